Background: an optimization exercise with open tools, aiming at small area. Do not read the settings as production practice.
RTL that was checked went through simulation tests only; none was proved equivalent to the original.
Order is by start time. A run may have started before the one above it ended, and the first run may already hold edits.
Some runs may be left out. An edit can pass the tests and still lose a function that they never use.
The RTL of run 16 was laid out without a check of its function.
Power and IR drop assume default switching activity.

==> flow/config.mk <==
export PLATFORM = sky130hd
export DESIGN_NAME = Digtal_Top
export DESIGN_NICKNAME = Digtal_Top
export VERILOG_FILES = /design/flow/design.v
export SDC_FILE = /design/flow/constraint.sdc
export NUM_CORES = 4
export LEC_CHECK = 0
export CAP_MARGIN = 20
export CORE_MARGIN = 2
export CORE_UTILIZATION = 40
export PLACE_DENSITY = 0.6
export SLEW_MARGIN = 20
==> flow/constraint.sdc <==
create_clock -name core_clock -period 5.0 [get_ports {CLOCK_Digtal}]
set_input_delay 1.0000 -clock core_clock [delete_from_list [all_inputs] [get_ports {CLOCK_Digtal}]]
set_output_delay 1.0000 -clock core_clock [all_outputs]
set_load 0.01 [all_outputs]
==> flow/design.v <==
module Digtal_Baud(
	input 		Clock,
	input 		RST,
	output 		Baud16X_Tick
);
	parameter unsigned CLOCK_Frequency = 29491200;
	parameter unsigned Baud_Frequency = 921600;
	localparam DIV = CLOCK_Frequency / Baud_Frequency / 16;
	reg [31:0]	Counter;
	reg 			Baud_16X_Reg;
	always @(posedge Clock)	begin
		if(RST == 1'B1)	begin
			Counter <= 32'D0;
			Baud_16X_Reg <= 1'B0;
		end
		else if(DIV == 2)	begin
			Counter <= Counter + 1'B1;
		end
		else	begin
			if(Counter == (DIV >> 1))	begin
				Baud_16X_Reg <= 1'B1;
				Counter <= Counter + 1'B1;
			end
			else if(Counter >= (DIV - 1))	begin
				Baud_16X_Reg <= 1'B0;
				Counter <= 32'D0;
			end
			else	begin
				Counter <= Counter + 1'B1;
			end
		end
	end
	assign Baud16X_Tick = (DIV == 2) ? ~Counter[0] : (Counter == (DIV >> 1));
endmodule
module Digtal_Rx	(
	input 			Clock,
	input 			RST,
	input 			Baud16X_Tick,
	input 			Rx,
	output			RD,
	output [7:0]	Data
);
	parameter Rx_Length = 8;
	reg 			Counter_EN;
	reg [7:0]	Counter;
	reg 			StopBit_Error;
	reg 			Receive_Complete;
	reg [7:0]	StartBit_Detection;
	reg [7:0]	Data_Reg;
	reg [7:0] 	Digtal_DATA_Reg;
	reg 			Counter_EN_Next;
	always @(posedge Clock)	begin
		if(RST == 1'B1)	begin
			StartBit_Detection <= 8'HFF;
		end
		else if(Baud16X_Tick == 1'B1)	begin
			StartBit_Detection <= {StartBit_Detection[6:0], Rx};
		end
	end
	always @(posedge Clock)	begin
		if(RST == 1'B1)	begin
			Counter <= 8'D0;
		end
		else if(Baud16X_Tick == 1'B1)	begin
			if(Counter_EN == 1'B0)	begin
				Counter <= 8'D0;
			end
			else	begin
				Counter <= Counter + 1'B1;
			end
		end
	end
	always @(posedge Clock)	begin
		if(RST == 1'B1)	begin
			Counter_EN <= 1'B0;
			StopBit_Error <= 1'B0;
			Receive_Complete <= 1'B0;
			Data_Reg <= 8'D0;
			Digtal_DATA_Reg <= 8'D0;
		end
		else if(Baud16X_Tick == 1'B1)	begin
		Counter_EN_Next = Counter_EN;
		if(StartBit_Detection == 8'B0000_0000)	begin
			Counter_EN_Next = 1'B1;
		end
		if(Counter_EN_Next == 1'B1)	begin
			if(Counter == 8'D1)	begin
				StopBit_Error <= 		1'B0;
				Receive_Complete <= 	1'B0;
			end
			else if(Counter == 8'D16)	begin
				Data_Reg[0] <= Rx;
			end
			else if(Counter == 8'D32)	begin
				Data_Reg[1] <= Rx;
			end
			else if(Counter == 8'D48)	begin
				Data_Reg[2] <= Rx;
			end
			else if(Counter == 8'D64)	begin
				Data_Reg[3] <= Rx;
			end
			else if(Counter == 8'D80)	begin
				Data_Reg[4] <= Rx;
			end
			else if(Counter == 8'D96)	begin
				Data_Reg[5] <= Rx;
			end
			else if(Counter == 8'D112)	begin
				Data_Reg[6] <= Rx;
			end
			else if(Counter == 8'D128)	begin
				Data_Reg[7] <= Rx;
			end
			else if(Counter == 8'D144)	begin
				if(Rx_Length == 8)	begin
					if(Rx == 1'B1)	begin
						StopBit_Error <= 1'B0;
						Receive_Complete <= 1'B1;
						Counter_EN_Next = 1'B0;
						Digtal_DATA_Reg[7:0] <= Data_Reg[7:0];
					end
					else	begin
						StopBit_Error <= 1'B1;
						Counter_EN_Next = 1'B0;
					end
				end
				else if(Rx_Length == 9)	begin
					StopBit_Error <= 1'B0;
				end
				else 	begin
					StopBit_Error <= 1'B0;
				end
			end
			else if(Counter == 8'D160)	begin
				if(Rx_Length == 9)	begin
					if(Rx == 1'B1)	begin
						StopBit_Error <= 1'B0;
						Receive_Complete <= 1'B1;
						Counter_EN_Next = 1'B0;
						Digtal_DATA_Reg[7:0] <= Data_Reg[7:0];
					end
					else	begin
						StopBit_Error <= 1'B1;
						Counter_EN_Next = 1'B0;
					end
				end
				else	begin
					StopBit_Error <= 1'B0;
				end
			end
			else	begin
				Counter_EN_Next = Counter_EN_Next;
			end
		end
		Counter_EN <= Counter_EN_Next;
		end
	end
	assign RD = Receive_Complete;
	assign Data[7:0] = (RD == 1'B1) ? Digtal_DATA_Reg[7:0] : 8'H00;
endmodule
module Digtal_Main(
	input 			CLOCK_Digtal,
	input 			RST,
	input 			CS,
	output [7:0]	Out_Data,
	input 			RD,
	input [7:0]		Rx_Data,
	output [7:0]	RAM_Data_In,
	output [30:0]	RAM_RDADD,
	output [30:0]	RAM_WRADD,
	output 			RAM_RDEN,
	output 			RAM_WREN,
	input [7:0]		RAM_Q
	);
	parameter unsigned 			Mode = 0;
	parameter unsigned 			Length_InsertOrFrameheader = 4;
	parameter 						Byte1_InsertOrFrameheader = 8'HEB;
	parameter 						Byte2_InsertOrFrameheader = 8'H90;
	parameter 						Byte3_InsertOrFrameheader = 8'H90;
	parameter 						Byte4_InsertOrFrameheader = 8'HEB;
	parameter 						Byte5_InsertOrFrameheader = 8'HEB;
	parameter 						Byte6_InsertOrFrameheader = 8'H90;
	parameter 						Byte7_InsertOrFrameheader = 8'H90;
	parameter 						Byte8_InsertOrFrameheader = 8'HEB;
	localparam 						Write_Delay = 15;
	localparam 						Idle_FrameMode = 8'HAA;
	localparam unsigned 			Length_Frame = 16'D50;
	reg [1:0] 	Digtal_CS_Edge;
	reg [1:0] 	Digtal_DATA_RD_Edge;
	reg 			CLK_Counter_W_EN;
	reg [7:0]	CLK_Counter_W;
	reg 			CLK_Counter_R_EN;
	reg [7:0] 	CLK_Counter_R;
	reg [31:0] 	RAM_wraddress_Reg;
	reg [31:0] 	RAM_rdaddress_Reg;
	reg [9:0] 	ByteModeStatus;
	reg [8:0]	ReceiveFrameHeaderStatus;
	reg [15:0]	ReceiveFrameStatus;
	reg 			EN_SendFrame;
	reg [8:0]	SendFrameHeaderStatus;
	reg [15:0]	SendFrameStatus;
	reg [7:0] 	OUTPUT_data_Reg;
	reg 			RAM_rden_Reg;
	reg 			RAM_wren_Reg;
	always @(posedge CLOCK_Digtal)	begin
		if(RST == 1'B1)	begin
			Digtal_CS_Edge <= 2'B00;
		end
		else	begin
			Digtal_CS_Edge <= {Digtal_CS_Edge[0], CS};
		end
	end
	always @(posedge CLOCK_Digtal)	begin
		if(RST == 1'B1)	begin
			Digtal_DATA_RD_Edge <= 2'B00;
		end
		else	begin
			Digtal_DATA_RD_Edge <= {Digtal_DATA_RD_Edge[0], RD};
		end
	end	
	always @(posedge CLOCK_Digtal)	begin
		if(RST == 1'B1)	begin
			CLK_Counter_W <= 8'D0;
			CLK_Counter_R <= 8'D0;
		end
		else	begin
		if(CLK_Counter_W_EN == 1'B1)	begin
			CLK_Counter_W <= CLK_Counter_W + 1'B1;
		end
		else	begin
			CLK_Counter_W <= 8'D0;
		end
		if(CLK_Counter_R_EN == 1'B1)	begin
			CLK_Counter_R <= CLK_Counter_R + 1'B1;
		end
		else	begin
			CLK_Counter_R <= 8'D0;
		end
		end
	end	
	always @(posedge CLOCK_Digtal)	begin
		if(RST == 1'B1)	begin
			CLK_Counter_W_EN <= 1'B0;
			CLK_Counter_R_EN <= 1'B0;
			RAM_wraddress_Reg = 32'D0;
			RAM_rdaddress_Reg = 32'D0;
			ByteModeStatus = 10'B10_0000_0001;
			ReceiveFrameHeaderStatus = 9'D0;
			ReceiveFrameStatus = 16'D0;
			EN_SendFrame = 1'B0;
			SendFrameHeaderStatus = 9'D0;
			SendFrameStatus = 16'D0;
			OUTPUT_data_Reg = 8'D0;
			RAM_rden_Reg = 1'B0;
			RAM_wren_Reg = 1'B0;
		end
		else
		if(Mode == 1)	begin
			if(CLK_Counter_W > Write_Delay)	begin
				CLK_Counter_W_EN <= 1'B0;
			end
			if(Digtal_DATA_RD_Edge == 2'B01)	begin
				CLK_Counter_W_EN <= 1'B1;
			end
			else if(Digtal_DATA_RD_Edge == 2'B10)	begin
				CLK_Counter_W_EN <= 1'B0;
			end
			else begin											
				case(CLK_Counter_W)
					8'D1:	begin
					end
					8'D2:	begin
						RAM_wren_Reg = 1'B1;
					end
					8'D3:	begin
						RAM_wren_Reg = 1'B1;
					end
					8'D4:	begin
						RAM_wren_Reg = 1'B1;
					end
					8'D5:	begin
						RAM_wren_Reg = 1'B0;
					end
					8'D6:	begin
						RAM_wraddress_Reg[31:0] = RAM_wraddress_Reg[31:0] + 1'B1;
					end
					8'D7:	begin
						RAM_wren_Reg = 1'B0;
					end
					default :	begin
						RAM_wraddress_Reg[31:0] = RAM_wraddress_Reg[31:0];
					end
				endcase
			end
			if(Digtal_CS_Edge == 2'B01)	begin
				if(ByteModeStatus[9] == 1'B1)	begin
					if(ByteModeStatus[0] == 1'B1)				OUTPUT_data_Reg = Byte1_InsertOrFrameheader;
					else if(ByteModeStatus[1] == 1'B1)		OUTPUT_data_Reg = Byte2_InsertOrFrameheader;
					else if(ByteModeStatus[2] == 1'B1)		OUTPUT_data_Reg = Byte3_InsertOrFrameheader;
					else if(ByteModeStatus[3] == 1'B1)		OUTPUT_data_Reg = Byte4_InsertOrFrameheader;
					else if(ByteModeStatus[4] == 1'B1)		OUTPUT_data_Reg = Byte5_InsertOrFrameheader;
					else if(ByteModeStatus[5] == 1'B1)		OUTPUT_data_Reg = Byte6_InsertOrFrameheader;
					else if(ByteModeStatus[6] == 1'B1)		OUTPUT_data_Reg = Byte7_InsertOrFrameheader;
					else if(ByteModeStatus[7] == 1'B1)		OUTPUT_data_Reg = Byte8_InsertOrFrameheader;
				end
				else if(ByteModeStatus[8] == 1'B1)	begin
					CLK_Counter_R_EN <= 1'B1;
				end
			end
			else if(Digtal_CS_Edge == 2'B11)	begin
				case(CLK_Counter_R)
					8'D1:	begin
						RAM_rden_Reg = 1'B1;
					end
					8'D2:	begin
						RAM_rden_Reg = 1'B1;
					end
					8'D3:	begin
						RAM_rden_Reg = 1'B1;
					end
					8'D4:	begin
						RAM_rden_Reg = 1'B1;
						OUTPUT_data_Reg = RAM_Q;
					end
					8'D5:	begin
						RAM_rden_Reg = 1'B0;
					end
					8'D6:	begin
						CLK_Counter_R_EN <= 1'B0;
						RAM_rdaddress_Reg[31:0] = RAM_rdaddress_Reg[31:0] + 1'B1;
					end
					default:	begin
						RAM_rdaddress_Reg = RAM_rdaddress_Reg;
					end
				endcase
			end
			else if(Digtal_CS_Edge == 2'B10)	begin
				if(ByteModeStatus[9] == 1'B1)	begin
					if(ByteModeStatus[0] == 1'B1)	begin
						ByteModeStatus = 10'B10_0000_0010;
					end
					else if(ByteModeStatus[1] == 1'B1)	begin
						ByteModeStatus = 10'B10_0000_0100;
					end
					else if(ByteModeStatus[2] == 1'B1)	begin
						ByteModeStatus = 10'B10_0000_1000;
					end
					else if(ByteModeStatus[3] == 1'B1)	begin
						if(Length_InsertOrFrameheader == 4)	begin
							if((RAM_rdaddress_Reg + 1) <= RAM_wraddress_Reg)	begin
								ByteModeStatus = 10'B01_0000_0000;
							end
							else begin
								ByteModeStatus = 10'B10_0000_0001;
							end
						end
						else	begin
							ByteModeStatus = 10'B10_0001_0000;
						end
					end
					else if(ByteModeStatus[4] == 1'B1)	begin
						if(Length_InsertOrFrameheader == 5)	begin
							if(RAM_rdaddress_Reg + 1 <= RAM_wraddress_Reg)	begin
								ByteModeStatus = 10'B01_0000_0000;
							end
							else begin
								ByteModeStatus = 10'B10_0000_0001;
							end
						end
						else	begin
							ByteModeStatus = 10'B10_0010_0000;
						end
					end
					else if(ByteModeStatus[5] == 1'B1)	begin
						if(Length_InsertOrFrameheader == 6)	begin
							if(RAM_rdaddress_Reg + 1 <= RAM_wraddress_Reg)	begin
								ByteModeStatus = 10'B01_0000_0000;
							end
							else begin
								ByteModeStatus = 10'B10_0000_0001;
							end
						end
						else	begin
							ByteModeStatus = 10'B10_0100_0000;
						end
					end
					else if(ByteModeStatus[6] == 1'B1)	begin
						if(Length_InsertOrFrameheader == 7)	begin
							if(RAM_rdaddress_Reg + 1 <= RAM_wraddress_Reg)	begin
								ByteModeStatus = 10'B01_0000_0000;
							end
							else begin
								ByteModeStatus = 10'B10_0000_0001;
							end
						end
						else	begin
							ByteModeStatus = 10'B10_1000_0000;
						end
					end
					else if(ByteModeStatus[7] == 1'B1)			begin
						if(RAM_rdaddress_Reg + 1 <= RAM_wraddress_Reg)	begin
							ByteModeStatus = 10'B01_0000_0000;
						end
						else begin
							ByteModeStatus = 10'B10_0000_0001;
						end
					end
				end
				else if(ByteModeStatus[9] == 1'B0)	begin
					if(RAM_rdaddress_Reg[31] == 1'B1 && RAM_wraddress_Reg[31] == 1'B1)		begin
						RAM_rdaddress_Reg[31] = 1'B0;
						RAM_wraddress_Reg[31] = 1'B0;
					end
					if(RAM_rdaddress_Reg + 1 <= RAM_wraddress_Reg)	begin
						ByteModeStatus = 10'B01_0000_0000;
					end
					else begin
						ByteModeStatus = 10'B10_0000_0001;
					end
				end
			end
			else begin
				CLK_Counter_R_EN <= 1'B0;
			end
		end
		else	begin
			if(CLK_Counter_W > Write_Delay)	begin
				CLK_Counter_W_EN <= 1'B0;
			end
			if(Digtal_DATA_RD_Edge == 2'B01)	begin
				if(ReceiveFrameHeaderStatus[8] == 1'B1)	begin
					CLK_Counter_W_EN <= 1'B1;
				end
				else	begin
					if(ReceiveFrameHeaderStatus[0] == 1'B0)	begin
						if(Rx_Data == Byte1_InsertOrFrameheader)	begin
							ReceiveFrameHeaderStatus = 9'B0_0000_0001;
							ReceiveFrameStatus = 16'D1;
						end
						else	begin
							ReceiveFrameHeaderStatus = 9'B0_0000_0000;
							ReceiveFrameStatus = 16'D0;
						end
					end
					else if(ReceiveFrameHeaderStatus[1] == 1'B0)	begin
						if(Rx_Data == Byte2_InsertOrFrameheader)	begin
							ReceiveFrameHeaderStatus[1] = 1'B1;
							ReceiveFrameStatus = 16'D2;
							if(Length_InsertOrFrameheader == 2)	begin
								ReceiveFrameHeaderStatus[8] = 1'B1;
							end
							else	begin
								ReceiveFrameHeaderStatus[8] = 1'B0;
							end
						end
						else if(Rx_Data == Byte1_InsertOrFrameheader)	begin
							ReceiveFrameHeaderStatus = 9'B0_0000_0001;
							ReceiveFrameStatus = 16'D1;
						end
						else	begin
							ReceiveFrameHeaderStatus = 9'B0_0000_0000;
							ReceiveFrameStatus = 16'D0;
						end
					end
					else if(ReceiveFrameHeaderStatus[2] == 1'B0)	begin
						if(Rx_Data == Byte3_InsertOrFrameheader)	begin
							ReceiveFrameHeaderStatus[2] = 1'B1;
							ReceiveFrameStatus = 16'D3;
							if(Length_InsertOrFrameheader == 3)	begin
								ReceiveFrameHeaderStatus[8] = 1'B1;
							end
							else	begin
								ReceiveFrameHeaderStatus[8] = 1'B0;
							end
						end
						else if(Rx_Data == Byte1_InsertOrFrameheader)	begin
							ReceiveFrameHeaderStatus = 9'B0_0000_0001;
							ReceiveFrameStatus = 16'D1;
						end
						else	begin
							ReceiveFrameHeaderStatus = 9'B0_0000_0000;
							ReceiveFrameStatus = 16'D0;
						end
					end
					else if(ReceiveFrameHeaderStatus[3] == 1'B0)	begin
						if(Rx_Data == Byte4_InsertOrFrameheader)	begin
							ReceiveFrameHeaderStatus[3] = 1'B1;
							ReceiveFrameStatus = 16'D4;
							if(Length_InsertOrFrameheader == 4)	begin
								ReceiveFrameHeaderStatus[8] = 1'B1;
							end
							else	begin
								ReceiveFrameHeaderStatus[8] = 1'B0;
							end
						end
						else if(Rx_Data == Byte1_InsertOrFrameheader)	begin
							ReceiveFrameHeaderStatus = 9'B0_0000_0001;
							ReceiveFrameStatus = 16'D1;
						end
						else	begin
							ReceiveFrameHeaderStatus = 9'B0_0000_0000;
							ReceiveFrameStatus = 16'D0;
						end
					end
					else if(ReceiveFrameHeaderStatus[4] == 1'B0)	begin
						if(Rx_Data == Byte5_InsertOrFrameheader)	begin
							ReceiveFrameHeaderStatus[4] = 1'B1;
							ReceiveFrameStatus = 16'D5;
							if(Length_InsertOrFrameheader == 5)	begin
								ReceiveFrameHeaderStatus[8] = 1'B1;
							end
							else	begin
								ReceiveFrameHeaderStatus[8] = 1'B0;
							end
						end
						else if(Rx_Data == Byte1_InsertOrFrameheader)	begin
							ReceiveFrameHeaderStatus = 9'B0_0000_0001;
							ReceiveFrameStatus = 16'D1;
						end
						else	begin
							ReceiveFrameHeaderStatus = 9'B0_0000_0000;
							ReceiveFrameStatus = 16'D0;
						end
					end
					else if(ReceiveFrameHeaderStatus[5] == 1'B0)	begin
						if(Rx_Data == Byte6_InsertOrFrameheader)	begin
							ReceiveFrameHeaderStatus[5] = 1'B1;
							ReceiveFrameStatus = 16'D6;
							if(Length_InsertOrFrameheader == 6)	begin
								ReceiveFrameHeaderStatus[8] = 1'B1;
							end
							else	begin
								ReceiveFrameHeaderStatus[8] = 1'B0;
							end
						end
						else if(Rx_Data == Byte1_InsertOrFrameheader)	begin
							ReceiveFrameHeaderStatus = 9'B0_0000_0001;
							ReceiveFrameStatus = 16'D1;
						end
						else	begin
							ReceiveFrameHeaderStatus = 9'B0_0000_0000;
							ReceiveFrameStatus = 16'D0;
						end
					end
					else if(ReceiveFrameHeaderStatus[6] == 1'B0)	begin
						if(Rx_Data == Byte7_InsertOrFrameheader)	begin
							ReceiveFrameHeaderStatus[6] = 1'B1;
							ReceiveFrameStatus = 16'D7;
							if(Length_InsertOrFrameheader == 7)	begin
								ReceiveFrameHeaderStatus[8] = 1'B1;
							end
							else	begin
								ReceiveFrameHeaderStatus[8] = 1'B0;
							end
						end
						else if(Rx_Data == Byte1_InsertOrFrameheader)	begin
							ReceiveFrameHeaderStatus = 9'B0_0000_0001;
							ReceiveFrameStatus = 16'D1;
						end
						else	begin
							ReceiveFrameHeaderStatus = 9'B0_0000_0000;
							ReceiveFrameStatus = 16'D0;
						end
					end
					else if(ReceiveFrameHeaderStatus[7] == 1'B0)	begin
						if(Rx_Data == Byte8_InsertOrFrameheader)	begin
							ReceiveFrameHeaderStatus = 9'B1_1111_1111;
							ReceiveFrameStatus = 16'D8;
						end
						else if(Rx_Data == Byte1_InsertOrFrameheader)	begin
							ReceiveFrameHeaderStatus = 9'B0_0000_0001;
							ReceiveFrameStatus = 16'D1;
						end
						else	begin
							ReceiveFrameHeaderStatus = 9'B0_0000_0000;
							ReceiveFrameStatus = 16'D0;
						end
					end
				end
			end
			else if(Digtal_DATA_RD_Edge == 2'B10)	begin
				CLK_Counter_W_EN <= 1'B0;
			end
			else begin											
				case(CLK_Counter_W)
					8'D1:	begin
					end
					8'D2:	begin
						RAM_wren_Reg = 1'B1;
					end
					8'D3:	begin
						RAM_wren_Reg = 1'B1;
					end
					8'D4:	begin
						RAM_wren_Reg = 1'B1;
					end
					8'D5:	begin
						RAM_wren_Reg = 1'B0;
						ReceiveFrameStatus = ReceiveFrameStatus + 1'B1;
					end
					8'D6:	begin
						RAM_wraddress_Reg[31:0] = RAM_wraddress_Reg[31:0] + 1'B1;
						if(ReceiveFrameStatus >= Length_Frame)	begin
							EN_SendFrame = 1'B1;
							ReceiveFrameHeaderStatus = 9'B0_0000_0000;
							ReceiveFrameStatus = 16'D0;
						end
						else	begin
							ReceiveFrameHeaderStatus = ReceiveFrameHeaderStatus ;
						end
					end
					8'D7:	begin
						RAM_wren_Reg = 1'B0;
					end
					default :	begin
						RAM_wraddress_Reg[31:0] = RAM_wraddress_Reg[31:0];
					end
				endcase
			end
			if(Digtal_CS_Edge == 2'B01)	begin
				if(EN_SendFrame == 1'B0)	begin
					OUTPUT_data_Reg = Idle_FrameMode;
				end
				else	begin
					if(SendFrameHeaderStatus[8] == 1'B0)	begin
						if(SendFrameHeaderStatus[0] == 1'B0)	begin
							OUTPUT_data_Reg = Byte1_InsertOrFrameheader;
							SendFrameHeaderStatus[0] = 1'B1;
							SendFrameStatus = 16'D1;
						end
						else if(SendFrameHeaderStatus[1] == 1'B0)	begin
							OUTPUT_data_Reg = Byte2_InsertOrFrameheader;
							SendFrameHeaderStatus[1] = 1'B1;
							SendFrameStatus = 16'D2;
							if(Length_InsertOrFrameheader == 2) 	begin
								SendFrameHeaderStatus[8] = 1'B1;
							end
						end 
						else if(SendFrameHeaderStatus[2] == 1'B0)	begin
							OUTPUT_data_Reg = Byte3_InsertOrFrameheader;
							SendFrameHeaderStatus[2] = 1'B1;
							SendFrameStatus = 16'D3;
							if(Length_InsertOrFrameheader == 3) 	begin
								SendFrameHeaderStatus[8] = 1'B1;
							end
						end 
						else if(SendFrameHeaderStatus[3] == 1'B0)	begin
							OUTPUT_data_Reg = Byte4_InsertOrFrameheader;
							SendFrameHeaderStatus[3] = 1'B1;
							SendFrameStatus = 16'D4;
							if(Length_InsertOrFrameheader == 4) 	begin
								SendFrameHeaderStatus[8] = 1'B1;
							end
						end 
						else if(SendFrameHeaderStatus[4] == 1'B0)	begin
							OUTPUT_data_Reg = Byte5_InsertOrFrameheader;
							SendFrameHeaderStatus[4] = 1'B1;
							SendFrameStatus = 16'D5;
							if(Length_InsertOrFrameheader == 5) 	begin
								SendFrameHeaderStatus[8] = 1'B1;
							end
						end
						else if(SendFrameHeaderStatus[5] == 1'B0)	begin
							OUTPUT_data_Reg = Byte6_InsertOrFrameheader;
							SendFrameHeaderStatus[5] = 1'B1;
							SendFrameStatus = 16'D6;
							if(Length_InsertOrFrameheader == 6) 	begin
								SendFrameHeaderStatus[8] = 1'B1;
							end
						end
						else if(SendFrameHeaderStatus[6] == 1'B0)	begin
							OUTPUT_data_Reg = Byte7_InsertOrFrameheader;
							SendFrameHeaderStatus[6] = 1'B1;
							SendFrameStatus = 16'D7;
							if(Length_InsertOrFrameheader == 7) 	begin
								SendFrameHeaderStatus[8] = 1'B1;
							end
						end
						else if(SendFrameHeaderStatus[7] == 1'B0)	begin
							OUTPUT_data_Reg = Byte8_InsertOrFrameheader;
							SendFrameHeaderStatus = 9'B1_1111_1111;
							SendFrameStatus = 16'D8;
						end 
					end
					else	begin
						CLK_Counter_R_EN <= 1'B1;
					end
				end 
			end
			else if(Digtal_CS_Edge == 2'B11)	begin
				case(CLK_Counter_R)
					8'D1:	begin
						RAM_rden_Reg = 1'B1;
					end
					8'D2:	begin
						RAM_rden_Reg = 1'B1;
					end
					8'D3:	begin
						RAM_rden_Reg = 1'B1;
					end
					8'D4:	begin
						RAM_rden_Reg = 1'B1;
						OUTPUT_data_Reg = RAM_Q;
					end
					8'D5:	begin
						RAM_rden_Reg = 1'B0;
					end
					8'D6:	begin
						CLK_Counter_R_EN <= 1'B0;
						RAM_rdaddress_Reg[31:0] = RAM_rdaddress_Reg[31:0] + 1'B1;
						SendFrameStatus = SendFrameStatus + 1'B1;
					end
					default:	begin
						RAM_rdaddress_Reg = RAM_rdaddress_Reg;
					end
				endcase
			end
			else if(Digtal_CS_Edge == 2'B10)	begin
				if(SendFrameStatus >= Length_Frame)		begin
					EN_SendFrame = 1'B0;
					SendFrameStatus = 16'D0;
					SendFrameHeaderStatus = 9'B0_0000_0000;
				end
				else	begin
					SendFrameHeaderStatus = SendFrameHeaderStatus;
				end
			end
			else begin
				CLK_Counter_R_EN <= 1'B0;
			end
		end
	end
	assign RAM_WREN = RAM_wren_Reg;
	assign RAM_RDEN = RAM_rden_Reg;
	assign RAM_Data_In = Rx_Data;
	assign RAM_RDADD = RAM_rdaddress_Reg[30:0];
	assign RAM_WRADD = RAM_wraddress_Reg[30:0];
	assign Out_Data = (CS == 1'B1)? OUTPUT_data_Reg : 8'H00;
endmodule
module Digtal_Top(
	input 			CLOCK_Digtal,
	input 			RST,
	input 			Rx,
	input 			CS,
	output [7:0]	Out_Data,
	output [7:0]	RAM_Data_In,
	output [30:0]	RAM_RDADD,
	output [30:0]	RAM_WRADD,
	output 			RAM_RDEN,
	output 			RAM_WREN,
	input [7:0]		RAM_Q
	);
	wire 			baud_tick;
	wire 			rx_rd;
	wire [7:0]	rx_data;
	Digtal_Baud u_baud(
		.Clock(CLOCK_Digtal),
		.RST(RST),
		.Baud16X_Tick(baud_tick)
	);
	Digtal_Rx u_rx(
		.Clock(CLOCK_Digtal),
		.RST(RST),
		.Baud16X_Tick(baud_tick),
		.Rx(Rx),
		.RD(rx_rd),
		.Data(rx_data)
	);
	Digtal_Main u_main(
		.CLOCK_Digtal(CLOCK_Digtal),
		.RST(RST),
		.CS(CS),
		.Out_Data(Out_Data),
		.RD(rx_rd),
		.Rx_Data(rx_data),
		.RAM_Data_In(RAM_Data_In),
		.RAM_RDADD(RAM_RDADD),
		.RAM_WRADD(RAM_WRADD),
		.RAM_RDEN(RAM_RDEN),
		.RAM_WREN(RAM_WREN),
		.RAM_Q(RAM_Q)
	);
endmodule
==> flow/run.sh <==
#!/bin/bash
# synth_recipe.tcl (not shown) runs the flow's synth.tcl, then flattens the netlist and writes it again
# the make line also repeats each setting of config.mk as NAME=value (left out here)
make -C /OpenROAD-flow-scripts/flow DESIGN_CONFIG=/design/flow/config.mk WORK_HOME=/design/flow/orfs CLKGATE_MAP_FILE= SYNTH_SCRIPT=/design/flow/synth_recipe.tcl finish
==> results of run 1 <==
worst max-delay path, stage by stage (launching register included):
cell and delay, ns:
dfxtp_1 0.35, or4_1 0.72, nor3_4 0.26, o211a_1 0.42, o211ai_1 0.48, buf_4 0.36, or4_1 0.50, a21oi_1 0.15
cell type report:
cell class | instances | area (um^2)
fill | 2162 | 11200
multi-input combinational | 800 | 4940
sequential | 180 | 3600
timing repair buffer | 96 | 946
clock buffer | 17 | 425
tap | 280 | 350
clock inverter | 15 | 191
inverter | 37 | 139
metrics by stage:
stage,setup slack (ns),hold slack [ns]
6_report,1.67,0.462
3_5_place_dp,1.67,0.451
3_3_place_gp,1.75,0.448
5_1_grt,1.44,0.478
2_1_floorplan,2.62,0.430
4_1_cts,1.66,0.463
per-layer routing:
| layer | vias to the layer above | share of wire, % | track usage, % |
|---|---|---|---|
| met1 | 3550 | 49 | 24.2 |
| met4 | 0 | 1.6 | 5.64 |
| met2 | 138 | 44 | 28.0 |
| met3 | 26 | 4.7 | 4.39 |
| met5 | - | 0 | 0 |
| li1 | 3918 | - | - |
worst paths after layout:
kind / startpoint / endpoint / cells after the start / slack [ns]
worst max register to register: u_main.CLK_Counter_W[4] / u_main.SendFrameStatus[7] / 7 / 1.67
worst min-delay path: u_rx.Data_Reg[7] / u_rx.Data_Reg[7] / 2 / 0.46
worst max-delay path: u_main.CLK_Counter_W[4] / u_main.SendFrameStatus[7] / 7 / 1.67
worst min register to register: u_rx.Data_Reg[7] / u_rx.Data_Reg[7] / 2 / 0.46
cell families (layout without fill, tap and decap cells):
group,after synthesis,in the layout,share of synthesized area [%]
AO/OA/AOI/OAI,191,191,13.8
flip-flops,180,180,40.6
adder cells (fa/ha/maj),24,24,3.39
buffers and inverters,83,165,3.68
multiplexers,16,16,1.83
XOR/XNOR,81,81,8.00
AND/OR/NAND/NOR,488,488,28.7
sequential cells by signal, indices dropped and copies added, names as in the netlist, 2 cells and up:
name	cells
u_main.Digtal_CS_Edge	2
u_rx.Digtal_DATA_Reg	8
u_main.SendFrameStatus	16
u_main.Digtal_DATA_RD_Edge	2
u_main.RAM_rdaddress_Reg	31
u_main.ReceiveFrameHeaderStatus	9
u_main.RAM_wraddress_Reg	31
u_main.SendFrameHeaderStatus	9
u_main.CLK_Counter_W	8
u_main.CLK_Counter_R	8
u_rx.StartBit_Detection	8
u_rx.Data_Reg	8
u_rx.Counter	8
u_main.ReceiveFrameStatus	16
u_main.OUTPUT_data_Reg	8
synthesized netlist by cell type (21+ instances only):
| master | n |
|---|---|
| xnor2_1 | 26 |
| and3_1 | 21 |
| xor2_1 | 55 |
| dfxtp_1 | 180 |
| nand2_1 | 68 |
| nand4_1 | 38 |
| nand3_1 | 53 |
| and2_1 | 21 |
| o21ai_0 | 27 |
| inv_1 | 36 |
| clkbuf_1 | 38 |
| ha_1 | 24 |
| a21oi_1 | 62 |
| or4_1 | 21 |
| nor2_1 | 152 |
| nor3_1 | 24 |
power by group:
group / internal (mW) / total [mW] / switching, mW
Clock: 0.681 / 1.36 / 0.675
Combinational: 0.0343 / 0.0915 / 0.0571
Sequential: 1.44 / 1.45 / 0.00719
Total: 2.16 / 2.90 / 0.739
==> summary.md, run 1 <==
| Metric | Value |
|---|---|
| Status | `finished clean` |
| Most common cell after layout, fill and taps aside | `dfxtp_1` |
| Area after DPL | `9980 um^2` |
| N_diodes | `0` |
| Hold crit path type | `reg -> reg` |
| Synthesized area per cell | `8.34 um^2` |
| Leading post-synthesis cells by cell area | `dfxtp_1 41%, nor2_1 6.4%, xor2_1 5.4%, a21oi_1 3.5%, ha_1 3.4%` |
| Total grt overflow | `0` |
| Clk latency of the worst-skew pair | `0.44 ns` |
| PD cells | `273 nW/um^2` |
| Crit Path Max Fanout | `15` |
| Post-synth EDFFs | `0` |
| Placer Congestion | `0.837` |
| Routed Antenna Nets | `0` |
| Core Region | `~22000 um^2` |
| Fmax | `300 MHz` |
| Worst vdd ir | `about 190 uV` |
| Final min period | `approximately 3.3 ns` |
| Crit path DAT | `roughly 3.7 ns` |
| Synth Flop Type | `dfxtp_1` |
| Global-route wire length before repair | `around 35000 um` |
| DRT Pass-1 Iters | `5` |
| Rel. slew slack | `32.9%` |
| Fin nets | `1168` |
| Wire per inst | `14.5 um` |
| Synthesis Warnings | `3` |
| Setup CP Type | `reg -> reg` |
| Worst-Margin Slew | `about 1 ns` |
| Share of cells above drive strength 1 | `under 10%` |
| Via-to-Cell Ratio | `about 5.4` |
| Cts hold-fix bufs | `0` |
| DIE AREA | `23400 um^2` |
| Flops & latches, synth | `180` |
| Final Max Slew Viols | `0` |
| Unique masters post-synth | `65` |
| Total chip power | `2.90 mW` |
| Fin crit share | `66.7%` |
| Ports | `92` |
| # setup viols final | `0` |
| Clock Sinks | `180` |
| Vias in the first global route | `7264` |
| Total CTS buffers | `17` |
| Sequential area share after synthesis | `between 40% and 50%` |
| Design area | `10600 um^2` |
| Largest net degree at the start of global routing | `64` |
| Cell Rows | `54` |
| Required @ worst endpoint | `5.36 ns` |
| Longest Clk Path Bufs | `2` |
| Cells after Synth | `1063` |
| H-tree Lvls | `4` |
| Pleak | `3.59 nW` |
| Post-Syn Area | `between 8000 and 9000 um^2` |
| Most frequent cells in the layout | `180 x dfxtp_1, 152 x nor2_1, 90 x clkdlybuf4s50_1` |
| Hold Fails Final Rpt | `0` |
| Post-synth top area cell | `dfxtp_1` |
| Worst Setup End Kind | `register` |
| Routed Wire Length | `20700 um` |
| Net Count, Synth | `between 1000 and 1500` |
| CTS resizes | `0` |
| Max Clock Skew | `0.0129 ns` |
| Setup TNS | `0 ns` |
| Final core occ | `48.5%` |
| RSZ-0062 raised after global routing | `no` |
| Placed insts | `approximately 1400` |
| Synth top area share | `40.6%` |
| Post-CTS Setup Inserts | `0` |
| Gr usage total | `17.8%` |
| Die span in y | `153 um` |
| Area grow syn2layout | `19.5%` |
| Dpl hpwl | `about 14000 um` |
| Final std cells w/o fill | `between 1000 and 1500` |
| CTS tree | `built` |
| Post-synth ARST share | `0%` |
| Initial Util | `between 40% and 50%` |
| DRC | `0` |
| DIE WIDTH | `about 150 um` |
| Vias after detailed routing | `about 7600` |
| Initial DRC Count | `409` |
| Worst setup SP type | `register` |
| Root Buffer | `clkbuf_16` |
| Max Cap Viol | `0` |
| IO Port Bufs | `91` |
| Clock slew seen by the registers of the worst setup and hold paths | `0.08 ns` |
| Initial antenna violation count | `1` |
==> inputs of run 2 (changes only) <==
==> flow/design.v (replaced) <==
module Digtal_Top(
	input 			CLOCK_Digtal,
	input 			RST,
	input 			Rx,
	input 			CS,
	output [7:0]	Out_Data,
	output [7:0]	RAM_Data_In,
	output [30:0]	RAM_RDADD,
	output [30:0]	RAM_WRADD,
	output 			RAM_RDEN,
	output 			RAM_WREN,
	input [7:0]		RAM_Q
	);
	reg 		b;
	wire 		tick = ~b;
	reg [3:0]	z;		 
	reg [7:0]	cnt;	 
	reg 		en;		 
	reg 		good;	 
	reg [7:0]	data;	 
	wire 		det  = z[3];
	wire 		hi   = cnt[7] & cnt[4];			 
	wire 		post = hi & (cnt[2:0] != 3'd0) & (cnt[2:0] != 3'd6);
	wire 		at144 = hi & (cnt[2:0] == 3'd0);
	wire 		samp = (cnt[3:0] == 4'd0) & (cnt[7:4] != 4'd0) & ~hi;
	reg [1:0]	cs_s;	 
	reg [2:0]	c;		 
	reg [5:0]	r;		 
	reg [5:0]	s;		 
	reg 		en_send;
	reg [7:0]	out;
	reg [30:0]	wradd;
	reg [30:0]	rdadd;
	wire 		frame = r[5] | r[4] | r[3] | r[2];			 
	wire 		wr_on = good & frame & hi & (((cnt[2:0] == 3'd3) & ~b) | (cnt[2:0] == 3'd4));
	wire 		ev9   = good & hi & (cnt[2:0] == 3'd5) & b;
	wire 		r_last = (r == 6'd49);
	wire 		done  = ev9 & frame & r_last;
	wire 		en_send_n = en_send | done;
	wire 		cs_rise = cs_s[0] & ~cs_s[1];
	wire 		cs_fall = ~cs_s[0] & cs_s[1];
	wire 		s_full = s[5] & s[4] & s[1];				 
	wire 		s_hdr = (s[5:2] == 4'd0);
	wire 		is_eb = (data == 8'hEB);
	wire 		is_90 = (data == 8'h90);
	always @(posedge CLOCK_Digtal) begin
		if (RST) begin
			b <= 1'b0;
			z <= 4'd0;
			cnt <= 8'd0;
			en <= 1'b0;
		end else begin
			b <= ~b;
			if (tick) begin
				if (Rx)
					z <= 4'd0;
				else if (!z[3])
					z <= z + 1'b1;
				if (en | (post & ~det))
					cnt <= cnt + 1'b1;
				else
					cnt <= 8'd0;
				if (en)
					en <= ~at144;
				else
					en <= det;
			end
		end
	end
	always @(posedge CLOCK_Digtal) begin
		if (tick & en & at144)
			good <= Rx;
		if (tick & en & samp)
			data <= {Rx, data[7:1]};
	end
	always @(posedge CLOCK_Digtal) begin
		if (RST) begin
			cs_s <= 2'b00;
			c <= 3'd0;
			r <= 6'd0;
			s <= 6'd0;
			en_send <= 1'b0;
			out <= 8'd0;
			wradd <= 31'd0;
			rdadd <= 31'd0;
		end else begin
			cs_s <= {cs_s[0], CS};
			if (ev9) begin
				if (!frame) begin
					if (is_eb)
						r <= (r == 6'd3) ? 6'd4 : 6'd1;
					else if (is_90 & (r == 6'd1 || r == 6'd2))
						r <= r + 1'b1;
					else
						r <= 6'd0;
				end else begin
					wradd <= wradd + 1'b1;
					r <= r_last ? 6'd0 : r + 1'b1;
				end
			end
			if (c != 3'd0)
				c <= c + 1'b1;
			if (c == 3'd5)
				out <= RAM_Q;
			if (c == 3'd7) begin
				rdadd <= rdadd + 1'b1;
				s <= s + 1'b1;
			end
			en_send <= en_send_n;
			if (cs_rise) begin
				if (!en_send_n)
					out <= 8'hAA;
				else if (s_hdr) begin
					out <= (s[1:0] == 2'd1 || s[1:0] == 2'd2) ? 8'h90 : 8'hEB;
					s <= s + 1'b1;
				end else
					c <= 3'd1;
			end
			if (cs_fall & s_full) begin
				en_send <= 1'b0;
				s <= 6'd0;
			end
		end
	end
	assign RAM_WREN = wr_on;
	assign RAM_RDEN = c[2] ^ (c[1] & c[0]);
	assign RAM_Data_In = data;
	assign RAM_WRADD = wradd;
	assign RAM_RDADD = rdadd;
	assign Out_Data = out;
endmodule
==> run 2 against run 1 <==
Critical path type is now reg -> out. Register-to-register slack improved by 0.91 ns. Clock power fell by 41%. Largest cell class unchanged. Still clean. Sequential cell count fell by 69.
==> summary.md, run 2 <==
| Metric | Value |
|---|---|
| Status | `finished clean` |
| Initial Util | `40.9%` |
| Post-CTS Setup Inserts | `0` |
| Fmax | `316 MHz` |
| Final std cells w/o fill | `between 800 and 900` |
| CP bufs+invs | `1` |
| Crit path from | `r[2]` |
| Root Buffer | `clkbuf_16` |
| Clock slew seen by the registers of the worst setup and hold paths | `approximately 0.070 ns` |
| Synth Flop Type | `dfxtp_1` |
| Global-route wire length before repair | `approximately 20000 um` |
| Vias after detailed routing | `4360` |
| CTS resizes | `0` |
| Worst-Margin Slew | `about 0.97 ns` |
| Initial antenna violation count | `0` |
| Die span in y | `around 120 um` |
| Hold crit path type | `reg -> reg` |
| Worst setup SP type | `register` |
| H-tree Lvls | `3` |
| Fraction of the mapped netlist area in adder cells | `under 10%` |
| Cts hold-fix bufs | `0` |
| Area after DPL | `6200 um^2` |
| Simple-Gate Fraction of Synth Area | `26.5%` |
| Cells after Synth | `572` |
| N_diodes | `0` |
| Core Region | `~13000 um^2` |
| Synth top area share | `39.7%` |
| DIE WIDTH | `117 um` |
| Fin crit share | `between 60% and 70%` |
| Worst vdd ir | `170 uV` |
| Max Clock Skew | `0.00637 ns` |
| IO Port Bufs | `slightly above 90` |
| Design area | `6540 um^2` |
| Main combinational cell family by area after synthesis | `simple AND/OR/NAND/NOR gates` |
| Cell Rows | `41` |
| Unique masters post-synth | `56` |
| Worst Reg-to-Reg Cells | `7` |
| Longest Clk Path Bufs | `2` |
| Hold Fails Final Rpt | `0` |
| RSZ-0062 raised after global routing | `no` |
| Most frequent cells in the layout | `102 x dfxtp_1, 90 x clkdlybuf4s50_1, 80 x nor2_1` |
| Area grow syn2layout | `27.2%` |
| Max Cap Viol | `0` |
| Fin nets | `685` |
| Flops & latches, synth | `111` |
| Via-to-Cell Ratio | `around 5.2` |
| Post-synth EDFFs | `9` |
| Placer Congestion | `0.805` |
| CTS tree | `built` |
| PD cells | `279 nW/um^2` |
| Most common cell after layout, fill and taps aside | `dfxtp_1` |
| Mux contribution to synthesized area | `~2.4%` |
| R2r setup slk | `~2.6 ns` |
| Post-synthesis xor/xnor area fraction | `9.19%` |
| Slowest Stage Delay on Critical Path | `0.76 ns` |
| DRT Pass-1 Iters | `4` |
| Top post-synthesis cells by count | `102 x dfxtp_1, 80 x nor2_1, 40 x xor2_1` |
| Sequential area share after synthesis | `45.0%` |
| Worst path top cell family by delay | `simple AND/OR/NAND/NOR gates` |
| Synthesis Warnings | `1` |
| Critical Path, Cell by Cell | `nor4_2, nor3_1, clkdlybuf4s50_1` |
| Dpl hpwl | `8450 um` |
| DIE AREA | `13800 um^2` |
| Share of cells above drive strength 1 | `under 10%` |
| Min-Delay Startpoint | `wradd[30]` |
| Ports | `92` |
| # setup viols final | `0` |
| Rel. slew slack | `35.6%` |
| Post-synth ARST share | `0%` |
| DRC | `0` |
| Crit path DAT | `2.16 ns` |
| Leading post-synthesis cells by cell area | `dfxtp_1 40%, xor2_1 6.8%, nor2_1 5.8%, edfxtp_1 5.3%, ha_1 3.9%` |
| Clock Sinks | `about 110` |
| Post-synth top area cell | `dfxtp_1` |
| Wire per inst | `between 10 and 15 um` |
| Final core occ | `52.1%` |
| Compound-Gate Fraction of Synth Area | `10.1%` |
| Post-Syn Area | `5140 um^2` |
| Crit Path Max Fanout | `9` |
| Levels on crit path | `3` |
| Most numerous cell in the Yosys netlist | `dfxtp_1` |
| Vias in the first global route | `around 4200` |
| Total CTS buffers | `9` |
| Gr usage total | `17.5%` |
| Fillcell total | `1175` |
| Final Max Slew Viols | `0` |
| Total grt overflow | `0` |
| Final min period | `~3.2 ns` |
| Setup TNS | `0 ns` |
| Reg2reg start | `c[0]` |
| Synthesized area per cell | `8.99 um^2` |
| Routed Antenna Nets | `0` |
| Worst reg2reg path endpoint | `rdadd[26]` |
| Clk latency of the worst-skew pair | `approximately 0.35 ns` |
| Worst Setup End Kind | `output port` |
| Worst setup endpoint | `RAM_WREN` |
| Max stage delay cell, worst path | `nor4_2` |
| Placed insts | `between 800 and 900` |
| Pleak | `2.32 nW` |
| Required @ worst endpoint | `4.00 ns` |
| Largest net degree at the start of global routing | `54` |
| Setup CP Type | `reg -> out` |
| Routed Wire Length | `around 12000 um` |
| Net Count, Synth | `600` |
| Initial DRC Count | `approximately 260` |
[run 2: cell types whose count changed in the layout (fill, tap and decap cells not counted), sizes merged, moves of 17 or more]
cell   delta
dfxtp    -78
inv      -21
nand2    -34
nand3    -28
a21oi    -34
nor2     -73
or4      -17
[run 2: cell families after synthesis]
family | count (synthesis)
xor+xnor | 54
flops | 111
fa+ha+maj | 16
compound gates | 85
buf+inv | 39
mux | 12
simple gates | 255
[run 2: how the worst min path moves through the flow]
| stage | to | slack (ns) | depth (start not counted) |
|---|---|---|---|
| 3_3_place_gp | wradd[30] | 0.47 | 2 |
| 5_1_grt | wradd[30] | 0.52 | 2 |
| 3_5_place_dp | data[6] | 0.48 | 0 |
| 4_1_cts | wradd[30] | 0.49 | 2 |
| 6_report | wradd[30] | 0.49 | 2 |
| 2_1_floorplan | z[2] | 0.46 | 2 |
[run 2: worst register-to-register path, delay by kind of cell (launching register included)]
| family | cells | cell delay, ns |
|---|---|---|
| DFF | 1 | 0.36 |
| adders and majority gates | 2 | 0.57 |
| and+or+nand+nor | 5 | 1.43 |
[run 2: final cells by class]
cell class	instances	area, um^2	share of cell area [%]
Clock inverter	4	73.8	1.13
Timing Repair Buffer	94	928	14.2
Sequential cell	111	2310	35.3
Multi-Input combinational cell	422	2680	40.9
Tap cell	172	215	3.29
Inverter	19	71.3	1.09
Clock buffer	12	268	4.09
[run 2: power by group]
group / leakage, nW / switching (mW) / total (mW) / internal, mW
logic: 1.25 / 0.0517 / 0.0957 / 0.0439
registers: 0.904 / 0.0117 / 0.919 / 0.907
clock network: 0.164 / 0.325 / 0.809 / 0.484
total: 2.32 / 0.389 / 1.82 / 1.44
[run 2: stage by stage]
step | hold WS (ns) | worst slack [ns] | power [mW]
2_1_floorplan | 0.463 | 2.82 | 1.00
3_3_place_gp | 0.469 | 2.21 | 1.03
3_5_place_dp | 0.481 | 2.18 | 1.04
4_1_cts | 0.491 | 1.80 | 1.85
5_1_grt | 0.516 | 1.69 | 1.90
6_report | 0.485 | 1.84 | 1.82
[run 2: routing by layer]
| metal | vias to the layer above | global-route usage, % | wire, um |
|---|---|---|---|
| met2 | 91 | 28.7 | 5410 |
| li1 | 2205 | - | - |
| met3 | 17 | 3.89 | 512 |
| met5 | - | 0 | 0 |
| met1 | 2047 | 22.1 | 5590 |
| met4 | 0 | 7.45 | 245 |
==> inputs of run 3 (changes only) <==
--- a/flow/config.mk
+++ b/flow/config.mk
@@ -5,8 +5,9 @@
 export SDC_FILE = /design/flow/constraint.sdc
 export NUM_CORES = 4
 export LEC_CHECK = 0
+export ABC_AREA = 1
 export CAP_MARGIN = 20
 export CORE_MARGIN = 2
-export CORE_UTILIZATION = 40
-export PLACE_DENSITY = 0.6
+export CORE_UTILIZATION = 60
+export PLACE_DENSITY = 0.75
 export SLEW_MARGIN = 20
==> run 3 against run 2 <==
Still clean on timing, DRC and antenna. Non-clock buffer count is the same. Die area decreased by 22%. Combinational power decreased by 8.6%. Clock skew grew 0.0097 ns. Design area is 10% higher. Count of clock-buffer cells in the layout decreased by 2. Register-to-register slack worse by 0.20 ns. Clock power fell by about 30%. Hold slack got worse by 0.023 ns. Global-route usage is 10 points higher. Power fell by 14%. Critical path type unchanged. Largest power group unchanged. Highest routed layer unchanged.
==> summary.md, run 3 <==
| Metric | Value |
|---|---|
| Status | `finished clean` |
| Share of cells above drive strength 1 | `5.05%` |
| Net Count, Synth | `904` |
| Area grow syn2layout | `20.7%` |
| Max Cap Viol | `0` |
| Cell Rows | `36` |
| Hold crit path type | `reg -> reg` |
| Unique masters post-synth | `40` |
| PD cells | `218 nW/um^2` |
| Cts hold-fix bufs | `0` |
| Fmax | `approximately 330 MHz` |
| Die span in y | `between 100 and 150 um` |
| Post-Syn Area | `5970 um^2` |
| Worst setup SP type | `register` |
| Clk latency of the worst-skew pair | `0.40 ns` |
| DRC | `0` |
| Fin crit share | `between 50% and 60%` |
| Vias in the first global route | `5669` |
| Crit Path Max Fanout | `7` |
| Largest net degree at the start of global routing | `just over 40` |
| Max Clock Skew | `0.0161 ns` |
| Placed insts | `1087` |
| Design area | `7210 um^2` |
| Leading post-synthesis cells by cell area | `dfxtp_1 34%, nand2_1 15%, nor2_1 7.5%, inv_1 6.5%, a21oi_1 6.1%` |
| CTS resizes | `0` |
| Final std cells w/o fill | `1103` |
| Setup TNS | `0 ns` |
| Post-synth ARST share | `0%` |
| Setup CP Type | `reg -> out` |
| CTS tree | `built` |
| Root Buffer | `clkbuf_8` |
| Routed Wire Length | `14700 um` |
| Routed Antenna Nets | `0` |
| DRT Pass-1 Iters | `5` |
| Worst Setup End Kind | `output port` |
| WL met2 | `7080 um` |
| Most frequent cells in the layout | `233 x nand2_1, 120 x nor2_1, 104 x inv_1` |
| Initial antenna violation count | `0` |
| DIE AREA | `around 11000 um^2` |
| Area after DPL | `7000 um^2` |
| H-tree Lvls | `3` |
| RSZ-0062 raised after global routing | `no` |
| Synth top area share | `34.2%` |
| Dpl hpwl | `10900 um` |
| Final core occ | `74.1%` |
| Most common cell after layout, fill and taps aside | `nand2_1` |
| Post-CTS Setup Inserts | `0` |
| Via-to-Cell Ratio | `5.40` |
| Most numerous cell in the Yosys netlist | `nand2_1` |
| Total grt overflow | `0` |
| Vias after detailed routing | `5954` |
| Required @ worst endpoint | `4.00 ns` |
| Total CTS buffers | `9` |
| Top post-synthesis cells by count | `233 x nand2_1, 120 x nor2_1, 104 x inv_1` |
| DIE WIDTH | `104 um` |
| # setup viols final | `0` |
| Initial DRC Count | `about 330` |
| Metal3 WL | `879 um` |
| Gr usage total | `between 20% and 30%` |
| N_diodes | `0` |
| Final Max Slew Viols | `0` |
| Clock Sinks | `between 100 and 150` |
| Crit path DAT | `2.00 ns` |
| M1 WL | `6570 um` |
| Global-route wire length before repair | `24800 um` |
| Core Region | `just under 10000 um^2` |
| Clock slew seen by the registers of the worst setup and hold paths | `roughly 0.1 ns` |
| Worst-Margin Slew | `0.897 ns` |
| Pleak | `2.69 nW` |
| Fin nets | `between 900 and 1000` |
| Final min period | `roughly 3 ns` |
| Worst vdd ir | `about 190 uV` |
| Hold Fails Final Rpt | `0` |
| Synthesis Warnings | `1` |
| Flops & latches, synth | `111` |
| Synthesized area per cell | `6.82 um^2` |
| IO Port Bufs | `91` |
| Cells after Synth | `876` |
| Synth Flop Type | `dfxtp_1` |
| R2r setup slk | `2.38 ns` |
| Longest Clk Path Bufs | `2` |
| Placer Congestion | `roughly 0.92` |
| Ports | `slightly above 90` |
| Initial Util | `61.4%` |
| Wire per inst | `13.4 um` |
| Highest routed layer | `met4` |
| Post-synth top area cell | `dfxtp_1` |
| Post-synth EDFFs | `9` |
| Sequential area share after synthesis | `38.7%` |
| Rel. slew slack | `40.0%` |
==> run 3: cell families after synthesis <==
logic type	count (synthesis)	share of synthesized area (%)
DFF	111	38.7
muxes	2	0.335
buffers and inverters	121	7.79
AOI/OAI and AO/OA	129	11.5
and+or+nand+nor	484	36.5
xor gates and xnor gates	13	1.91
adders and majority gates	16	3.35
==> run 3: per-stage QoR <==
step | hold WS [ns] | power, mW | setup slack, ns
floorplan | 0.429 | 0.989 | 2.96
global placement | 0.441 | 1.02 | 1.81
detailed placement | 0.447 | 1.02 | 1.72
CTS | 0.462 | 1.58 | 1.99
global route | 0.487 | 1.63 | 1.88
finish | 0.462 | 1.57 | 2.00
==> run 3: layout make-up <==
type                            count  area [um^2]
Timing Repair Buffer               94          933
Inverter                          105          395
Clock inverter                      6         68.8
Sequential cell                   111         2310
Tap cell                          133          166
Fill cell                         801         2520
Clock buffer                       10          138
Multi-Input combinational cell    644         3200
==> run 3: power breakdown <==
| group | total [mW] | internal (mW) | switching [mW] |
|---|---|---|---|
| sequential | 0.914 | 0.905 | 0.00921 |
| clock | 0.570 | 0.249 | 0.321 |
| combinational | 0.0875 | 0.0356 | 0.0520 |
| total | 1.57 | 1.19 | 0.382 |
==> run 3: worst max-delay path: stages, from the launching register on <==
cell             delay (ns)
dfxtp_1                0.42
nor2_1                 0.10
nand3_2                0.19
inv_1                  0.13
nor3_1                 0.20
clkdlybuf4s50_1        0.57
==> run 3: final timing paths <==
kind / startpoint / endpoint / cells after the start
max reg2reg: c[0] / rdadd[17] / 9
max: r[2] / RAM_WREN / 5
min reg2reg: cs_s[0] / cs_s[1] / 2
min: cs_s[0] / cs_s[1] / 2
==> run 3: per-layer routing <==
layer | vias to the layer above | global-route usage [%]
li1 | 3014 | -
met1 | 2739 | 33.3
met2 | 183 | 47.4
met3 | 18 | 7.55
met4 | 0 | 9.27
met5 | - | 0
==> inputs of run 4 (changes only) <==
--- a/flow/design.v
+++ b/flow/design.v
@@ -33,7 +33,8 @@
 	reg [30:0]	rdadd;
 	wire 		frame = r[5] | r[4] | r[3] | r[2];			 
 	wire 		wr_on = good & frame & hi & (((cnt[2:0] == 3'd3) & ~b) | (cnt[2:0] == 3'd4));
-	wire 		ev9   = good & hi & (cnt[2:0] == 3'd5) & b;
+	reg 		ev9;	 
+	wire 		ev8   = good & hi & (cnt[2:0] == 3'd4) & ~b;
 	wire 		r_last = (r == 6'd49);
 	wire 		done  = ev9 & frame & r_last;
 	wire 		en_send_n = en_send | done;
@@ -73,18 +74,37 @@
 		if (tick & en & samp)
 			data <= {Rx, data[7:1]};
 	end
+	wire 		wr_inc = ev9 & frame;
+	wire 		rd_inc = (c == 3'd7);
+	wire [31:0]	wt, rt;
+	assign wt[0] = wr_inc;
+	assign rt[0] = rd_inc;
+	genvar i;
+	generate for (i = 0; i < 31; i = i + 1) begin : g_add
+		if (i == 16 || i == 24) begin : g_skip
+			assign wt[i] = wt[i-8] & (&wradd[i-1:i-8]);
+			assign rt[i] = rt[i-8] & (&rdadd[i-1:i-8]);
+		end else if (i != 0) begin : g_rip
+			assign wt[i] = wt[i-1] & wradd[i-1];
+			assign rt[i] = rt[i-1] & rdadd[i-1];
+		end
+		always @(posedge CLOCK_Digtal) begin
+			wradd[i] <= ~RST & (wradd[i] ^ wt[i]);
+			rdadd[i] <= ~RST & (rdadd[i] ^ rt[i]);
+		end
+	end endgenerate
 	always @(posedge CLOCK_Digtal) begin
 		if (RST) begin
 			cs_s <= 2'b00;
+			ev9 <= 1'b0;
 			c <= 3'd0;
 			r <= 6'd0;
 			s <= 6'd0;
 			en_send <= 1'b0;
 			out <= 8'd0;
-			wradd <= 31'd0;
-			rdadd <= 31'd0;
 		end else begin
 			cs_s <= {cs_s[0], CS};
+			ev9 <= ev8;
 			if (ev9) begin
 				if (!frame) begin
 					if (is_eb)
@@ -94,7 +114,6 @@
 					else
 						r <= 6'd0;
 				end else begin
-					wradd <= wradd + 1'b1;
 					r <= r_last ? 6'd0 : r + 1'b1;
 				end
 			end
@@ -103,7 +122,6 @@
 			if (c == 3'd5)
 				out <= RAM_Q;
 			if (c == 3'd7) begin
-				rdadd <= rdadd + 1'b1;
 				s <= s + 1'b1;
 			end
 			en_send <= en_send_n;
==> flow/config.mk (replaced) <==
export PLATFORM = sky130hd
export DESIGN_NAME = Digtal_Top
export DESIGN_NICKNAME = Digtal_Top
export VERILOG_FILES = /design/flow/design.v
export SDC_FILE = /design/flow/constraint.sdc
export NUM_CORES = 4
export LEC_CHECK = 0
export CAP_MARGIN = 20
export CORE_MARGIN = 2
export CORE_UTILIZATION = 40
export PLACE_DENSITY = 0.6
export SLEW_MARGIN = 20
==> run 4 against run 3 <==
Power up 10%. Clock power up 25%. Cell count down 38%. Highest routed layer unchanged. Critical path type is now reg -> reg. Largest cell class unchanged. Still clean on timing, DRC and antenna. Sequential power up 1%. Maximum frequency down 29%. Core utilization down 21 points. First-iteration DRC count down 73%. Hold slack better by 0.021 ns. Synthesized cell count down 49%. Non-clock buffer count down 1.
==> summary.md, run 4 <==
| Metric | Value |
|---|---|
| Status | `finished clean` |
| CP bufs+invs | `0` |
| Clk latency of the worst-skew pair | `0.34 ns` |
| IO Port Bufs | `91` |
| Initial antenna violation count | `0` |
| Fin nets | `between 600 and 700` |
| Vias in the first global route | `3400` |
| N_diodes | `0` |
| Clock Sinks | `112` |
| Clock slew seen by the registers of the worst setup and hold paths | `0.07 ns` |
| Fraction of the mapped netlist area in adder cells | `approximately 18%` |
| Core Region | `around 12000 um^2` |
| Max Clock Skew | `0.00489 ns` |
| Via-to-Cell Ratio | `4.95` |
| Synth Flop Type | `dfxtp_1` |
| Synth top area share | `~43%` |
| Initial DRC Count | `just under 90` |
| Initial Util | `41.5%` |
| Hold crit path type | `reg -> reg` |
| Simple-Gate Fraction of Synth Area | `between 10% and 20%` |
| Worst vdd ir | `136 uV` |
| CTS tree | `built` |
| Max stage delay cell, worst path | `nor4_2` |
| Cells after Synth | `446` |
| DIE AREA | `12900 um^2` |
| H-tree Lvls | `3` |
| Synthesized area per cell | `approximately 11 um^2` |
| Cell Rows | `39` |
| Post-CTS Setup Inserts | `0` |
| Crit path DAT | `4.41 ns` |
| PD cells | `281 nW/um^2` |
| Share of cells above drive strength 1 | `4.42%` |
| Die span in y | `114 um` |
| Fmax | `238 MHz` |
| Worst Reg-to-Reg Cells | `20` |
| Most numerous cell in the Yosys netlist | `dfxtp_1` |
| Longest Clk Path Bufs | `2` |
| Post-synth ARST share | `0%` |
| DRT Pass-1 Iters | `4` |
| Critical Path, Cell by Cell | `nor4_2, nor2b_1, ha_1, ha_1, ha_1, ha_1, ha_1, ha_1, ha_1, ha_1, nand2_1, nor3_1, ha_1, ha_1, ha_1, ha_1, ha_1, ha_1, ha_1, nor2b_1` |
| Most common cell after layout, fill and taps aside | `dfxtp_1` |
| CTS resizes | `0` |
| Worst path top cell family by delay | `adder cells` |
| Global-route wire length before repair | `15900 um` |
| Hold Fails Final Rpt | `0` |
| Most frequent cells in the layout | `103 x dfxtp_1, 90 x clkdlybuf4s50_1, 69 x ha_1` |
| Area grow syn2layout | `28.3%` |
| Cell repeated most along the worst path | `ha_1` |
| Area of the multi-input gates | `2370 um^2` |
| DRC | `0` |
| Post-synthesis xor/xnor area fraction | `3.47%` |
| Setup TNS | `0 ns` |
| Min-Delay Startpoint | `cs_s[0]` |
| Compound-Gate Fraction of Synth Area | `6.47%` |
| DIE WIDTH | `114 um` |
| Crit path from | `r[2]` |
| Pleak | `2.66 nW` |
| Levels on crit path | `20` |
| Crit Path Max Fanout | `6` |
| Total chip power | `1.73 mW` |
| Worst setup SP type | `register` |
| Top post-synthesis cells by count | `103 x dfxtp_1, 69 x ha_1, 62 x nor2b_1` |
| Post-synth EDFFs | `9` |
| Post-Syn Area | `around 4800 um^2` |
| Required @ worst endpoint | `5.21 ns` |
| Leading post-synthesis cells by cell area | `dfxtp_1 43%, ha_1 18%, nor2b_1 8.1%, edfxtp_1 5.6%, nor2_1 2.6%` |
| # setup viols final | `0` |
| R2r setup slk | `0.79 ns` |
| Worst-Margin Slew | `around 1 ns` |
| Wire per inst | `between 10 and 15 um` |
| Cts hold-fix bufs | `0` |
| Largest net degree at the start of global routing | `71` |
| Unique masters post-synth | `43` |
| Routed Antenna Nets | `0` |
| Fin crit share | `84.2%` |
| Vias after detailed routing | `3398` |
| Placer Congestion | `0.840` |
| Worst Setup End Kind | `register` |
| Total grt overflow | `0` |
| Seq. cell area | `between 2000 and 2500 um^2` |
| Flops & latches, synth | `112` |
| RSZ-0062 raised after global routing | `no` |
| Dpl hpwl | `6670 um` |
| Final Max Slew Viols | `0` |
| Total CTS buffers | `9` |
| Rel. slew slack | `32.5%` |
| Slowest Stage Delay on Critical Path | `0.50 ns` |
| Max Cap Viol | `0` |
| Sequential area share after synthesis | `roughly half` |
| Synthesis Warnings | `1` |
| Reg2reg start | `r[2]` |
| Gr usage total | `15.4%` |
| Net Count, Synth | `527` |
| Hold Path Stages | `1` |
| Ports | `92` |
| Fillcell total | `between 1000 and 1500` |
| Root Buffer | `clkbuf_16` |
| Final min period | `4.21 ns` |
| Main combinational cell family by area after synthesis | `simple AND/OR/NAND/NOR gates` |
| Post-synth top area cell | `dfxtp_1` |
| Routed Wire Length | `9290 um` |
| Mux contribution to synthesized area | `approximately 2.3%` |
| Setup CP Type | `reg -> reg` |
run 4: cell count changes in the layout (fill, tap and decap cells not counted), moves of 6 or more:
| cell | before | now |
|---|---|---|
| nor2_1 | 120 | 33 |
| nand3_2 | 6 | 0 |
| nor3_1 | 17 | 9 |
| clkbuf_16 | 0 | 9 |
| ha_1 | 16 | 69 |
| o21ai_0 | 39 | 6 |
| nand2_1 | 233 | 15 |
| inv_1 | 104 | 12 |
| nor2b_1 | 0 | 62 |
| nand3_1 | 54 | 9 |
| a21oi_1 | 73 | 15 |
| mux2i_1 | 2 | 11 |
| xnor2_1 | 2 | 12 |
run 4: per-layer routing:
layer  vias up  global-route usage [%]  share of wire (%)
li1       1745                       -                  -
met1      1566                    20.7                 49
met2        75                    23.2                 43
met3        12                    4.46                5.7
met4         0                    6.34                1.9
met5         -                       0                  0
run 4: final timing paths:
path	endpoint
setup / recovery	wradd[22]
setup reg to reg	wradd[22]
hold / removal	cs_s[1]
hold reg to reg	cs_s[1]
run 4: stage by stage:
step	setup WS, ns	hold slack (ns)	util, %	area (um^2)	cells
floorplan	1.11	0.459	-	4800	446
global placement	0.852	0.476	50.6	5850	670
detailed placement	0.766	0.475	50.6	5850	670
CTS	0.752	0.488	53.2	6160	686
global route	0.508	0.501	53.2	6160	686
finish	0.792	0.483	53.2	6160	686
run 4: power breakdown:
part | internal (mW) | switching, mW | leakage, nW
clock network | 0.407 | 0.307 | 0.153
registers | 0.915 | 0.0105 | 0.912
logic | 0.0415 | 0.0484 | 1.59
total | 1.36 | 0.366 | 2.66
run 4: area by class of cell:
type,count,share of cell area [%]
multi-input combinational,310,38.6
sequential,112,37.9
timing repair buffer,93,15.0
clock buffer,15,4.84
tap,143,2.91
inverter,12,0.732
clock inverter,1,0.102
run 4: logic make-up after synthesis:
| logic type | count (synthesis) |
|---|---|
| simple gates | 165 |
| flops | 112 |
| fa+ha+maj | 69 |
| compound gates | 46 |
| buf+inv | 24 |
| xor+xnor | 19 |
| mux | 11 |
run 4: worst reg2reg max path, stage by stage (launching register included):
cell and delay, ns:
dfxtp_1 0.36, nor4_2 0.50, nor2b_1 0.14, ha_1 0.21, ha_1 0.18, ha_1 0.18, ha_1 0.18, ha_1 0.18
ha_1 0.19, ha_1 0.18, ha_1 0.20, nand2_1 0.07, nor3_1 0.06, ha_1 0.18, ha_1 0.18, ha_1 0.18
ha_1 0.18, ha_1 0.18, ha_1 0.17, ha_1 0.26, nor2b_1 0.13
==> inputs of run 5 (changes only) <==
==> flow/flow/run.sh (new file) <==
#!/bin/bash
# Standard ORFS layout; ports are buffered with the smallest buffer and the
# clock tree is built from small clock buffers without dummy loads.
set -euo pipefail
export BUFFER_PORTS_ARGS="-buffer_cell sky130_fd_sc_hd__buf_1"
export CTS_ARGS="-sink_clustering_enable -repair_clock_nets -dont_use_dummy_load -buf_list {sky130_fd_sc_hd__clkbuf_2 sky130_fd_sc_hd__clkbuf_4 sky130_fd_sc_hd__clkbuf_8}"
bash standard.sh > standard.log 2>&1
==> flow/standard.sh (new file) <==
#!/bin/bash
# synth_recipe.tcl (not shown) runs the flow's synth.tcl, then flattens the netlist and writes it again
# the make line also repeats each setting of config.mk as NAME=value (left out here)
make -C /OpenROAD-flow-scripts/flow DESIGN_CONFIG=/design/flow/config.mk WORK_HOME=/design/flow/orfs CLKGATE_MAP_FILE= SYNTH_SCRIPT=/design/flow/synth_recipe.tcl "${@:-finish}"
removed: flow/run.sh
==> run 5 against run 4 <==
Still clean. Cell count is 1.0% lower. Critical path depth stayed put. Clock skew is 0.0044 ns higher. Critical endpoint unchanged.
==> summary.md, run 5 <==
| Metric | Value |
|---|---|
| IO Port Bufs | `91` |
| Vias after detailed routing | `3428` |
| RSZ-0062 raised after global routing | `no` |
| Synth top area share | `43.0%` |
| Area after DPL | `5290 um^2` |
| Post-synth EDFFs | `9` |
| Root Buffer | `clkbuf_8` |
| Placer Congestion | `~0.77` |
| Clk latency of the worst-skew pair | `0.38 ns` |
| Gr usage total | `14.9%` |
| Leading post-synthesis cells by cell area | `dfxtp_1 43%, ha_1 18%, nor2b_1 8.1%, edfxtp_1 5.6%, nor2_1 2.6%` |
| Fin crit share | `84.4%` |
| Final min period | `about 4.2 ns` |
| Fmax | `237 MHz` |
| Initial antenna violation count | `0` |
| DIE WIDTH | `114 um` |
| Setup CP Type | `reg -> reg` |
| Final std cells w/o fill | `679` |
| Longest Clk Path Bufs | `2` |
| CTS resizes | `0` |
| DRC | `0` |
| Wire per inst | `13.5 um` |
| Vias in the first global route | `3280` |
| Total chip power | `between 1 and 1.5 mW` |
| Post-CTS Setup Inserts | `0` |
| Hold crit path type | `reg -> reg` |
| Placed insts | `670` |
| Hold endpoint | `cs_s[1]` |
| Worst Setup End Kind | `register` |
| Worst setup SP type | `register` |
| Cell Rows | `39` |
| Clock slew seen by the registers of the worst setup and hold paths | `about 0.090 ns` |
| Hold Fails Final Rpt | `0` |
| Share of cells above drive strength 1 | `3.36%` |
| Reg2reg start | `r[2]` |
| Pleak | `2.36 nW` |
| Psw | `0.332 mW` |
| Crit path DAT | `4.46 ns` |
| Post-synth top area cell | `dfxtp_1` |
| Worst slack, placed | `around 0.74 ns` |
| Synthesized area per cell | `10.8 um^2` |
| Die span in y | `114 um` |
| Initial DRC Count | `150` |
| Clock Sinks | `between 100 and 150` |
| Setup TNS | `0 ns` |
| Most common cell after layout, fill and taps aside | `dfxtp_1` |
| Worst vdd ir | `169 uV` |
| Initial Util | `41.5%` |
| Global-route wire length before repair | `15400 um` |
| DRT Pass-1 Iters | `4` |
| Routed Wire Length | `roughly 9200 um` |
| Synth Flop Type | `dfxtp_1` |
| H-tree Lvls | `3` |
| Total grt overflow | `0` |
| Fillcell total | `1104` |
| Sw frac | `23.0%` |
| Final WS setup | `around 0.78 ns` |
| Status | `finished clean` |
| Max Clock Skew | `about 0.009 ns` |
| Final Max Slew Viols | `0` |
| Post-synth ARST share | `0%` |
| Min-Delay Startpoint | `cs_s[0]` |
| Ports | `about 90` |
| Post-Syn Area | `4800 um^2` |
| Unique masters post-synth | `43` |
| Routed Antenna Nets | `0` |
| Clk pwr share | `30.2%` |
| Cells after Synth | `approximately 450` |
| Net Count, Synth | `527` |
| CTS tree | `built` |
| Most frequent cells in the layout | `103 x dfxtp_1, 90 x buf_1, 69 x ha_1` |
| PD cells | `266 nW/um^2` |
| R2r setup slk | `roughly 0.78 ns` |
| Via-to-Cell Ratio | `5.05` |
| Top post-synthesis cells by count | `103 x dfxtp_1, 69 x ha_1, 62 x nor2b_1` |
| Worst reg2reg path endpoint | `wradd[22]` |
| Rel. slew slack | `32.5%` |
| Worst Reg-to-Reg Cells | `20` |
| Most numerous cell in the Yosys netlist | `dfxtp_1` |
| DIE AREA | `about 13000 um^2` |
| Internal Power | `between 1 and 1.5 mW` |
| Required @ worst endpoint | `5.24 ns` |
| Fin nets | `619` |
| N_diodes | `0` |
| Hold Path Stages | `1` |
| Dpl hpwl | `6640 um` |
| Total CTS buffers | `9` |
| # setup viols final | `0` |
| Flops & latches, synth | `112` |
| Flop pwr share | `64.2%` |
| Synthesis Warnings | `1` |
| Sequential area share after synthesis | `around half` |
| Cts hold-fix bufs | `0` |
| Crit Path Max Fanout | `6` |
| Largest net degree at the start of global routing | `74` |
| Max Cap Viol | `0` |
| Worst-Margin Slew | `1.00 ns` |
| Comb pwr share | `5.5%` |
| Area grow syn2layout | `12.8%` |
| Design area | `5410 um^2` |
| Core Region | `11600 um^2` |
-- run 5: cell types whose count changed in the layout (fill, tap and decap cells not counted) --
cell / before / now
buf_1: 0 / 90
clkbuf_1: 1 / 0
clkbuf_16: 9 / 0
clkbuf_8: 5 / 9
clkdlybuf4s50_1: 90 / 0
inv_4: 1 / 0
-- run 5: metrics by stage --
stage	hold slack [ns]	utilization, %
floorplan	0.459	-
global route	0.502	46.8
CTS	0.497	46.8
detailed placement	0.481	45.7
global placement	0.476	45.7
finish	0.494	46.8
-- run 5: power groups by stage --
| stage | clock network (mW) | logic [mW] | registers [mW] |
|---|---|---|---|
| 5_1_grt | 0.493 | 0.0914 | 0.927 |
| 2_1_floorplan | 0 | 0.0623 | 0.944 |
| 3_5_place_dp | 0 | 0.0808 | 0.946 |
| 4_1_cts | 0.458 | 0.0808 | 0.925 |
| 6_report | 0.435 | 0.0799 | 0.925 |
| 3_3_place_gp | 0 | 0.0782 | 0.945 |
-- run 5: final cells by class --
class                   instances  area [um^2]  share of cell area, %
multi-input cells             310         2370                   43.9
flip-flops and latches        112         2330                   43.1
repair buffers                 93          358                   6.61
well taps                     143          179                   3.31
clock buffers                   9          124                   2.29
inverters                      12         45.0                  0.832
-- run 5: kinds of logic after synthesis --
group           count (synthesis)  synth area share [%]
buf+inv                        24                  1.88
mux                            11                  2.30
fa+ha+maj                      69                  18.0
xor+xnor                       19                  3.47
simple gates                  165                  19.3
compound gates                 46                  6.47
flops                         112                  48.6
-- run 5: worst max-delay path, cell delays in order (launching register included) --
cell and delay [ns]:
dfxtp_1 0.36, nor4_2 0.50, nor2b_1 0.14, ha_1 0.21
ha_1 0.19, ha_1 0.18, ha_1 0.18, ha_1 0.17
ha_1 0.18, ha_1 0.18, ha_1 0.21, nand2_1 0.08
nor3_1 0.06, ha_1 0.18, ha_1 0.18, ha_1 0.17
ha_1 0.17, ha_1 0.18, ha_1 0.18, ha_1 0.26
nor2b_1 0.12
-- run 5: routing by layer --
metal | vias up | GRT usage [%] | routed length, um | share of wire, %
met4 | 0 | 7.48 | 202 | 2.2
met3 | 13 | 3.77 | 457 | 5.0
li1 | 1730 | - | - | -
met1 | 1610 | 19.4 | 4470 | 49
met5 | - | 0 | 0 | 0
met2 | 75 | 23.2 | 4060 | 44
-- run 5: worst max path at each step --
stage | start | to | depth (start not counted)
2_1_floorplan | r[2] | wradd[22] | 20
3_3_place_gp | r[2] | wradd[22] | 20
3_5_place_dp | r[2] | wradd[22] | 20
4_1_cts | r[2] | wradd[22] | 20
5_1_grt | r[2] | wradd[22] | 20
6_report | r[2] | wradd[22] | 20
==> inputs of run 6 (changes only) <==
==> flow/design.v (replaced) <==
module Digtal_Top(
	input 			CLOCK_Digtal,
	input 			RST,
	input 			Rx,
	input 			CS,
	output [7:0]	Out_Data,
	output [7:0]	RAM_Data_In,
	output [30:0]	RAM_RDADD,
	output [30:0]	RAM_WRADD,
	output 			RAM_RDEN,
	output 			RAM_WREN,
	input [7:0]		RAM_Q
	);
	reg 		b;
	wire 		tick = ~b;
	reg [3:0]	z;
	reg [7:0]	cnt;
	reg [7:0]	data;
	wire 		det  = z[3];
	wire 		hi   = cnt[7] & cnt[4];
	wire 		rcv  = ~hi | (cnt[2:0] == 3'd0);
	wire 		post = hi & (cnt[2:0] != 3'd0) & (cnt[2:0] != 3'd6);
	wire 		samp = (cnt[3:0] == 4'd0) & (cnt[7:4] != 4'd0) & ~hi;
	reg good;
	reg [1:0]	cs_s;
	reg [2:0]	c;
	reg [5:0]	r;
	reg [5:0]	s;		 
	reg [7:0]	out;
	reg [30:0]	wradd;
	reg [30:0]	rdadd;
	reg 		ev9;	 
	wire 		frame = r[5] | r[4] | r[3] | r[2];
	wire 		ev8   = good & hi & (cnt[2:0] == 3'd4) & ~b;
	wire 		wr_on = good & frame & hi & (((cnt[2:0] == 3'd3) & ~b) | (cnt[2:0] == 3'd4));
	wire 		r_last = (r == 6'd49);
	wire 		done  = ev9 & frame & r_last;
	wire 		dis   = s[5] & s[4] & s[3];
	wire [5:0]	s_cur = (done & dis) ? 6'd0 : s;
	wire 		cs_rise = cs_s[0] & ~cs_s[1];
	wire 		cs_fall = ~cs_s[0] & cs_s[1];
	wire 		is_eb = (data == 8'hEB);
	wire 		is_90 = (data == 8'h90);
	always @(posedge CLOCK_Digtal) begin
		if (RST) begin
			b <= 1'b0;
			z <= 4'd0;
			cnt <= 8'd150;
		end else begin
			b <= ~b;
			if (tick) begin
				if (Rx)
					z <= 4'd0;
				else if (!z[3])
					z <= z + 1'b1;
				if (rcv) begin
					cnt <= cnt + 1'b1;
				end else if (det)
					cnt <= 8'd0;
				else if (post)
					cnt <= cnt + 1'b1;
			end
		end
	end
	always @(posedge CLOCK_Digtal) begin
		if (tick & rcv & samp)
			data <= {Rx, data[7:1]};
		if (tick & rcv & hi)
			good <= Rx;
	end
	wire 		wr_inc = ev9 & frame;
	wire 		rd_inc = (c == 3'd7);
	wire [31:0]	wt, rt;
	assign wt[0] = wr_inc;
	assign rt[0] = rd_inc;
	genvar i;
	generate for (i = 0; i < 31; i = i + 1) begin : g_add
		if (i == 16 || i == 24) begin : g_skip
			assign wt[i] = wt[i-8] & (&wradd[i-1:i-8]);
			assign rt[i] = rt[i-8] & (&rdadd[i-1:i-8]);
		end else if (i != 0) begin : g_rip
			assign wt[i] = wt[i-1] & wradd[i-1];
			assign rt[i] = rt[i-1] & rdadd[i-1];
		end
		always @(posedge CLOCK_Digtal) begin
			wradd[i] <= ~RST & (wradd[i] ^ wt[i]);
			rdadd[i] <= ~RST & (rdadd[i] ^ rt[i]);
		end
	end endgenerate
	always @(posedge CLOCK_Digtal) begin
		if (RST) begin
			cs_s <= 2'b00;
			ev9 <= 1'b0;
			c <= 3'd0;
			r <= 6'd0;
			s <= 6'd56;
			out <= 8'd0;
		end else begin
			cs_s <= {cs_s[0], CS};
			ev9 <= ev8;
			if (ev9) begin
				if (!frame) begin
					if (is_eb)
						r <= (r == 6'd3) ? 6'd4 : 6'd1;
					else if (is_90 & (r == 6'd1 || r == 6'd2))
						r <= r + 1'b1;
					else
						r <= 6'd0;
				end else
					r <= r_last ? 6'd0 : r + 1'b1;
			end
			if (c != 3'd0)
				c <= c + 1'b1;
			if (c == 3'd5)
				out <= RAM_Q;
			s <= s_cur;
			if (c == 3'd7)
				s <= s_cur + 1'b1;
			if (cs_rise) begin
				if (dis & ~done)
					out <= 8'hAA;
				else if (s_cur[5:2] == 4'd0) begin
					out <= (s_cur[1:0] == 2'd1 || s_cur[1:0] == 2'd2) ? 8'h90 : 8'hEB;
					s <= s_cur + 1'b1;
				end else
					c <= 3'd1;
			end
			if (cs_fall & s_cur[5] & s_cur[4] & s_cur[1]) begin
				s <= 6'd56;
			end
		end
	end
	assign RAM_WREN = wr_on;
	assign RAM_RDEN = c[2] ^ (c[1] & c[0]);
	assign RAM_Data_In = data;
	assign RAM_WRADD = wradd;
	assign RAM_RDADD = rdadd;
	assign Out_Data = out;
endmodule
==> run 6 against run 5 <==
Sequential cell count fell by 2. Power rose by 6.6%. Die area rose by 1.6%. Design area rose by 0.83%.
==> summary.md, run 6 <==
| Metric | Value |
|---|---|
| Status | `finished clean` |
| Levels on crit path | `21` |
| Net Count, Synth | `roughly 550` |
| Unique masters post-synth | `51` |
| Synthesized area per cell | `10.4 um^2` |
| Post-CTS Setup Inserts | `0` |
| Final core occ | `45.6%` |
| Clk latency of the worst-skew pair | `approximately 0.38 ns` |
| Worst vdd ir | `167 uV` |
| Share of cells above drive strength 1 | `about 3%` |
| Mux contribution to synthesized area | `0.616%` |
| Simple-Gate Fraction of Synth Area | `about a fifth` |
| Worst-Margin Slew | `~0.65 ns` |
| Sequential area share after synthesis | `47.0%` |
| Initial DRC Count | `170` |
| Post-synth top area cell | `dfxtp_1` |
| Required @ worst endpoint | `5.25 ns` |
| Main combinational cell family by area after synthesis | `simple AND/OR/NAND/NOR gates` |
| Area after DPL | `5330 um^2` |
| Compound-Gate Fraction of Synth Area | `under 10%` |
| Largest net degree at the start of global routing | `47` |
| Longest Clk Path Bufs | `2` |
| DIE AREA | `13100 um^2` |
| Post-synth EDFFs | `9` |
| Cts hold-fix bufs | `0` |
| Most numerous cell in the Yosys netlist | `dfxtp_1` |
| RSZ-0062 raised after global routing | `no` |
| Rel. slew slack | `between 50% and 60%` |
| Via-to-Cell Ratio | `5.17` |
| Pleak | `2.33 nW` |
| Fmax | `233 MHz` |
| Global-route wire length before repair | `16000 um` |
| Routed Wire Length | `9660 um` |
| Crit path DAT | `4.54 ns` |
| Synth top area share | `41.5%` |
| Total CTS buffers | `9` |
| Design area | `5460 um^2` |
| Hold Path Stages | `2` |
| Root Buffer | `clkbuf_8` |
| Initial Util | `between 40% and 50%` |
| PD cells | `281 nW/um^2` |
| Hold crit path type | `reg -> reg` |
| Cells after Synth | `about 470` |
| Final Max Slew Viols | `0` |
| Worst path top cell family by delay | `adder cells` |
| IO Port Bufs | `91` |
| Cell repeated most along the worst path | `ha_1` |
| Vias in the first global route | `between 3000 and 4000` |
| CTS tree | `built` |
| Post-synth ARST share | `0%` |
| Fin crit share | `85.8%` |
| Flops & latches, synth | `110` |
| Gr usage total | `~15%` |
| Area grow syn2layout | `11.9%` |
| Final min period | `~4.3 ns` |
| Placer Congestion | `around 0.8` |
| Total grt overflow | `0` |
| Synthesis Warnings | `1` |
| Synth Flop Type | `dfxtp_1` |
| Routed Antenna Nets | `0` |
| Leading post-synthesis cells by cell area | `dfxtp_1 41%, ha_1 18%, nor2b_1 7.7%, edfxtp_1 5.5%, nand2_1 2.2%` |
| Dpl hpwl | `approximately 7100 um` |
| Top post-synthesis cells by count | `101 x dfxtp_1, 69 x ha_1, 60 x nor2b_1` |
| Wire per inst | `approximately 14 um` |
| DRT Pass-1 Iters | `4` |
| Setup CP Type | `reg -> reg` |
| Core Region | `12000 um^2` |
| CTS resizes | `0` |
| Fraction of the mapped netlist area in adder cells | `around 18%` |
| Worst Reg-to-Reg Cells | `21` |
| Ports | `a little over 90` |
| Cell Rows | `40` |
| Initial antenna violation count | `0` |
| DRC | `0` |
| Clock slew seen by the registers of the worst setup and hold paths | `~0.090 ns` |
| Crit Path Max Fanout | `10` |
| Max stage delay cell, worst path | `nor4_1` |
| CP bufs+invs | `0` |
| Most common cell after layout, fill and taps aside | `dfxtp_1` |
| Max Cap Viol | `0` |
| DIE WIDTH | `114 um` |
| H-tree Lvls | `3` |
| Worst Setup End Kind | `register` |
| Critical Path, Cell by Cell | `nor4_1, nor2_1, ha_1, ha_1, ha_1, ha_1, ha_1, ha_1, ha_1, ha_1, nand3_1, nor3_1, ha_1, ha_1, ha_1, ha_1, ha_1, ha_1, ha_1, xnor2_1, nor2_1` |
| Vias after detailed routing | `3616` |
| Fin nets | `between 600 and 700` |
| Hold Fails Final Rpt | `0` |
| Die span in y | `around 110 um` |
| Most frequent cells in the layout | `101 x dfxtp_1, 90 x buf_1, 69 x ha_1` |
| Clock Sinks | `110` |
| # setup viols final | `0` |
| Post-synthesis xor/xnor area fraction | `2.34%` |
| Setup TNS | `0 ns` |
| Worst setup SP type | `register` |
| N_diodes | `0` |
| Post-Syn Area | `between 4000 and 5000 um^2` |
| Slowest Stage Delay on Critical Path | `roughly 0.49 ns` |
| Max Clock Skew | `0.0227 ns` |
[run 6: layout make-up]
cell class | count | area (um^2)
clock buffer | 9 | 124
multi-input combinational | 328 | 2450
timing repair buffer | 93 | 358
fill | 1172 | 6500
tap | 147 | 184
sequential | 110 | 2290
inverter | 12 | 45.0
[run 6: power by group]
part | total, mW | internal (mW) | leakage, nW | switching, mW
registers | 0.935 | 0.912 | 0.897 | 0.0236
logic | 0.174 | 0.0687 | 1.37 | 0.105
clock network | 0.427 | 0.162 | 0.0647 | 0.264
[run 6: path summary, 6_finish.rpt]
path / endpoint / slack, ns / from
worst max-delay path: wradd[23] / 0.71 / r[4]
worst min-delay path: out[2] / 0.49 / out[2]
worst max register to register: wradd[23] / 0.71 / r[4]
worst min register to register: out[2] / 0.49 / out[2]
[run 6: worst min-delay path: stages (launching register included)]
cell,delay [ns]
dfxtp_1,0.33
nand2_1,0.06
a21oi_1,0.05
[run 6: logic make-up (layout without fill, tap and decap cells)]
group / Yosys count / in the layout
simple gates: 181 / 181
fa+ha+maj: 69 / 69
buf+inv: 33 / 114
xor+xnor: 13 / 13
compound gates: 62 / 62
flops: 110 / 110
mux: 3 / 3
[run 6: per-layer routing]
metal	vias up	track usage (%)	routed length, um
li1	1830	-	-
met1	1666	21.1	4680
met2	108	22.6	4170
met3	12	4.55	643
met4	0	6.91	155
met5	-	0	0
[run 6: metrics by stage]
| step | power, mW | std cells | worst slack, ns | hold slack, ns |
|---|---|---|---|---|
| 6_report | 1.54 | 699 | 0.708 | 0.485 |
| 5_1_grt | 1.63 | 699 | 0.422 | 0.510 |
| 4_1_cts | 1.56 | 699 | 0.672 | 0.489 |
| 3_5_place_dp | 1.13 | 690 | 0.701 | 0.474 |
| 3_3_place_gp | 1.12 | 690 | 0.841 | 0.465 |
| 2_1_floorplan | 1.09 | 471 | 1.09 | 0.453 |
==> inputs of run 7 (changes only) <==
==> flow/design.v: back to that of run 4 <==
==> flow/flow/run.sh (replaced) <==
#!/bin/bash
# Standard ORFS layout with three changes:
#  - synthesis maps logic with an area-oriented ABC script (flow/abc.script);
#    everything else in synthesis is the standard script, so the registers
#    are those of the standard synthesis
#  - ports are buffered with the smallest buffer
#  - the clock tree is built from small clock buffers without dummy loads
set -euo pipefail
here=$(pwd)
rm -rf "$here/scripts_abc"
cp -r "$FLOW_HOME/scripts" "$here/scripts_abc"
cp "$here/flow/abc.script" "$here/scripts_abc/abc_speed.script"
export BUFFER_PORTS_ARGS="-buffer_cell sky130_fd_sc_hd__buf_1"
export CTS_ARGS="-sink_clustering_enable -repair_clock_nets -dont_use_dummy_load -buf_list {sky130_fd_sc_hd__clkbuf_2 sky130_fd_sc_hd__clkbuf_4 sky130_fd_sc_hd__clkbuf_8}"
bash standard.sh SCRIPTS_DIR="$here/scripts_abc" synth > "$here/synth.log" 2>&1
bash standard.sh > "$here/standard.log" 2>&1
==> flow/flow/abc.script (new file) <==
&get -n
&st
&deepsyn -T 20
&dch
&nf -a -R 1000
&put
topo
stime -c
==> run 7 against run 6 <==
Power decreased by 5.7%. Combinational power down 53%. Critical path depth fell by 1. Sequential cell count grew 2. Design area down 4.3%. Hold slack worse by 0.0064 ns. Register-to-register slack better by 0.19 ns. Clock power about the same. First-iteration DRC count shrank 22%. Critical endpoint is now wradd[22]. Largest power group unchanged.
==> summary.md, run 7 <==
| Metric | Value |
|---|---|
| Status | `finished clean` |
| DRC | `0` |
| Wire per inst | `12.6 um` |
| Setup CP Type | `reg -> reg` |
| Via-to-Cell Ratio | `around 4.9` |
| Post-synth ARST share | `0%` |
| Total grt overflow | `0` |
| H-tree Lvls | `3` |
| Leading post-synthesis cells by cell area | `dfxtp_1 45%, ha_1 19%, nor2b_1 8.5%, edfxtp_1 5.9%, nor2_1 3.0%` |
| Crit Path Max Fanout | `5` |
| Final Max Slew Viols | `0` |
| Cells after Synth | `423` |
| Pleak | `2.28 nW` |
| DIE WIDTH | `111 um` |
| Worst-Margin Slew | `0.561 ns` |
| Worst setup SP type | `register` |
| Worst Setup End Kind | `register` |
| Post-synth EDFFs | `9` |
| Hold Slack | `0.479 ns` |
| Worst slack, placed | `0.845 ns` |
| Initial antenna violation count | `0` |
| Max Cap Viol | `0` |
| Dpl hpwl | `6340 um` |
| Fin nets | `~610` |
| Clk latency of the worst-skew pair | `0.38 ns` |
| Area grow syn2layout | `14.6%` |
| Synth Flop Type | `dfxtp_1` |
| Final WS setup | `0.897 ns` |
| Clock slew seen by the registers of the worst setup and hold paths | `0.11 ns` |
| Gr usage total | `approximately 14%` |
| Synthesis Warnings | `1` |
| R2r setup slk | `0.90 ns` |
| Worst vdd ir | `180 uV` |
| Post-Syn Area | `4560 um^2` |
| Longest Clk Path Bufs | `2` |
| Most common cell after layout, fill and taps aside | `dfxtp_1` |
| Most frequent cells in the layout | `103 x dfxtp_1, 90 x buf_1, 69 x ha_1` |
| N_diodes | `0` |
| Setup TNS | `0 ns` |
| Vias in the first global route | `3182` |
| Cell Rows | `38` |
| Max Clock Skew | `0.0220 ns` |
| DIE AREA | `12300 um^2` |
| Total CTS buffers | `9` |
| Hold crit path type | `reg -> reg` |
| Routed Antenna Nets | `0` |
| Synthesized area per cell | `approximately 11 um^2` |
| # setup viols final | `0` |
| Initial Util | `41.5%` |
| Required @ worst endpoint | `5.27 ns` |
| CTS resizes | `0` |
| Synth top area share | `a little under half` |
| Vias after detailed routing | `~3300` |
| Rel. slew slack | `62.6%` |
| Net Count, Synth | `slightly above 500` |
| RSZ-0062 raised after global routing | `no` |
| Flops & latches, synth | `112` |
| Fin crit share | `~80%` |
| Share of cells above drive strength 1 | `2.47%` |
| Routed Wire Length | `8410 um` |
| PD cells | `roughly 280 nW/um^2` |
| Post-synth top area cell | `dfxtp_1` |
| Total chip power | `1.45 mW` |
| Placer Congestion | `0.818` |
| Die span in y | `approximately 110 um` |
| Global-route wire length before repair | `between 10000 and 15000 um` |
| Cts hold-fix bufs | `0` |
| DRT Pass-1 Iters | `4` |
| Sequential area share after synthesis | `51.2%` |
| Fmax | `244 MHz` |
| Most numerous cell in the Yosys netlist | `dfxtp_1` |
| Core Region | `11000 um^2` |
| CTS tree | `built` |
| Post-CTS Setup Inserts | `0` |
| Unique masters post-synth | `36` |
| Ports | `92` |
| Hold Fails Final Rpt | `0` |
| Largest net degree at the start of global routing | `39` |
| Clock Sinks | `112` |
| Final min period | `about 4.1 ns` |
| Top post-synthesis cells by count | `103 x dfxtp_1, 69 x ha_1, 62 x nor2b_1` |
| Crit path DAT | `~4.4 ns` |
| Initial DRC Count | `132` |
| IO Port Bufs | `91` |
| Root Buffer | `clkbuf_8` |
run 7: path summary, 6_finish.rpt:
path         startpoint        end  cells after the start
max reg2reg        r[2]  wradd[22]                     20
max                r[2]  wradd[22]                     20
min                z[2]       z[2]                      1
min reg2reg        z[2]       z[2]                      1
run 7: layout make-up:
class	count	area, um^2
sequential	112	2330
fill	1059	5760
timing repair buffer	94	365
multi-input combinational	298	2180
tap	140	175
inverter	13	48.8
clock buffer	9	124
run 7: per-layer routing:
layer  up-vias  global-route usage, %  routed length, um
met5         -                      0                  0
met4         0                   5.00                133
met3         9                   4.76                424
met2        67                   23.8               3940
met1      1515                   17.8               3910
li1       1686                      -                  -
run 7: critical path, cell delays in order, from the launching register on:
cell and delay (ns):
dfxtp_1 0.35, nor4_1 0.46, nor2b_1 0.11, ha_1 0.20, ha_1 0.18, ha_1 0.18
ha_1 0.18, ha_1 0.18, ha_1 0.18, ha_1 0.17, ha_1 0.21, nand3_1 0.09
nor3_1 0.07, ha_1 0.18, ha_1 0.17, ha_1 0.18, ha_1 0.18, ha_1 0.18
ha_1 0.18, ha_1 0.26, nor2b_1 0.12
run 7: stage by stage:
step / cell area (um^2) / std cells / util, %
6_report: 5220 / 666 / 47.6
5_1_grt: 5220 / 666 / 47.6
4_1_cts: 5220 / 666 / 47.6
3_5_place_dp: 5100 / 657 / 46.4
3_3_place_gp: 5100 / 657 / 46.4
2_1_floorplan: 4560 / 423 / -
run 7: kinds of logic (layout without fill, tap and decap cells):
group / count (synthesis) / count (layout) / synth area share [%]
AOI/OAI and AO/OA: 43 / 43 / 6.01
xor gates and xnor gates: 10 / 10 / 1.92
adders and majority gates: 69 / 69 / 18.9
buffers and inverters: 13 / 116 / 1.07
DFF: 112 / 112 / 51.2
and+or+nand+nor: 176 / 176 / 20.9
run 7: power by group:
part	leakage, nW	switching [mW]	internal (mW)
Combinational	1.30	0.0473	0.0345
Sequential	0.913	0.0170	0.921
Clock	0.0647	0.265	0.162
Total	2.28	0.330	1.12
==> inputs of run 8 (changes only) <==
==> flow/design.v: back to that of run 6 <==
==> run 8 against run 7 <==
Design area rose by 0.17%. Sequential power is 0.5% higher. Sequential share of layout area is 0.84 points lower. Global-route usage barely moved. Via count grew 1.7%. Register-to-register slack worse by 0.19 ns. Non-clock buffer count decreased by 1. Largest power group unchanged.
==> summary.md, run 8 <==
| Metric | Value |
|---|---|
| Routed Wire Length | `slightly above 8000 um` |
| Clock Sinks | `110` |
| Worst slack, placed | `between 0.6 and 0.7 ns` |
| CTS tree | `built` |
| Flops & latches, synth | `110` |
| CP bufs+invs | `0` |
| Dpl hpwl | `6270 um` |
| Max stage delay cell, worst path | `or4_1` |
| Rel. slew slack | `a little under a third` |
| Hold Fails Final Rpt | `0` |
| Setup CP Type | `reg -> reg` |
| Total CTS buffers | `9` |
| Max Cap Viol | `0` |
| IO Port Bufs | `91` |
| Post-synth top area cell | `dfxtp_1` |
| N_diodes | `0` |
| Initial antenna violation count | `0` |
| Final WS setup | `a little over 0.7 ns` |
| Initial DRC Count | `134` |
| Longest Clk Path Bufs | `2` |
| Cts hold-fix bufs | `0` |
| # setup viols final | `0` |
| Setup TNS | `0 ns` |
| Synthesized area per cell | `10.6 um^2` |
| Total grt overflow | `0` |
| Fin nets | `around 620` |
| Worst Setup End Kind | `register` |
| R2r setup slk | `0.71 ns` |
| Hold crit path type | `reg -> reg` |
| Crit path DAT | `approximately 4.5 ns` |
| CTS resizes | `0` |
| DIE WIDTH | `111 um` |
| Vias after detailed routing | `approximately 3300` |
| Worst Reg-to-Reg Cells | `20` |
| Final Max Slew Viols | `0` |
| Share of cells above drive strength 1 | `2.25%` |
| Levels on crit path | `20` |
| Unique masters post-synth | `36` |
| Most common cell after layout, fill and taps aside | `dfxtp_1` |
| Initial Util | `40.6%` |
| Net Count, Synth | `512` |
| Status | `finished clean` |
| Post-Syn Area | `4570 um^2` |
| Routed Antenna Nets | `0` |
| Worst reg2reg path endpoint | `wradd[22]` |
| Gr usage total | `between 10 and 15%` |
| Most frequent cells in the layout | `101 x dfxtp_1, 90 x buf_1, 69 x ha_1` |
| Slowest Stage Delay on Critical Path | `roughly 0.61 ns` |
| Crit Path Max Fanout | `6` |
| Cell Rows | `39` |
| Post-synth EDFFs | `9` |
| Worst vdd ir | `181 uV` |
| Fmax | `around 230 MHz` |
| Worst path top cell family by delay | `adder cells` |
| Die span in y | `111 um` |
| Clock slew seen by the registers of the worst setup and hold paths | `0.10 ns` |
| Worst setup SP type | `register` |
| Worst setup endpoint | `wradd[22]` |
| Sequential area share after synthesis | `50.1%` |
| Critical Path, Cell by Cell | `or4_1, and2_0, ha_1, ha_1, ha_1, ha_1, ha_1, ha_1, ha_1, ha_1, nand2_1, nor3_1, ha_1, ha_1, ha_1, ha_1, ha_1, ha_1, ha_1, nor2b_1` |
| Total chip power | `1.52 mW` |
| Pleak | `approximately 2.3 nW` |
| Core Region | `11300 um^2` |
| Final min period | `4.29 ns` |
| Clk latency of the worst-skew pair | `about 0.38 ns` |
| Largest net degree at the start of global routing | `38` |
| Cells after Synth | `431` |
| DIE AREA | `12300 um^2` |
| Cell repeated most along the worst path | `ha_1` |
| PD cells | `290 nW/um^2` |
| Root Buffer | `clkbuf_8` |
| Top post-synthesis cells by count | `101 x dfxtp_1, 69 x ha_1, 59 x nor2b_1` |
| H-tree Lvls | `3` |
| Vias in the first global route | `3221` |
| Wire per inst | `12.3 um` |
| Post-CTS Setup Inserts | `0` |
| Worst-Margin Slew | `1.02 ns` |
| DRC | `0` |
| Synth Flop Type | `dfxtp_1` |
| Required @ worst endpoint | `roughly 5.3 ns` |
| DRT Pass-1 Iters | `4` |
| Global-route wire length before repair | `14500 um` |
| Placer Congestion | `between 0.8 and 0.9` |
| Most numerous cell in the Yosys netlist | `dfxtp_1` |
| Synthesis Warnings | `1` |
| RSZ-0062 raised after global routing | `no` |
| Reg2reg start | `r[2]` |
| Crit path from | `r[2]` |
| Synth top area share | `44.2%` |
| Max Clock Skew | `0.0260 ns` |
| Fin crit share | `a little under nine tenths` |
| Leading post-synthesis cells by cell area | `dfxtp_1 44%, ha_1 19%, nor2b_1 8.1%, edfxtp_1 5.9%, nor2_1 3.1%` |
| Area grow syn2layout | `14.4%` |
| Via-to-Cell Ratio | `~4.9` |
| Ports | `92` |
| Post-synth ARST share | `0%` |
## run 8: changes by cell type after synthesis, moves of 3 or more
| cell | previous run | this run |
|---|---|---|
| nor3_1 | 18 | 14 |
| and4_1 | 1 | 4 |
| and2_0 | 3 | 9 |
| a31oi_1 | 3 | 6 |
| nand2_1 | 15 | 22 |
| nor2b_1 | 62 | 59 |
| a21oi_1 | 17 | 12 |
| xnor2_1 | 7 | 10 |
## run 8: kinds of logic (layout without fill, tap and decap cells)
group                      Yosys count  count (layout)  share of synthesized area, %
and+or+nand+nor                    187             187                          22.2
DFF                                110             110                          50.1
adders and majority gates           69              69                          18.9
AOI/OAI and AO/OA                   38              38                          5.12
buffers and inverters               14             116                          1.15
xor gates and xnor gates            12              12                          2.30
muxes                                1               1                         0.219
## run 8: through the flow
stage	instances	util, %	area [um^2]	hold slack [ns]
after global placement	667	45.3	5110	0.465
after detailed placement	667	45.3	5110	0.464
after CTS	676	46.4	5230	0.482
after global routing	676	46.4	5230	0.511
final	676	46.4	5230	0.482
after floorplan	431	-	4570	0.453
## run 8: final cells by class
class                           instances  area (um^2)
Sequential cell                       110         2290
Clock buffer                            9          124
Timing Repair Buffer                   93          358
Inverter                               14         52.6
Fill cell                            1121         6040
Tap cell                              143          179
Multi-Input combinational cell        307         2230
## run 8: worst min-delay path by stage
stage	startpoint	endpoint	slack [ns]	cells after the start
detailed placement	out[2]	out[2]	0.46	1
CTS	cs_s[0]	cs_s[1]	0.48	1
global route	cs_s[0]	cs_s[1]	0.51	1
global placement	out[2]	out[2]	0.46	1
floorplan	cs_s[0]	cs_s[1]	0.45	1
finish	cs_s[0]	cs_s[1]	0.48	1
## run 8: routing by layer
| metal | track usage [%] | routed length (um) | vias to the layer above |
|---|---|---|---|
| li1 | - | - | 1704 |
| met1 | 17.8 | 3960 | 1557 |
| met2 | 23.2 | 3740 | 64 |
| met3 | 5.96 | 491 | 9 |
| met4 | 4.50 | 104 | 0 |
| met5 | 0 | 0 | - |
## run 8: power by group
part | internal, mW | leakage, nW | switching, mW
Clock | 0.162 | 0.0647 | 0.262
Combinational | 0.0607 | 1.37 | 0.0870
Sequential | 0.915 | 0.897 | 0.0285
==> inputs of run 9 (changes only) <==
--- a/flow/design.v
+++ b/flow/design.v
@@ -70,15 +70,17 @@
 	end
 	wire 		wr_inc = ev9 & frame;
 	wire 		rd_inc = (c == 3'd7);
+	reg 		wcy, rcy;
 	wire [31:0]	wt, rt;
-	assign wt[0] = wr_inc;
-	assign rt[0] = rd_inc;
 	genvar i;
 	generate for (i = 0; i < 31; i = i + 1) begin : g_add
-		if (i == 16 || i == 24) begin : g_skip
-			assign wt[i] = wt[i-8] & (&wradd[i-1:i-8]);
-			assign rt[i] = rt[i-8] & (&rdadd[i-1:i-8]);
-		end else if (i != 0) begin : g_rip
+		if (i == 0) begin : g_lo
+			assign wt[i] = wr_inc;
+			assign rt[i] = rd_inc;
+		end else if (i == 16) begin : g_hi
+			assign wt[i] = wcy;
+			assign rt[i] = rcy;
+		end else begin : g_rip
 			assign wt[i] = wt[i-1] & wradd[i-1];
 			assign rt[i] = rt[i-1] & rdadd[i-1];
 		end
@@ -87,6 +89,10 @@
 			rdadd[i] <= ~RST & (rdadd[i] ^ rt[i]);
 		end
 	end endgenerate
+	always @(posedge CLOCK_Digtal) begin
+		wcy <= ~RST & wt[15] & wradd[15];
+		rcy <= ~RST & rt[15] & rdadd[15];
+	end
 	always @(posedge CLOCK_Digtal) begin
 		if (RST) begin
 			cs_s <= 2'b00;
==> flow/flow/run.sh (replaced) <==
#!/bin/bash
# Standard ORFS layout with three changes:
#  - synthesis maps all logic, adders included, with an area-oriented ABC
#    script (flow/abc.script) instead of extracting half adders first;
#    everything else in synthesis is the standard script, so the registers
#    are those of the standard synthesis
#  - ports are buffered with the smallest buffer
#  - the clock tree is built from small clock buffers without dummy loads
set -euo pipefail
here=$(pwd)
rm -rf "$here/scripts_abc"
cp -r "$FLOW_HOME/scripts" "$here/scripts_abc"
cp "$here/flow/abc.script" "$here/scripts_abc/abc_speed.script"
export BUFFER_PORTS_ARGS="-buffer_cell sky130_fd_sc_hd__buf_1"
export CTS_ARGS="-sink_clustering_enable -repair_clock_nets -dont_use_dummy_load -buf_list {sky130_fd_sc_hd__clkbuf_2 sky130_fd_sc_hd__clkbuf_4 sky130_fd_sc_hd__clkbuf_8}"
bash standard.sh SCRIPTS_DIR="$here/scripts_abc" ADDER_MAP_FILE= synth > "$here/synth.log" 2>&1
bash standard.sh > "$here/standard.log" 2>&1
==> flow/flow/abc.script (replaced) <==
&get -n
&st
&deepsyn -T 20
&dch
&nf -R 1000
&put
topo
stime -c
==> run 9 against run 8 <==
Still clean on timing, DRC and antenna. Non-clock buffer count grew 1. Clock power shrank 1%. Maximum frequency is 38% higher. Count of clock-buffer cells in the layout stayed put. Sequential share of layout area increased by 5.0 points.
==> summary.md, run 9 <==
| Metric | Value |
|---|---|
| Status | `finished clean` |
| # setup viols final | `0` |
| Setup TNS | `0 ns` |
| Psw | `around 0.3 mW` |
| Cell Rows | `37` |
| Hold Path Stages | `1` |
| Routed Wire Length | `8300 um` |
| Net Count, Synth | `roughly 450` |
| DRT Pass-1 Iters | `4` |
| Initial DRC Count | `160` |
| Most numerous cell in the Yosys netlist | `dfxtp_1` |
| Most frequent cells in the layout | `103 x dfxtp_1, 90 x buf_1, 57 x nor3_1` |
| CP bufs+invs | `0` |
| Area grow syn2layout | `16.0%` |
| Die span in y | `105 um` |
| Critical Path, Cell by Cell | `and3_1, and3_1, and3_1, and3_1, and3_1, and2_0, and3_1, and2_0, and3_1, and3_1, nor3_1` |
| Area after DPL | `4650 um^2` |
| Post-synth ARST share | `0%` |
| Rel. slew slack | `41.4%` |
| Flops & latches, synth | `112` |
| Synthesis Warnings | `1` |
| Cts hold-fix bufs | `0` |
| Worst Reg-to-Reg Cells | `11` |
| DRC | `0` |
| Share of cells above drive strength 1 | `~2.4%` |
| Total CTS buffers | `9` |
| Sequential area share after synthesis | `56.7%` |
| Cells after Synth | `approximately 440` |
| Unique masters post-synth | `31` |
| Worst setup SP type | `register` |
| Synthesized area per cell | `9.38 um^2` |
| Clock Sinks | `112` |
| Placer Congestion | `~0.74` |
| Cell repeated most along the worst path | `and3_1` |
| Post-synth top area cell | `dfxtp_1` |
| Longest Clk Path Bufs | `2` |
| Crit path DAT | `3.32 ns` |
| CTS resizes | `0` |
| Clk pwr share | `30.1%` |
| Leading post-synthesis cells by cell area | `dfxtp_1 50%, nor3_1 6.9%, a21oi_1 6.7%, edfxtp_1 6.6%, and3_1 4.9%` |
| Clock slew seen by the registers of the worst setup and hold paths | `approximately 0.1 ns` |
| Max Clock Skew | `approximately 0.030 ns` |
| Post-Syn Area | `just over 4000 um^2` |
| Global-route wire length before repair | `approximately 14000 um` |
| Levels on crit path | `11` |
| Clk latency of the worst-skew pair | `0.36 ns` |
| CTS tree | `built` |
| Routed Antenna Nets | `0` |
| Wire per inst | `between 10 and 15 um` |
| Core Region | `10100 um^2` |
| Worst vdd ir | `159 uV` |
| Flop pwr share | `66.1%` |
| Max Cap Viol | `0` |
| Fmax | `between 300 and 400 MHz` |
| Comb pwr share | `~3.8%` |
| Hold Slack | `about 0.47 ns` |
| Initial antenna violation count | `0` |
| Setup CP Type | `reg -> reg` |
| Max stage delay cell, worst path | `dfxtp_1` |
| IO Port Bufs | `91` |
| Initial Util | `about two fifths` |
| Fin nets | `between 500 and 600` |
| Ports | `92` |
| DIE WIDTH | `105 um` |
| H-tree Lvls | `3` |
| Most common cell after layout, fill and taps aside | `dfxtp_1` |
| Final Max Slew Viols | `0` |
| Worst path top cell family by delay | `simple AND/OR/NAND/NOR gates` |
| Total grt overflow | `0` |
| Largest net degree at the start of global routing | `45` |
| Worst-Margin Slew | `0.879 ns` |
| Post-CTS Setup Inserts | `0` |
| Slowest Stage Delay on Critical Path | `0.45 ns` |
| PD cells | `292 nW/um^2` |
| Final min period | `3.10 ns` |
| Root Buffer | `clkbuf_8` |
| Via-to-Cell Ratio | `roughly 5.0` |
| Placed insts | `669` |
| Hold crit path type | `reg -> reg` |
| Synth Flop Type | `dfxtp_1` |
| Pleak | `1.75 nW` |
| Top post-synthesis cells by count | `103 x dfxtp_1, 57 x nor3_1, 55 x a21oi_1` |
| RSZ-0062 raised after global routing | `no` |
| Vias after detailed routing | `3413` |
| Post-synth EDFFs | `9` |
| Hold Fails Final Rpt | `0` |
| Worst Setup End Kind | `register` |
| Final std cells w/o fill | `a little under 700` |
| Required @ worst endpoint | `5.21 ns` |
| Sw frac | `a little over a fifth` |
| N_diodes | `0` |
| Crit Path Max Fanout | `8` |
| Internal Power | `approximately 1.1 mW` |
| Synth top area share | `50.1%` |
| DIE AREA | `approximately 11000 um^2` |
| Fin crit share | `between 60% and 70%` |
| Gr usage total | `15.3%` |
| Vias in the first global route | `3136` |
| Design area | `4780 um^2` |
| Dpl hpwl | `6000 um` |
## run 9: changes by cell type after synthesis, moves of 13 or more
cell      change
a21oi_1      +43
and3_1       +24
clkinv_1     -13
ha_1         -69
nor2_1       +15
nor2b_1      -52
nor3_1       +43
o21a_1       +25
## run 9: path summary, 6_finish.rpt
path	start	to	slack (ns)
setup / recovery	c[1]	rdadd[15]	1.90
hold / removal	cs_s[0]	cs_s[1]	0.47
setup reg to reg	c[1]	rdadd[15]	1.90
hold reg to reg	cs_s[0]	cs_s[1]	0.47
## run 9: routing by layer
metal,GRT usage (%),wire length [um]
met3,3.22,314
met5,0,0
met2,26.5,3910
met1,19.2,4010
met4,4.57,76
## run 9: final cells by class
| class | instances | area (um^2) |
|---|---|---|
| multi-input combinational | 326 | 1780 |
| tap | 136 | 170 |
| clock buffer | 9 | 124 |
| inverter | 1 | 3.75 |
| timing repair buffer | 94 | 365 |
| fill | 978 | 5360 |
| sequential | 112 | 2330 |
## run 9: logic make-up (layout without fill, tap and decap cells)
logic type	after synthesis	after routing	synth area share, %
and+or+nand+nor	216	216	26.8
DFF	112	112	56.7
AOI/OAI and AO/OA	103	103	15.0
xor gates and xnor gates	7	7	1.49
buffers and inverters	1	104	0.0911
## run 9: worst register-to-register path, stage by stage, from the launching register on
cell and delay (ns):
dfxtp_1 0.45, and3_1 0.34, and3_1 0.27, and3_1 0.23, and3_1 0.24, and3_1 0.21
and2_0 0.25, and3_1 0.23, and2_0 0.25, and3_1 0.27, and3_1 0.19, nor3_1 0.04
## run 9: per-stage QoR
step                      power (mW)  utilization, %  setup slack (ns)
after global routing            1.46            47.1              1.49
after global placement         0.993            45.9              2.02
after CTS                       1.41            47.1              1.91
after detailed placement       0.995            45.9              1.92
final                           1.39            47.1              1.90
after floorplan                0.971               -              2.25
## run 9: power groups by stage
stage | Sequential, mW | Combinational (mW) | Clock, mW
after floorplan | 0.941 | 0.0305 | 0
after global placement | 0.942 | 0.0517 | 0
after detailed placement | 0.942 | 0.0531 | 0
after CTS | 0.922 | 0.0530 | 0.440
after global routing | 0.924 | 0.0607 | 0.475
final | 0.922 | 0.0523 | 0.420
==> inputs of run 10 (changes only) <==
--- a/flow/design.v
+++ b/flow/design.v
@@ -70,17 +70,15 @@
 	end
 	wire 		wr_inc = ev9 & frame;
 	wire 		rd_inc = (c == 3'd7);
-	reg 		wcy, rcy;
 	wire [31:0]	wt, rt;
+	assign wt[0] = wr_inc;
+	assign rt[0] = rd_inc;
 	genvar i;
 	generate for (i = 0; i < 31; i = i + 1) begin : g_add
-		if (i == 0) begin : g_lo
-			assign wt[i] = wr_inc;
-			assign rt[i] = rd_inc;
-		end else if (i == 16) begin : g_hi
-			assign wt[i] = wcy;
-			assign rt[i] = rcy;
-		end else begin : g_rip
+		if (i == 16 || i == 24) begin : g_skip
+			assign wt[i] = wt[i-8] & (&wradd[i-1:i-8]);
+			assign rt[i] = rt[i-8] & (&rdadd[i-1:i-8]);
+		end else if (i != 0) begin : g_rip
 			assign wt[i] = wt[i-1] & wradd[i-1];
 			assign rt[i] = rt[i-1] & rdadd[i-1];
 		end
@@ -89,10 +87,6 @@
 			rdadd[i] <= ~RST & (rdadd[i] ^ rt[i]);
 		end
 	end endgenerate
-	always @(posedge CLOCK_Digtal) begin
-		wcy <= ~RST & wt[15] & wradd[15];
-		rcy <= ~RST & rt[15] & rdadd[15];
-	end
 	always @(posedge CLOCK_Digtal) begin
 		if (RST) begin
 			cs_s <= 2'b00;
==> run 10 against run 9 <==
Clock skew is essentially flat. Synthesized cell count shrank 1.1%. Non-clock buffer count grew 13. Setup slack lost 1.6 ns. Critical path depth grew 13. Die area shrank 1.4%. Core utilization grew 2.3 points. Global-route usage shrank 0.082 points. Via count grew 1.1%. Sequential power shrank 2%. Hold slack lost 0.021 ns. Largest power group unchanged. Highest routed layer unchanged.
==> summary.md, run 10 <==
| Metric | Value |
|---|---|
| Status | `finished clean` |
| Total CTS buffers | `9` |
| DIE AREA | `11000 um^2` |
| Global-route wire length before repair | `roughly 14000 um` |
| Simple-Gate Fraction of Synth Area | `26.8%` |
| Max Cap Viol | `0` |
| Fin crit share | `93.5%` |
| Via-to-Cell Ratio | `5.05` |
| Routed Antenna Nets | `0` |
| Sequential area share after synthesis | `56.5%` |
| Initial Util | `41.3%` |
| Compound-Gate Fraction of Synth Area | `15.8%` |
| Synthesized area per cell | `9.35 um^2` |
| Post-CTS Setup Inserts | `0` |
| Post-synth EDFFs | `9` |
| Area grow syn2layout | `19.6%` |
| Setup TNS | `0 ns` |
| Post-synthesis xor/xnor area fraction | `0.648%` |
| Synth Flop Type | `dfxtp_1` |
| Clock slew seen by the registers of the worst setup and hold paths | `0.10 ns` |
| Ports | `92` |
| Final min period | `4.67 ns` |
| Routed Wire Length | `8070 um` |
| Post-Syn Area | `4060 um^2` |
| Share of cells above drive strength 1 | `7.45%` |
| Setup CP Type | `reg -> reg` |
| IO Port Bufs | `91` |
| Core Region | `9820 um^2` |
| Most common cell after layout, fill and taps aside | `dfxtp_1` |
| Most numerous cell in the Yosys netlist | `dfxtp_1` |
| DRT Pass-1 Iters | `4` |
| Most frequent cells in the layout | `100 x dfxtp_1, 90 x buf_1, 54 x nor3_1` |
| Rel. slew slack | `57.9%` |
| DIE WIDTH | `105 um` |
| Vias after detailed routing | `3449` |
| Wire per inst | `about 12 um` |
| Crit Path Max Fanout | `5` |
| Worst Setup End Kind | `register` |
| CTS tree | `built` |
| Required @ worst endpoint | `5.30 ns` |
| Top post-synthesis cells by count | `101 x dfxtp_1, 56 x nor3_1, 54 x a21oi_1` |
| Worst setup SP type | `register` |
| Synth top area share | `49.8%` |
| PD cells | `281 nW/um^2` |
| Mux contribution to synthesized area | `0%` |
| Post-synth top area cell | `dfxtp_1` |
| Total grt overflow | `0` |
| Post-synth ARST share | `0%` |
| H-tree Lvls | `3` |
| Synthesis Warnings | `1` |
| Max Clock Skew | `0.0299 ns` |
| R2r setup slk | `0.33 ns` |
| Initial DRC Count | `112` |
| Gr usage total | `roughly 15%` |
| Fin nets | `564` |
| Clk latency of the worst-skew pair | `0.36 ns` |
| Final Max Slew Viols | `0` |
| Die span in y | `roughly 100 um` |
| Cell Rows | `36` |
| Longest Clk Path Bufs | `2` |
| Unique masters post-synth | `36` |
| Initial antenna violation count | `0` |
| Fraction of the mapped netlist area in adder cells | `0%` |
| Hold crit path type | `reg -> reg` |
| Dpl hpwl | `a little under 6000 um` |
| Final core occ | `49.4%` |
| Flops & latches, synth | `between 100 and 150` |
| Area of the multi-input gates | `around 1800 um^2` |
| N_diodes | `0` |
| Pleak | `between 1.5 and 2 nW` |
| Worst vdd ir | `around 180 uV` |
| DRC | `0` |
| Cells after Synth | `between 400 and 500` |
| Fmax | `214 MHz` |
| Leading post-synthesis cells by cell area | `dfxtp_1 50%, nor3_1 6.9%, a21oi_1 6.7%, edfxtp_1 6.7%, nor2_1 4.9%` |
| Seq. cell area | `about 2300 um^2` |
| # setup viols final | `0` |
| Vias in the first global route | `3126` |
| Hold Slack | `0.452 ns` |
| Largest net degree at the start of global routing | `58` |
| Hold Fails Final Rpt | `0` |
| Root Buffer | `clkbuf_8` |
| Placer Congestion | `between 0.7 and 0.8` |
| Main combinational cell family by area after synthesis | `simple AND/OR/NAND/NOR gates` |
| Fillcell total | `997` |
| Clock Sinks | `110` |
| Crit path DAT | `4.98 ns` |
| Worst-Margin Slew | `approximately 0.63 ns` |
| Net Count, Synth | `between 400 and 500` |
run 10: cell types whose count changed after synthesis, moves of 3 or more:
| cell | previous run | this run |
|---|---|---|
| o22ai_1 | 0 | 3 |
| a211oi_1 | 0 | 3 |
| nand3_1 | 3 | 6 |
| o21a_1 | 25 | 22 |
| nand4_1 | 5 | 2 |
| nor2b_1 | 7 | 3 |
| and3_1 | 32 | 28 |
| nand2_1 | 23 | 19 |
| a31oi_1 | 5 | 1 |
| and2_0 | 17 | 24 |
| xor2_1 | 5 | 2 |
run 10: logic make-up after synthesis:
group	Yosys count
AOI/OAI and AO/OA	105
buffers and inverters	3
xor gates and xnor gates	3
and+or+nand+nor	213
DFF	110
run 10: worst paths after layout:
check / to / startpoint / cells past startpoint
setup / recovery: wradd[30] / r[3] / 24
hold / removal: out[4] / out[4] / 1
setup reg to reg: wradd[30] / r[3] / 24
hold reg to reg: out[4] / out[4] / 1
run 10: layer usage:
layer	vias up	part of all wire, %	GRT usage (%)
met4	0	2.6	6.38
li1	1811	-	-
met1	1555	46	17.5
met5	-	0	0
met3	14	5.2	5.30
met2	69	46	25.8
run 10: timing repair:
action / 4_1_cts / 5_1_grt
gates resized for setup: 0 / 23
hold buffers: 0 / 0
endpoints found under the setup margin: 0 / 8
run 10: cell type report:
| class | instances | area share (%) |
|---|---|---|
| repair buffers | 107 | 9.54 |
| clock buffers | 9 | 2.55 |
| flip-flops and latches | 110 | 47.3 |
| multi-input cells | 321 | 37.0 |
| inverters | 3 | 0.232 |
| well taps | 133 | 3.43 |
run 10: metrics by stage:
step | instances | total power, mW | area [um^2] | setup WS, ns
final | 683 | 1.36 | 4850 | 0.326
after global routing | 683 | 1.43 | 4850 | -0.00168
after global placement | 674 | 0.968 | 4690 | 0.133
after floorplan | 434 | 0.948 | 4060 | 0.0121
after CTS | 683 | 1.39 | 4810 | 0.0115
after detailed placement | 674 | 0.969 | 4690 | 0.0105
run 10: critical path: stages (launching register included):
cell	delay, ns
dfxtp_1	0.34
nor2_2	0.12
nand2_1	0.08
and3_1	0.20
and2_0	0.17
and3_1	0.20
and2_0	0.18
and3_4	0.19
and2_0	0.16
and3_1	0.20
and2_0	0.16
and3_1	0.20
and2_0	0.17
and3_4	0.19
and2_2	0.22
and3_1	0.21
and2_4	0.18
and3_1	0.20
and2_2	0.22
and3_1	0.21
and2_4	0.18
and3_1	0.20
and2_4	0.18
and3_1	0.19
nor3_2	0.09
run 10: report_power, final:
group	internal [mW]	leakage (nW)	total, mW	switching, mW
registers	0.894	0.897	0.902	0.00818
logic	0.0173	0.848	0.0464	0.0291
clock network	0.162	0.0647	0.415	0.253
==> inputs of run 11 (changes only) <==
--- a/flow/design.v
+++ b/flow/design.v
@@ -70,15 +70,17 @@
 	end
 	wire 		wr_inc = ev9 & frame;
 	wire 		rd_inc = (c == 3'd7);
+	reg 		wcy, rcy;
 	wire [31:0]	wt, rt;
-	assign wt[0] = wr_inc;
-	assign rt[0] = rd_inc;
 	genvar i;
 	generate for (i = 0; i < 31; i = i + 1) begin : g_add
-		if (i == 16 || i == 24) begin : g_skip
-			assign wt[i] = wt[i-8] & (&wradd[i-1:i-8]);
-			assign rt[i] = rt[i-8] & (&rdadd[i-1:i-8]);
-		end else if (i != 0) begin : g_rip
+		if (i == 0) begin : g_lo
+			assign wt[i] = wr_inc;
+			assign rt[i] = rd_inc;
+		end else if (i == 16) begin : g_hi
+			assign wt[i] = wcy;
+			assign rt[i] = rcy;
+		end else begin : g_rip
 			assign wt[i] = wt[i-1] & wradd[i-1];
 			assign rt[i] = rt[i-1] & rdadd[i-1];
 		end
@@ -87,6 +89,10 @@
 			rdadd[i] <= ~RST & (rdadd[i] ^ rt[i]);
 		end
 	end endgenerate
+	always @(posedge CLOCK_Digtal) begin
+		wcy <= ~RST & wt[15] & wradd[15];
+		rcy <= ~RST & rt[15] & rdadd[15];
+	end
 	always @(posedge CLOCK_Digtal) begin
 		if (RST) begin
 			cs_s <= 2'b00;
==> flow/flow/abc.script (replaced) <==
&get -n
&st
&deepsyn -J 50 -T 100
&dch -f
&nf -R 1000
&put
topo
stime -c
==> run 11 against run 10 <==
Still clean. Synthesized cell count is 0.23% lower. Maximum frequency is 40% higher. Combinational power is 5.8% higher. Via count is 0.64% higher. First-iteration DRC count is 6.3% lower. Critical path depth is 12 lower. Non-clock buffer count is 14 lower. Clock skew hardly changed. Largest power group unchanged.
==> summary.md, run 11 <==
| Metric | Value |
|---|---|
| Status | `finished clean` |
| Vias in the first global route | `3116` |
| Total grt overflow | `0` |
| Net Count, Synth | `445` |
| Placer Congestion | `0.782` |
| R2r setup slk | `between 1.5 and 2 ns` |
| Global-route wire length before repair | `13900 um` |
| Clock slew seen by the registers of the worst setup and hold paths | `0.10 ns` |
| Highest routed layer | `met4` |
| CTS resizes | `0` |
| Gr usage total | `about 15%` |
| H-tree Lvls | `3` |
| Hold Fails Final Rpt | `0` |
| Longest Clk Path Bufs | `2` |
| Cells after Synth | `433` |
| Cts hold-fix bufs | `0` |
| Most numerous cell in the Yosys netlist | `dfxtp_1` |
| Fin crit share | `66.6%` |
| Worst Setup End Kind | `register` |
| Worst vdd ir | `123 uV` |
| Via-to-Cell Ratio | `5.20` |
| Root Buffer | `clkbuf_8` |
| Routed Wire Length | `between 8000 and 9000 um` |
| Die span in y | `~110 um` |
| IO Port Bufs | `91` |
| Worst setup SP type | `register` |
| Max Cap Viol | `0` |
| Unique masters post-synth | `37` |
| PD cells | `292 nW/um^2` |
| WL met2 | `3680 um` |
| Required @ worst endpoint | `roughly 5.3 ns` |
| Total chip power | `1.39 mW` |
| Initial antenna violation count | `0` |
| CTS tree | `built` |
| Worst Reg-to-Reg Cells | `12` |
| Routed Antenna Nets | `0` |
| Most common cell after layout, fill and taps aside | `dfxtp_1` |
| Max Clock Skew | `0.0296 ns` |
| DIE AREA | `11100 um^2` |
| RSZ-0062 raised after global routing | `no` |
| Dpl hpwl | `6010 um` |
| Post-CTS Setup Inserts | `0` |
| Area grow syn2layout | `15.8%` |
| Flops & latches, synth | `112` |
| Min-Delay Startpoint | `wradd[15]` |
| Setup TNS | `0 ns` |
| Final min period | `3.33 ns` |
| Pleak | `1.88 nW` |
| Most frequent cells in the layout | `103 x dfxtp_1, 90 x buf_1, 60 x a21oi_1` |
| Synth top area share | `50.3%` |
| Ports | `92` |
| Initial Util | `41.6%` |
| Post-synth top area cell | `dfxtp_1` |
| Fmax | `300 MHz` |
| Hold endpoint | `wcy` |
| Crit Path Max Fanout | `5` |
| Total CTS buffers | `9` |
| Reg2reg start | `r[2]` |
| Post-synth ARST share | `0%` |
| # setup viols final | `0` |
| Clk latency of the worst-skew pair | `0.36 ns` |
| Initial DRC Count | `~110` |
| Worst reg2reg path endpoint | `wradd[15]` |
| Fin nets | `between 500 and 600` |
| DIE WIDTH | `105 um` |
| Final Max Slew Viols | `0` |
| N_diodes | `0` |
| Top post-synthesis cells by count | `103 x dfxtp_1, 60 x a21oi_1, 52 x nor3_1` |
| Rel. slew slack | `31.5%` |
| Hold Path Stages | `2` |
| Worst-Margin Slew | `1.02 ns` |
| Hold crit path type | `reg -> reg` |
| DRT Pass-1 Iters | `4` |
| Share of cells above drive strength 1 | `2.24%` |
| Largest net degree at the start of global routing | `41` |
| Clock Sinks | `112` |
| Post-Syn Area | `4100 um^2` |
| Leading post-synthesis cells by cell area | `dfxtp_1 50%, a21oi_1 7.3%, edfxtp_1 6.6%, nor3_1 6.3%, and3_1 5.2%` |
| Synthesis Warnings | `1` |
| Vias after detailed routing | `roughly 3500` |
| Sequential area share after synthesis | `a little under three fifths` |
| DRC | `0` |
| M1 WL | `3930 um` |
| Metal3 WL | `510 um` |
| Wire per inst | `12.5 um` |
| Synthesized area per cell | `9.48 um^2` |
| Setup CP Type | `reg -> reg` |
| Post-synth EDFFs | `9` |
| Cell Rows | `36` |
| Crit path DAT | `3.64 ns` |
| Synth Flop Type | `dfxtp_1` |
| Core Region | `9860 um^2` |
==> run 11: cell count changes in the layout (fill, tap and decap cells not counted), moves of 5 or more <==
cell      change
buf_4        -14
o21a_1       -19
a21oi_1       +7
and2_4        -5
and3_1        +9
o21bai_1     +22
nor2_1        -7
==> run 11: worst max-delay path by stage <==
stage | to | start | depth (start not counted)
2_1_floorplan | wradd[15] | r[2] | 12
3_3_place_gp | wradd[15] | r[2] | 12
3_5_place_dp | wradd[15] | r[2] | 12
4_1_cts | wradd[15] | r[2] | 12
5_1_grt | wradd[15] | r[2] | 12
6_report | wradd[15] | r[2] | 12
==> run 11: critical path, stage by stage, from the launching register on <==
cell     delay [ns]
dfxtp_1        0.36
or4_1          0.59
and3_1         0.26
and3_1         0.22
and3_1         0.23
and3_1         0.21
and2_0         0.21
and3_1         0.23
and2_0         0.22
and3_1         0.26
and3_1         0.23
a21oi_1        0.14
o21a_1         0.12
==> run 11: cell families after synthesis <==
group / after synthesis / synth area share, %
and+or+nand+nor: 200 / 25.3
AOI/OAI and AO/OA: 113 / 16.5
DFF: 112 / 56.8
xor gates and xnor gates: 4 / 0.854
buffers and inverters: 3 / 0.274
muxes: 1 / 0.244
==> run 11: layout make-up <==
class                   count  area (um^2)
clock buffers               9          124
repair buffers             93          358
inverters                   3         11.3
well taps                 133          166
flip-flops and latches    112         2330
multi-input cells         318         1760
fillers                   946         5110
==> run 11: power breakdown <==
part / internal [mW] / switching, mW / total (mW)
combinational: 0.0201 / 0.0289 / 0.0491
sequential: 0.911 / 0.00832 / 0.919
clock: 0.163 / 0.256 / 0.418
total: 1.09 / 0.293 / 1.39
==> run 11: through the flow <==
stage / instance area [um^2] / hold WS [ns] / setup WS (ns) / cells / utilization [%]
after floorplan: 4100 / 0.445 / 1.93 / 433 / -
after global placement: 4630 / 0.450 / 1.77 / 659 / 46.9
after detailed placement: 4630 / 0.456 / 1.69 / 659 / 46.9
after CTS: 4750 / 0.472 / 1.65 / 668 / 48.2
after global routing: 4750 / 0.492 / 1.38 / 668 / 48.2
final: 4750 / 0.469 / 1.67 / 668 / 48.2
==> run 11: routing by layer <==
metal / vias to the layer above / global-route usage (%)
met2: 88 / 23.4
li1: 1790 / -
met1: 1571 / 19.4
met3: 22 / 3.96
met4: 0 / 7.81
met5: - / 0
==> inputs of run 12 (changes only) <==
--- a/flow/flow/run.sh
+++ b/flow/flow/run.sh
@@ -12,6 +12,6 @@
 cp -r "$FLOW_HOME/scripts" "$here/scripts_abc"
 cp "$here/flow/abc.script" "$here/scripts_abc/abc_speed.script"
 export BUFFER_PORTS_ARGS="-buffer_cell sky130_fd_sc_hd__buf_1"
-export CTS_ARGS="-sink_clustering_enable -repair_clock_nets -dont_use_dummy_load -buf_list {sky130_fd_sc_hd__clkbuf_2 sky130_fd_sc_hd__clkbuf_4 sky130_fd_sc_hd__clkbuf_8}"
+export CTS_ARGS="-sink_clustering_enable -repair_clock_nets -dont_use_dummy_load -sink_clustering_size 20 -buf_list {sky130_fd_sc_hd__clkbuf_8}"
 bash standard.sh SCRIPTS_DIR="$here/scripts_abc" ADDER_MAP_FILE= synth > "$here/synth.log" 2>&1
 bash standard.sh > "$here/standard.log" 2>&1
==> run 12 against run 11 <==
Die area stayed put. Synthesized area stayed put. Sequential share of layout area stayed put. Largest cell class unchanged. Core utilization stayed put. Maximum frequency stayed put. Global-route usage stayed put.
==> summary.md, run 12 <==
| Metric | Value |
|---|---|
| Initial Util | `41.6%` |
| IO Port Bufs | `91` |
| Sequential area share after synthesis | `between 50 and 60%` |
| Area grow syn2layout | `15.8%` |
| CTS tree | `built` |
| Final std cells w/o fill | `668` |
| Rel. slew slack | `a little under a third` |
| Pleak | `1.88 nW` |
| N_diodes | `0` |
| Net Count, Synth | `445` |
| Hold Fails Final Rpt | `0` |
| DIE AREA | `about 11000 um^2` |
| Unique masters post-synth | `37` |
| Slowest Stage Delay on Critical Path | `between 0.5 and 0.6 ns` |
| Worst setup SP type | `register` |
| Share of cells above drive strength 1 | `under 10%` |
| CTS resizes | `0` |
| Worst-Margin Slew | `~1 ns` |
| Final min period | `3.33 ns` |
| Max stage delay cell, worst path | `or4_1` |
| Simple-Gate Fraction of Synth Area | `25.3%` |
| Fmax | `300 MHz` |
| Post-synth ARST share | `0%` |
| RSZ-0062 raised after global routing | `no` |
| CP bufs+invs | `0` |
| H-tree Lvls | `3` |
| Crit path DAT | `3.64 ns` |
| Cell Rows | `36` |
| Area of the multi-input gates | `1760 um^2` |
| Required @ worst endpoint | `5.31 ns` |
| Fin crit share | `66.6%` |
| Final Max Slew Viols | `0` |
| Largest net degree at the start of global routing | `41` |
| Ports | `92` |
| Initial DRC Count | `105` |
| Setup TNS | `0 ns` |
| Post-CTS Setup Inserts | `0` |
| Max Clock Skew | `0.0296 ns` |
| Vias in the first global route | `3116` |
| Cts hold-fix bufs | `0` |
| Clk latency of the worst-skew pair | `about 0.36 ns` |
| Main combinational cell family by area after synthesis | `simple AND/OR/NAND/NOR gates` |
| Synth Flop Type | `dfxtp_1` |
| Via-to-Cell Ratio | `5.20` |
| Leading post-synthesis cells by cell area | `dfxtp_1 50%, a21oi_1 7.3%, edfxtp_1 6.6%, nor3_1 6.3%, and3_1 5.2%` |
| Most frequent cells in the layout | `103 x dfxtp_1, 90 x buf_1, 60 x a21oi_1` |
| Clock Sinks | `112` |
| Vias after detailed routing | `3471` |
| Fraction of the mapped netlist area in adder cells | `0%` |
| Max Cap Viol | `0` |
| DIE WIDTH | `105 um` |
| Critical Path, Cell by Cell | `or4_1, and3_1, and3_1, and3_1, and3_1, and2_0, and3_1, and2_0, and3_1, and3_1, a21oi_1, o21a_1` |
| Status | `finished clean` |
| Crit Path Max Fanout | `5` |
| Synth top area share | `50.3%` |
| Seq. cell area | `~2300 um^2` |
| Routed Antenna Nets | `0` |
| # setup viols final | `0` |
| Post-synth EDFFs | `9` |
| Flops & latches, synth | `112` |
| Top post-synthesis cells by count | `103 x dfxtp_1, 60 x a21oi_1, 52 x nor3_1` |
| Fillcell total | `about 950` |
| Longest Clk Path Bufs | `2` |
| Fin nets | `549` |
| Worst Setup End Kind | `register` |
| Mux contribution to synthesized area | `less than 1%` |
| Most common cell after layout, fill and taps aside | `dfxtp_1` |
| Worst vdd ir | `123 uV` |
| Post-synthesis xor/xnor area fraction | `0.854%` |
| Synthesized area per cell | `9.48 um^2` |
| Core Region | `9860 um^2` |
| Synthesis Warnings | `1` |
| Setup CP Type | `reg -> reg` |
| Placer Congestion | `0.782` |
| Initial antenna violation count | `0` |
| R2r setup slk | `1.67 ns` |
| Global-route wire length before repair | `13900 um` |
| Cells after Synth | `433` |
| PD cells | `between 200 and 300 nW/um^2` |
| Clock slew seen by the registers of the worst setup and hold paths | `0.10 ns` |
| Hold crit path type | `reg -> reg` |
| Wire per inst | `12.5 um` |
| Compound-Gate Fraction of Synth Area | `approximately 16%` |
| Total CTS buffers | `9` |
| Post-synth top area cell | `dfxtp_1` |
| Routed Wire Length | `around 8400 um` |
| Post-Syn Area | `4100 um^2` |
| Most numerous cell in the Yosys netlist | `dfxtp_1` |
| Worst path top cell family by delay | `simple AND/OR/NAND/NOR gates` |
| DRT Pass-1 Iters | `4` |
| Cell repeated most along the worst path | `and3_1` |
| Placed insts | `659` |
| Dpl hpwl | `around 6000 um` |
| Die span in y | `roughly 110 um` |
| Total grt overflow | `0` |
| DRC | `0` |
| Root Buffer | `clkbuf_8` |
| Gr usage total | `15.1%` |
-- run 12: worst register-to-register path, cell delays in order, from the launching register on --
cell and delay [ns]:
dfxtp_1 0.36, or4_1 0.59, and3_1 0.26, and3_1 0.22, and3_1 0.23, and3_1 0.21
and2_0 0.21, and3_1 0.23, and2_0 0.22, and3_1 0.26, and3_1 0.23, a21oi_1 0.14
o21a_1 0.12
-- run 12: stage by stage --
stage                     hold WS (ns)  util, %  cell area [um^2]  worst slack [ns]  total power [mW]
after floorplan                  0.445        -              4100              1.93             0.966
after global routing             0.492     48.2              4750              1.38              1.45
after global placement           0.450     46.9              4630              1.77             0.988
after CTS                        0.472     48.2              4750              1.65              1.41
final                            0.469     48.2              4750              1.67              1.39
after detailed placement         0.456     46.9              4630              1.69             0.989
-- run 12: cell families after synthesis --
logic type | after synthesis
AOI/OAI and AO/OA | 113
xor gates and xnor gates | 4
buffers and inverters | 3
DFF | 112
muxes | 1
and+or+nand+nor | 200
-- run 12: worst paths after layout --
check / startpoint / to / depth (start not counted)
max reg2reg: r[2] / wradd[15] / 12
min: wradd[15] / wcy / 2
max: r[2] / wradd[15] / 12
min reg2reg: wradd[15] / wcy / 2
-- run 12: layout make-up --
| cell class | count | area share [%] |
|---|---|---|
| Timing Repair Buffer | 93 | 7.53 |
| Sequential cell | 112 | 49.1 |
| Multi-Input combinational cell | 318 | 37.0 |
| Tap cell | 133 | 3.50 |
| Inverter | 3 | 0.237 |
| Clock buffer | 9 | 2.61 |
-- run 12: metal layers --
metal  up-vias  routed length [um]  GRT usage, %
li1       1790                   -             -
met1      1571                3930          19.4
met2        88                3680          23.4
met3        22                 510          3.96
met4         0                 242          7.81
met5         -                   0             0
-- run 12: where the power goes --
| group | switching (mW) | internal [mW] | leakage [nW] |
|---|---|---|---|
| Combinational | 0.0289 | 0.0201 | 0.905 |
| Sequential | 0.00832 | 0.911 | 0.913 |
| Clock | 0.256 | 0.163 | 0.0647 |
| Total | 0.293 | 1.09 | 1.88 |
==> inputs of run 13 (changes only) <==
==> flow/flow/run.sh (replaced) <==
#!/bin/bash
# Standard ORFS layout with three changes:
#  - synthesis maps all logic, adders included, with an area-oriented ABC
#    script (flow/abc.script) instead of extracting half adders first; it is
#    run with several random seeds for ABC's &deepsyn and the smallest
#    netlist is kept. Everything else in synthesis is the standard script, so
#    the registers are those of the standard synthesis.
#  - ports are buffered with the smallest buffer
#  - the clock tree is built from small clock buffers without dummy loads
set -euo pipefail
here=$(pwd)
orfs="$here/orfs"
export BUFFER_PORTS_ARGS="-buffer_cell sky130_fd_sc_hd__buf_1"
export CTS_ARGS="-sink_clustering_enable -repair_clock_nets -dont_use_dummy_load -buf_list {sky130_fd_sc_hd__clkbuf_2 sky130_fd_sc_hd__clkbuf_4 sky130_fd_sc_hd__clkbuf_8}"
best=""
best_area=""
for seed in 0 1 2 3 4 5 6 7; do
	rm -rf "$here/scripts_abc" "$orfs"
	cp -r "$FLOW_HOME/scripts" "$here/scripts_abc"
	sed "s/SEED/$seed/" "$here/flow/abc.script" > "$here/scripts_abc/abc_speed.script"
	if bash standard.sh SCRIPTS_DIR="$here/scripts_abc" ADDER_MAP_FILE= synth > "$here/synth_$seed.log" 2>&1; then
		area=$(grep "Chip area for module" "$orfs"/reports/*/*/base/synth_stat.txt | awk '{print $NF}')
		echo "seed $seed area $area" >> "$here/synth_choice.log"
		if [[ -z "$best_area" ]] || awk "BEGIN{exit !($area < $best_area)}"; then
			best=$seed
			best_area=$area
			rm -rf "$here/orfs_best"
			cp -a "$orfs" "$here/orfs_best"
		fi
	fi
done
echo "kept seed $best area $best_area" >> "$here/synth_choice.log"
rm -rf "$orfs" "$here/scripts_abc"
mv "$here/orfs_best" "$orfs"
bash standard.sh > "$here/standard.log" 2>&1
==> flow/flow/abc.script (replaced) <==
&get -n
&st
&deepsyn -J 50 -T 100 -S SEED
&dch -f
&nf -R 1000
&put
topo
stime -c
==> run 13 against run 12 <==
Still clean on timing, DRC and antenna. Non-clock buffer count unchanged. Power increased by 1.1%. Register-to-register slack improved by 0.32 ns. Highest routed layer unchanged.
==> summary.md, run 13 <==
| Metric | Value |
|---|---|
| Final Max Slew Viols | `0` |
| Fmax | `332 MHz` |
| Worst Setup End Kind | `register` |
| Levels on crit path | `11` |
| DIE AREA | `between 10000 and 15000 um^2` |
| Comb pwr share | `4.0%` |
| Synth top area share | `51.4%` |
| Highest routed layer | `met4` |
| Net Count, Synth | `approximately 440` |
| Max Clock Skew | `0.0271 ns` |
| Via-to-Cell Ratio | `between 5 and 6` |
| Synthesis Warnings | `1` |
| Leading post-synthesis cells by cell area | `dfxtp_1 51%, a21oi_1 7.9%, edfxtp_1 6.7%, o21ai_0 6.2%, and3_1 5.9%` |
| Dpl hpwl | `~6000 um` |
| Hold crit path type | `reg -> reg` |
| Unique masters post-synth | `36` |
| WL met2 | `3860 um` |
| Ports | `92` |
| Die span in y | `~100 um` |
| Vias in the first global route | `2998` |
| Worst vdd ir | `around 160 uV` |
| Global-route wire length before repair | `around 14000 um` |
| Pleak | `between 1.5 and 2 nW` |
| CP bufs+invs | `0` |
| RSZ-0062 raised after global routing | `no` |
| DRC | `0` |
| Max stage delay cell, worst path | `dfxtp_1` |
| Share of cells above drive strength 1 | `~2.4%` |
| PD cells | `301 nW/um^2` |
| Root Buffer | `clkbuf_8` |
| Final core occ | `47.7%` |
| Area grow syn2layout | `16.3%` |
| Crit path DAT | `between 3 and 4 ns` |
| Post-synth ARST share | `0%` |
| Cells after Synth | `between 400 and 500` |
| Final std cells w/o fill | `roughly 670` |
| Hold Path Stages | `1` |
| Cts hold-fix bufs | `0` |
| Critical Path, Cell by Cell | `and3_1, and3_1, and3_1, and3_1, and3_1, and2_0, and3_1, and2_0, and3_1, and3_1, nor3_1` |
| Worst setup SP type | `register` |
| DIE WIDTH | `104 um` |
| Top post-synthesis cells by count | `103 x dfxtp_1, 63 x a21oi_1, 50 x o21ai_0` |
| Fin nets | `547` |
| CTS tree | `built` |
| Metal3 WL | `421 um` |
| Final min period | `3.01 ns` |
| IO Port Bufs | `91` |
| Vias after detailed routing | `3416` |
| Cell Rows | `36` |
| Post-CTS Setup Inserts | `0` |
| Initial DRC Count | `121` |
| Setup TNS | `0 ns` |
| Most common cell after layout, fill and taps aside | `dfxtp_1` |
| Post-Syn Area | `between 4000 and 5000 um^2` |
| CTS resizes | `0` |
| Hold Fails Final Rpt | `0` |
| Flops & latches, synth | `112` |
| Total chip power | `1.40 mW` |
| Max Cap Viol | `0` |
| Initial antenna violation count | `0` |
| Placer Congestion | `approximately 0.7` |
| Sw frac | `21.8%` |
| H-tree Lvls | `3` |
| Cell repeated most along the worst path | `and3_1` |
| Largest net degree at the start of global routing | `between 40 and 50` |
| N_diodes | `0` |
| Total CTS buffers | `9` |
| DRT Pass-1 Iters | `4` |
| Psw | `slightly above 0.3 mW` |
| Setup CP Type | `reg -> reg` |
| Placed insts | `657` |
| Wire per inst | `between 10 and 15 um` |
| Initial Util | `41.0%` |
| Most frequent cells in the layout | `103 x dfxtp_1, 90 x buf_1, 63 x a21oi_1` |
| Internal Power | `1.10 mW` |
| Post-synth top area cell | `dfxtp_1` |
| Status | `finished clean` |
| Required @ worst endpoint | `5.20 ns` |
| Rel. slew slack | `52.3%` |
| M1 WL | `between 4000 and 5000 um` |
| Fin crit share | `around 60%` |
| Worst path top cell family by delay | `simple AND/OR/NAND/NOR gates` |
| Clock slew seen by the registers of the worst setup and hold paths | `0.08 ns` |
| Synthesized area per cell | `9.30 um^2` |
| Worst slack, placed | `roughly 2 ns` |
| Total grt overflow | `0` |
| Gr usage total | `15.4%` |
| Longest Clk Path Bufs | `2` |
| Clk latency of the worst-skew pair | `roughly 0.36 ns` |
| Routed Wire Length | `between 8000 and 9000 um` |
| Crit Path Max Fanout | `8` |
| Sequential area share after synthesis | `58.2%` |
| Post-synth EDFFs | `9` |
| Clk pwr share | `30.1%` |
| Most numerous cell in the Yosys netlist | `dfxtp_1` |
| Worst-Margin Slew | `0.715 ns` |
| Synth Flop Type | `dfxtp_1` |
| Final WS setup | `about 2.0 ns` |
| Flop pwr share | `between 60% and 70%` |
| Worst Reg-to-Reg Cells | `11` |
| Clock Sinks | `approximately 110` |
| Core Region | `9770 um^2` |
| # setup viols final | `0` |
| Slowest Stage Delay on Critical Path | `approximately 0.40 ns` |
| Routed Antenna Nets | `0` |
run 13: cell count changes after synthesis, moves of 3 or more:
cell      delta
and3_1       +4
nor3_1      -18
a21oi_1      +3
nand2_1      +5
o21bai_1    -24
o21ai_0     +42
nand2b_1     -5
run 13: final cells by class:
cell class	count	area, um^2
clock buffer	9	124
fill	1001	5110
inverter	3	11.3
multi-input combinational	316	1670
sequential	112	2330
tap	133	166
timing repair buffer	93	358
run 13: logic make-up after synthesis:
group / count (synthesis) / share of synthesized area [%]
xor+xnor: 3 / 0.655
simple gates: 178 / 22.4
compound gates: 135 / 18.5
flops: 112 / 58.2
buf+inv: 3 / 0.281
run 13: power by group through the flow:
stage	registers [mW]	logic, mW	clock network (mW)
2_1_floorplan	0.944	0.0347	0
3_3_place_gp	0.944	0.0560	0
3_5_place_dp	0.945	0.0570	0
4_1_cts	0.924	0.0571	0.446
5_1_grt	0.927	0.0653	0.478
6_report	0.924	0.0565	0.421
run 13: worst paths after layout:
path / slack, ns / from / end
max reg2reg: 1.99 / c[0] / rdadd[15]
min reg2reg: 0.47 / cs_s[0] / cs_s[1]
max: 1.99 / c[0] / rdadd[15]
min: 0.47 / cs_s[0] / cs_s[1]
run 13: layer usage:
metal	vias to the layer above	GRT usage (%)
met5	-	0
met4	0	3.96
met3	8	5.01
met2	60	25.4
met1	1565	19.5
li1	1783	-
run 13: stage by stage:
| step | hold slack (ns) | area, um^2 |
|---|---|---|
| global route | 0.493 | 4660 |
| detailed placement | 0.457 | 4530 |
| finish | 0.472 | 4660 |
| floorplan | 0.444 | 4010 |
| CTS | 0.478 | 4660 |
| global placement | 0.453 | 4530 |
==> inputs of run 14 (changes only) <==
--- a/flow/design.v
+++ b/flow/design.v
@@ -21,7 +21,6 @@
 	wire 		rcv  = ~hi | (cnt[2:0] == 3'd0);
 	wire 		post = hi & (cnt[2:0] != 3'd0) & (cnt[2:0] != 3'd6);
 	wire 		samp = (cnt[3:0] == 4'd0) & (cnt[7:4] != 4'd0) & ~hi;
-	reg good;
 	reg [1:0]	cs_s;
 	reg [2:0]	c;
 	reg [5:0]	r;
@@ -29,10 +28,9 @@
 	reg [7:0]	out;
 	reg [30:0]	wradd;
 	reg [30:0]	rdadd;
-	reg 		ev9;	 
 	wire 		frame = r[5] | r[4] | r[3] | r[2];
-	wire 		ev8   = good & hi & (cnt[2:0] == 3'd4) & ~b;
-	wire 		wr_on = good & frame & hi & (((cnt[2:0] == 3'd3) & ~b) | (cnt[2:0] == 3'd4));
+	wire 		ev9   = hi & (cnt[2:0] == 3'd5) & b;	 
+	wire 		wr_on = frame & hi & (((cnt[2:0] == 3'd3) & ~b) | (cnt[2:0] == 3'd4));
 	wire 		r_last = (r == 6'd49);
 	wire 		done  = ev9 & frame & r_last;
 	wire 		dis   = s[5] & s[4] & s[3];
@@ -54,7 +52,10 @@
 				else if (!z[3])
 					z <= z + 1'b1;
 				if (rcv) begin
-					cnt <= cnt + 1'b1;
+					if (hi)
+						cnt <= Rx ? 8'd145 : 8'd150;
+					else
+						cnt <= cnt + 1'b1;
 				end else if (det)
 					cnt <= 8'd0;
 				else if (post)
@@ -62,12 +63,9 @@
 			end
 		end
 	end
-	always @(posedge CLOCK_Digtal) begin
+	always @(posedge CLOCK_Digtal)
 		if (tick & rcv & samp)
 			data <= {Rx, data[7:1]};
-		if (tick & rcv & hi)
-			good <= Rx;
-	end
 	wire 		wr_inc = ev9 & frame;
 	wire 		rd_inc = (c == 3'd7);
 	reg 		wcy, rcy;
@@ -96,14 +94,12 @@
 	always @(posedge CLOCK_Digtal) begin
 		if (RST) begin
 			cs_s <= 2'b00;
-			ev9 <= 1'b0;
 			c <= 3'd0;
 			r <= 6'd0;
 			s <= 6'd56;
 			out <= 8'd0;
 		end else begin
 			cs_s <= {cs_s[0], CS};
-			ev9 <= ev8;
 			if (ev9) begin
 				if (!frame) begin
 					if (is_eb)
==> run 14 against run 13 <==
Power fell by 4.4%. Non-clock buffer count rose by 1. Maximum frequency fell by 21%. Wire length rose by 0.35%. Via count fell by 0.67%.
==> summary.md, run 14 <==
| Metric | Value |
|---|---|
| Initial DRC Count | `179` |
| IO Port Bufs | `91` |
| R2r setup slk | `1.17 ns` |
| # setup viols final | `0` |
| Sequential area share after synthesis | `57.4%` |
| Fmax | `261 MHz` |
| Total grt overflow | `0` |
| Worst-Margin Slew | `0.752 ns` |
| Share of cells above drive strength 1 | `roughly 2.5%` |
| DRC | `0` |
| Simple-Gate Fraction of Synth Area | `22.4%` |
| Final Max Slew Viols | `0` |
| Synthesized area per cell | `between 9 and 10 um^2` |
| Worst vdd ir | `106 uV` |
| Synth Flop Type | `dfxtp_1` |
| Hold endpoint | `wradd[10]` |
| Post-synthesis xor/xnor area fraction | `1.10%` |
| Via-to-Cell Ratio | `5.17` |
| Clk latency of the worst-skew pair | `0.35 ns` |
| Routed Wire Length | `approximately 8400 um` |
| Post-synth top area cell | `dfxtp_1` |
| DIE WIDTH | `approximately 100 um` |
| Worst Reg-to-Reg Cells | `13` |
| Hold crit path type | `reg -> reg` |
| Leading post-synthesis cells by cell area | `dfxtp_1 51%, a21oi_1 8.1%, edfxtp_1 6.0%, o21ai_0 5.9%, and3_1 5.5%` |
| Total CTS buffers | `9` |
| Vias after detailed routing | `3393` |
| Hold Fails Final Rpt | `0` |
| Most numerous cell in the Yosys netlist | `dfxtp_1` |
| Flops & latches, synth | `110` |
| Unique masters post-synth | `36` |
| Global-route wire length before repair | `14100 um` |
| Core Region | `9730 um^2` |
| RSZ-0062 raised after global routing | `no` |
| Ports | `92` |
| Post-CTS Setup Inserts | `0` |
| Fin crit share | `76.5%` |
| Vias in the first global route | `~3100` |
| Gr usage total | `15.7%` |
| Final min period | `3.83 ns` |
| Routed Antenna Nets | `0` |
| Post-synth ARST share | `0%` |
| Rel. slew slack | `49.5%` |
| Post-synth EDFFs | `8` |
| Longest Clk Path Bufs | `2` |
| Max Cap Viol | `0` |
| Clock Sinks | `between 100 and 150` |
| Fin nets | `537` |
| DIE AREA | `10800 um^2` |
| Initial Util | `40.9%` |
| Status | `finished clean` |
| Cts hold-fix bufs | `0` |
| Fraction of the mapped netlist area in adder cells | `0%` |
| Worst setup SP type | `register` |
| PD cells | `289 nW/um^2` |
| Initial antenna violation count | `0` |
| Most frequent cells in the layout | `102 x dfxtp_1, 90 x buf_1, 64 x a21oi_1` |
| Worst slack, placed | `1.24 ns` |
| Placer Congestion | `0.794` |
| Worst reg2reg path endpoint | `wradd[15]` |
| Largest net degree at the start of global routing | `42` |
| Final WS setup | `1.17 ns` |
| Area grow syn2layout | `16.5%` |
| Post-Syn Area | `3980 um^2` |
| DRT Pass-1 Iters | `4` |
| Max Clock Skew | `0.0215 ns` |
| Compound-Gate Fraction of Synth Area | `18.7%` |
| H-tree Lvls | `3` |
| Pleak | `about 1.7 nW` |
| Crit path DAT | `around 4.0 ns` |
| CTS tree | `built` |
| Cell Rows | `36` |
| Setup TNS | `0 ns` |
| Wire per inst | `12.9 um` |
| Die span in y | `between 100 and 150 um` |
| Required @ worst endpoint | `5.20 ns` |
| Synth top area share | `51.4%` |
| Setup CP Type | `reg -> reg` |
| Dpl hpwl | `5940 um` |
| Net Count, Synth | `432` |
| Root Buffer | `clkbuf_8` |
| Mux contribution to synthesized area | `0.252%` |
| Most common cell after layout, fill and taps aside | `dfxtp_1` |
| Crit Path Max Fanout | `8` |
| Hold Path Stages | `1` |
| Top post-synthesis cells by count | `102 x dfxtp_1, 64 x a21oi_1, 47 x o21ai_0` |
| Cells after Synth | `420` |
| Clock slew seen by the registers of the worst setup and hold paths | `0.08 ns` |
| Synthesis Warnings | `1` |
| Min-Delay Startpoint | `wradd[10]` |
| Main combinational cell family by area after synthesis | `simple AND/OR/NAND/NOR gates` |
| Worst Setup End Kind | `register` |
| Reg2reg start | `b` |
| CTS resizes | `0` |
| N_diodes | `0` |
[run 14: cell types whose count changed in the layout (fill, tap and decap cells not counted), moves of 4 or more]
cell / before / now
nor2_1: 45 / 32
nand2_1: 24 / 19
o21a_1: 2 / 6
nor4_1: 4 / 10
and2_0: 14 / 21
[run 14: worst max path at each step]
stage	cells past startpoint	slack, ns	end	start
floorplan	13	1.67	wcy	b
global placement	13	1.34	wradd[15]	b
detailed placement	13	1.24	wradd[15]	b
CTS	13	1.20	wradd[15]	b
global route	13	0.69	wradd[15]	b
finish	13	1.17	wradd[15]	b
[run 14: kinds of logic after synthesis]
| group | count (synthesis) |
|---|---|
| AND/OR/NAND/NOR | 168 |
| AO/OA/AOI/OAI | 134 |
| flip-flops | 110 |
| XOR/XNOR | 5 |
| buffers and inverters | 2 |
| multiplexers | 1 |
[run 14: area by class of cell]
| type | count | area (um^2) |
|---|---|---|
| timing repair buffer | 94 | 365 |
| clock buffer | 9 | 124 |
| tap | 133 | 166 |
| inverter | 2 | 7.51 |
| multi-input combinational | 308 | 1690 |
| fill | 988 | 5100 |
| sequential | 110 | 2280 |
[run 14: where the power goes]
group | internal (mW) | total [mW] | switching, mW
Combinational | 0.0108 | 0.0329 | 0.0221
Clock | 0.163 | 0.415 | 0.252
Sequential | 0.889 | 0.893 | 0.00380
Total | 1.06 | 1.34 | 0.278
[run 14: metal layers]
metal | up-vias | track usage [%] | share of wire (%)
li1 | 1759 | - | -
met1 | 1563 | 19.8 | 48
met2 | 63 | 26.5 | 47
met3 | 8 | 3.15 | 4.0
met4 | 0 | 6.08 | 0.97
met5 | - | 0 | 0
[run 14: critical path, cell delays in order, from the launching register on]
cell     delay (ns)
dfxtp_1        0.46
nor2b_1        0.13
nor4_1         0.67
nor2b_1        0.31
and3_1         0.26
and3_1         0.21
and2_0         0.24
and3_1         0.23
and2_0         0.24
and3_1         0.25
and3_1         0.22
and3_1         0.24
and3_1         0.19
nor3_1         0.05
[run 14: through the flow]
step           instances  util (%)  power, mW  hold WS, ns  cell area [um^2]
2_1_floorplan        420         -      0.929        0.443              3980
3_3_place_gp         647      46.3      0.946        0.461              4510
3_5_place_dp         647      46.3      0.947        0.471              4510
4_1_cts              656      47.6       1.36        0.489              4630
5_1_grt              656      47.6       1.40        0.510              4630
6_report             656      47.6       1.34        0.488              4630
==> inputs of run 15 (changes only) <==
==> flow/flow/run.sh (replaced) <==
#!/bin/bash
# Standard ORFS layout with three changes:
#  - synthesis maps all logic, adders included, with an area-oriented ABC
#    script (flow/abc.script) instead of extracting half adders first; it is
#    run with 16 random seeds for ABC's &deepsyn (4 at a time, each in a work
#    folder of its own) and the smallest netlist is kept. Everything else in
#    synthesis is the standard script, so the registers are those of the
#    standard synthesis.
#  - ports are buffered with the smallest buffer
#  - the clock tree is built from small clock buffers without dummy loads
set -euo pipefail
here=$(pwd)
orfs="$here/orfs"
export BUFFER_PORTS_ARGS="-buffer_cell sky130_fd_sc_hd__buf_1"
export CTS_ARGS="-sink_clustering_enable -repair_clock_nets -dont_use_dummy_load -buf_list {sky130_fd_sc_hd__clkbuf_2 sky130_fd_sc_hd__clkbuf_4 sky130_fd_sc_hd__clkbuf_8}"

# standard.sh with its work folder taken from $WH
grep -q "WORK_HOME=$orfs " standard.sh
sed "s|WORK_HOME=$orfs |WORK_HOME=\$WH |" standard.sh > "$here/standard_wh.sh"

synth_seed() {
	local seed=$1
	local d="$here/seed_$seed"
	rm -rf "$d"
	mkdir -p "$d"
	cp -r "$FLOW_HOME/scripts" "$d/scripts"
	sed "s/SEED/$seed/" "$here/flow/abc.script" > "$d/scripts/abc_speed.script"
	WH="$d/orfs" bash "$here/standard_wh.sh" SCRIPTS_DIR="$d/scripts" ADDER_MAP_FILE= synth > "$here/synth_$seed.log" 2>&1 || true
}

for round in 0 1 2 3; do
	for k in 0 1 2 3; do
		synth_seed $((round * 4 + k)) &
	done
	wait
done

best=""
best_area=""
for seed in $(seq 0 15); do
	stat="$here/seed_$seed/orfs/reports/sky130hd/Digtal_Top/base/synth_stat.txt"
	[[ -f "$here/seed_$seed/orfs/results/sky130hd/Digtal_Top/base/1_synth.odb" && -f "$stat" ]] || continue
	area=$(grep "Chip area for module" "$stat" | awk '{print $NF}')
	echo "seed $seed area $area" >> "$here/synth_choice.log"
	if [[ -z "$best_area" ]] || awk "BEGIN{exit !($area < $best_area)}"; then
		best=$seed
		best_area=$area
	fi
done
echo "kept seed $best area $best_area" >> "$here/synth_choice.log"
rm -rf "$orfs"
mv "$here/seed_$best/orfs" "$orfs"
rm -rf "$here"/seed_*
bash standard.sh > "$here/standard.log" 2>&1
==> run 15 against run 14 <==
Cell count unchanged. Sequential cell count unchanged. Count of clock-buffer cells in the layout is the same. Setup slack unchanged. Synthesized cell count stayed put. Largest cell class unchanged. Largest power group unchanged. Register-to-register slack is essentially flat.
==> summary.md, run 15 <==
| Metric | Value |
|---|---|
| Synth top area share | `about half` |
| Routed Wire Length | `roughly 8400 um` |
| N_diodes | `0` |
| Placer Congestion | `0.794` |
| WL met2 | `3940 um` |
| Worst setup SP type | `register` |
| Cells after Synth | `420` |
| Cell Rows | `36` |
| Metal3 WL | `340 um` |
| Hold Fails Final Rpt | `0` |
| Final WS setup | `1.17 ns` |
| Final min period | `3.83 ns` |
| Die span in y | `just over 100 um` |
| Highest routed layer | `met4` |
| Worst Setup End Kind | `register` |
| Synthesized area per cell | `9.47 um^2` |
| Vias after detailed routing | `3393` |
| Status | `finished clean` |
| Routed Antenna Nets | `0` |
| Worst path top cell family by delay | `simple AND/OR/NAND/NOR gates` |
| Total CTS buffers | `9` |
| Share of cells above drive strength 1 | `2.49%` |
| Hold Slack | `between 0.4 and 0.5 ns` |
| Most frequent cells in the layout | `102 x dfxtp_1, 90 x buf_1, 64 x a21oi_1` |
| RSZ-0062 raised after global routing | `no` |
| Clock slew seen by the registers of the worst setup and hold paths | `0.08 ns` |
| IO Port Bufs | `slightly above 90` |
| Pleak | `roughly 1.7 nW` |
| CP bufs+invs | `0` |
| # setup viols final | `0` |
| Fmax | `around 260 MHz` |
| Setup TNS | `0 ns` |
| Crit Path Max Fanout | `8` |
| Initial Util | `40.9%` |
| Post-synth EDFFs | `8` |
| Rel. slew slack | `49.5%` |
| Total grt overflow | `0` |
| Initial antenna violation count | `0` |
| Top post-synthesis cells by count | `102 x dfxtp_1, 64 x a21oi_1, 47 x o21ai_0` |
| Worst-Margin Slew | `0.752 ns` |
| Final core occ | `47.6%` |
| Initial DRC Count | `179` |
| Fin nets | `537` |
| DRC | `0` |
| Crit path DAT | `4.03 ns` |
| Global-route wire length before repair | `14100 um` |
| Ports | `92` |
| Clock Sinks | `110` |
| Unique masters post-synth | `36` |
| DIE WIDTH | `104 um` |
| Sequential area share after synthesis | `between 50% and 60%` |
| Flops & latches, synth | `110` |
| Critical Path, Cell by Cell | `nor2b_1, nor4_1, nor2b_1, and3_1, and3_1, and2_0, and3_1, and2_0, and3_1, and3_1, and3_1, and3_1, nor3_1` |
| Leading post-synthesis cells by cell area | `dfxtp_1 51%, a21oi_1 8.1%, edfxtp_1 6.0%, o21ai_0 5.9%, and3_1 5.5%` |
| Max stage delay cell, worst path | `nor4_1` |
| Max Cap Viol | `0` |
| Slowest Stage Delay on Critical Path | `0.67 ns` |
| Hold crit path type | `reg -> reg` |
| Fin crit share | `76.5%` |
| Setup CP Type | `reg -> reg` |
| Root Buffer | `clkbuf_8` |
| Worst vdd ir | `106 uV` |
| M1 WL | `4070 um` |
| Most numerous cell in the Yosys netlist | `dfxtp_1` |
| Seq. cell area | `2280 um^2` |
| Area grow syn2layout | `16.5%` |
| DIE AREA | `10800 um^2` |
| H-tree Lvls | `3` |
| Via-to-Cell Ratio | `5.17` |
| Post-CTS Setup Inserts | `0` |
| DRT Pass-1 Iters | `4` |
| Net Count, Synth | `432` |
| Clk latency of the worst-skew pair | `0.35 ns` |
| Worst slack, placed | `1.24 ns` |
| CTS resizes | `0` |
| Required @ worst endpoint | `5.20 ns` |
| Post-synth ARST share | `0%` |
| Gr usage total | `around 16%` |
| Vias in the first global route | `3134` |
| Synth Flop Type | `dfxtp_1` |
| Cell repeated most along the worst path | `and3_1` |
| Wire per inst | `12.9 um` |
| CTS tree | `built` |
| PD cells | `between 200 and 300 nW/um^2` |
| Post-synth top area cell | `dfxtp_1` |
| Final Max Slew Viols | `0` |
| Most common cell after layout, fill and taps aside | `dfxtp_1` |
| Core Region | `9730 um^2` |
| Post-Syn Area | `about 4000 um^2` |
| Largest net degree at the start of global routing | `42` |
| Synthesis Warnings | `1` |
| Longest Clk Path Bufs | `2` |
| Dpl hpwl | `5940 um` |
| Area of the multi-input gates | `~1700 um^2` |
| Max Clock Skew | `~0.021 ns` |
| Fillcell total | `~990` |
| Cts hold-fix bufs | `0` |
-- run 15: cell counts in the layout (fill, tap and decap cells not counted) --
No cell type changed its count.
-- run 15: cell type report --
type,instances,area share (%)
tap,133,3.59
clock buffer,9,2.67
multi-input combinational,308,36.4
timing repair buffer,94,7.89
inverter,2,0.162
sequential,110,49.3
-- run 15: where the power goes --
group	internal, mW	switching (mW)	leakage (nW)
Clock	0.163	0.252	0.0647
Combinational	0.0108	0.0221	0.779
Sequential	0.889	0.00380	0.895
-- run 15: path summary, 6_finish.rpt --
kind / startpoint / endpoint / slack (ns) / depth (start not counted)
worst min register to register: wradd[10] / wradd[10] / 0.49 / 1
worst max register to register: b / wradd[15] / 1.17 / 13
worst min-delay path: wradd[10] / wradd[10] / 0.49 / 1
worst max-delay path: b / wradd[15] / 1.17 / 13
-- run 15: kinds of logic after synthesis --
kind of cell	count (synthesis)	synth area share [%]
compound gates	134	18.7
xor+xnor	5	1.10
buf+inv	2	0.189
flops	110	57.4
mux	1	0.252
simple gates	168	22.4
-- run 15: metal layers --
metal | GRT usage, % | up-vias
met1 | 19.8 | 1563
met2 | 26.5 | 63
met4 | 6.08 | 0
met5 | 0 | -
met3 | 3.15 | 8
li1 | - | 1759
-- run 15: stage by stage --
stage	std cells	instance area, um^2	total power [mW]
2_1_floorplan	420	3980	0.929
3_3_place_gp	647	4510	0.946
3_5_place_dp	647	4510	0.947
4_1_cts	656	4630	1.36
5_1_grt	656	4630	1.40
6_report	656	4630	1.34
==> inputs of run 16 (changes only) <==
--- a/flow/design.v
+++ b/flow/design.v
@@ -25,6 +25,7 @@
 	reg [2:0]	c;
 	reg [5:0]	r;
 	reg [5:0]	s;		 
+	reg 		en_send;
 	reg [7:0]	out;
 	reg [30:0]	wradd;
 	reg [30:0]	rdadd;
@@ -33,8 +34,7 @@
 	wire 		wr_on = frame & hi & (((cnt[2:0] == 3'd3) & ~b) | (cnt[2:0] == 3'd4));
 	wire 		r_last = (r == 6'd49);
 	wire 		done  = ev9 & frame & r_last;
-	wire 		dis   = s[5] & s[4] & s[3];
-	wire [5:0]	s_cur = (done & dis) ? 6'd0 : s;
+	wire 		en_send_n = en_send | done;
 	wire 		cs_rise = cs_s[0] & ~cs_s[1];
 	wire 		cs_fall = ~cs_s[0] & cs_s[1];
 	wire 		is_eb = (data == 8'hEB);
@@ -96,7 +96,8 @@
 			cs_s <= 2'b00;
 			c <= 3'd0;
 			r <= 6'd0;
-			s <= 6'd56;
+			s <= 6'd0;
+			en_send <= 1'b0;
 			out <= 8'd0;
 		end else begin
 			cs_s <= {cs_s[0], CS};
@@ -115,20 +116,21 @@
 				c <= c + 1'b1;
 			if (c == 3'd5)
 				out <= RAM_Q;
-			s <= s_cur;
 			if (c == 3'd7)
-				s <= s_cur + 1'b1;
+				s <= s + 1'b1;
 			if (cs_rise) begin
-				if (dis & ~done)
+				if (!en_send_n)
 					out <= 8'hAA;
-				else if (s_cur[5:2] == 4'd0) begin
-					out <= (s_cur[1:0] == 2'd1 || s_cur[1:0] == 2'd2) ? 8'h90 : 8'hEB;
-					s <= s_cur + 1'b1;
+				else if (s[5:2] == 4'd0) begin
+					out <= (s[1:0] == 2'd1 || s[1:0] == 2'd2) ? 8'h90 : 8'hEB;
+					s <= s + 1'b1;
 				end else
 					c <= 3'd1;
 			end
-			if (cs_fall & s_cur[5] & s_cur[4] & s_cur[1]) begin
-				s <= 6'd56;
+			en_send <= en_send_n;
+			if (cs_fall & s[5] & s[4] & s[1]) begin	 
+				s <= 6'd0;
+				en_send <= 1'b0;
 			end
 		end
 	end
==> run 16 against run 15 <==
Still clean. Cell count is 1.5% higher. Combinational power is 120% higher. Clock skew is 0.013 ns higher. Design area is 0.32% higher. Sequential power is 4.6% higher. Core utilization is 0.15 points higher. Hold slack worse by 0.032 ns. Synthesized cell count is 2.4% higher. Register-to-register slack better by 0.11 ns. Count of clock-buffer cells in the layout stayed put. Critical path depth stayed put. Critical path type unchanged. Highest routed layer unchanged.
==> summary.md, run 16 <==
| Metric | Value |
|---|---|
| WL met2 | `4040 um` |
| Final std cells w/o fill | `666` |
| Worst path top cell family by delay | `simple AND/OR/NAND/NOR gates` |
| PD cells | `307 nW/um^2` |
| Max stage delay cell, worst path | `nor4_1` |
| Gr usage total | `15.7%` |
| Post-synth EDFFs | `8` |
| Clk latency of the worst-skew pair | `0.36 ns` |
| Post-Syn Area | `3990 um^2` |
| Setup TNS | `0 ns` |
| Placer Congestion | `0.824` |
| Synth top area share | `51.7%` |
| Worst-Margin Slew | `0.767 ns` |
| Required @ worst endpoint | `approximately 5.3 ns` |
| Highest routed layer | `met4` |
| Rel. slew slack | `a little under 50%` |
| Status | `finished clean` |
| Global-route wire length before repair | `14100 um` |
| Cts hold-fix bufs | `0` |
| DRT Pass-1 Iters | `4` |
| Crit path from | `cnt[4]` |
| Via-to-Cell Ratio | `roughly 5` |
| # setup viols final | `0` |
| CTS resizes | `0` |
| Top post-synthesis cells by count | `103 x dfxtp_1, 61 x a21oi_1, 50 x nor2_1` |
| Dpl hpwl | `6010 um` |
| Crit path DAT | `4.00 ns` |
| Longest Clk Path Bufs | `2` |
| Synthesis Warnings | `1` |
| Most frequent cells in the layout | `103 x dfxtp_1, 90 x buf_1, 61 x a21oi_1` |
| Sequential area share after synthesis | `57.7%` |
| Min-Delay Startpoint | `data[2]` |
| Routed Wire Length | `8570 um` |
| Initial Util | `approximately 40%` |
| Share of cells above drive strength 1 | `2.44%` |
| Final Max Slew Viols | `0` |
| Largest net degree at the start of global routing | `47` |
| Post-synth top area cell | `dfxtp_1` |
| Fin crit share | `around three quarters` |
| Setup CP Type | `reg -> reg` |
| DIE WIDTH | `104 um` |
| Post-synth ARST share | `0%` |
| CTS tree | `built` |
| Metal3 WL | `466 um` |
| Fin nets | `547` |
| Initial DRC Count | `between 150 and 200` |
| Leading post-synthesis cells by cell area | `dfxtp_1 52%, a21oi_1 7.6%, edfxtp_1 6.0%, and3_1 5.6%, o21ai_0 5.5%` |
| Vias after detailed routing | `3422` |
| Reg2reg start | `cnt[4]` |
| Cell repeated most along the worst path | `and3_1` |
| Net Count, Synth | `442` |
| RSZ-0062 raised after global routing | `no` |
| Placed insts | `between 600 and 700` |
| DIE AREA | `10800 um^2` |
| Die span in y | `104 um` |
| Cell Rows | `36` |
| Root Buffer | `clkbuf_8` |
| Core Region | `9730 um^2` |
| IO Port Bufs | `91` |
| Routed Antenna Nets | `0` |
| Max Cap Viol | `0` |
| Final min period | `3.71 ns` |
| Hold Fails Final Rpt | `0` |
| Critical Path, Cell by Cell | `and2_0, nand2_1, nor4_1, and3_1, and3_1, and3_1, and3_1, and2_0, and3_1, and2_0, and3_1, and3_1, and2_0` |
| Clock Sinks | `111` |
| Slowest Stage Delay on Critical Path | `roughly 0.54 ns` |
| Pleak | `1.73 nW` |
| DRC | `0` |
| Area grow syn2layout | `16.4%` |
| Synth Flop Type | `dfxtp_1` |
| Total grt overflow | `0` |
| Clock slew seen by the registers of the worst setup and hold paths | `0.09 ns` |
| Vias in the first global route | `2983` |
| Worst Setup End Kind | `register` |
| Post-CTS Setup Inserts | `0` |
| Fmax | `269 MHz` |
| Flops & latches, synth | `about 110` |
| Crit Path Max Fanout | `7` |
| N_diodes | `0` |
| Max Clock Skew | `0.0342 ns` |
| Cells after Synth | `430` |
| Synthesized area per cell | `9.28 um^2` |
| Worst setup SP type | `register` |
| Unique masters post-synth | `35` |
| Initial antenna violation count | `0` |
| Ports | `92` |
| Total CTS buffers | `9` |
| Worst vdd ir | `roughly 130 uV` |
| CP bufs+invs | `0` |
| Wire per inst | `approximately 13 um` |
| M1 WL | `4030 um` |
| Most numerous cell in the Yosys netlist | `dfxtp_1` |
| Hold crit path type | `reg -> reg` |
| Most common cell after layout, fill and taps aside | `dfxtp_1` |
| H-tree Lvls | `3` |
==> run 16: final timing paths <==
check,endpoint,slack (ns),cells past startpoint
worst max register to register,wcy,1.29,13
worst min-delay path,data[1],0.46,0
worst min register to register,data[1],0.46,0
worst max-delay path,wcy,1.29,13
==> run 16: metrics by stage <==
stage	worst slack, ns	total power, mW	area (um^2)	util [%]	hold WS [ns]
CTS	1.29	1.45	4650	47.8	0.456
finish	1.29	1.42	4650	47.8	0.455
floorplan	1.76	0.998	3990	-	0.444
detailed placement	1.31	1.03	4520	46.5	0.455
global placement	1.43	1.02	4520	46.5	0.447
global route	0.935	1.49	4650	47.8	0.475
==> run 16: layout make-up <==
type / instances / area [um^2]
fillers: 999 / 5080
repair buffers: 94 / 365
inverters: 1 / 3.75
well taps: 133 / 166
multi-input cells: 318 / 1690
flip-flops and latches: 111 / 2300
clock buffers: 9 / 124
==> run 16: routing by layer <==
metal  vias up  global-route usage (%)
li1       1777                       -
met1      1576                    19.8
met2        67                    26.5
met3         2                    5.20
met4         0                    2.90
met5         -                       0
==> run 16: worst reg2reg max path: stages, from the launching register on <==
cell and delay, ns:
dfxtp_1 0.40, and2_0 0.33, nand2_1 0.12, nor4_1 0.54, and3_1 0.32, and3_1 0.25, and3_1 0.24, and3_1 0.21
and2_0 0.24, and3_1 0.22, and2_0 0.23, and3_1 0.26, and3_1 0.19, and2_0 0.11
==> run 16: cells by family after synthesis <==
logic type,after synthesis,synth area share (%)
buffers and inverters,1,0.0940
and+or+nand+nor,189,24.2
AOI/OAI and AO/OA,123,16.7
DFF,111,57.7
xor gates and xnor gates,6,1.32
==> run 16: where the power goes <==
part           internal (mW)  total [mW]  leakage, nW  switching (mW)
Combinational         0.0282      0.0713        0.764          0.0431
Clock                  0.163       0.419       0.0647           0.256
Sequential             0.910       0.934        0.904          0.0241
Total                   1.10        1.42         1.73           0.324
==> inputs of run 17 (changes only) <==
--- a/flow/design.v
+++ b/flow/design.v
@@ -25,7 +25,6 @@
 	reg [2:0]	c;
 	reg [5:0]	r;
 	reg [5:0]	s;		 
-	reg 		en_send;
 	reg [7:0]	out;
 	reg [30:0]	wradd;
 	reg [30:0]	rdadd;
@@ -34,7 +33,8 @@
 	wire 		wr_on = frame & hi & (((cnt[2:0] == 3'd3) & ~b) | (cnt[2:0] == 3'd4));
 	wire 		r_last = (r == 6'd49);
 	wire 		done  = ev9 & frame & r_last;
-	wire 		en_send_n = en_send | done;
+	wire 		dis   = s[5] & s[4] & s[3];
+	wire [5:0]	s_cur = (done & dis) ? 6'd0 : s;
 	wire 		cs_rise = cs_s[0] & ~cs_s[1];
 	wire 		cs_fall = ~cs_s[0] & cs_s[1];
 	wire 		is_eb = (data == 8'hEB);
@@ -96,8 +96,7 @@
 			cs_s <= 2'b00;
 			c <= 3'd0;
 			r <= 6'd0;
-			s <= 6'd0;
-			en_send <= 1'b0;
+			s <= 6'd56;
 			out <= 8'd0;
 		end else begin
 			cs_s <= {cs_s[0], CS};
@@ -116,21 +115,20 @@
 				c <= c + 1'b1;
 			if (c == 3'd5)
 				out <= RAM_Q;
+			s <= s_cur;
 			if (c == 3'd7)
-				s <= s + 1'b1;
+				s <= s_cur + 1'b1;
 			if (cs_rise) begin
-				if (!en_send_n)
+				if (dis & ~done)
 					out <= 8'hAA;
-				else if (s[5:2] == 4'd0) begin
-					out <= (s[1:0] == 2'd1 || s[1:0] == 2'd2) ? 8'h90 : 8'hEB;
-					s <= s + 1'b1;
+				else if (s_cur[5:2] == 4'd0) begin
+					out <= (s_cur[1:0] == 2'd1 || s_cur[1:0] == 2'd2) ? 8'h90 : 8'hEB;
+					s <= s_cur + 1'b1;
 				end else
 					c <= 3'd1;
 			end
-			en_send <= en_send_n;
-			if (cs_fall & s[5] & s[4] & s[1]) begin	 
-				s <= 6'd0;
-				en_send <= 1'b0;
+			if (cs_fall & s_cur[5] & s_cur[4] & s_cur[1]) begin
+				s <= 6'd56;
 			end
 		end
 	end
--- a/flow/flow/run.sh
+++ b/flow/flow/run.sh
@@ -12,7 +12,7 @@
 here=$(pwd)
 orfs="$here/orfs"
 export BUFFER_PORTS_ARGS="-buffer_cell sky130_fd_sc_hd__buf_1"
-export CTS_ARGS="-sink_clustering_enable -repair_clock_nets -dont_use_dummy_load -buf_list {sky130_fd_sc_hd__clkbuf_2 sky130_fd_sc_hd__clkbuf_4 sky130_fd_sc_hd__clkbuf_8}"
+export CTS_ARGS="-sink_clustering_enable -repair_clock_nets -dont_use_dummy_load -sink_clustering_size 30 -sink_clustering_max_diameter 100 -buf_list {sky130_fd_sc_hd__clkbuf_16}"
 
 # standard.sh with its work folder taken from $WH
 grep -q "WORK_HOME=$orfs " standard.sh
@@ -28,7 +28,7 @@
 	WH="$d/orfs" bash "$here/standard_wh.sh" SCRIPTS_DIR="$d/scripts" ADDER_MAP_FILE= synth > "$here/synth_$seed.log" 2>&1 || true
 }
 
-for round in 0 1 2 3; do
+for round in 1; do
 	for k in 0 1 2 3; do
 		synth_seed $((round * 4 + k)) &
 	done
==> run 17 against run 16 <==
Maximum frequency fell by 4.6%. Largest cell class unchanged. Setup slack got worse by 0.18 ns. Core utilization is 0.89 points higher. Still clean on timing, DRC and antenna. Clock skew fell by 0.021 ns. Combinational power is 54% lower. Hold slack better by 0.028 ns. Critical path depth unchanged. Non-clock buffer count is the same. Sequential share of layout area is 1.3 points lower. Die area is 0.36% lower. Power increased by 6.4%. Design area is 1.9% higher.
==> summary.md, run 17 <==
| Metric | Value |
|---|---|
| Placer Congestion | `roughly 0.8` |
| Top post-synthesis cells by count | `102 x dfxtp_1, 64 x a21oi_1, 47 x o21ai_0` |
| Met1 Use GR | `19.9%` |
| CTS tree | `built` |
| Total chip power | `1.52 mW` |
| Core Region | `9730 um^2` |
| Slowest Stage Delay on Critical Path | `approximately 0.75 ns` |
| Most numerous cell in the Yosys netlist | `dfxtp_1` |
| Cells after Synth | `420` |
| Ports | `92` |
| Status | `finished clean` |
| Clock slew seen by the registers of the worst setup and hold paths | `0.06 ns` |
| M3 GR Usage | `4.09%` |
| Via-to-Cell Ratio | `5.19` |
| Largest net degree at the start of global routing | `42` |
| Global-route wire length before repair | `14100 um` |
| Fin nets | `537` |
| Worst setup SP type | `register` |
| Clock Sinks | `110` |
| Share of cells above drive strength 1 | `2.49%` |
| Hold endpoint | `wradd[10]` |
| Gr usage total | `around 16%` |
| Longest Clk Path Bufs | `2` |
| Max Cap Viol | `0` |
| Min-Delay Startpoint | `wradd[10]` |
| Hold crit path type | `reg -> reg` |
| Post-CTS Setup Inserts | `0` |
| Worst Reg-to-Reg Cells | `13` |
| Gr busiest metal | `met2` |
| Post-synth ARST share | `0%` |
| Worst reg2reg path endpoint | `wradd[15]` |
| Worst vdd ir | `180 uV` |
| Hold Slack | `0.484 ns` |
| Area grow syn2layout | `19.0%` |
| Total CTS buffers | `9` |
| Clk latency of the worst-skew pair | `about 0.33 ns` |
| RSZ-0062 raised after global routing | `no` |
| Dpl hpwl | `5940 um` |
| Worst path top cell family by delay | `simple AND/OR/NAND/NOR gates` |
| Final min period | `about 4 ns` |
| Reg2reg start | `b` |
| Worst Setup End Kind | `register` |
| DRC | `0` |
| # setup viols final | `0` |
| Global Route met2 Usage | `26.6%` |
| Crit Path Max Fanout | `8` |
| Unique masters post-synth | `36` |
| Total grt overflow | `0` |
| Hold Path Stages | `1` |
| Root Buffer | `clkbuf_16` |
| Cts hold-fix bufs | `0` |
| CTS resizes | `0` |
| Worst slack, placed | `1.24 ns` |
| Worst-Margin Slew | `between 0.8 and 0.9 ns` |
| Cell repeated most along the worst path | `and3_1` |
| Pleak | `between 1.5 and 2 nW` |
| Wire per inst | `13.0 um` |
| Post-synth EDFFs | `8` |
| Hold Fails Final Rpt | `0` |
| Final std cells w/o fill | `around 660` |
| Setup CP Type | `reg -> reg` |
| PD cells | `320 nW/um^2` |
| N_diodes | `0` |
| DIE WIDTH | `between 100 and 150 um` |
| Initial antenna violation count | `0` |
| Critical Path, Cell by Cell | `nor2b_1, nor4_1, nor2b_1, and3_1, and3_1, and2_0, and3_1, and2_0, and3_1, and3_1, and3_1, and3_1, nor3_1` |
| Sequential area share after synthesis | `57.4%` |
| Fin crit share | `~78%` |
| Flops & latches, synth | `110` |
| Leading post-synthesis cells by cell area | `dfxtp_1 51%, a21oi_1 8.1%, edfxtp_1 6.0%, o21ai_0 5.9%, and3_1 5.5%` |
| Crit path DAT | `4.08 ns` |
| Routed Wire Length | `8500 um` |
| Initial DRC Count | `about 170` |
| Most common cell after layout, fill and taps aside | `dfxtp_1` |
| Final Max Slew Viols | `0` |
| Post-Syn Area | `3980 um^2` |
| Required @ worst endpoint | `5.18 ns` |
| Post-synth top area cell | `dfxtp_1` |
| Synth top area share | `51.4%` |
| Cell Rows | `36` |
| R2r setup slk | `~1.1 ns` |
| Die span in y | `104 um` |
| Max stage delay cell, worst path | `nor4_1` |
| Routed Antenna Nets | `0` |
| Synth Flop Type | `dfxtp_1` |
| Setup TNS | `0 ns` |
| Initial Util | `around 40%` |
| Final WS setup | `1.11 ns` |
| Max Clock Skew | `0.0132 ns` |
| Placed insts | `647` |
| H-tree Lvls | `3` |
| Vias after detailed routing | `3406` |
| Most frequent cells in the layout | `102 x dfxtp_1, 90 x buf_1, 64 x a21oi_1` |
| Synthesized area per cell | `9.47 um^2` |
| CP bufs+invs | `0` |
| Vias in the first global route | `3078` |
| Net Count, Synth | `432` |
| Fmax | `~260 MHz` |
| DIE AREA | `10800 um^2` |
| IO Port Bufs | `91` |
| DRT Pass-1 Iters | `4` |
| Synthesis Warnings | `1` |
| Rel. slew slack | `42.9%` |
run 17: metal layers:
layer / vias up / part of all wire, % / routed length, um
met1: 1561 / 49 / 4130
met2: 76 / 47 / 3990
li1: 1765 / - / -
met3: 4 / 4.1 / 347
met5: - / 0 / 0
met4: 0 / 0.44 / 37
run 17: power breakdown:
group          internal [mW]  switching (mW)
logic                 0.0108          0.0222
clock network          0.318           0.271
registers              0.890         0.00382
total                   1.22           0.297
run 17: cells by family (layout without fill, tap and decap cells):
group,after synthesis,after routing,synth area share [%]
compound gates,134,134,18.7
xor+xnor,5,5,1.10
buf+inv,2,105,0.189
flops,110,110,57.4
mux,1,1,0.252
simple gates,168,168,22.4
run 17: per-stage QoR:
| stage | cell area, um^2 | utilization, % |
|---|---|---|
| finish | 4730 | 48.6 |
| global route | 4730 | 48.6 |
| CTS | 4730 | 48.6 |
| detailed placement | 4510 | 46.3 |
| global placement | 4510 | 46.3 |
| floorplan | 3980 | - |
run 17: worst max-delay path by stage:
stage	from	to	slack (ns)	depth (start not counted)
floorplan	b	wcy	1.67	13
global placement	b	wradd[15]	1.34	13
detailed placement	b	wradd[15]	1.24	13
CTS	b	wradd[15]	1.15	13
global route	b	wradd[15]	0.64	13
finish	b	wradd[15]	1.11	13
run 17: layout make-up:
type	instances	area [um^2]
inverter	2	7.51
tap	133	166
sequential	110	2280
clock buffer	9	225
timing repair buffer	94	365
multi-input combinational	308	1690
fill	975	5000
run 17: worst reg2reg max path: stages, from the launching register on:
cell	delay, ns
dfxtp_1	0.45
nor2b_1	0.12
nor4_1	0.75
nor2b_1	0.31
and3_1	0.26
and3_1	0.21
and2_0	0.24
and3_1	0.23
and2_0	0.24
and3_1	0.25
and3_1	0.22
and3_1	0.24
and3_1	0.19
nor3_1	0.05
==> inputs of run 18 (changes only) <==
--- a/flow/flow/run.sh
+++ b/flow/flow/run.sh
@@ -12,7 +12,7 @@
 here=$(pwd)
 orfs="$here/orfs"
 export BUFFER_PORTS_ARGS="-buffer_cell sky130_fd_sc_hd__buf_1"
-export CTS_ARGS="-sink_clustering_enable -repair_clock_nets -dont_use_dummy_load -sink_clustering_size 30 -sink_clustering_max_diameter 100 -buf_list {sky130_fd_sc_hd__clkbuf_16}"
+export CTS_ARGS="-sink_clustering_enable -repair_clock_nets -dont_use_dummy_load -sink_clustering_size 10 -sink_clustering_max_diameter 40 -root_buf sky130_fd_sc_hd__clkbuf_8 -buf_list {sky130_fd_sc_hd__clkbuf_4}"
 
 # standard.sh with its work folder taken from $WH
 grep -q "WORK_HOME=$orfs " standard.sh
==> run 18 against run 17 <==
Still clean on timing, DRC and antenna. Sequential power about the same. Hold slack better by 0.0039 ns. Clock skew is 0.0082 ns higher. Maximum frequency up 1.7%. Setup slack better by 0.064 ns. Synthesized area is the same. Count of clock-buffer cells in the layout stayed put. Synthesized cell count unchanged. Global-route usage barely moved.
==> summary.md, run 18 <==
| Metric | Value |
|---|---|
| Cells after Synth | `420` |
| Met1 Use GR | `approximately a fifth` |
| Clk latency of the worst-skew pair | `0.35 ns` |
| Area grow syn2layout | `16.5%` |
| R2r setup slk | `1.17 ns` |
| Cts hold-fix bufs | `0` |
| Via-to-Cell Ratio | `5.17` |
| Placer Congestion | `0.794` |
| RSZ-0062 raised after global routing | `no` |
| Net Count, Synth | `432` |
| H-tree Lvls | `3` |
| Status | `finished clean` |
| N_diodes | `0` |
| Routed Antenna Nets | `0` |
| Leading post-synthesis cells by cell area | `dfxtp_1 51%, a21oi_1 8.1%, edfxtp_1 6.0%, o21ai_0 5.9%, and3_1 5.5%` |
| Initial Util | `between 40 and 50%` |
| Crit path DAT | `4.03 ns` |
| IO Port Bufs | `91` |
| Wire per inst | `12.9 um` |
| Flops & latches, synth | `110` |
| Required @ worst endpoint | `5.20 ns` |
| Area of the multi-input gates | `1690 um^2` |
| Vias after detailed routing | `3393` |
| Post-synth ARST share | `0%` |
| Final min period | `about 3.8 ns` |
| Initial DRC Count | `179` |
| Post-synth top area cell | `dfxtp_1` |
| Worst Setup End Kind | `register` |
| Synth top area share | `51.4%` |
| Crit path from | `b` |
| Routed Wire Length | `8430 um` |
| Global-route wire length before repair | `14100 um` |
| Worst Reg-to-Reg Cells | `13` |
| Largest net degree at the start of global routing | `42` |
| Total grt overflow | `0` |
| Worst reg2reg path endpoint | `wradd[15]` |
| Fillcell total | `988` |
| Most numerous cell in the Yosys netlist | `dfxtp_1` |
| Clock Sinks | `110` |
| Rel. slew slack | `49.5%` |
| M3 GR Usage | `roughly 3.1%` |
| Core Region | `~9700 um^2` |
| Worst setup SP type | `register` |
| Top post-synthesis cells by count | `102 x dfxtp_1, 64 x a21oi_1, 47 x o21ai_0` |
| Synth Flop Type | `dfxtp_1` |
| Final Max Slew Viols | `0` |
| Ports | `92` |
| DIE AREA | `10800 um^2` |
| Most frequent cells in the layout | `102 x dfxtp_1, 90 x buf_1, 64 x a21oi_1` |
| Initial antenna violation count | `0` |
| Placed insts | `between 600 and 700` |
| Max Cap Viol | `0` |
| # setup viols final | `0` |
| PD cells | `289 nW/um^2` |
| CTS tree | `built` |
| Fin crit share | `76.5%` |
| Sequential area share after synthesis | `a little under three fifths` |
| Hold crit path type | `reg -> reg` |
| DIE WIDTH | `104 um` |
| Max Clock Skew | `around 0.021 ns` |
| Pleak | `1.74 nW` |
| Worst-Margin Slew | `0.752 ns` |
| Global Route met2 Usage | `26.5%` |
| Worst slack, placed | `1.24 ns` |
| Seq. cell area | `2280 um^2` |
| Die span in y | `around 100 um` |
| CTS resizes | `0` |
| Synthesized area per cell | `9.47 um^2` |
| Post-synth EDFFs | `8` |
| Crit Path Max Fanout | `8` |
| Post-CTS Setup Inserts | `0` |
| Dpl hpwl | `5940 um` |
| Post-Syn Area | `3980 um^2` |
| Longest Clk Path Bufs | `2` |
| DRC | `0` |
| Fin nets | `between 500 and 600` |
| Setup CP Type | `reg -> reg` |
| DRT Pass-1 Iters | `4` |
| Vias in the first global route | `about 3100` |
| Synthesis Warnings | `1` |
| Reg2reg start | `b` |
| Final std cells w/o fill | `656` |
| Hold Fails Final Rpt | `0` |
| Clock slew seen by the registers of the worst setup and hold paths | `0.08 ns` |
| Fmax | `261 MHz` |
| Gr usage total | `between 10% and 20%` |
| Root Buffer | `clkbuf_8` |
| Gr busiest metal | `met2` |
| Worst vdd ir | `approximately 110 uV` |
| Cell Rows | `36` |
| Unique masters post-synth | `36` |
| Final WS setup | `approximately 1.2 ns` |
| Most common cell after layout, fill and taps aside | `dfxtp_1` |
| Total CTS buffers | `9` |
| Share of cells above drive strength 1 | `2.49%` |
| Worst setup endpoint | `wradd[15]` |
| Setup TNS | `0 ns` |
run 18: changes by cell type in the layout (fill, tap and decap cells not counted):
cell and delta:
clkbuf_8 +9, clkbuf_16 -9
run 18: cells by family (layout without fill, tap and decap cells):
kind of cell	after synthesis	count (layout)	synth area share (%)
AND/OR/NAND/NOR	168	168	22.4
AO/OA/AOI/OAI	134	134	18.7
flip-flops	110	110	57.4
XOR/XNOR	5	5	1.10
buffers and inverters	2	105	0.189
multiplexers	1	1	0.252
run 18: layout make-up:
type | count | share of cell area (%)
Multi-Input combinational cell | 308 | 36.4
Clock buffer | 9 | 2.67
Sequential cell | 110 | 49.3
Inverter | 2 | 0.162
Timing Repair Buffer | 94 | 7.89
Tap cell | 133 | 3.59
run 18: worst max-delay path, stage by stage (launching register included):
cell	delay, ns
dfxtp_1	0.46
nor2b_1	0.13
nor4_1	0.67
nor2b_1	0.31
and3_1	0.26
and3_1	0.21
and2_0	0.24
and3_1	0.23
and2_0	0.24
and3_1	0.25
and3_1	0.22
and3_1	0.24
and3_1	0.19
nor3_1	0.05
run 18: worst min-delay path by stage:
stage / start / slack [ns] / cells past startpoint / endpoint
after floorplan: r[5] / 0.44 / 1 / r[5]
after global placement: wradd[26] / 0.46 / 1 / wradd[26]
after detailed placement: wradd[10] / 0.47 / 1 / wradd[10]
after CTS: wradd[10] / 0.49 / 1 / wradd[10]
after global routing: out[5] / 0.51 / 1 / out[5]
final: wradd[10] / 0.49 / 1 / wradd[10]
run 18: power by group:
| part | switching, mW | internal (mW) | leakage, nW |
|---|---|---|---|
| sequential | 0.00380 | 0.889 | 0.895 |
| combinational | 0.0221 | 0.0108 | 0.779 |
| clock | 0.252 | 0.163 | 0.0647 |
| total | 0.278 | 1.06 | 1.74 |
run 18: metal layers:
metal | share of wire (%) | vias up
li1 | - | 1759
met1 | 48 | 1563
met2 | 47 | 63
met3 | 4.0 | 8
met4 | 0.97 | 0
met5 | 0 | -
run 18: through the flow:
stage                     total power, mW  cell area, um^2  util [%]  hold WS (ns)
after detailed placement            0.947             4510      46.3         0.471
after floorplan                     0.929             3980         -         0.443
after CTS                            1.36             4630      47.6         0.489
final                                1.34             4630      47.6         0.488
after global routing                 1.40             4630      47.6         0.510
after global placement              0.946             4510      46.3         0.461
==> inputs of run 19 (changes only) <==
==> flow/flow/run.sh (replaced) <==
#!/bin/bash
# Standard ORFS layout with three changes:
#  - synthesis maps all logic, adders included, with an area-oriented ABC
#    script instead of extracting half adders first. Two scripts
#    (flow/abc1.script, flow/abc2.script) are each run with 16 random seeds
#    for ABC's &deepsyn (4 runs at a time, each in a work folder of its own)
#    and the smallest netlist is kept. Everything else in synthesis is the
#    standard script, so the registers are those of the standard synthesis.
#  - ports are buffered with the smallest buffer
#  - the clock tree is built from small clock buffers without dummy loads
set -euo pipefail
here=$(pwd)
orfs="$here/orfs"
export BUFFER_PORTS_ARGS="-buffer_cell sky130_fd_sc_hd__buf_1"
export CTS_ARGS="-sink_clustering_enable -repair_clock_nets -dont_use_dummy_load -buf_list {sky130_fd_sc_hd__clkbuf_2 sky130_fd_sc_hd__clkbuf_4 sky130_fd_sc_hd__clkbuf_8}"

# standard.sh with its work folder taken from $WH
grep -q "WORK_HOME=$orfs " standard.sh
sed "s|WORK_HOME=$orfs |WORK_HOME=\$WH |" standard.sh > "$here/standard_wh.sh"

# run number n: script 1 + n / 16, seed n % 16
synth_run() {
	local n=$1
	local d="$here/run_$n"
	rm -rf "$d"
	mkdir -p "$d"
	cp -r "$FLOW_HOME/scripts" "$d/scripts"
	sed "s/SEED/$((n % 16))/" "$here/flow/abc$((1 + n / 16)).script" > "$d/scripts/abc_speed.script"
	WH="$d/orfs" bash "$here/standard_wh.sh" SCRIPTS_DIR="$d/scripts" ADDER_MAP_FILE= synth > "$here/synth_$n.log" 2>&1 || true
}

for round in $(seq 0 7); do
	for k in 0 1 2 3; do
		synth_run $((round * 4 + k)) &
	done
	wait
done

best=""
best_area=""
for n in $(seq 0 31); do
	stat="$here/run_$n/orfs/reports/sky130hd/Digtal_Top/base/synth_stat.txt"
	[[ -f "$here/run_$n/orfs/results/sky130hd/Digtal_Top/base/1_synth.odb" && -f "$stat" ]] || continue
	area=$(grep "Chip area for module" "$stat" | awk '{print $NF}')
	echo "run $n area $area" >> "$here/synth_choice.log"
	if [[ -z "$best_area" ]] || awk "BEGIN{exit !($area < $best_area)}"; then
		best=$n
		best_area=$area
	fi
done
echo "kept run $best area $best_area" >> "$here/synth_choice.log"
rm -rf "$orfs"
mv "$here/run_$best/orfs" "$orfs"
rm -rf "$here"/run_*
bash standard.sh > "$here/standard.log" 2>&1
==> flow/flow/abc1.script (new file) <==
&get -n
&st
&deepsyn -J 50 -T 100 -S SEED
&dch -f
&nf -R 1000
&put
topo
stime -c
==> flow/flow/abc2.script (new file) <==
&get -n
&st
&deepsyn -J 50 -T 100 -S SEED
&dch -f
&nf -R 1000
&st
&dch -f
&nf -R 1000
&put
topo
stime -c
removed: flow/flow/abc.script
==> run 19 against run 18 <==
Still clean. Sequential power about the same. Clock power is essentially flat. Critical path depth did not move. Sequential share of layout area unchanged. Clock skew unchanged. Critical endpoint unchanged. Largest power group unchanged.
==> summary.md, run 19 <==
| Metric | Value |
|---|---|
| Most numerous cell in the Yosys netlist | `dfxtp_1` |
| Core Region | `9730 um^2` |
| Vias after detailed routing | `roughly 3400` |
| Net Count, Synth | `432` |
| Total chip power | `1.34 mW` |
| Sw frac | `20.7%` |
| Worst-Margin Slew | `0.752 ns` |
| Max Clock Skew | `about 0.021 ns` |
| RSZ-0062 raised after global routing | `no` |
| Post-synth top area cell | `dfxtp_1` |
| Post-Syn Area | `3980 um^2` |
| DRC | `0` |
| Cells after Synth | `420` |
| Pleak | `around 1.7 nW` |
| Largest net degree at the start of global routing | `42` |
| Root Buffer | `clkbuf_8` |
| Clock slew seen by the registers of the worst setup and hold paths | `0.08 ns` |
| Post-synth ARST share | `0%` |
| Flop pwr share | `between 60% and 70%` |
| Via-to-Cell Ratio | `5.17` |
| Top post-synthesis cells by count | `102 x dfxtp_1, 64 x a21oi_1, 47 x o21ai_0` |
| Hold crit path type | `reg -> reg` |
| Sequential area share after synthesis | `between 50 and 60%` |
| Wire per inst | `12.9 um` |
| Initial Util | `40.9%` |
| Area grow syn2layout | `16.5%` |
| Global-route wire length before repair | `14100 um` |
| Crit path DAT | `4.03 ns` |
| Clock Sinks | `110` |
| Setup TNS | `0 ns` |
| Clk pwr share | `30.9%` |
| Unique masters post-synth | `36` |
| Ports | `92` |
| R2r setup slk | `1.17 ns` |
| Fin nets | `537` |
| Cell Rows | `36` |
| Worst setup SP type | `register` |
| Internal Power | `~1.1 mW` |
| Placed insts | `647` |
| Cts hold-fix bufs | `0` |
| Routed Wire Length | `8430 um` |
| Crit Path Max Fanout | `8` |
| Initial DRC Count | `179` |
| IO Port Bufs | `91` |
| Psw | `0.278 mW` |
| Final std cells w/o fill | `656` |
| Worst Setup End Kind | `register` |
| DIE AREA | `10800 um^2` |
| Synthesis Warnings | `1` |
| Status | `finished clean` |
| Synth top area share | `between 50% and 60%` |
| N_diodes | `0` |
| Total CTS buffers | `9` |
| # setup viols final | `0` |
| Worst vdd ir | `106 uV` |
| Comb pwr share | `2.5%` |
| Fin crit share | `between 70% and 80%` |
| H-tree Lvls | `3` |
| Flops & latches, synth | `110` |
| Share of cells above drive strength 1 | `2.49%` |
| Fmax | `261 MHz` |
| Placer Congestion | `0.794` |
| DIE WIDTH | `104 um` |
| Max Cap Viol | `0` |
| Rel. slew slack | `49.5%` |
| Final min period | `roughly 3.8 ns` |
| Clk latency of the worst-skew pair | `0.35 ns` |
| Most common cell after layout, fill and taps aside | `dfxtp_1` |
| DRT Pass-1 Iters | `4` |
| Fillcell total | `988` |
| Most frequent cells in the layout | `102 x dfxtp_1, 90 x buf_1, 64 x a21oi_1` |
| Setup CP Type | `reg -> reg` |
| Total grt overflow | `0` |
| Die span in y | `104 um` |
| Synth Flop Type | `dfxtp_1` |
| Final Max Slew Viols | `0` |
| Vias in the first global route | `around 3100` |
| Initial antenna violation count | `0` |
| Hold Fails Final Rpt | `0` |
| Dpl hpwl | `between 5000 and 6000 um` |
| Post-synth EDFFs | `8` |
| PD cells | `289 nW/um^2` |
| Routed Antenna Nets | `0` |
| Post-CTS Setup Inserts | `0` |
| CTS tree | `built` |
| Gr usage total | `15.7%` |
| Leading post-synthesis cells by cell area | `dfxtp_1 51%, a21oi_1 8.1%, edfxtp_1 6.0%, o21ai_0 5.9%, and3_1 5.5%` |
| Required @ worst endpoint | `5.20 ns` |
| Synthesized area per cell | `9.47 um^2` |
| Longest Clk Path Bufs | `2` |
| CTS resizes | `0` |
-- run 19: cell counts after synthesis --
No cell type changed its count.
-- run 19: final cells by class --
cell class                      count  area [um^2]  area share (%)
Clock buffer                        9          124            2.67
Tap cell                          133          166            3.59
Multi-Input combinational cell    308         1690            36.4
Timing Repair Buffer               94          365            7.89
Inverter                            2         7.51           0.162
Sequential cell                   110         2280            49.3
-- run 19: metal layers --
| metal | GRT usage, % | wire [um] |
|---|---|---|
| met5 | 0 | 0 |
| met3 | 3.15 | 340 |
| met4 | 6.08 | 82 |
| met2 | 26.5 | 3940 |
| met1 | 19.8 | 4070 |
-- run 19: worst max-delay path, cell delays in order (launching register included) --
cell and delay [ns]:
dfxtp_1 0.46, nor2b_1 0.13, nor4_1 0.67, nor2b_1 0.31
and3_1 0.26, and3_1 0.21, and2_0 0.24, and3_1 0.23
and2_0 0.24, and3_1 0.25, and3_1 0.22, and3_1 0.24
and3_1 0.19, nor3_1 0.05
-- run 19: cell families (layout without fill, tap and decap cells) --
group | Yosys count | after routing | share of synthesized area, %
AO/OA/AOI/OAI | 134 | 134 | 18.7
AND/OR/NAND/NOR | 168 | 168 | 22.4
multiplexers | 1 | 1 | 0.252
XOR/XNOR | 5 | 5 | 1.10
buffers and inverters | 2 | 105 | 0.189
flip-flops | 110 | 110 | 57.4
-- run 19: worst paths after layout --
check             startpoint        end  cells after the start
hold / removal     wradd[10]  wradd[10]                      1
hold reg to reg    wradd[10]  wradd[10]                      1
setup reg to reg           b  wradd[15]                     13
setup / recovery           b  wradd[15]                     13
-- run 19: power groups by stage --
| stage | logic, mW | clock network (mW) | registers (mW) |
|---|---|---|---|
| finish | 0.0329 | 0.415 | 0.893 |
| detailed placement | 0.0333 | 0 | 0.913 |
| global placement | 0.0331 | 0 | 0.913 |
| CTS | 0.0336 | 0.438 | 0.893 |
| floorplan | 0.0150 | 0 | 0.914 |
| global route | 0.0368 | 0.470 | 0.894 |
-- run 19: per-stage QoR --
| stage | worst slack (ns) | instance area, um^2 | utilization (%) | hold slack [ns] |
|---|---|---|---|---|
| after floorplan | 1.67 | 3980 | - | 0.443 |
| after global placement | 1.34 | 4510 | 46.3 | 0.461 |
| after detailed placement | 1.24 | 4510 | 46.3 | 0.471 |
| after CTS | 1.20 | 4630 | 47.6 | 0.489 |
| after global routing | 0.695 | 4630 | 47.6 | 0.510 |
| final | 1.17 | 4630 | 47.6 | 0.488 |
==> inputs of run 20 (changes only) <==
==> flow/flow/run.sh (replaced) <==
#!/bin/bash
# Standard ORFS layout with three changes:
#  - synthesis maps all logic, adders included, with an area-oriented ABC
#    script (flow/abc.script) instead of extracting half adders first; it is
#    run with 16 random seeds for ABC's &deepsyn (4 at a time, each in a work
#    folder of its own) and the smallest netlist is kept. Everything else in
#    synthesis is the standard script, so the registers are those of the
#    standard synthesis.
#  - ports are buffered with the smallest buffer
#  - the clock tree is built from small clock buffers without dummy loads
set -euo pipefail
here=$(pwd)
orfs="$here/orfs"
export BUFFER_PORTS_ARGS="-buffer_cell sky130_fd_sc_hd__buf_1"
export CTS_ARGS="-repair_clock_nets -dont_use_dummy_load -buf_list {sky130_fd_sc_hd__clkbuf_2 sky130_fd_sc_hd__clkbuf_4 sky130_fd_sc_hd__clkbuf_8}"

# standard.sh with its work folder taken from $WH
grep -q "WORK_HOME=$orfs " standard.sh
sed "s|WORK_HOME=$orfs |WORK_HOME=\$WH |" standard.sh > "$here/standard_wh.sh"

synth_seed() {
	local seed=$1
	local d="$here/seed_$seed"
	rm -rf "$d"
	mkdir -p "$d"
	cp -r "$FLOW_HOME/scripts" "$d/scripts"
	sed "s/SEED/$seed/" "$here/flow/abc.script" > "$d/scripts/abc_speed.script"
	WH="$d/orfs" bash "$here/standard_wh.sh" SCRIPTS_DIR="$d/scripts" ADDER_MAP_FILE= synth > "$here/synth_$seed.log" 2>&1 || true
}

for round in 1; do
	for k in 0 1 2 3; do
		synth_seed $((round * 4 + k)) &
	done
	wait
done

best=""
best_area=""
for seed in $(seq 0 15); do
	stat="$here/seed_$seed/orfs/reports/sky130hd/Digtal_Top/base/synth_stat.txt"
	[[ -f "$here/seed_$seed/orfs/results/sky130hd/Digtal_Top/base/1_synth.odb" && -f "$stat" ]] || continue
	area=$(grep "Chip area for module" "$stat" | awk '{print $NF}')
	echo "seed $seed area $area" >> "$here/synth_choice.log"
	if [[ -z "$best_area" ]] || awk "BEGIN{exit !($area < $best_area)}"; then
		best=$seed
		best_area=$area
	fi
done
echo "kept seed $best area $best_area" >> "$here/synth_choice.log"
rm -rf "$orfs"
mv "$here/seed_$best/orfs" "$orfs"
rm -rf "$here"/seed_*
bash standard.sh > "$here/standard.log" 2>&1
==> flow/flow/abc.script (new file) <==
&get -n
&st
&deepsyn -J 50 -T 100 -S SEED
&dch -f
&nf -R 1000
&put
topo
stime -c
removed: flow/flow/abc1.script
removed: flow/flow/abc2.script
==> run 20 against run 19 <==
Global-route usage did not move. Still clean. Power did not move. Synthesized cell count did not move. Core utilization did not move. First-iteration DRC count did not move. Largest power group unchanged. Non-clock buffer count did not move. Count of clock-buffer cells in the layout did not move. Critical path type unchanged. Largest cell class unchanged. Maximum frequency did not move. Synthesized area did not move. Design area did not move.
==> summary.md, run 20 <==
| Metric | Value |
|---|---|
| DRC | `0` |
| Sequential area share after synthesis | `a little under three fifths` |
| Initial Util | `40.9%` |
| Fillcell total | `988` |
| Comb pwr share | `2.5%` |
| Required @ worst endpoint | `approximately 5.2 ns` |
| Post-CTS Setup Inserts | `0` |
| Area of the multi-input gates | `1690 um^2` |
| Hold Fails Final Rpt | `0` |
| DIE WIDTH | `between 100 and 150 um` |
| Flops & latches, synth | `110` |
| CP bufs+invs | `0` |
| Worst Setup End Kind | `register` |
| Critical Path, Cell by Cell | `nor2b_1, nor4_1, nor2b_1, and3_1, and3_1, and2_0, and3_1, and2_0, and3_1, and3_1, and3_1, and3_1, nor3_1` |
| Post-Syn Area | `3980 um^2` |
| Wire per inst | `roughly 13 um` |
| Crit Path Max Fanout | `8` |
| Share of cells above drive strength 1 | `2.49%` |
| Clk latency of the worst-skew pair | `approximately 0.35 ns` |
| Slowest Stage Delay on Critical Path | `0.67 ns` |
| Synth top area share | `51.4%` |
| Setup CP Type | `reg -> reg` |
| Sw frac | `20.7%` |
| Status | `finished clean` |
| Seq. cell area | `2280 um^2` |
| Most common cell after layout, fill and taps aside | `dfxtp_1` |
| Fmax | `261 MHz` |
| Flop pwr share | `66.6%` |
| Gr usage total | `15.7%` |
| Net Count, Synth | `432` |
| Post-synth ARST share | `0%` |
| Synthesis Warnings | `1` |
| H-tree Lvls | `3` |
| Cells after Synth | `420` |
| Final Max Slew Viols | `0` |
| Cts hold-fix bufs | `0` |
| Pleak | `~1.7 nW` |
| CTS resizes | `0` |
| Ports | `92` |
| Final std cells w/o fill | `~660` |
| Final min period | `3.83 ns` |
| Total chip power | `1.34 mW` |
| Area grow syn2layout | `16.5%` |
| Max Cap Viol | `0` |
| Vias after detailed routing | `3393` |
| Synthesized area per cell | `roughly 9.5 um^2` |
| Setup TNS | `0 ns` |
| Root Buffer | `clkbuf_8` |
| Worst-Margin Slew | `0.752 ns` |
| Most frequent cells in the layout | `102 x dfxtp_1, 90 x buf_1, 64 x a21oi_1` |
| Top post-synthesis cells by count | `102 x dfxtp_1, 64 x a21oi_1, 47 x o21ai_0` |
| Worst vdd ir | `106 uV` |
| Synth Flop Type | `dfxtp_1` |
| # setup viols final | `0` |
| Vias in the first global route | `3134` |
| Fin nets | `537` |
| DIE AREA | `10800 um^2` |
| DRT Pass-1 Iters | `4` |
| Routed Wire Length | `around 8400 um` |
| Worst setup SP type | `register` |
| Initial antenna violation count | `0` |
| RSZ-0062 raised after global routing | `no` |
| IO Port Bufs | `~90` |
| Unique masters post-synth | `36` |
| Hold crit path type | `reg -> reg` |
| Most numerous cell in the Yosys netlist | `dfxtp_1` |
| Core Region | `9730 um^2` |
| Max Clock Skew | `between 0.02 and 0.025 ns` |
| Rel. slew slack | `around half` |
| Die span in y | `104 um` |
| Placed insts | `647` |
| Post-synth top area cell | `dfxtp_1` |
| Total CTS buffers | `9` |
| Dpl hpwl | `about 5900 um` |
| Crit path DAT | `4.03 ns` |
| Longest Clk Path Bufs | `2` |
| R2r setup slk | `~1.2 ns` |
| Post-synth EDFFs | `8` |
| Via-to-Cell Ratio | `5.17` |
| Clock slew seen by the registers of the worst setup and hold paths | `about 0.080 ns` |
| Global-route wire length before repair | `14100 um` |
| Routed Antenna Nets | `0` |
| Worst path top cell family by delay | `simple AND/OR/NAND/NOR gates` |
| Cell Rows | `36` |
| Largest net degree at the start of global routing | `42` |
| PD cells | `289 nW/um^2` |
| Max stage delay cell, worst path | `nor4_1` |
| Fin crit share | `76.5%` |
| Placer Congestion | `roughly 0.79` |
| Clock Sinks | `110` |
| Initial DRC Count | `179` |
| N_diodes | `0` |
| Psw | `approximately 0.28 mW` |
| Internal Power | `approximately 1.1 mW` |
| Cell repeated most along the worst path | `and3_1` |
| Leading post-synthesis cells by cell area | `dfxtp_1 51%, a21oi_1 8.1%, edfxtp_1 6.0%, o21ai_0 5.9%, and3_1 5.5%` |
| CTS tree | `built` |
| Total grt overflow | `0` |
| Clk pwr share | `30.9%` |
-- run 20: power groups by stage --
stage	Combinational [mW]	Clock, mW	Sequential (mW)
floorplan	0.0150	0	0.914
global placement	0.0331	0	0.913
detailed placement	0.0333	0	0.913
CTS	0.0336	0.438	0.893
global route	0.0368	0.470	0.894
finish	0.0329	0.415	0.893
-- run 20: stage by stage --
step / area (um^2) / utilization [%] / hold WS (ns) / setup slack, ns
global placement: 4510 / 46.3 / 0.461 / 1.34
floorplan: 3980 / - / 0.443 / 1.67
finish: 4630 / 47.6 / 0.488 / 1.17
global route: 4630 / 47.6 / 0.510 / 0.695
detailed placement: 4510 / 46.3 / 0.471 / 1.24
CTS: 4630 / 47.6 / 0.489 / 1.20
-- run 20: kinds of logic after synthesis --
family | share of synthesized area [%]
multiplexers | 0.252
AND/OR/NAND/NOR | 22.4
AO/OA/AOI/OAI | 18.7
XOR/XNOR | 1.10
flip-flops | 57.4
buffers and inverters | 0.189
-- run 20: worst paths after layout --
| check | from | end | cells past startpoint |
|---|---|---|---|
| worst max-delay path | b | wradd[15] | 13 |
| worst min-delay path | wradd[10] | wradd[10] | 1 |
| worst max register to register | b | wradd[15] | 13 |
| worst min register to register | wradd[10] | wradd[10] | 1 |
-- run 20: final cells by class --
| class | instances | share of cell area, % |
|---|---|---|
| Inverter | 2 | 0.162 |
| Sequential cell | 110 | 49.3 |
| Tap cell | 133 | 3.59 |
| Timing Repair Buffer | 94 | 7.89 |
| Multi-Input combinational cell | 308 | 36.4 |
| Clock buffer | 9 | 2.67 |
-- run 20: metal layers --
metal | global-route usage [%] | vias up | share of wire [%]
li1 | - | 1759 | -
met1 | 19.8 | 1563 | 48
met2 | 26.5 | 63 | 47
met3 | 3.15 | 8 | 4.0
met4 | 6.08 | 0 | 0.97
met5 | 0 | - | 0
==> inputs of run 21 (changes only) <==
--- a/flow/flow/run.sh
+++ b/flow/flow/run.sh
@@ -12,7 +12,7 @@
 here=$(pwd)
 orfs="$here/orfs"
 export BUFFER_PORTS_ARGS="-buffer_cell sky130_fd_sc_hd__buf_1"
-export CTS_ARGS="-repair_clock_nets -dont_use_dummy_load -buf_list {sky130_fd_sc_hd__clkbuf_2 sky130_fd_sc_hd__clkbuf_4 sky130_fd_sc_hd__clkbuf_8}"
+export CTS_ARGS="-sink_clustering_enable -repair_clock_nets -dont_use_dummy_load -sink_clustering_size 24 -sink_clustering_max_diameter 200 -buf_list {sky130_fd_sc_hd__clkbuf_4 sky130_fd_sc_hd__clkbuf_8 sky130_fd_sc_hd__clkbuf_16}"
 
 # standard.sh with its work folder taken from $WH
 grep -q "WORK_HOME=$orfs " standard.sh
==> run 21 against run 20 <==
Still clean on timing, DRC and antenna. First-iteration DRC count is the same. Maximum frequency is the same. Count of clock-buffer cells in the layout is the same. Clock power is essentially flat. Power is the same. Sequential share of layout area is the same. Critical path depth is the same. Core utilization is the same. Via count is the same. Highest routed layer unchanged.
==> summary.md, run 21 <==
| Metric | Value |
|---|---|
| Post-synth ARST share | `0%` |
| Synth Flop Type | `dfxtp_1` |
| Psw | `0.278 mW` |
| Reg2reg start | `b` |
| Global Route met2 Usage | `26.5%` |
| Setup TNS | `0 ns` |
| Synth top area share | `between 50% and 60%` |
| Post-synth EDFFs | `8` |
| Total grt overflow | `0` |
| PD cells | `289 nW/um^2` |
| H-tree Lvls | `3` |
| CTS tree | `built` |
| Unique masters post-synth | `36` |
| Hold Fails Final Rpt | `0` |
| Gr usage total | `15.7%` |
| Die span in y | `slightly above 100 um` |
| RSZ-0062 raised after global routing | `no` |
| Net Count, Synth | `432` |
| Flops & latches, synth | `110` |
| Clock Sinks | `110` |
| Worst-Margin Slew | `around 0.75 ns` |
| Most frequent cells in the layout | `102 x dfxtp_1, 90 x buf_1, 64 x a21oi_1` |
| Worst Setup End Kind | `register` |
| Worst setup SP type | `register` |
| Fin crit share | `76.5%` |
| Crit path DAT | `4.03 ns` |
| Synthesized area per cell | `~9.5 um^2` |
| Total chip power | `1.34 mW` |
| N_diodes | `0` |
| Comb pwr share | `2.5%` |
| Initial Util | `40.9%` |
| Status | `finished clean` |
| Vias in the first global route | `3134` |
| Post-synth top area cell | `dfxtp_1` |
| Internal Power | `1.06 mW` |
| DIE AREA | `~11000 um^2` |
| Core Region | `just under 10000 um^2` |
| Vias after detailed routing | `3393` |
| Final min period | `3.83 ns` |
| Setup CP Type | `reg -> reg` |
| Initial DRC Count | `179` |
| DRT Pass-1 Iters | `4` |
| # setup viols final | `0` |
| Final core occ | `47.6%` |
| Met1 Use GR | `around 20%` |
| Clk pwr share | `between 30% and 40%` |
| Post-Syn Area | `3980 um^2` |
| Ports | `92` |
| Share of cells above drive strength 1 | `2.49%` |
| Leading post-synthesis cells by cell area | `dfxtp_1 51%, a21oi_1 8.1%, edfxtp_1 6.0%, o21ai_0 5.9%, and3_1 5.5%` |
| DIE WIDTH | `roughly 100 um` |
| DRC | `0` |
| Cells after Synth | `420` |
| Crit path from | `b` |
| Post-CTS Setup Inserts | `0` |
| M3 GR Usage | `3.15%` |
| Final WS setup | `1.17 ns` |
| CTS resizes | `0` |
| Crit Path Max Fanout | `8` |
| Max Cap Viol | `0` |
| Global-route wire length before repair | `about 14000 um` |
| Max Clock Skew | `0.0215 ns` |
| Routed Antenna Nets | `0` |
| Sw frac | `between 20% and 30%` |
| Clk latency of the worst-skew pair | `around 0.35 ns` |
| Flop pwr share | `66.6%` |
| Rel. slew slack | `49.5%` |
| Placer Congestion | `roughly 0.8` |
| Cell Rows | `36` |
| Most numerous cell in the Yosys netlist | `dfxtp_1` |
| Worst slack, placed | `1.24 ns` |
| Pleak | `1.74 nW` |
| Root Buffer | `clkbuf_8` |
| Worst vdd ir | `106 uV` |
| Final Max Slew Viols | `0` |
| Sequential area share after synthesis | `between 50% and 60%` |
| Top post-synthesis cells by count | `102 x dfxtp_1, 64 x a21oi_1, 47 x o21ai_0` |
| Min-Delay Startpoint | `wradd[10]` |
| Largest net degree at the start of global routing | `42` |
| Gr busiest metal | `met2` |
| Wire per inst | `about 13 um` |
| Hold crit path type | `reg -> reg` |
| Synthesis Warnings | `1` |
| Clock slew seen by the registers of the worst setup and hold paths | `0.08 ns` |
| Area grow syn2layout | `16.5%` |
| Total CTS buffers | `9` |
| Longest Clk Path Bufs | `2` |
| Initial antenna violation count | `0` |
| Via-to-Cell Ratio | `5.17` |
| IO Port Bufs | `91` |
| Required @ worst endpoint | `5.20 ns` |
| Cts hold-fix bufs | `0` |
| Fmax | `261 MHz` |
| Dpl hpwl | `a little under 6000 um` |
| Fin nets | `537` |
| Routed Wire Length | `8430 um` |
| Most common cell after layout, fill and taps aside | `dfxtp_1` |
## run 21: cell counts in the layout (fill, tap and decap cells not counted)
No cell type changed its count.
## run 21: worst paths after layout
check	end	slack, ns	cells after the start
worst max-delay path	wradd[15]	1.17	13
worst min-delay path	wradd[10]	0.49	1
worst max register to register	wradd[15]	1.17	13
worst min register to register	wradd[10]	0.49	1
## run 21: kinds of logic after synthesis
group | share of synthesized area (%)
xor+xnor | 1.10
mux | 0.252
flops | 57.4
compound gates | 18.7
buf+inv | 0.189
simple gates | 22.4
## run 21: critical path, stage by stage (launching register included)
cell     delay [ns]
dfxtp_1        0.46
nor2b_1        0.13
nor4_1         0.67
nor2b_1        0.31
and3_1         0.26
and3_1         0.21
and2_0         0.24
and3_1         0.23
and2_0         0.24
and3_1         0.25
and3_1         0.22
and3_1         0.24
and3_1         0.19
nor3_1         0.05
## run 21: metal layers
metal	wire, um	vias to the layer above
li1	-	1759
met1	4070	1563
met2	3940	63
met3	340	8
met4	82	0
met5	0	-
## run 21: cell type report
class	instances	area, um^2
fillers	988	5100
inverters	2	7.51
clock buffers	9	124
well taps	133	166
repair buffers	94	365
multi-input cells	308	1690
flip-flops and latches	110	2280
## run 21: through the flow
stage / std cells / cell area (um^2) / hold WS, ns
detailed placement: 647 / 4510 / 0.471
finish: 656 / 4630 / 0.488
floorplan: 420 / 3980 / 0.443
CTS: 656 / 4630 / 0.489
global placement: 647 / 4510 / 0.461
global route: 656 / 4630 / 0.510
## run 21: power groups by stage
stage | Combinational [mW] | Clock, mW | Sequential [mW]
finish | 0.0329 | 0.415 | 0.893
global route | 0.0368 | 0.470 | 0.894
CTS | 0.0336 | 0.438 | 0.893
detailed placement | 0.0333 | 0 | 0.913
global placement | 0.0331 | 0 | 0.913
floorplan | 0.0150 | 0 | 0.914
==> inputs of run 22 (changes only) <==
--- a/flow/flow/run.sh
+++ b/flow/flow/run.sh
@@ -12,7 +12,7 @@
 here=$(pwd)
 orfs="$here/orfs"
 export BUFFER_PORTS_ARGS="-buffer_cell sky130_fd_sc_hd__buf_1"
-export CTS_ARGS="-sink_clustering_enable -repair_clock_nets -dont_use_dummy_load -sink_clustering_size 24 -sink_clustering_max_diameter 200 -buf_list {sky130_fd_sc_hd__clkbuf_4 sky130_fd_sc_hd__clkbuf_8 sky130_fd_sc_hd__clkbuf_16}"
+export CTS_ARGS="-sink_clustering_enable -repair_clock_nets -dont_use_dummy_load -buf_list {sky130_fd_sc_hd__clkbuf_2 sky130_fd_sc_hd__clkbuf_4 sky130_fd_sc_hd__clkbuf_8}"
 
 # standard.sh with its work folder taken from $WH
 grep -q "WORK_HOME=$orfs " standard.sh
--- a/flow/config.mk
+++ b/flow/config.mk
@@ -7,6 +7,6 @@
 export LEC_CHECK = 0
 export CAP_MARGIN = 20
 export CORE_MARGIN = 2
-export CORE_UTILIZATION = 40
-export PLACE_DENSITY = 0.6
+export CORE_UTILIZATION = 65
+export PLACE_DENSITY = 0.8
 export SLEW_MARGIN = 20
==> run 22 against run 21 <==
Global-route usage up 8.7 points. Via count up 1.2%. Clock power is essentially flat. Largest cell class unchanged. Setup slack got worse by 0.042 ns. Core utilization is 29 points higher. Non-clock buffer count is the same. Critical path type unchanged. Count of clock-buffer cells in the layout is the same. Die area decreased by 37%. Maximum frequency down 1.1%. Critical path depth stayed put. Hold slack got worse by 0.0014 ns.
==> summary.md, run 22 <==
| Metric | Value |
|---|---|
| Total grt overflow | `0` |
| Hold crit path type | `reg -> reg` |
| Gr usage total | `24.4%` |
| Crit path DAT | `4.18 ns` |
| DRT Pass-1 Iters | `4` |
| # setup viols final | `0` |
| Top post-synthesis cells by count | `102 x dfxtp_1, 64 x a21oi_1, 47 x o21ai_0` |
| Sequential area share after synthesis | `a little under three fifths` |
| Required @ worst endpoint | `5.31 ns` |
| DIE WIDTH | `a little over 80 um` |
| Area grow syn2layout | `14.7%` |
| Wire per inst | `around 14 um` |
| Synthesis Warnings | `1` |
| Routed Antenna Nets | `0` |
| Final Max Slew Viols | `0` |
| N_diodes | `0` |
| CTS tree | `built` |
| DIE AREA | `6760 um^2` |
| Fin nets | `about 540` |
| Fmax | `between 200 and 300 MHz` |
| Most frequent cells in the layout | `102 x dfxtp_1, 90 x buf_1, 64 x a21oi_1` |
| Cells after Synth | `420` |
| Flops & latches, synth | `110` |
| Fillcell total | `467` |
| Ports | `~90` |
| Worst vdd ir | `just over 200 uV` |
| Hold Fails Final Rpt | `0` |
| Max Clock Skew | `0.0219 ns` |
| DRC | `0` |
| Design area | `4560 um^2` |
| Area after DPL | `4440 um^2` |
| Leading post-synthesis cells by cell area | `dfxtp_1 51%, a21oi_1 8.1%, edfxtp_1 6.0%, o21ai_0 5.9%, and3_1 5.5%` |
| Clock Sinks | `110` |
| Total CTS buffers | `9` |
| Vias after detailed routing | `between 3000 and 4000` |
| Core Region | `between 5000 and 6000 um^2` |
| Cts hold-fix bufs | `0` |
| Vias in the first global route | `roughly 3000` |
| Routed Wire Length | `8280 um` |
| Synth top area share | `51.4%` |
| Most common cell after layout, fill and taps aside | `dfxtp_1` |
| H-tree Lvls | `3` |
| Post-synth top area cell | `dfxtp_1` |
| Final core occ | `roughly 77%` |
| Most numerous cell in the Yosys netlist | `dfxtp_1` |
| Net Count, Synth | `432` |
| Unique masters post-synth | `36` |
| Worst-Margin Slew | `0.798 ns` |
| Status | `finished clean` |
| Initial Util | `67.2%` |
| Setup TNS | `0 ns` |
| Initial DRC Count | `138` |
| Post-CTS Setup Inserts | `0` |
| Synthesized area per cell | `9.47 um^2` |
| Clock slew seen by the registers of the worst setup and hold paths | `~0.1 ns` |
| Clk latency of the worst-skew pair | `approximately 0.36 ns` |
| Via-to-Cell Ratio | `5.74` |
| CTS resizes | `0` |
| Post-synth ARST share | `0%` |
| Worst Setup End Kind | `register` |
| Initial antenna violation count | `0` |
| IO Port Bufs | `91` |
| Die span in y | `82.2 um` |
| Final min period | `between 3 and 4 ns` |
| Max Cap Viol | `0` |
| Root Buffer | `clkbuf_8` |
| Post-synth EDFFs | `8` |
| Fin crit share | `77.4%` |
| Setup CP Type | `reg -> reg` |
| Crit Path Max Fanout | `8` |
| Synth Flop Type | `dfxtp_1` |
| Worst setup SP type | `register` |
| Hold Slack | `0.486 ns` |
| RSZ-0062 raised after global routing | `no` |
| Rel. slew slack | `a little under half` |
| Post-Syn Area | `between 3000 and 4000 um^2` |
| Share of cells above drive strength 1 | `~2.5%` |
| Largest net degree at the start of global routing | `32` |
| Cell Rows | `28` |
| Global-route wire length before repair | `approximately 13000 um` |
| Pleak | `about 1.7 nW` |
| PD cells | `roughly 290 nW/um^2` |
| Placer Congestion | `0.862` |
| Dpl hpwl | `5900 um` |
| Longest Clk Path Bufs | `2` |
## run 22: critical path: stages (launching register included)
cell and delay [ns]:
dfxtp_1 0.45, nor2b_1 0.13, nor4_1 0.71, nor2b_1 0.33, and3_1 0.26, and3_1 0.21, and2_0 0.23, and3_1 0.22
and2_0 0.23, and3_1 0.26, and3_1 0.22, and3_1 0.25, and3_1 0.20, and2_0 0.13
## run 22: final cells by class
cell class	instances	area, um^2	area share (%)
multi-input cells	308	1690	37.0
well taps	75	93.8	2.06
repair buffers	94	365	8.01
inverters	2	7.51	0.165
flip-flops and latches	110	2280	50.1
clock buffers	9	124	2.72
## run 22: path summary, 6_finish.rpt
path | slack, ns | cells after the start | to | startpoint
setup / recovery | 1.13 | 13 | wcy | b
hold / removal | 0.49 | 1 | out[4] | out[4]
setup reg to reg | 1.13 | 13 | wcy | b
hold reg to reg | 0.49 | 1 | out[4] | out[4]
## run 22: logic make-up after synthesis
family,Yosys count,synth area share (%)
and+or+nand+nor,168,22.4
AOI/OAI and AO/OA,134,18.7
DFF,110,57.4
xor gates and xnor gates,5,1.10
buffers and inverters,2,0.189
muxes,1,0.252
## run 22: power by group
part	switching [mW]	leakage (nW)	internal, mW	total [mW]
combinational	0.0214	0.779	0.0108	0.0322
sequential	0.00376	0.895	0.889	0.893
clock	0.251	0.0647	0.162	0.414
## run 22: per-stage QoR
step                      cells  worst slack [ns]  power [mW]
after floorplan             420              1.67       0.929
after global placement      589              1.40       0.945
after detailed placement    589              1.19       0.945
after CTS                   598              1.15        1.35
after global routing        598             0.739        1.38
final                       598              1.13        1.34
## run 22: metal layers
layer	vias to the layer above	wire (um)	track usage, %
li1	1753	-	-
met1	1597	3800	30.9
met2	73	4010	40.9
met3	11	342	4.13
met4	0	126	11.0
met5	-	0	0
==> inputs of run 23 (changes only) <==
--- a/flow/config.mk
+++ b/flow/config.mk
@@ -7,6 +7,6 @@
 export LEC_CHECK = 0
 export CAP_MARGIN = 20
 export CORE_MARGIN = 2
-export CORE_UTILIZATION = 65
-export PLACE_DENSITY = 0.8
+export CORE_UTILIZATION = 55
+export PLACE_DENSITY = 0.7
 export SLEW_MARGIN = 20
==> run 23 against run 22 <==
Still clean. Maximum frequency shrank 1.2%. Via count shrank 0.90%. Sequential power is essentially flat. Critical endpoint unchanged.
==> summary.md, run 23 <==
| Metric | Value |
|---|---|
| Status | `finished clean` |
| Fmax | `255 MHz` |
| Gr usage total | `20.5%` |
| Comb pwr share | `2.4%` |
| Net Count, Synth | `432` |
| Largest net degree at the start of global routing | `43` |
| PD cells | `292 nW/um^2` |
| CTS resizes | `0` |
| Dpl hpwl | `5610 um` |
| Top post-synthesis cells by count | `102 x dfxtp_1, 64 x a21oi_1, 47 x o21ai_0` |
| Core Region | `roughly 6900 um^2` |
| Wire per inst | `13.0 um` |
| Fillcell total | `around 620` |
| Global-route wire length before repair | `12900 um` |
| Root Buffer | `clkbuf_8` |
| Setup CP Type | `reg -> reg` |
| Synth top area share | `about 51%` |
| Clock slew seen by the registers of the worst setup and hold paths | `about 0.1 ns` |
| Post-synth ARST share | `0%` |
| Clk latency of the worst-skew pair | `about 0.35 ns` |
| Total grt overflow | `0` |
| Synth Flop Type | `dfxtp_1` |
| Vias after detailed routing | `3403` |
| Fin crit share | `78.3%` |
| Worst setup SP type | `register` |
| Hold crit path type | `reg -> reg` |
| Ports | `92` |
| Sequential area share after synthesis | `57.4%` |
| Sw frac | `about a fifth` |
| N_diodes | `0` |
| # setup viols final | `0` |
| Unique masters post-synth | `36` |
| Placer Congestion | `approximately 0.78` |
| Routed Antenna Nets | `0` |
| Worst Setup End Kind | `register` |
| Post-synth top area cell | `dfxtp_1` |
| Flop pwr share | `66.6%` |
| Post-CTS Setup Inserts | `0` |
| Share of cells above drive strength 1 | `2.49%` |
| Design area | `4590 um^2` |
| Pleak | `1.74 nW` |
| DIE WIDTH | `roughly 89 um` |
| Total chip power | `around 1.3 mW` |
| Area of the multi-input gates | `1690 um^2` |
| Rel. slew slack | `approximately 44%` |
| Final core occ | `about two thirds` |
| Final Max Slew Viols | `0` |
| DRC | `0` |
| Crit path DAT | `around 4.2 ns` |
| Cts hold-fix bufs | `0` |
| IO Port Bufs | `91` |
| Worst-Margin Slew | `0.829 ns` |
| Cell Rows | `30` |
| Routed Wire Length | `8020 um` |
| Post-synth EDFFs | `8` |
| Total CTS buffers | `9` |
| Synthesis Warnings | `1` |
| Synthesized area per cell | `around 9.5 um^2` |
| Initial Util | `57.6%` |
| Seq. cell area | `2280 um^2` |
| Setup TNS | `0 ns` |
| Hold Fails Final Rpt | `0` |
| Max Clock Skew | `between 0.015 and 0.02 ns` |
| Clk pwr share | `31.0%` |
| Required @ worst endpoint | `5.29 ns` |
| Crit Path Max Fanout | `8` |
| Final min period | `3.92 ns` |
| Area grow syn2layout | `15.3%` |
| DRT Pass-1 Iters | `4` |
| Initial antenna violation count | `0` |
| Post-Syn Area | `3980 um^2` |
| Initial DRC Count | `124` |
| Area after DPL | `approximately 4500 um^2` |
| Die span in y | `89.0 um` |
| Clock Sinks | `110` |
| Vias in the first global route | `2973` |
| Longest Clk Path Bufs | `2` |
| CTS tree | `built` |
| Leading post-synthesis cells by cell area | `dfxtp_1 51%, a21oi_1 8.1%, edfxtp_1 6.0%, o21ai_0 5.9%, and3_1 5.5%` |
| Worst vdd ir | `182 uV` |
| Hold Slack | `0.484 ns` |
| Max Cap Viol | `0` |
| Fin nets | `537` |
| Cells after Synth | `420` |
| RSZ-0062 raised after global routing | `no` |
| Flops & latches, synth | `between 100 and 150` |
| Most numerous cell in the Yosys netlist | `dfxtp_1` |
| DIE AREA | `about 7900 um^2` |
| H-tree Lvls | `3` |
| Psw | `around 0.28 mW` |
| Most frequent cells in the layout | `102 x dfxtp_1, 90 x buf_1, 64 x a21oi_1` |
| Most common cell after layout, fill and taps aside | `dfxtp_1` |
| Internal Power | `between 1 and 1.5 mW` |
| Via-to-Cell Ratio | `around 5.5` |
## run 23: layout make-up
cell class / count / area share (%)
well taps: 96 / 2.62
multi-input cells: 308 / 36.8
repair buffers: 94 / 7.97
flip-flops and latches: 110 / 49.8
clock buffers: 9 / 2.70
inverters: 2 / 0.164
## run 23: final timing paths
kind	startpoint	endpoint	slack, ns	depth (start not counted)
max	b	wcy	1.08	13
min	wcy	wradd[16]	0.48	1
max reg2reg	b	wcy	1.08	13
min reg2reg	wcy	wradd[16]	0.48	1
## run 23: power groups by stage
stage / sequential (mW) / clock, mW / combinational (mW)
after global placement: 0.913 / 0 / 0.0326
after floorplan: 0.914 / 0 / 0.0150
after global routing: 0.894 / 0.452 / 0.0362
after detailed placement: 0.913 / 0 / 0.0327
after CTS: 0.893 / 0.427 / 0.0328
final: 0.893 / 0.416 / 0.0323
## run 23: critical path: stages (launching register included)
cell,delay [ns]
dfxtp_1,0.46
nor2b_1,0.14
nor4_1,0.74
nor2b_1,0.30
and3_1,0.26
and3_1,0.22
and2_0,0.25
and3_1,0.22
and2_0,0.23
and3_1,0.25
and3_1,0.23
and3_1,0.24
and3_1,0.19
and2_0,0.12
## run 23: logic make-up (layout without fill, tap and decap cells)
group	count (synthesis)	in the layout	share of synthesized area, %
mux	1	1	0.252
compound gates	134	134	18.7
xor+xnor	5	5	1.10
simple gates	168	168	22.4
buf+inv	2	105	0.189
flops	110	110	57.4
## run 23: per-layer routing
layer  up-vias  track usage [%]  part of all wire [%]
met5         -                0                     0
met4         0             7.73                   1.7
met3        12             3.60                   6.1
met2       104             34.4                    45
met1      1531             26.7                    47
li1       1756                -                     -
## run 23: metrics by stage
| stage | instances | setup slack [ns] |
|---|---|---|
| after floorplan | 420 | 1.67 |
| after global placement | 610 | 1.35 |
| after detailed placement | 610 | 1.22 |
| after CTS | 619 | 1.16 |
| after global routing | 619 | 0.728 |
| final | 619 | 1.08 |
==> inputs of run 24 (changes only) <==
--- a/flow/flow/run.sh
+++ b/flow/flow/run.sh
@@ -2,7 +2,7 @@
 # Standard ORFS layout with three changes:
 #  - synthesis maps all logic, adders included, with an area-oriented ABC
 #    script (flow/abc.script) instead of extracting half adders first; it is
-#    run with 16 random seeds for ABC's &deepsyn (4 at a time, each in a work
+#    run with 48 random seeds for ABC's &deepsyn (4 at a time, each in a work
 #    folder of its own) and the smallest netlist is kept. Everything else in
 #    synthesis is the standard script, so the registers are those of the
 #    standard synthesis.
@@ -28,7 +28,7 @@
 	WH="$d/orfs" bash "$here/standard_wh.sh" SCRIPTS_DIR="$d/scripts" ADDER_MAP_FILE= synth > "$here/synth_$seed.log" 2>&1 || true
 }
 
-for round in 1; do
+for round in $(seq 0 11); do
 	for k in 0 1 2 3; do
 		synth_seed $((round * 4 + k)) &
 	done
@@ -37,7 +37,7 @@
 
 best=""
 best_area=""
-for seed in $(seq 0 15); do
+for seed in $(seq 0 47); do
 	stat="$here/seed_$seed/orfs/reports/sky130hd/Digtal_Top/base/synth_stat.txt"
 	[[ -f "$here/seed_$seed/orfs/results/sky130hd/Digtal_Top/base/1_synth.odb" && -f "$stat" ]] || continue
 	area=$(grep "Chip area for module" "$stat" | awk '{print $NF}')
--- a/flow/config.mk
+++ b/flow/config.mk
@@ -7,6 +7,6 @@
 export LEC_CHECK = 0
 export CAP_MARGIN = 20
 export CORE_MARGIN = 2
-export CORE_UTILIZATION = 55
-export PLACE_DENSITY = 0.7
+export CORE_UTILIZATION = 40
+export PLACE_DENSITY = 0.6
 export SLEW_MARGIN = 20
==> run 24 against run 23 <==
Global-route usage is 5.0 points lower. Critical path depth unchanged. Hold slack got worse by 0.0012 ns. Design area rose by 1.1%. Sequential share of layout area shrank 0.52 points. Wire length is 6.2% higher. Synthesized cell count is 0.95% higher. Sequential power barely moved. Largest power group unchanged. Combinational power grew 2%.
==> summary.md, run 24 <==
| Metric | Value |
|---|---|
| Cell Rows | `36` |
| Vias after detailed routing | `3445` |
| Via-to-Cell Ratio | `roughly 5.2` |
| Fmax | `308 MHz` |
| Share of cells above drive strength 1 | `between 2 and 3%` |
| Design area | `4630 um^2` |
| # setup viols final | `0` |
| Worst setup SP type | `register` |
| Most common cell after layout, fill and taps aside | `dfxtp_1` |
| Synthesis Warnings | `1` |
| M1 WL | `4090 um` |
| Synth top area share | `51.4%` |
| Placer Congestion | `roughly 0.82` |
| Most numerous cell in the Yosys netlist | `dfxtp_1` |
| Required @ worst endpoint | `5.28 ns` |
| Crit path DAT | `3.52 ns` |
| Setup TNS | `0 ns` |
| CTS resizes | `0` |
| Worst slack, placed | `1.81 ns` |
| Sequential area share after synthesis | `57.5%` |
| Initial antenna violation count | `0` |
| Worst-Margin Slew | `0.581 ns` |
| Cts hold-fix bufs | `0` |
| Flops & latches, synth | `110` |
| Net Count, Synth | `436` |
| Cells after Synth | `424` |
| Metal3 WL | `356 um` |
| Gr usage total | `15.5%` |
| Pleak | `1.77 nW` |
| Core Region | `9680 um^2` |
| WL met2 | `3940 um` |
| H-tree Lvls | `3` |
| RSZ-0062 raised after global routing | `no` |
| DIE AREA | `10700 um^2` |
| Hold Fails Final Rpt | `0` |
| Hold crit path type | `reg -> reg` |
| Vias in the first global route | `slightly above 3000` |
| Largest net degree at the start of global routing | `44` |
| PD cells | `290 nW/um^2` |
| Rel. slew slack | `between 60 and 70%` |
| Worst Setup End Kind | `register` |
| DRC | `0` |
| Worst vdd ir | `116 uV` |
| Highest routed layer | `met4` |
| Top post-synthesis cells by count | `102 x dfxtp_1, 63 x a21oi_1, 50 x o21ai_0` |
| Global-route wire length before repair | `between 10000 and 15000 um` |
| Dpl hpwl | `5980 um` |
| Initial Util | `between 40% and 50%` |
| N_diodes | `0` |
| Final std cells w/o fill | `661` |
| Total chip power | `about 1.3 mW` |
| Area grow syn2layout | `16.7%` |
| IO Port Bufs | `91` |
| Crit Path Max Fanout | `9` |
| Root Buffer | `clkbuf_8` |
| Setup CP Type | `reg -> reg` |
| Status | `finished clean` |
| CTS tree | `built` |
| Hold Slack | `0.483 ns` |
| Fin nets | `542` |
| Max Clock Skew | `about 0.037 ns` |
| Routed Wire Length | `between 8000 and 9000 um` |
| Final min period | `3.25 ns` |
| Die span in y | `between 100 and 150 um` |
| DRT Pass-1 Iters | `5` |
| Unique masters post-synth | `35` |
| Post-synth ARST share | `0%` |
| Most frequent cells in the layout | `102 x dfxtp_1, 90 x buf_1, 63 x a21oi_1` |
| Final core occ | `47.9%` |
| Post-Syn Area | `a little under 4000 um^2` |
| Placed insts | `652` |
| Ports | `around 90` |
| Clk latency of the worst-skew pair | `0.36 ns` |
| Wire per inst | `12.9 um` |
| Clock slew seen by the registers of the worst setup and hold paths | `0.10 ns` |
| Total grt overflow | `0` |
| Leading post-synthesis cells by cell area | `dfxtp_1 51%, a21oi_1 7.9%, o21ai_0 6.3%, and3_1 6.1%, edfxtp_1 6.0%` |
| Longest Clk Path Bufs | `2` |
| Initial DRC Count | `132` |
| Post-synth top area cell | `dfxtp_1` |
| Synthesized area per cell | `9.37 um^2` |
| Fin crit share | `64.9%` |
| Post-CTS Setup Inserts | `0` |
| Final Max Slew Viols | `0` |
| Clock Sinks | `110` |
| Routed Antenna Nets | `0` |
| Total CTS buffers | `9` |
| Area after DPL | `approximately 4500 um^2` |
| Post-synth EDFFs | `8` |
| Final WS setup | `1.75 ns` |
| Synth Flop Type | `dfxtp_1` |
| R2r setup slk | `1.75 ns` |
| Max Cap Viol | `0` |
| DIE WIDTH | `104 um` |
run 24: cell count changes after synthesis, moves of 4 or more:
| cell | previous run | this run |
|---|---|---|
| and2_0 | 21 | 15 |
| and3_1 | 35 | 39 |
| nand2_1 | 19 | 14 |
| nor2_1 | 32 | 39 |
| o21a_1 | 6 | 2 |
run 24: area by class of cell:
type / count / area [um^2]
Timing Repair Buffer: 95 / 373
Sequential cell: 110 / 2280
Clock buffer: 9 / 124
Inverter: 4 / 15.0
Fill cell: 967 / 5050
Tap cell: 133 / 166
Multi-Input combinational cell: 310 / 1670
run 24: critical path: stages (launching register included):
cell and delay (ns):
dfxtp_1 0.47, nor2b_1 0.13, nor4_1 0.28, buf_4 0.20
and3_1 0.24, and3_1 0.22, and3_1 0.24, and3_1 0.24
and3_1 0.23, and3_1 0.24, and3_1 0.25, and3_1 0.22
o21ai_0 0.09, a21oi_1 0.13
run 24: cell families (layout without fill, tap and decap cells):
kind of cell | Yosys count | in the layout | share of synthesized area [%]
flops | 110 | 110 | 57.5
xor+xnor | 5 | 5 | 1.10
compound gates | 136 | 136 | 18.7
simple gates | 169 | 169 | 22.3
buf+inv | 4 | 108 | 0.378
run 24: final timing paths:
path	start	end	cells past startpoint
min	wradd[15]	wradd[15]	1
max	b	wradd[15]	13
max reg2reg	b	wradd[15]	13
min reg2reg	wradd[15]	wradd[15]	1
run 24: power by group:
part           leakage (nW)  internal, mW  switching, mW
logic                 0.806        0.0104         0.0225
clock network        0.0647         0.163          0.254
registers             0.895         0.889        0.00319
run 24: routing by layer:
layer	vias up	GRT usage, %
met2	80	26.3
met4	0	5.79
met3	12	3.02
met5	-	0
li1	1770	-
met1	1583	19.6

port drivers added, routing unchanged:
How much do the figures lean on ideal ports? The routed layouts below were timed once more, with nothing changed but the port constraints. Step 1 (the two cells are an assumption about what drives the block):
set clk [get_ports {CLOCK_Digtal}]
set_driving_cell -lib_cell sky130_fd_sc_hd__clkbuf_16 $clk
set_driving_cell -lib_cell sky130_fd_sc_hd__buf_2 [delete_from_list [all_inputs] $clk]
Step 2 adds t to the input delays and takes it off the output delays; t is the mean of the earliest and latest rising clock arrival at the registers after step 1. Input paths then give back, and output paths get back, about the clock's delay inside the block. a / b / c = no drivers / after step 1 / after step 2; a / b = the first two.
run | shift t [ns] | setup slack, ns | worst data-port slew with drivers (ns)
run 1 | 0.480 | 1.667 / 1.667 / 1.667 | 0.10
run 2 | 0.393 | 1.838 / 1.796 / 2.189 | 0.04
run 3 | 0.423 | 2.001 / 1.965 / 1.684 | 0.04
run 4 | 0.379 | 0.792 / 0.792 / 0.792 | 0.04
run 5 | 0.405 | 0.781 / 0.781 / 0.781 | 0.04
run 6 | 0.402 | 0.708 / 0.708 / 0.708 | 0.03
run 7 | 0.401 | 0.897 / 0.897 / 0.897 | 0.03
run 8 | 0.396 | 0.709 / 0.709 / 0.709 | 0.03
run 9 | 0.375 | 1.899 / 1.899 / 1.899 | 0.03
run 10 | 0.381 | 0.326 / 0.326 / 0.326 | 0.03
run 11 | 0.374 | 1.670 / 1.670 / 1.670 | 0.03
run 12 | 0.374 | 1.670 / 1.670 / 1.670 | 0.03
run 13 | 0.379 | 1.991 / 1.991 / 1.991 | 0.03
run 14 | 0.375 | 1.173 / 1.173 / 1.173 | 0.03
run 15 | 0.375 | 1.173 / 1.173 / 1.173 | 0.03
run 16 | 0.371 | 1.287 / 1.287 / 1.287 | 0.05
run 17 | 0.359 | 1.110 / 1.110 / 1.110 | 0.03
run 18 | 0.375 | 1.173 / 1.173 / 1.173 | 0.03
run 19 | 0.375 | 1.173 / 1.173 / 1.173 | 0.03
run 20 | 0.375 | 1.173 / 1.173 / 1.173 | 0.03
run 21 | 0.375 | 1.173 / 1.173 / 1.173 | 0.03
run 22 | 0.379 | 1.131 / 1.131 / 1.131 | 0.04
run 23 | 0.377 | 1.084 / 1.084 / 1.084 | 0.04
run 24 | 0.370 | 1.754 / 1.754 / 1.754 | 0.03
After both steps setup and hold are still met in every run listed. The setup slack of run 3, which loses most, moves by -0.036 ns with the drivers and by -0.317 ns with both steps.
